Context: an optimization exercise on an open-source flow, tuned for small area. The choices shown serve that exercise and are no tape-out recipe.
Where RTL was checked, it was by simulation tests only, not by an equivalence proof against the original.
Order is by start time. A run may have started before the one above it ended, and the first run may already hold edits.
Not every run is shown, and edits may drop behaviour that the tests do not exercise.
For runs 8 to 10, only the layout was checked, not whether the RTL still works.
Power and IR drop assume default switching activity.

===== flow/constraint.sdc =====
create_clock -name core_clock -period 10.0 [get_ports {clk_i}]
set_input_delay 2.0000 -clock core_clock [delete_from_list [all_inputs] [get_ports {clk_i}]]
set_output_delay 2.0000 -clock core_clock [all_outputs]
set_load 0.01 [all_outputs]

===== flow/run.sh =====
#!/bin/bash
# synth_recipe.tcl (not shown) runs the flow's synth.tcl, then flattens the netlist and writes it again
# the make line also repeats each setting of config.mk as NAME=value (left out here)
make -C /OpenROAD-flow-scripts/flow DESIGN_CONFIG=/design/flow/config.mk WORK_HOME=/design/flow/orfs CLKGATE_MAP_FILE= SYNTH_SCRIPT=/design/flow/synth_recipe.tcl finish

===== flow/config.mk =====
export PLATFORM = sky130hd
export DESIGN_NAME = uart
export DESIGN_NICKNAME = uart
export VERILOG_FILES = /design/flow/design.v
export SDC_FILE = /design/flow/constraint.sdc
export NUM_CORES = 4
export LEC_CHECK = 0
export CAP_MARGIN = 20
export CORE_MARGIN = 2
export CORE_UTILIZATION = 40
export PLACE_DENSITY = 0.6
export SLEW_MARGIN = 20

===== flow/design.v =====
module count_fifo #(   
    parameter DATA_WIDTH = 8,
    parameter FIFO_DEPTH = 4
) (
    input logic clk,
    input logic rst,
    input logic wr_en,
    input logic rd_en,
    input logic [DATA_WIDTH-1:0] wdata,
    output logic [DATA_WIDTH-1:0] rdata,
    output logic full,
    output logic empty
);
  localparam ADDR_WIDTH = $clog2(FIFO_DEPTH);
  logic [DATA_WIDTH-1:0] fifo_mem[FIFO_DEPTH];
  logic [ADDR_WIDTH-1:0] write_ptr, read_ptr;
  logic [ADDR_WIDTH:0] fifo_count;
  always_ff @(posedge clk) begin
    if (rst) begin
      write_ptr  <= 0;
      read_ptr   <= 0;
      fifo_count <= 0;
    end else begin
      case ({
        wr_en, rd_en
      })
        2'b10:   fifo_count <= fifo_count + 1;
        2'b01:   fifo_count <= fifo_count - 1;
        default: fifo_count <= fifo_count;
      endcase
      if (wr_en && !full) begin
        fifo_mem[write_ptr] <= wdata;
        write_ptr <= write_ptr + 1;
      end
      if (rd_en && !empty) begin
        rdata <= fifo_mem[read_ptr];
        read_ptr <= read_ptr + 1;
      end
    end
  end
  assign full  = (fifo_count == FIFO_DEPTH);
  assign empty = (fifo_count == 0);
endmodule
module le_fifo #(
    parameter DATA_WIDTH = 8,
    parameter FIFO_DEPTH = 4
) (
    input logic clk,
    input logic rst,
    input logic wr_en,
    input logic rd_en,
    input logic [DATA_WIDTH-1:0] wdata,
    output logic [DATA_WIDTH-1:0] rdata,
    output logic full,
    output logic empty
);
  localparam ADDR_WIDTH = $clog2(FIFO_DEPTH);
  logic [DATA_WIDTH-1:0] fifo_mem[FIFO_DEPTH];
  logic [ADDR_WIDTH-1:0] write_ptr, read_ptr;
  always_ff @(posedge clk) begin
    if (rst) begin
      write_ptr <= 0;
      read_ptr  <= 0;
    end else begin
      if (wr_en && !full) begin
        fifo_mem[write_ptr] <= wdata;
        write_ptr <= write_ptr + 1;
      end
      if (rd_en && !empty) begin
        rdata <= fifo_mem[read_ptr];
        read_ptr <= read_ptr + 1;
      end
    end
  end
  assign full  = ((write_ptr + 1'b1) == read_ptr);
  assign empty = (write_ptr == read_ptr);
endmodule
module wbit_fifo #(
    parameter DATA_WIDTH = 8,
    parameter FIFO_DEPTH = 4
) (
    input logic clk,
    input logic rst,
    input logic wr_en,
    input logic rd_en,
    input logic [DATA_WIDTH-1:0] wdata,
    output logic [DATA_WIDTH-1:0] rdata,
    output logic full,
    output logic empty
);
  localparam ADDR_WIDTH = $clog2(FIFO_DEPTH);
  logic [DATA_WIDTH-1:0] fifo_mem[FIFO_DEPTH];
  logic [ADDR_WIDTH:0] write_ptr, read_ptr;
  logic wrap_around;
  always_ff @(posedge clk) begin
    if (rst) begin
      write_ptr <= 0;
      read_ptr  <= 0;
    end else begin
      if (wr_en && !full) begin
        fifo_mem[write_ptr[ADDR_WIDTH-1:0]] <= wdata;
        write_ptr <= write_ptr + 1;
      end
      if (rd_en && !empty) begin
        rdata <= fifo_mem[read_ptr[ADDR_WIDTH-1:0]];
        read_ptr <= read_ptr + 1;
      end
    end
  end
  assign wrap_around = (write_ptr[ADDR_WIDTH] ^ read_ptr[ADDR_WIDTH]);
  assign full = wrap_around & (write_ptr[ADDR_WIDTH-1:0] == read_ptr[ADDR_WIDTH-1:0]);
  assign empty = (write_ptr == read_ptr);
endmodule
module uart_tx #(
    parameter DATA_WIDTH = 8,
    parameter FIFO_DEPTH = 16
) (
    input logic clk_i,
    input logic rst_ni,
    input logic [15:0] baud_div_i,
    input logic tx_we_i,      
    input logic tx_en_i,      
    input logic [DATA_WIDTH-1:0] din_i,  
    output logic empty_o,   
    output logic full_o,    
    output logic tx_bit_o   
);
  localparam COUNTER_WIDTH = $clog2(DATA_WIDTH);
  logic                     rd_en;   
  logic [   DATA_WIDTH-1:0] data;   
  logic [   DATA_WIDTH-1:0] data_q;   
  logic [COUNTER_WIDTH-1:0] bit_counter;   
  logic [             15:0] baud_counter;   
  typedef enum logic [1:0] {
    IDLE,            
    SENDING_START,   
    SENDING_DATA,    
    SENDING_STOP     
  } state_t;
  state_t state, next_state;
  wbit_fifo #(
      .DATA_WIDTH(DATA_WIDTH),
      .FIFO_DEPTH(FIFO_DEPTH)
  ) tx_buffer (
      .clk  (clk_i),
      .rst  (!rst_ni),
      .wr_en(tx_we_i),
      .rd_en(rd_en),
      .wdata(din_i),
      .rdata(data),
      .full (full_o),
      .empty(empty_o)
  );
  always_comb begin
    next_state = state;
    rd_en = 1'b0;   
    unique case (state)
      IDLE: begin
        if (tx_en_i && !empty_o) begin
          rd_en = 1'b1;
          next_state = SENDING_START;
        end
      end
      SENDING_START: begin
        if (baud_counter == baud_div_i - 1) begin
          next_state = SENDING_DATA;
        end
      end
      SENDING_DATA: begin
        if (baud_counter == baud_div_i - 1 && bit_counter == DATA_WIDTH - 1) begin
          next_state = SENDING_STOP;
        end
      end
      SENDING_STOP: begin
        if (baud_counter == baud_div_i - 1) begin
          if (tx_en_i && !empty_o) begin
            rd_en = 1'b1;
            next_state = SENDING_START;
          end else begin
            next_state = IDLE;
          end
        end
      end
    endcase
    case (state)
      IDLE:          tx_bit_o = 1'b1;
      SENDING_START: tx_bit_o = 1'b0;
      SENDING_DATA:  tx_bit_o = data_q[bit_counter];
      SENDING_STOP:  tx_bit_o = 1'b1;
      default:       tx_bit_o = 1'b1;
    endcase
  end
  always_ff @(posedge clk_i or negedge rst_ni) begin
    if (!rst_ni) begin
      state <= IDLE;
      baud_counter <= 0;
      bit_counter <= 0;
      data_q <= '1;
    end else begin
      state <= next_state;
      if (state == IDLE) begin
        baud_counter <= 0;
      end else if (baud_counter == baud_div_i - 1) begin
        baud_counter <= 0;
      end else begin
        baud_counter <= baud_counter + 1;
      end
      if (baud_counter == baud_div_i - 1) begin
        case (state)
          IDLE: begin
            bit_counter <= 0;
          end
          SENDING_START: begin
            bit_counter <= 0;
            data_q <= data;
          end
          SENDING_DATA: begin
            if (bit_counter < DATA_WIDTH - 1) begin
              bit_counter <= bit_counter + 1;
            end
          end
          SENDING_STOP: begin
            bit_counter <= 0;
          end
          default: ;
        endcase
      end
    end
  end
endmodule
module uart_rx #(
    parameter DATA_WIDTH = 8,
    parameter FIFO_DEPTH = 16
) (
    input logic        clk_i,        
    input logic        rst_ni,       
    input logic [15:0] baud_div_i,   
    input logic        rx_re_i,      
    input logic        rx_en_i,      
    input logic        rx_bit_i,     
    output logic [DATA_WIDTH-1:0] dout_o,   
    output logic                  full_o,   
    output logic                  empty_o   
);
  localparam COUNTER_WIDTH = $clog2(DATA_WIDTH + 1);
  logic [   DATA_WIDTH-1:0] rx_data_reg;   
  logic [COUNTER_WIDTH-1:0] bit_counter;   
  logic [             15:0] baud_counter;   
  typedef enum logic [1:0] {
    IDLE,   
    START_BIT,   
    DATA_BITS,   
    STOP_BIT   
  } state_t;
  state_t state, next_state;
  logic mid_tick;
  logic end_tick;
  logic rx_we;
  assign mid_tick = (baud_counter == (baud_div_i >> 1));
  assign end_tick = (baud_counter == baud_div_i);
  wbit_fifo #(
      .DATA_WIDTH(DATA_WIDTH),
      .FIFO_DEPTH(FIFO_DEPTH)
  ) rx_buffer (
      .clk  (clk_i),
      .rst  (!rst_ni),
      .wr_en(rx_we),
      .rd_en(rx_re_i),
      .wdata(rx_data_reg),
      .rdata(dout_o),
      .full (full_o),
      .empty(empty_o)
  );
  assign rx_we = (state == STOP_BIT) && end_tick;
  always_comb begin
    next_state = state;
    unique case (state)
      IDLE: begin
        if (rx_en_i && !rx_bit_i && !full_o) begin
          next_state = START_BIT;
        end
      end
      START_BIT: begin
        if (mid_tick) begin
          if (!rx_bit_i) begin
            next_state = DATA_BITS;
          end else begin
            next_state = IDLE;
          end
        end
      end
      DATA_BITS: begin
        if (mid_tick && bit_counter == DATA_WIDTH - 1) begin
          next_state = STOP_BIT;
        end
      end
      STOP_BIT: begin
        if (mid_tick) begin
          if (rx_bit_i == 1'b1) begin
            next_state = IDLE;
          end
        end
      end
    endcase
  end
  always_ff @(posedge clk_i or negedge rst_ni) begin
    if (!rst_ni) begin
      state    <= IDLE;
      baud_counter <= '0;
      bit_counter <= '0;
      rx_data_reg <= '0;
    end else begin
      state <= next_state;
      if (state == IDLE || end_tick) begin
        baud_counter <= '0;
      end else begin
        baud_counter <= baud_counter + 1'b1;
      end
      if (mid_tick) begin
        if (state == DATA_BITS) begin
          rx_data_reg[bit_counter] <= rx_bit_i;
          if (bit_counter < DATA_WIDTH - 1) begin
            bit_counter <= bit_counter + 1'b1;
          end
        end else if (state == START_BIT) begin
          bit_counter <= '0;
        end
      end
    end
  end
endmodule
module uart #(
    parameter DATA_WIDTH = 8,
    parameter FIFO_DEPTH = 16
) (
    input  logic        clk_i,        
    input  logic        rst_ni,       
    input  logic        stb_i,        
    input  logic [ 1:0] adr_i,        
    input  logic [ 3:0] byte_sel_i,   
    input  logic        we_i,         
    input  logic [31:0] dat_i,        
    output logic [31:0] dat_o,        
    input  logic        uart_rx_i,    
    output logic        uart_tx_o     
);
  logic                                                                                                               [          15:0] baud_div_reg;   
  logic                                                                                                                                tx_en_reg;   
  logic                                                                                                                                rx_en_reg;   
  logic                                                                                                                                tx_full_o;   
  logic                                                                                                                                tx_empty_o;   
  logic                                                                                                                                rx_full_o;   
  logic                                                                                                                                rx_empty_o;   
  logic                                                                                                                                rx_frame_error;   
  logic                                                                                                                                tx_we_o;   
  logic                                                                                                                                rx_re_o;   
  logic                                                                                                               [DATA_WIDTH-1:0] dout_o;   
  logic                                                                                                               [          31:0] rdata;
  logic                                                                                                                                rd_state;
  assign rx_frame_error = 1'b0;
  enum logic [1:0] {UART_BAUD_ADDR = 2'b00, UART_CTRL_ADDR = 2'b01, UART_STATUS_ADDR = 2'b10, UART_DATA_ADDR = 2'b11}                  uart_reg_e;
  uart_tx #(
      .DATA_WIDTH(DATA_WIDTH),
      .FIFO_DEPTH(FIFO_DEPTH)
  ) uart_tx_inst (
      .clk_i     (clk_i),
      .rst_ni    (rst_ni),
      .baud_div_i(baud_div_reg),
      .tx_we_i   (tx_we_o),
      .tx_en_i   (tx_en_reg),
      .din_i     (dat_i[DATA_WIDTH-1:0]),
      .full_o    (tx_full_o),
      .empty_o   (tx_empty_o),
      .tx_bit_o  (uart_tx_o)
  );
  uart_rx #(
      .DATA_WIDTH(DATA_WIDTH),
      .FIFO_DEPTH(FIFO_DEPTH)
  ) uart_rx_inst (
      .clk_i     (clk_i),
      .rst_ni    (rst_ni),
      .baud_div_i(baud_div_reg),
      .rx_re_i   (rx_re_o),
      .rx_en_i   (rx_en_reg),
      .dout_o    (dout_o),
      .full_o    (rx_full_o),
      .empty_o   (rx_empty_o),
      .rx_bit_i  (uart_rx_i)
  );
  always_ff @(posedge clk_i) begin
    if (!rst_ni) begin
      baud_div_reg <= 16'd0;
      tx_en_reg    <= 1'b0;
      rx_en_reg    <= 1'b0;
    end else if (stb_i && we_i) begin
      unique case (adr_i)
        UART_BAUD_ADDR: begin
          if (byte_sel_i[0] || byte_sel_i[1]) baud_div_reg <= dat_i[15:0];
        end
        UART_CTRL_ADDR: begin
          if (byte_sel_i[0]) begin
            tx_en_reg <= dat_i[0];
            rx_en_reg <= dat_i[1];
          end
        end
        default: ;   
      endcase
    end
  end
  always_comb begin
    tx_we_o = 1'b0;
    rx_re_o = 1'b0;
    if (stb_i) begin
      unique case (adr_i)
        UART_DATA_ADDR: begin
          if (we_i) begin
            tx_we_o = ~tx_full_o;
          end else begin
            rx_re_o = ~rx_empty_o;
          end
        end
        default: ;
      endcase
    end
  end
  always_ff @(posedge clk_i) begin
    if (!rst_ni) begin
      rdata <= '0;
      rd_state <= '0;
    end else begin
      rdata <= rdata;
      rd_state <= stb_i && adr_i == UART_DATA_ADDR && !we_i && !rx_empty_o;
      if (stb_i) begin
        unique case (adr_i)
          UART_BAUD_ADDR:   rdata <= {16'b0, baud_div_reg};
          UART_CTRL_ADDR:   rdata <= {29'b0, rx_en_reg, tx_en_reg};
          UART_STATUS_ADDR: rdata <= {27'b0, rx_frame_error, rx_empty_o, rx_full_o, tx_empty_o, tx_full_o};
          default:          rdata <= '0;
        endcase
      end
    end
  end
  assign dat_o = rd_state ? {{(32 - DATA_WIDTH) {1'b0}}, dout_o} : rdata;
endmodule

==> results of run 1 <==
## area by class of cell
cell class	instances	area [µm²]
Inverter	30	113
Clock buffer	62	1270
Clock inverter	13	181
Sequential cell	386	10800
Timing Repair Buffer	51	483
Fill cell	3622	22800
Multi-Input combinational cell	694	5750
Tap cell	539	674
## Yosys cell counts (3+ instances only)
master / instances
nor2_1: 110
mux2i_1: 9
dfxtp_1: 55
buf_1: 6
mux4_2: 82
nand3b_1: 4
o31ai_1: 5
o22ai_1: 3
o211ai_1: 4
buf_2: 4
nor2b_1: 22
nand4_1: 18
o21ai_0: 36
xor2_1: 43
nand2_1: 69
a21o_1: 3
buf_6: 4
and3_1: 9
nor3b_1: 4
a21oi_1: 46
buf_4: 18
nor4_1: 12
nor3_1: 7
mux2_1: 8
or4_1: 5
xnor2_1: 53
dfstp_2: 8
clkbuf_1: 44
nand3_1: 28
ha_1: 26
mux2_2: 11
or3_1: 14
edfxtp_1: 272
clkbuf_8: 6
dfrtp_1: 51
inv_1: 29
nand2b_1: 3
## through the flow
stage,utilization (%),setup slack (ns),hold slack [ns],total power [µW]
after floorplan,-,5.89,0.434,2150
after global placement,42.3,4.73,0.440,2250
after detailed placement,42.3,4.70,0.449,2260
after CTS,45.7,5.28,0.465,3880
after global routing,45.7,5.02,0.482,4000
final,45.7,5.30,0.461,3840
## worst reg2reg max path: cells and delay by family (launching register included)
family | cells | cell delay (ns)
buffers and inverters | 1 | 0.56
flip-flops | 1 | 0.31
XOR/XNOR | 1 | 0.18
AND/OR/NAND/NOR | 5 | 2.15
## layer usage
layer | wire length, µm | up-vias
met3 | 1540 | 46
met1 | 15800 | 4732
met5 | 0 | -
met2 | 17300 | 176
li1 | - | 4400
met4 | 607 | 0
## power by group through the flow
stage / clock, µW / combinational [µW] / sequential (µW)
after detailed placement: 0 / 289 / 1980
after CTS: 1640 / 291 / 1940
after floorplan: 0 / 227 / 1920
final: 1610 / 289 / 1940
after global routing: 1700 / 331 / 1960
after global placement: 0 / 283 / 1970
## final timing paths
check	start	slack, ns	to
setup / recovery	adr_i[1]	5.30	uart_tx_inst.tx_buffer.fifo_mem[12][4]$_DFFE_PP_
hold / removal	uart_tx_inst.tx_buffer.rdata[7]$_DFFE_PP_	0.46	uart_tx_inst.data_q[7]$_DFFE_PN1P_
setup reg to reg	uart_tx_inst.tx_buffer.read_ptr[0]$_SDFFE_PN0P_	6.43	uart_tx_inst.tx_buffer.fifo_mem[12][4]$_DFFE_PP_
hold reg to reg	uart_tx_inst.tx_buffer.rdata[7]$_DFFE_PP_	0.46	uart_tx_inst.data_q[7]$_DFFE_PN1P_
max in group asynchronous	rst_ni	7.79	uart_tx_inst.baud_counter[4]$_DFF_PN0_
min in group asynchronous	rst_ni	1.58	uart_tx_inst.bit_counter[0]$_DFFE_PN0P_
## cells by family after synthesis
kind of cell | synth area share, %
compound gates | 4.41
buf+inv | 3.51
other cells | 0.0220
xor+xnor | 4.93
mux | 12.6
simple gates | 9.49
fa+ha+maj | 1.91
flops | 63.1
==> flow_metrics.env, run 1 <==
export IMPL_gp_congestion=0.777
export IMPL_cap_violations=0
export IMPL_holdBufCountCts=0
export IMPL_required_ns=10.18
export IMPL_rows=75
export IMPL_ff2ff_path_depth=7
export IMPL_dp_final_hpwl_mm=23.0
export IMPL_crit_family="simple AND/OR/NAND/NOR gates"
export IMPL_dp_cells=1700
export IMPL_initial_core_util_pct=40.5
export IMPL_grtUsageMet2_pct=26.9
export IMPL_grt_use_met3_pct=3.19
export IMPL_cpMostUsedCell="nand3_1"
export IMPL_cts_resized=0
export IMPL_cts_setup_buffers=0
export IMPL_grt_pass1_vias=9486
export IMPL_pin_count=76
export IMPL_synth_edf_count=272
export IMPL_die_y_um=210
export IMPL_port_buffers=41
export IMPL_setup_violations=0
export IMPL_drv_slew=0
export IMPL_skew_ns=0.0274
export IMPL_power_share_switching_pct=24.4
export IMPL_grt_max_degree=71
export IMPL_fin_nets=1273
export IMPL_p_seq_share_pct=50.6
export IMPL_crit_type="input pin to register"
export IMPL_grt_pass1_wl_mm=55.3
export IMPL_min_period_ns=4.70
export IMPL_dieArea_um2=44300
export IMPL_rsz0062_at_grt="false"
export IMPL_synth_flop_cell="edfxtp_1"
export IMPL_async_flop_share_pct=15.3
export IMPL_finalCritPeriodShare_pct=47.0
export IMPL_grt_overflow=0
export IMPL_ant_nets=0
export IMPL_setup_tns_ns=0
export IMPL_area_delta_synth_final_pct=12.8
export IMPL_clockBufferDepth=3
export IMPL_top_regs="uart_rx_inst.rx_buffer.fifo_mem: 128 flops, uart_tx_inst.tx_buffer.fifo_mem: 128 flops"
export IMPL_antenna_diode_count=0
export IMPL_max_freq_mhz=213
export IMPL_clkPwrFrac_pct=41.9
export IMPL_slew_headroom_pct=30.8
export IMPL_yosys_warnings=4
export IMPL_drc=0
export IMPL_holdPathStages=1
export IMPL_startpoint_type="input pin"
export IMPL_ys_ff_latch=386
export IMPL_netlist_top_cells_area="edfxtp_1 (48%), mux4_2 (11%), dfrtp_1 (7.5%)"
export IMPL_routedWlPerCell_um=19.9
export IMPL_synth_cells=1178
export IMPL_drive_gt1_share_pct=16.1
export IMPL_clk_latency_ns=0.58
export IMPL_critPathBufInv=1
export IMPL_first_pass_iters=5
export IMPL_cpMaxStageDelayCell="nor3b_1"
export IMPL_busiest_layer="met2"
export IMPL_grt_use_met1_pct=22.3
export IMPL_cts_sinks=386
export IMPL_status="no timing/DRC/antenna violations"
export IMPL_hold_viol_final=0
export IMPL_critPathMaxFanout=11
export IMPL_antenna_found_initial=0
export IMPL_ir_drop_v=0.000114
export IMPL_cts_tree="done"
export IMPL_post_synth_cell_area_avg_um2=14.5
export IMPL_p_per_area_nw_per_um2=200
export IMPL_layout_commonest_cell="edfxtp_1"
export IMPL_power_internal_uw=2900
export IMPL_p_leak_uw=0.00653
export IMPL_max_stage_delay_ns=0.88
export IMPL_routed_wl_mm=35.3
export IMPL_avgViaCountPerCell=5.27
export IMPL_path_clk_slew_ns=0.06
export IMPL_finalNonFillerCells=1775
export IMPL_syn_area_um2=17000
export IMPL_p_sw_uw=935
export IMPL_endpoint_kind="register"
export IMPL_holdCritPathClass="register to register"
export IMPL_grt_usage_pct=16.3
export IMPL_die_w_um=210
export IMPL_drtIter0Drc=641
export IMPL_cts_buffers_inserted=41
export IMPL_yosysTopAreaCell="edfxtp_1"
export IMPL_core_area_um2=42000
export IMPL_power_frac_comb_pct=7.5
export IMPL_vias=9354
export IMPL_worst_path_stages=5
export IMPL_root_buffer="clkbuf_16"
export IMPL_fin_area_um2=19200
export IMPL_path_cells="clkdlybuf4s50_1, nand3_1, nor3b_1, nand3_1, nor2_1"
export IMPL_h_tree_depth=2
export IMPL_synth_cell_types=75
export IMPL_ys_seq_area_share_pct=63.1
export IMPL_synth_top_area_share_pct=47.9
export IMPL_crit_arrival_ns=4.88
export IMPL_layout_common_cells="edfxtp_1 (272), nor2_1 (110), mux4_2 (82)"
export IMPL_dpl_instance_area_um2=17800
export IMPL_worst_pin_slew_ns=1.04
==> run 2, diff against run 1 <==
==> flow/design.v (replaced) <==
module shift_fifo #(
    parameter DEPTH = 16,
    parameter EXTRA = 1
) (
    input  logic                        clk,
    input  logic                        rst,
    input  logic                        wr_en,   
    input  logic                        rd_en,   
    input  logic [7:0]                  wdata,
    output logic [8*(DEPTH+EXTRA)-1:0]  mem,
    output logic [$clog2(DEPTH+1)-1:0]  count
);
  always_ff @(posedge clk) begin
    if (wr_en) mem <= {mem[8*(DEPTH+EXTRA)-9:0], wdata};
  end
  always_ff @(posedge clk) begin
    if (rst) count <= '0;
    else if (wr_en && !rd_en) count <= count + 1'b1;
    else if (!wr_en && rd_en) count <= count - 1'b1;
  end
endmodule
module uart_tx (
    input  logic        clk_i,
    input  logic        rst_ni,
    input  logic [15:0] baud_div_i,
    input  logic        tx_we_i,    
    input  logic        tx_en_i,
    input  logic [ 7:0] din_i,
    output logic        empty_o,
    output logic        full_o,
    output logic        tx_bit_o
);
  function automatic logic [7:0] mux16(input logic [127:0] m, input logic [3:0] s);
    logic [63:0] l1;
    logic [31:0] l2;
    logic [15:0] l3;
    for (int i = 0; i < 8; i++) l1[8*i+:8] = s[0] ? m[16*i+8+:8] : m[16*i+:8];
    for (int i = 0; i < 4; i++) l2[8*i+:8] = s[1] ? l1[16*i+8+:8] : l1[16*i+:8];
    for (int i = 0; i < 2; i++) l3[8*i+:8] = s[2] ? l2[16*i+8+:8] : l2[16*i+:8];
    mux16 = s[3] ? l3[15:8] : l3[7:0];
  endfunction
  localparam logic [3:0] P_STOP = 4'b0000, P_IDLE = 4'b0001, P_START = 4'b0111;
  logic [  3:0] phase;
  logic [ 15:0] baud_counter;
  logic [135:0] mem;
  logic [  4:0] count;
  logic         tick, go, pop, push;
  logic [ 16:0] bc_inc;
  logic [  7:0] cur;
  assign empty_o = (count == 5'd0);
  assign full_o  = count[4];
  assign bc_inc = {1'b0, baud_counter} + 17'd1;
  assign tick   = (bc_inc == {1'b0, baud_div_i});
  assign go     = tx_en_i && !empty_o;
  assign pop    = go && (phase == P_IDLE || (phase == P_STOP && tick));
  assign push   = tx_we_i && !full_o;
  shift_fifo #(
      .DEPTH(16),
      .EXTRA(1)
  ) tx_buffer (
      .clk  (clk_i),
      .rst  (!rst_ni),
      .wr_en(push),
      .rd_en(pop),
      .wdata(din_i),
      .mem  (mem),
      .count(count)
  );
  assign cur = count[4] ? mem[135:128] : mux16(mem[127:0], count[3:0]);
  always_comb begin
    if (phase[3]) tx_bit_o = cur[phase[2:0]];
    else tx_bit_o = (phase != P_START);
  end
  always_ff @(posedge clk_i or negedge rst_ni) begin
    if (!rst_ni) begin
      phase <= P_IDLE;
    end else begin
      if (phase == P_IDLE) begin
        if (go) phase <= P_START;
      end else if (tick) begin
        if (phase == P_STOP) phase <= go ? P_START : P_IDLE;
        else phase <= phase + 4'd1;
      end
    end
  end
  always_ff @(posedge clk_i) begin
    if (phase == P_IDLE || tick) baud_counter <= '0;
    else baud_counter <= bc_inc[15:0];
  end
endmodule
module uart_rx (
    input  logic        clk_i,
    input  logic        rst_ni,
    input  logic [15:0] baud_div_i,
    input  logic        rx_re_i,    
    input  logic        rx_en_i,
    input  logic        rx_bit_i,
    output logic [ 7:0] dout_o,     
    output logic        full_o,
    output logic        empty_o
);
  function automatic logic [7:0] mux16(input logic [127:0] m, input logic [3:0] s);
    logic [63:0] l1;
    logic [31:0] l2;
    logic [15:0] l3;
    for (int i = 0; i < 8; i++) l1[8*i+:8] = s[0] ? m[16*i+8+:8] : m[16*i+:8];
    for (int i = 0; i < 4; i++) l2[8*i+:8] = s[1] ? l1[16*i+8+:8] : l1[16*i+:8];
    for (int i = 0; i < 2; i++) l3[8*i+:8] = s[2] ? l2[16*i+8+:8] : l2[16*i+:8];
    mux16 = s[3] ? l3[15:8] : l3[7:0];
  endfunction
  localparam logic [3:0] P_STOP = 4'b0000, P_IDLE = 4'b0001, P_START = 4'b0111;
  logic [  3:0] phase;
  logic [ 15:0] baud_counter;
  logic [  7:0] shift;
  logic [127:0] mem;
  logic [  4:0] count;
  logic         mid_tick, end_tick, rx_we;
  assign mid_tick = (baud_counter == {1'b0, baud_div_i[15:1]});
  assign end_tick = (baud_counter == baud_div_i);
  assign empty_o = (count == 5'd0);
  assign full_o  = count[4];
  assign rx_we   = (phase == P_STOP) && end_tick && !full_o;
  shift_fifo #(
      .DEPTH(16),
      .EXTRA(0)
  ) rx_buffer (
      .clk  (clk_i),
      .rst  (!rst_ni),
      .wr_en(rx_we),
      .rd_en(rx_re_i),
      .wdata(shift),
      .mem  (mem),
      .count(count)
  );
  assign dout_o = mux16(mem, count[3:0]);
  always_ff @(posedge clk_i or negedge rst_ni) begin
    if (!rst_ni) begin
      phase <= P_IDLE;
    end else begin
      if (phase == P_IDLE) begin
        if (rx_en_i && !rx_bit_i && !full_o) phase <= P_START;
      end else if (mid_tick) begin
        if (phase == P_START) phase <= rx_bit_i ? P_IDLE : 4'b1000;
        else if (phase == P_STOP) begin
          if (rx_bit_i) phase <= P_IDLE;
        end else phase <= phase + 4'd1;
      end
    end
  end
  always_ff @(posedge clk_i) begin
    if (phase == P_IDLE || end_tick) baud_counter <= '0;
    else baud_counter <= baud_counter + 16'd1;
  end
  always_ff @(posedge clk_i) begin
    if (phase[3] && mid_tick) shift <= {rx_bit_i, shift[7:1]};
  end
endmodule
module uart #(
    parameter DATA_WIDTH = 8,
    parameter FIFO_DEPTH = 16
) (
    input  logic        clk_i,
    input  logic        rst_ni,
    input  logic        stb_i,
    input  logic [ 1:0] adr_i,
    input  logic [ 3:0] byte_sel_i,
    input  logic        we_i,
    input  logic [31:0] dat_i,
    output logic [31:0] dat_o,
    input  logic        uart_rx_i,
    output logic        uart_tx_o
);
  logic [15:0] baud_div_reg;
  logic        tx_en_reg, rx_en_reg;
  logic        tx_full, tx_empty, rx_full, rx_empty;
  logic [ 7:0] rx_byte;
  logic [ 1:0] rd_adr;   
  logic [ 3:0] status_q;   
  uart_tx uart_tx_inst (
      .clk_i     (clk_i),
      .rst_ni    (rst_ni),
      .baud_div_i(baud_div_reg),
      .tx_we_i   (stb_i && we_i && adr_i == 2'd3),
      .tx_en_i   (tx_en_reg),
      .din_i     (dat_i[7:0]),
      .empty_o   (tx_empty),
      .full_o    (tx_full),
      .tx_bit_o  (uart_tx_o)
  );
  uart_rx uart_rx_inst (
      .clk_i     (clk_i),
      .rst_ni    (rst_ni),
      .baud_div_i(baud_div_reg),
      .rx_re_i   (stb_i && !we_i && adr_i == 2'd3 && !rx_empty),
      .rx_en_i   (rx_en_reg),
      .rx_bit_i  (uart_rx_i),
      .dout_o    (rx_byte),
      .full_o    (rx_full),
      .empty_o   (rx_empty)
  );
  always_ff @(posedge clk_i) begin
    if (!rst_ni) begin
      baud_div_reg <= 16'd0;
      tx_en_reg    <= 1'b0;
      rx_en_reg    <= 1'b0;
    end else if (stb_i && we_i) begin
      if (adr_i == 2'd0 && (byte_sel_i[0] || byte_sel_i[1])) baud_div_reg <= dat_i[15:0];
      if (adr_i == 2'd1 && byte_sel_i[0]) begin
        tx_en_reg <= dat_i[0];
        rx_en_reg <= dat_i[1];
      end
    end
  end
  always_ff @(posedge clk_i) begin
    rd_adr   <= adr_i;
    status_q <= {rx_empty, rx_full, tx_empty, tx_full};
  end
  always_comb begin
    dat_o = '0;
    unique case (rd_adr)
      2'd0: dat_o[15:0] = baud_div_reg;
      2'd1: dat_o[1:0] = {rx_en_reg, tx_en_reg};
      2'd2: dat_o[3:0] = status_q;
      2'd3: if (!status_q[3]) dat_o[7:0] = rx_byte;
    endcase
  end
endmodule
==> flow_metrics.env, run 2 <==
export IMPL_power_share_switching_pct=25.3
export IMPL_die_y_um=197
export IMPL_cts_resized=0
export IMPL_slew_headroom_pct=29.4
export IMPL_finalCritPeriodShare_pct=55.6
export IMPL_crit_type="register to primary output"
export IMPL_top_register="uart_tx_inst.tx_buffer.mem"
export IMPL_ys_seq_area_share_pct=64.7
export IMPL_dieArea_um2=39000
export IMPL_p_per_area_nw_per_um2=207
export IMPL_required_ns=8.00
export IMPL_clk_latency_ns=0.53
export IMPL_core_area_um2=36700
export IMPL_layout_commonest_cell="edfxtp_1"
export IMPL_h_tree_depth=2
export IMPL_area_delta_synth_final_pct=13.4
export IMPL_path_clk_slew_ns=0.06
export IMPL_critPathMaxFanout=29
export IMPL_endpoint_kind="primary output"
export IMPL_antenna_found_initial=0
export IMPL_fin_ws_ns=4.44
export IMPL_async_flop_share_pct=2.31
export IMPL_grt_pass1_vias=8249
export IMPL_rsz0062_at_grt="false"
export IMPL_die_w_um=197
export IMPL_n_fill_cell=3144
export IMPL_power_uw=3510
export IMPL_r2r_end="uart_tx_inst.tx_buffer.count[4]$_SDFFE_PN0P_"
export IMPL_ys_ff_latch=346
export IMPL_min_period_ns=5.56
export IMPL_ir_drop_v=0.000156
export IMPL_rrSetupSlack_ns=5.57
export IMPL_skew_ns=0.0134
export IMPL_clkPwrFrac_pct=38.8
export IMPL_holdPathStages=0
export IMPL_post_synth_cell_area_avg_um2=15.2
export IMPL_worst_pin_slew_ns=1.06
export IMPL_yosysTopAreaCell="edfxtp_1"
export IMPL_grt_usage_pct=15.1
export IMPL_routedWlPerCell_um=19.0
export IMPL_dp_slack_ns=4.79
export IMPL_initial_core_util_pct=40.8
export IMPL_dp_cells=1443
export IMPL_grt_overflow=0
export IMPL_vias=8108
export IMPL_max_freq_mhz=180
export IMPL_grt_max_degree=92
export IMPL_cap_violations=0
export IMPL_pin_count=76
export IMPL_yosys_warnings=5
export IMPL_grt_pass1_wl_mm=46.4
export IMPL_syn_area_um2=15000
export IMPL_cts_sinks=346
export IMPL_holdBufCountCts=0
export IMPL_avgViaCountPerCell=5.36
export IMPL_p_leak_uw=0.00564
export IMPL_finalNonFillerCells=1513
export IMPL_synth_common_cells="edfxtp_1 (272), mux4_2 (71), dfxtp_1 (66)"
export IMPL_ff2ff_path_depth=15
export IMPL_gp_congestion=0.847
export IMPL_cts_setup_buffers=0
export IMPL_power_internal_uw=2620
export IMPL_netlist_top_cells_area="edfxtp_1 (55%), mux4_2 (11%), dfxtp_1 (8.8%)"
export IMPL_drv_slew=0
export IMPL_cts_buffers_inserted=38
export IMPL_rr_startpoint="uart_tx_inst.baud_counter[4]$_SDFF_PP0_"
export IMPL_dp_final_hpwl_mm=18.0
export IMPL_startpoint_type="register"
export IMPL_clockBufferDepth=3
export IMPL_first_pass_iters=5
export IMPL_largest_reg_flops=136
export IMPL_synth_top_area_share_pct=54.5
export IMPL_ant_nets=0
export IMPL_routed_wl_mm=28.8
export IMPL_top_regs="uart_tx_inst.tx_buffer.mem: 136 flops, uart_rx_inst.rx_buffer.mem: 128 flops"
export IMPL_drc=0
export IMPL_fin_nets=1076
export IMPL_cp_startpoint="uart_tx_inst.tx_buffer.count[1]$_SDFFE_PN0P_"
export IMPL_rows=70
export IMPL_crit_arrival_ns=3.56
export IMPL_setup_tns_ns=0
export IMPL_p_seq_share_pct=49.0
export IMPL_synth_cell_types=67
export IMPL_hold_viol_final=0
export IMPL_holdCritPathClass="register to register"
export IMPL_antenna_diode_count=0
export IMPL_port_buffers=41
export IMPL_layout_common_cells="edfxtp_1 (272), mux4_2 (71), nor2_1 (63), dfxtp_1 (63)"
export IMPL_drive_gt1_share_pct=15.2
export IMPL_power_frac_comb_pct=12.3
export IMPL_status="no timing/DRC/antenna violations"
export IMPL_synth_edf_count=272
export IMPL_synth_flop_cell="edfxtp_1"
export IMPL_worstSetupEndpoint="uart_tx_o"
export IMPL_synth_most_common_cell="edfxtp_1"
export IMPL_setup_violations=0
export IMPL_cts_tree="done"
export IMPL_p_sw_uw=887
export IMPL_synth_cells=983
export IMPL_root_buffer="clkbuf_16"
export IMPL_drtIter0Drc=530
-- run 2: changes by cell type after synthesis, sizes merged, moves of 12 or more --
cell    delta
nor2      -46
nand2     -36
o21ai     -13
a21oi     -23
mux2i     +18
dfrtp     -45
clkbuf    -14
xnor2     -12
and2      +15
mux2      -16
-- run 2: worst min path at each step --
stage	start	to	slack, ns
floorplan	uart_rx_inst.rx_buffer.count[4]$_SDFFE_PN0P_	status_q[2]$_DFF_P_	0.39
global placement	uart_rx_inst.shift[0]$_DFFE_PP_	uart_rx_inst.rx_buffer.mem[0]$_DFFE_PP_	0.42
detailed placement	uart_rx_inst.shift[0]$_DFFE_PP_	uart_rx_inst.rx_buffer.mem[0]$_DFFE_PP_	0.42
CTS	uart_rx_inst.shift[0]$_DFFE_PP_	uart_rx_inst.rx_buffer.mem[0]$_DFFE_PP_	0.43
global route	uart_rx_inst.rx_buffer.mem[65]$_DFFE_PP_	uart_rx_inst.rx_buffer.mem[73]$_DFFE_PP_	0.45
finish	uart_rx_inst.shift[0]$_DFFE_PP_	uart_rx_inst.rx_buffer.mem[0]$_DFFE_PP_	0.43
-- run 2: kinds of logic after synthesis --
kind of cell / after synthesis / synth area share [%]
other cells: 1 / 0.0250
xor+xnor: 80 / 4.73
simple gates: 232 / 8.26
compound gates: 106 / 4.75
fa+ha+maj: 18 / 1.60
flops: 346 / 64.7
mux: 101 / 12.7
buf+inv: 99 / 3.20
-- run 2: power groups by stage --
stage	Combinational, µW	Sequential [µW]	Clock (µW)
global route	491	1730	1450
CTS	436	1720	1400
global placement	430	1740	0
finish	431	1720	1360
floorplan	361	1700	0
detailed placement	433	1750	0
-- run 2: stage by stage --
step           utilization, %  area (µm²)  hold slack [ns]
3_5_place_dp             42.9       15700            0.416
2_1_floorplan               -       15000            0.391
5_1_grt                  46.3       17000            0.447
4_1_cts                  46.2       17000            0.426
3_3_place_gp             42.9       15700            0.416
6_report                 46.3       17000            0.432
-- run 2: worst max-delay path: stages, from the launching register on --
cell and delay [ns]:
dfxtp_2 0.43, buf_4 0.45, mux4_2 0.58, mux2i_1 0.14, nor2_1 0.06, a211oi_1 0.34
a31oi_1 0.13, a32oi_1 0.19, o21ai_0 0.16, clkdlybuf4s50_1 0.52
-- run 2: cell type report --
type / count / area (µm²) / area share (%)
clock inverter: 21 / 169 / 0.995
sequential: 346 / 9700 / 57.1
tap: 468 / 586 / 3.45
clock buffer: 49 / 1050 / 6.21
timing repair buffer: 50 / 482 / 2.84
multi-input combinational: 553 / 4890 / 28.8
inverter: 26 / 97.6 / 0.575
-- run 2: layer usage --
layer  GRT usage [%]  vias up  share of wire [%]
met5               0        -                  0
met3            2.75       46                4.2
met1            22.3     4115                 48
li1                -     3789                  -
met2            22.4      158                 45
met4            5.24        0                2.7
==> run 3, diff against run 2 <==
--- a/flow/config.mk
+++ b/flow/config.mk
@@ -8,5 +8,6 @@
 export CAP_MARGIN = 20
 export CORE_MARGIN = 2
 export CORE_UTILIZATION = 40
+export CTS_BUF_LIST = sky130_fd_sc_hd__clkbuf_4
 export PLACE_DENSITY = 0.6
 export SLEW_MARGIN = 20
==> flow_metrics.env, run 3 <==
export IMPL_synth_edf_count=272
export IMPL_holdCritPathClass="register to register"
export IMPL_pin_count=76
export IMPL_ir_drop_v=0.000123
export IMPL_synth_most_common_cell="edfxtp_1"
export IMPL_holdBufCountCts=0
export IMPL_cts_sinks=346
export IMPL_slew_headroom_pct=28.6
export IMPL_largest_reg_flops=136
export IMPL_startpoint_type="register"
export IMPL_layout_common_cells="edfxtp_1 (272), clkbuf_4 (133), mux4_2 (71)"
export IMPL_yosysTopAreaCell="edfxtp_1"
export IMPL_synthMuxAreaShare_pct=12.7
export IMPL_required_ns=8.00
export IMPL_fin_nets=1131
export IMPL_cts_tree="done"
export IMPL_ff2ff_path_depth=15
export IMPL_path_clk_slew_ns=0.07
export IMPL_h_tree_depth=3
export IMPL_synthAdderAreaFrac_pct=1.60
export IMPL_setup_tns_ns=0
export IMPL_synth_compound_area_share_pct=4.75
export IMPL_hold_path_end="uart_rx_inst.rx_buffer.mem[0]$_DFFE_PP_"
export IMPL_async_flop_share_pct=2.31
export IMPL_status="no timing/DRC/antenna violations"
export IMPL_ys_seq_area_share_pct=64.7
export IMPL_ant_nets=0
export IMPL_routedWlPerCell_um=18.4
export IMPL_holdPathStages=0
export IMPL_path_cells="buf_4, mux4_2, mux2i_1, nor2_1, a211oi_1, a31oi_1, a32oi_1, o21ai_0, clkdlybuf4s50_1"
export IMPL_top_register="uart_tx_inst.tx_buffer.mem"
export IMPL_power_internal_uw=2480
export IMPL_skew_ns=0.0372
export IMPL_max_freq_mhz=172
export IMPL_synthSimpleGateAreaFrac_pct=8.26
export IMPL_avgViaCountPerCell=5.27
export IMPL_synth_top_family_by_area="multiplexers"
export IMPL_fin_ws_ns=4.20
export IMPL_synth_cells=983
export IMPL_antenna_found_initial=1
export IMPL_gp_congestion=0.847
export IMPL_syn_area_um2=15000
export IMPL_drc=0
export IMPL_critPathMaxFanout=29
export IMPL_power_frac_comb_pct=12.7
export IMPL_p_per_area_nw_per_um2=201
export IMPL_setup_violations=0
export IMPL_grt_usage_pct=15.8
export IMPL_initial_core_util_pct=40.8
export IMPL_r2r_end="uart_tx_inst.tx_buffer.count[4]$_SDFFE_PN0P_"
export IMPL_dieArea_um2=39000
export IMPL_drtIter0Drc=554
export IMPL_synth_top_area_share_pct=54.5
export IMPL_drv_slew=0
export IMPL_hold_viol_final=0
export IMPL_top_regs="uart_tx_inst.tx_buffer.mem: 136 flops, uart_rx_inst.rx_buffer.mem: 128 flops"
export IMPL_first_pass_iters=4
export IMPL_p_leak_uw=0.00573
export IMPL_root_buffer="clkbuf_4"
export IMPL_rows=70
export IMPL_cts_buffers_inserted=93
export IMPL_crit_type="register to primary output"
export IMPL_grt_max_degree=92
export IMPL_rr_startpoint="uart_tx_inst.baud_counter[4]$_SDFF_PP0_"
export IMPL_cts_resized=0
export IMPL_synthXorXnorAreaFrac_pct=4.73
export IMPL_rrSetupSlack_ns=5.57
export IMPL_synth_cell_types=67
export IMPL_grt_pass1_vias=8765
export IMPL_die_y_um=197
export IMPL_layout_commonest_cell="edfxtp_1"
export IMPL_clkPwrFrac_pct=36.8
export IMPL_p_sw_uw=913
export IMPL_cpMaxStageDelayCell="mux4_2"
export IMPL_dp_slack_ns=4.79
export IMPL_worst_pin_slew_ns=1.07
export IMPL_grt_pass1_wl_mm=47.9
export IMPL_p_seq_share_pct=50.6
export IMPL_critPathBufInv=2
export IMPL_ys_ff_latch=346
export IMPL_crit_arrival_ns=3.80
export IMPL_min_period_ns=5.80
export IMPL_clk_latency_ns=0.74
export IMPL_core_area_um2=36700
export IMPL_yosys_warnings=5
export IMPL_utilization_pct=46.1
export IMPL_power_uw=3400
export IMPL_die_w_um=197
export IMPL_clockBufferDepth=3
export IMPL_area_delta_synth_final_pct=13.1
export IMPL_dp_final_hpwl_mm=18.0
export IMPL_cap_violations=0
export IMPL_synth_flop_cell="edfxtp_1"
export IMPL_worstHoldStart="uart_rx_inst.shift[0]$_DFFE_PP_"
export IMPL_port_buffers=41
export IMPL_crit_family="buffers and inverters"
export IMPL_power_share_switching_pct=26.9
export IMPL_grt_overflow=0
export IMPL_endpoint_kind="primary output"
export IMPL_rsz0062_at_grt="false"
export IMPL_post_synth_cell_area_avg_um2=15.2
export IMPL_drive_gt1_share_pct=21.5
export IMPL_netlist_top_cells_area="edfxtp_1 (55%), mux4_2 (11%), dfxtp_1 (8.8%)"
export IMPL_finalCritPeriodShare_pct=58.0
export IMPL_vias=8476
export IMPL_synth_common_cells="edfxtp_1 (272), mux4_2 (71), dfxtp_1 (66)"
export IMPL_cts_setup_buffers=0
export IMPL_routed_wl_mm=29.6
export IMPL_max_stage_delay_ns=0.57
[run 3: power groups by stage]
stage | logic [µW] | registers [µW] | clock network, µW
after CTS | 437 | 1720 | 1300
after floorplan | 361 | 1700 | 0
final | 431 | 1720 | 1250
after global routing | 492 | 1730 | 1370
after detailed placement | 433 | 1750 | 0
after global placement | 430 | 1740 | 0
[run 3: kinds of logic (layout without fill, tap and decap cells)]
group | count (synthesis) | count (layout)
AO/OA/AOI/OAI | 106 | 106
XOR/XNOR | 80 | 80
adder cells (fa/ha/maj) | 18 | 18
buffers and inverters | 99 | 239
flip-flops | 346 | 346
multiplexers | 101 | 101
other | 1 | 17
AND/OR/NAND/NOR | 232 | 232
[run 3: worst max path at each step]
stage	startpoint	to	slack [ns]	depth (start not counted)
after floorplan	stb_i	uart_tx_inst.tx_buffer.count[4]$_SDFFE_PN0P_	0.50	10
after global placement	uart_tx_inst.tx_buffer.count[0]$_SDFFE_PN0P_	uart_tx_o	4.81	7
after detailed placement	uart_tx_inst.tx_buffer.count[0]$_SDFFE_PN0P_	uart_tx_o	4.79	8
after CTS	uart_tx_inst.tx_buffer.count[0]$_SDFFE_PN0P_	uart_tx_o	3.97	8
after global routing	uart_tx_inst.tx_buffer.count[1]$_SDFFE_PN0P_	uart_tx_o	3.93	9
final	uart_tx_inst.tx_buffer.count[1]$_SDFFE_PN0P_	uart_tx_o	4.20	9
[run 3: layer usage]
layer	global-route usage [%]	share of wire, %
met5	0	0
met2	22.8	45
met1	22.6	47
met3	3.98	5.6
met4	6.93	2.4
[run 3: area by class of cell]
type	instances	area, µm²
fillers	3200	19800
flip-flops and latches	346	9700
multi-input cells	553	4890
clock buffers	133	998
well taps	468	586
repair buffers	50	482
clock inverters	30	180
inverters	26	97.6
diodes	1	2.50
[run 3: stage by stage]
step / instance area, µm² / instances / hold slack, ns
2_1_floorplan: 15000 / 998 / 0.391
3_3_place_gp: 15700 / 1443 / 0.416
3_5_place_dp: 15700 / 1443 / 0.416
4_1_cts: 16900 / 1606 / 0.404
5_1_grt: 16900 / 1607 / 0.424
6_report: 16900 / 1607 / 0.410
==> run 4, diff against run 3 <==
--- a/flow/config.mk
+++ b/flow/config.mk
@@ -8,6 +8,8 @@
 export CAP_MARGIN = 20
 export CORE_MARGIN = 2
 export CORE_UTILIZATION = 40
-export CTS_BUF_LIST = sky130_fd_sc_hd__clkbuf_4
+export CTS_BUF_LIST = sky130_fd_sc_hd__clkbuf_16
+export CTS_CLUSTER_DIAMETER = 60
+export CTS_CLUSTER_SIZE = 30
 export PLACE_DENSITY = 0.6
 export SLEW_MARGIN = 20
==> flow_metrics.env, run 4 <==
export IMPL_die_y_um=197
export IMPL_routed_wl_mm=28.5
export IMPL_first_pass_iters=5
export IMPL_skew_ns=0.0388
export IMPL_required_ns=8.00
export IMPL_dp_slack_ns=4.79
export IMPL_gp_congestion=0.847
export IMPL_port_buffers=41
export IMPL_min_period_ns=5.62
export IMPL_initial_core_util_pct=40.8
export IMPL_rows=70
export IMPL_finalCritPeriodShare_pct=56.2
export IMPL_synth_cells=983
export IMPL_area_delta_synth_final_pct=12.9
export IMPL_top_register="uart_tx_inst.tx_buffer.mem"
export IMPL_drive_gt1_share_pct=15.0
export IMPL_path_clk_slew_ns=0.09
export IMPL_cap_violations=0
export IMPL_utilization_pct=46.1
export IMPL_synth_flop_cell="edfxtp_1"
export IMPL_avgViaCountPerCell=5.41
export IMPL_path_cells="buf_4, mux4_2, mux2i_1, nor2_1, a211oi_1, a31oi_1, a32oi_1, o21ai_0, clkdlybuf4s50_1"
export IMPL_p_leak_uw=0.00559
export IMPL_max_freq_mhz=178
export IMPL_routedWlPerCell_um=19.0
export IMPL_hold_viol_final=0
export IMPL_p_per_area_nw_per_um2=204
export IMPL_critPathBufInv=2
export IMPL_drc=0
export IMPL_core_area_um2=36700
export IMPL_status="no timing/DRC/antenna violations"
export IMPL_rsz0062_at_grt="false"
export IMPL_holdCritPathClass="register to register"
export IMPL_dieArea_um2=39000
export IMPL_synth_top_area_share_pct=54.5
export IMPL_post_synth_cell_area_avg_um2=15.2
export IMPL_cts_buffers_inserted=31
export IMPL_slew_headroom_pct=28.5
export IMPL_layout_common_cells="edfxtp_1 (272), mux4_2 (71), nor2_1 (63), dfxtp_1 (63)"
export IMPL_h_tree_depth=1
export IMPL_die_w_um=197
export IMPL_fin_ws_ns=4.38
export IMPL_seq_area_um2=9700
export IMPL_synth_edf_count=272
export IMPL_crit_family="buffers and inverters"
export IMPL_setup_tns_ns=0
export IMPL_grt_pass1_vias=8123
export IMPL_ys_ff_latch=346
export IMPL_cts_setup_buffers=0
export IMPL_setup_violations=0
export IMPL_cpMaxStageDelayCell="mux4_2"
export IMPL_antenna_diode_count=0
export IMPL_crit_arrival_ns=3.62
export IMPL_async_flop_share_pct=2.31
export IMPL_endpoint_kind="primary output"
export IMPL_ant_nets=0
export IMPL_antenna_found_initial=0
export IMPL_cts_tree="done"
export IMPL_max_stage_delay_ns=0.58
export IMPL_ys_seq_area_share_pct=64.7
export IMPL_grt_overflow=0
export IMPL_yosys_warnings=5
export IMPL_cts_sinks=346
export IMPL_critPathMaxFanout=29
export IMPL_grt_max_degree=92
export IMPL_drtIter0Drc=569
export IMPL_grt_usage_pct=14.9
export IMPL_rrSetupSlack_ns=5.56
export IMPL_root_buffer="clkbuf_16"
export IMPL_layout_commonest_cell="edfxtp_1"
export IMPL_yosysTopAreaCell="edfxtp_1"
export IMPL_largest_reg_flops=136
export IMPL_vias=8110
export IMPL_top_regs="uart_tx_inst.tx_buffer.mem: 136 flops, uart_rx_inst.rx_buffer.mem: 128 flops"
export IMPL_syn_area_um2=15000
export IMPL_clockBufferDepth=3
export IMPL_crit_type="register to primary output"
export IMPL_synth_common_cells="edfxtp_1 (272), mux4_2 (71), dfxtp_1 (66)"
export IMPL_ir_drop_v=0.000178
export IMPL_holdBufCountCts=0
export IMPL_worst_pin_slew_ns=1.07
export IMPL_netlist_top_cells_area="edfxtp_1 (55%), mux4_2 (11%), dfxtp_1 (8.8%)"
export IMPL_dp_final_hpwl_mm=18.0
export IMPL_grt_pass1_wl_mm=46.1
export IMPL_startpoint_type="register"
export IMPL_synth_cell_types=67
export IMPL_synth_most_common_cell="edfxtp_1"
export IMPL_clk_latency_ns=0.58
export IMPL_multi_input_area_um2=4890
export IMPL_fin_nets=1069
export IMPL_n_fill_cell=3144
export IMPL_pin_count=76
export IMPL_drv_slew=0
export IMPL_cts_resized=0
-- run 4: changes by cell type in the layout (fill, tap and decap cells not counted), moves of 2 or more --
cell and delta:
clkinv_8 +3, clkbuf_4 -133, inv_2 -2, clkinv_2 -2, clkinv_16 +2, clkinv_1 -17
inv_12 +6, inv_16 +4, clkbuf_16 +31
-- run 4: cells by family (layout without fill, tap and decap cells) --
kind of cell / Yosys count / count (layout) / synth area share [%]
compound gates: 106 / 106 / 4.75
xor+xnor: 80 / 80 / 4.73
fa+ha+maj: 18 / 18 / 1.60
buf+inv: 99 / 133 / 3.20
flops: 346 / 346 / 64.7
mux: 101 / 101 / 12.7
other cells: 1 / 16 / 0.0250
simple gates: 232 / 232 / 8.26
-- run 4: power breakdown --
| group | total [µW] | internal [µW] | switching, µW |
|---|---|---|---|
| combinational | 431 | 191 | 240 |
| clock | 1300 | 657 | 640 |
| sequential | 1720 | 1630 | 87.6 |
-- run 4: path summary, 6_finish.rpt --
path                                                         startpoint                                           end  cells after the start
max                        uart_tx_inst.tx_buffer.count[1]$_SDFFE_PN0P_                                     uart_tx_o                      9
min reg2reg                    uart_rx_inst.rx_buffer.mem[82]$_DFFE_PP_      uart_rx_inst.rx_buffer.mem[90]$_DFFE_PP_                      0
min in group asynchronous                                        rst_ni             uart_rx_inst.phase[1]$_DFFE_PN0P_                      2
max in group asynchronous                                        rst_ni             uart_tx_inst.phase[0]$_DFFE_PN1P_                      2
max reg2reg                     uart_tx_inst.baud_counter[4]$_SDFF_PP0_  uart_tx_inst.tx_buffer.count[4]$_SDFFE_PN0P_                     15
min                            uart_rx_inst.rx_buffer.mem[82]$_DFFE_PP_      uart_rx_inst.rx_buffer.mem[90]$_DFFE_PP_                      0
-- run 4: layout make-up --
cell class	instances	area share (%)
clock buffers	31	4.59
clock inverters	26	2.24
inverters	26	0.577
multi-input cells	553	28.9
flip-flops and latches	346	57.4
well taps	468	3.46
repair buffers	50	2.85
-- run 4: metrics by stage --
stage / area (µm²) / instances / total power [µW] / hold slack, ns
global route: 16900 / 1500 / 3610 / 0.437
floorplan: 15000 / 998 / 2060 / 0.391
global placement: 15700 / 1443 / 2170 / 0.416
detailed placement: 15700 / 1443 / 2180 / 0.416
finish: 16900 / 1500 / 3440 / 0.434
CTS: 16900 / 1500 / 3490 / 0.421
-- run 4: per-layer routing --
metal / track usage (%) / routed length (µm) / vias to the layer above
met1: 22.6 / 13900 / 4148
met2: 22.2 / 12800 / 138
li1: - / - / 3779
met4: 3.90 / 638 / 0
met3: 2.46 / 1200 / 45
met5: 0 / 0 / -
==> run 5, diff against run 4 <==
--- a/flow/config.mk
+++ b/flow/config.mk
@@ -8,8 +8,8 @@
 export CAP_MARGIN = 20
 export CORE_MARGIN = 2
 export CORE_UTILIZATION = 40
-export CTS_BUF_LIST = sky130_fd_sc_hd__clkbuf_16
-export CTS_CLUSTER_DIAMETER = 60
-export CTS_CLUSTER_SIZE = 30
+export CTS_BUF_LIST = sky130_fd_sc_hd__clkbuf_8
+export CTS_CLUSTER_DIAMETER = 40
+export CTS_CLUSTER_SIZE = 20
 export PLACE_DENSITY = 0.6
 export SLEW_MARGIN = 20
==> flow_metrics.env, run 5 <==
export IMPL_ir_drop_v=0.000181
export IMPL_pin_count=76
export IMPL_layout_common_cells="edfxtp_1 (272), mux4_2 (71), nor2_1 (63), dfxtp_1 (63), clkbuf_8 (49)"
export IMPL_ys_seq_area_share_pct=64.7
export IMPL_critPathMaxFanout=29
export IMPL_grt_overflow=0
export IMPL_port_buffers=41
export IMPL_p_leak_uw=0.00559
export IMPL_die_y_um=197
export IMPL_synth_cells=983
export IMPL_seq_area_um2=9700
export IMPL_drv_slew=0
export IMPL_rows=70
export IMPL_ant_nets=0
export IMPL_async_flop_share_pct=2.31
export IMPL_max_freq_mhz=178
export IMPL_drtIter0Drc=613
export IMPL_top_regs="uart_tx_inst.tx_buffer.mem: 136 flops, uart_rx_inst.rx_buffer.mem: 128 flops"
export IMPL_root_buffer="clkbuf_8"
export IMPL_routed_wl_mm=29.0
export IMPL_antenna_found_initial=0
export IMPL_multi_input_area_um2=4890
export IMPL_slew_headroom_pct=29.1
export IMPL_startpoint_type="register"
export IMPL_dp_cells=1443
export IMPL_yosys_warnings=5
export IMPL_layout_commonest_cell="edfxtp_1"
export IMPL_skew_ns=0.0283
export IMPL_p_seq_share_pct=50.9
export IMPL_avgViaCountPerCell=5.33
export IMPL_worst_pin_slew_ns=1.06
export IMPL_synth_most_common_cell="edfxtp_1"
export IMPL_synth_common_cells="edfxtp_1 (272), mux4_2 (71), dfxtp_1 (66)"
export IMPL_endpoint_kind="primary output"
export IMPL_worstSetupEndpoint="uart_tx_o"
export IMPL_power_frac_comb_pct=12.8
export IMPL_power_internal_uw=2440
export IMPL_grt_max_degree=92
export IMPL_synth_flop_cell="edfxtp_1"
export IMPL_dpl_instance_area_um2=15700
export IMPL_cts_buffers_inserted=49
export IMPL_status="no timing/DRC/antenna violations"
export IMPL_rsz0062_at_grt="false"
export IMPL_worstHoldStart="uart_rx_inst.shift[0]$_DFFE_PP_"
export IMPL_holdCritPathClass="register to register"
export IMPL_rr_startpoint="uart_tx_inst.baud_counter[4]$_SDFF_PP0_"
export IMPL_synth_edf_count=272
export IMPL_min_period_ns=5.62
export IMPL_clkPwrFrac_pct=36.4
export IMPL_rrSetupSlack_ns=5.55
export IMPL_grt_pass1_wl_mm=46.8
export IMPL_core_area_um2=36700
export IMPL_grt_pass1_vias=8293
export IMPL_setup_violations=0
export IMPL_setup_tns_ns=0
export IMPL_grt_usage_pct=15.4
export IMPL_gp_congestion=0.847
export IMPL_clk_latency_ns=0.62
export IMPL_hold_viol_final=0
export IMPL_synth_top_area_share_pct=54.5
export IMPL_syn_area_um2=15000
export IMPL_ys_ff_latch=346
export IMPL_power_share_switching_pct=27.6
export IMPL_first_pass_iters=4
export IMPL_drive_gt1_share_pct=17.3
export IMPL_die_w_um=197
export IMPL_top_register="uart_tx_inst.tx_buffer.mem"
export IMPL_cts_resized=0
export IMPL_n_fill_cell=3181
export IMPL_h_tree_depth=2
export IMPL_p_sw_uw=931
export IMPL_fin_nets=1087
export IMPL_finalCritPeriodShare_pct=56.2
export IMPL_netlist_top_cells_area="edfxtp_1 (55%), mux4_2 (11%), dfxtp_1 (8.8%)"
export IMPL_largest_reg_flops=136
export IMPL_cp_startpoint="uart_tx_inst.tx_buffer.count[1]$_SDFFE_PN0P_"
export IMPL_ff2ff_path_depth=15
export IMPL_holdBufCountCts=0
export IMPL_p_per_area_nw_per_um2=200
export IMPL_clockBufferDepth=3
export IMPL_path_clk_slew_ns=0.08
export IMPL_cts_sinks=346
export IMPL_area_delta_synth_final_pct=12.5
export IMPL_vias=8184
export IMPL_synth_cell_types=67
export IMPL_yosysTopAreaCell="edfxtp_1"
export IMPL_initial_core_util_pct=40.8
export IMPL_crit_type="register to primary output"
export IMPL_finalNonFillerCells=1535
export IMPL_cts_setup_buffers=0
export IMPL_required_ns=8.00
export IMPL_dieArea_um2=39000
export IMPL_dp_final_hpwl_mm=18.0
export IMPL_drc=0
export IMPL_post_synth_cell_area_avg_um2=15.2
export IMPL_r2r_end="uart_tx_inst.tx_buffer.count[4]$_SDFFE_PN0P_"
export IMPL_routedWlPerCell_um=18.9
export IMPL_antenna_diode_count=0
export IMPL_fin_area_um2=16800
export IMPL_crit_arrival_ns=3.62
export IMPL_cap_violations=0
export IMPL_cts_tree="done"
## run 5: changes by cell type in the layout (fill, tap and decap cells not counted), sizes merged
cell      previous run  this run
bufinv               1         5
clkbuf              31        49
clkinv              11        15
clkinvlp             1         7
inv                 39        42
## run 5: area by class of cell
cell class,count,share of cell area [%]
flip-flops and latches,346,57.6
multi-input cells,553,29.0
inverters,26,0.579
repair buffers,50,2.86
clock inverters,43,2.50
clock buffers,49,4.00
well taps,468,3.48
## run 5: routing by layer
metal	part of all wire, %	global-route usage, %	vias to the layer above
met1	48	22.4	4132
met4	2.4	5.99	0
met2	45	22.7	177
met3	4.8	3.19	48
met5	0	0	-
li1	-	-	3827
## run 5: worst max-delay path: stages, from the launching register on
cell and delay [ns]:
dfxtp_2 0.44, buf_4 0.46, mux4_2 0.58, mux2i_1 0.14
nor2_1 0.06, a211oi_1 0.32, a31oi_1 0.13, a32oi_1 0.19
o21ai_0 0.15, clkdlybuf4s50_1 0.52
## run 5: cells by family (layout without fill, tap and decap cells)
family                   Yosys count  count (layout)  share of synthesized area [%]
AO/OA/AOI/OAI                    106             106                           4.75
XOR/XNOR                          80              80                           4.73
adder cells (fa/ha/maj)           18              18                           1.60
buffers and inverters             99             168                           3.20
flip-flops                       346             346                           64.7
multiplexers                     101             101                           12.7
other                              1              16                         0.0250
AND/OR/NAND/NOR                  232             232                           8.26
## run 5: worst min path at each step
stage,depth (start not counted),endpoint,slack (ns)
final,0,uart_rx_inst.rx_buffer.mem[0]$_DFFE_PP_,0.43
after global routing,0,uart_rx_inst.rx_buffer.mem[44]$_DFFE_PP_,0.44
after CTS,0,uart_rx_inst.rx_buffer.mem[72]$_DFFE_PP_,0.44
after detailed placement,0,uart_rx_inst.rx_buffer.mem[0]$_DFFE_PP_,0.42
after global placement,0,uart_rx_inst.rx_buffer.mem[0]$_DFFE_PP_,0.42
after floorplan,0,status_q[2]$_DFF_P_,0.39
## run 5: power groups by stage
stage | registers [µW] | clock network (µW) | logic [µW]
6_report | 1720 | 1230 | 430
4_1_cts | 1720 | 1270 | 436
5_1_grt | 1730 | 1330 | 491
3_5_place_dp | 1750 | 0 | 433
3_3_place_gp | 1740 | 0 | 430
2_1_floorplan | 1700 | 0 | 361
## run 5: per-stage QoR
stage          worst slack [ns]  hold WS (ns)  util, %  power [µW]
2_1_floorplan             0.501         0.391        -        2060
3_3_place_gp               4.81         0.416     42.9        2170
3_5_place_dp               4.79         0.416     42.9        2180
4_1_cts                    4.11         0.437     45.9        3430
5_1_grt                    4.07         0.440     45.9        3550
6_report                   4.38         0.433     45.9        3370
==> run 6, diff against run 5 <==
==> flow/flow/run.sh (new file) <==
#!/bin/bash
# Standard layout with two changes: clock tree without dummy loads, and
# port buffers of the smallest buffer cell.
set -euo pipefail
export CTS_ARGS="-sink_clustering_enable -repair_clock_nets -dont_use_dummy_load"
export BUFFER_PORTS_ARGS="-buffer_cell sky130_fd_sc_hd__buf_1"
bash standard.sh > standard.log 2>&1
==> flow/standard.sh (new file) <==
#!/bin/bash
# synth_recipe.tcl (not shown) runs the flow's synth.tcl, then flattens the netlist and writes it again
# the make line also repeats each setting of config.mk as NAME=value (left out here)
make -C /OpenROAD-flow-scripts/flow DESIGN_CONFIG=/design/flow/config.mk WORK_HOME=/design/flow/orfs CLKGATE_MAP_FILE= SYNTH_SCRIPT=/design/flow/synth_recipe.tcl "${@:-finish}"
--- a/flow/config.mk
+++ b/flow/config.mk
@@ -8,8 +8,5 @@
 export CAP_MARGIN = 20
 export CORE_MARGIN = 2
 export CORE_UTILIZATION = 40
-export CTS_BUF_LIST = sky130_fd_sc_hd__clkbuf_8
-export CTS_CLUSTER_DIAMETER = 40
-export CTS_CLUSTER_SIZE = 20
 export PLACE_DENSITY = 0.6
 export SLEW_MARGIN = 20
removed: flow/run.sh
==> flow_metrics.env, run 6 <==
export IMPL_status="no timing/DRC/antenna violations"
export IMPL_worst_pin_slew_ns=0.971
export IMPL_largest_reg_flops=136
export IMPL_clockBufferDepth=3
export IMPL_root_buffer="clkbuf_16"
export IMPL_post_synth_cell_area_avg_um2=15.2
export IMPL_drv_slew=0
export IMPL_max_freq_mhz=190
export IMPL_grt_pass1_wl_mm=45.1
export IMPL_drive_gt1_share_pct=13.8
export IMPL_synth_most_common_cell="edfxtp_1"
export IMPL_dpl_instance_area_um2=15500
export IMPL_initial_core_util_pct=40.8
export IMPL_grt_max_degree=94
export IMPL_cap_violations=0
export IMPL_crit_type="register to primary output"
export IMPL_max_stage_delay_ns=0.60
export IMPL_crit_arrival_ns=3.27
export IMPL_grt_overflow=0
export IMPL_holdCritPathClass="register to register"
export IMPL_synth_top_area_share_pct=54.5
export IMPL_setup_tns_ns=0
export IMPL_synth_flop_cell="edfxtp_1"
export IMPL_die_w_um=197
export IMPL_ys_seq_area_share_pct=64.7
export IMPL_top_register="uart_tx_inst.tx_buffer.mem"
export IMPL_p_per_area_nw_per_um2=200
export IMPL_routedWlPerCell_um=19.0
export IMPL_cts_buffers_inserted=38
export IMPL_h_tree_depth=2
export IMPL_antenna_found_initial=0
export IMPL_min_period_ns=5.27
export IMPL_synth_cell_types=67
export IMPL_finalCritPeriodShare_pct=52.7
export IMPL_drtIter0Drc=730
export IMPL_yosys_warnings=5
export IMPL_dp_final_hpwl_mm=18.0
export IMPL_required_ns=8.00
export IMPL_first_pass_iters=5
export IMPL_slew_headroom_pct=35.2
export IMPL_pin_count=76
export IMPL_avgViaCountPerCell=5.44
export IMPL_cts_resized=0
export IMPL_critPathMaxFanout=20
export IMPL_clk_latency_ns=0.52
export IMPL_cts_tree="done"
export IMPL_cts_sinks=346
export IMPL_startpoint_type="register"
export IMPL_vias=8064
export IMPL_routed_wl_mm=28.2
export IMPL_layout_commonest_cell="edfxtp_1"
export IMPL_fin_ws_ns=4.73
export IMPL_rows=70
export IMPL_skew_ns=0.0606
export IMPL_grt_usage_pct=14.7
export IMPL_fin_nets=1077
export IMPL_port_buffers=41
export IMPL_synth_edf_count=272
export IMPL_dieArea_um2=39000
export IMPL_setup_violations=0
export IMPL_power_uw=3300
export IMPL_path_clk_slew_ns=0.06
export IMPL_synth_cells=983
export IMPL_area_delta_synth_final_pct=9.86
export IMPL_ir_drop_v=0.000140
export IMPL_gp_congestion=0.843
export IMPL_fin_area_um2=16500
export IMPL_netlist_top_cells_area="edfxtp_1 (55%), mux4_2 (11%), dfxtp_1 (8.8%)"
export IMPL_layout_common_cells="edfxtp_1 (272), mux4_2 (71), nor2_1 (63), dfxtp_1 (63)"
export IMPL_holdBufCountCts=0
export IMPL_top_regs="uart_tx_inst.tx_buffer.mem: 136 flops, uart_rx_inst.rx_buffer.mem: 128 flops"
export IMPL_yosysTopAreaCell="edfxtp_1"
export IMPL_async_flop_share_pct=2.31
export IMPL_ys_ff_latch=346
export IMPL_drc=0
export IMPL_die_y_um=197
export IMPL_syn_area_um2=15000
export IMPL_grt_pass1_vias=7958
export IMPL_ant_nets=0
export IMPL_hold_viol_final=0
export IMPL_p_leak_uw=0.00540
export IMPL_antenna_diode_count=0
export IMPL_endpoint_kind="primary output"
export IMPL_path_cells="buf_4, mux4_2, a22oi_1, a31oi_1, a211o_1, a32oi_1, o21ai_0, buf_1"
export IMPL_cts_setup_buffers=0
export IMPL_synth_common_cells="edfxtp_1 (272), mux4_2 (71), dfxtp_1 (66)"
export IMPL_rsz0062_at_grt="false"
export IMPL_cpMaxStageDelayCell="dfxtp_2"
export IMPL_core_area_um2=36700
export IMPL_dp_slack_ns=4.94
==> run 6: layout make-up <==
cell class	count	area, µm²
tap	468	586
multi-input combinational	553	4890
inverter	26	97.6
clock buffer	38	951
fill	3190	20200
timing repair buffer	51	233
sequential	346	9700
==> run 6: kinds of logic (layout without fill, tap and decap cells) <==
group,after synthesis,after routing,share of synthesized area [%]
DFF,346,346,64.7
and+or+nand+nor,232,232,8.26
AOI/OAI and AO/OA,106,106,4.75
muxes,101,101,12.7
buffers and inverters,99,115,3.20
xor gates and xnor gates,80,80,4.73
adders and majority gates,18,18,1.60
other,1,16,0.0250
==> run 6: through the flow <==
stage	instances	hold slack, ns	utilization, %
floorplan	998	0.391	-
global placement	1444	0.413	42.2
detailed placement	1444	0.413	42.2
CTS	1482	0.401	44.8
global route	1482	0.412	44.8
finish	1482	0.420	44.8
==> run 6: routing by layer <==
layer | global-route usage [%] | share of wire [%] | up-vias
li1 | - | - | 3763
met1 | 22.2 | 47 | 4056
met2 | 21.7 | 45 | 196
met3 | 2.61 | 5.2 | 49
met4 | 4.40 | 2.2 | 0
met5 | 0 | 0 | -
==> run 6: path summary, 6_finish.rpt <==
kind / startpoint / endpoint / slack [ns] / depth (start not counted)
max: uart_tx_inst.tx_buffer.count[0]$_SDFFE_PN0P_ / uart_tx_o / 4.73 / 8
min: uart_rx_inst.rx_buffer.mem[63]$_DFFE_PP_ / uart_rx_inst.rx_buffer.mem[71]$_DFFE_PP_ / 0.42 / 0
max reg2reg: uart_tx_inst.baud_counter[4]$_SDFF_PP0_ / uart_tx_inst.tx_buffer.count[4]$_SDFFE_PN0P_ / 5.55 / 15
min reg2reg: uart_rx_inst.rx_buffer.mem[63]$_DFFE_PP_ / uart_rx_inst.rx_buffer.mem[71]$_DFFE_PP_ / 0.42 / 0
max in group asynchronous: rst_ni / uart_rx_inst.phase[0]$_DFFE_PN1P_ / 8.15 / 2
min in group asynchronous: rst_ni / uart_tx_inst.phase[1]$_DFFE_PN0P_ / 1.50 / 2
==> run 6: report_power, final <==
group          switching [µW]  total, µW  leakage (µW)  internal, µW
clock                     496       1160      0.000468           665
combinational             242        420       0.00184           179
sequential               84.2       1720       0.00309          1630
total                     822       3300       0.00540          2480
==> run 6: critical path: cells and delay by family (launching register included) <==
kind / cells / cell delay (ns)
buf+inv: 2 / 0.60
mux: 1 / 0.55
flops: 1 / 0.60
compound gates: 5 / 1.00
==> run 7, diff against run 6 <==
==> flow/flow/run.sh (replaced) <==
#!/bin/bash
# Standard layout with two changes: clock tree without dummy loads, and
# port buffers of the smallest buffer cell.
set -euo pipefail
export CTS_ARGS="-sink_clustering_enable -repair_clock_nets -dont_use_dummy_load -buf_list sky130_fd_sc_hd__clkbuf_8 -sink_clustering_size 20 -sink_clustering_max_diameter 40"
export BUFFER_PORTS_ARGS="-buffer_cell sky130_fd_sc_hd__buf_1"
bash standard.sh > standard.log 2>&1
==> flow_metrics.env, run 7 <==
export IMPL_status="no timing/DRC/antenna violations"
export IMPL_synth_flop_cell="edfxtp_1"
export IMPL_max_stage_delay_ns=0.61
export IMPL_avgViaCountPerCell=5.40
export IMPL_area_delta_synth_final_pct=7.92
export IMPL_drtIter0Drc=517
export IMPL_async_flop_share_pct=2.31
export IMPL_clockBufferDepth=3
export IMPL_clk_latency_ns=0.59
export IMPL_hold_viol_final=0
export IMPL_p_per_area_nw_per_um2=187
export IMPL_layout_commonest_cell="edfxtp_1"
export IMPL_drive_gt1_share_pct=14.6
export IMPL_slew_headroom_pct=34.0
export IMPL_h_tree_depth=2
export IMPL_top_register="uart_tx_inst.tx_buffer.mem"
export IMPL_busiest_layer="met2"
export IMPL_synthXorXnorAreaFrac_pct=4.73
export IMPL_synthAdderAreaFrac_pct=1.60
export IMPL_top_regs="uart_tx_inst.tx_buffer.mem: 136 flops, uart_rx_inst.rx_buffer.mem: 128 flops"
export IMPL_required_ns=8.00
export IMPL_largest_reg_flops=136
export IMPL_initial_core_util_pct=40.8
export IMPL_multi_input_area_um2=4890
export IMPL_ys_seq_area_share_pct=64.7
export IMPL_holdCritPathClass="register to register"
export IMPL_rsz0062_at_grt="false"
export IMPL_die_y_um=197
export IMPL_synth_compound_area_share_pct=4.75
export IMPL_synth_most_common_cell="edfxtp_1"
export IMPL_drv_slew=0
export IMPL_dieArea_um2=39000
export IMPL_grt_usage_pct=14.9
export IMPL_yosysTopAreaCell="edfxtp_1"
export IMPL_skew_ns=0.0553
export IMPL_grtUsageMet2_pct=21.9
export IMPL_setup_violations=0
export IMPL_cts_sinks=346
export IMPL_cpMaxStageDelayCell="dfxtp_2"
export IMPL_rows=70
export IMPL_first_pass_iters=5
export IMPL_core_area_um2=36700
export IMPL_path_clk_slew_ns=0.07
export IMPL_grt_overflow=0
export IMPL_yosys_warnings=5
export IMPL_finalCritPeriodShare_pct=53.5
export IMPL_synth_top_family_by_area="multiplexers"
export IMPL_min_period_ns=5.35
export IMPL_setup_tns_ns=0
export IMPL_ant_nets=0
export IMPL_grt_use_met1_pct=21.8
export IMPL_p_leak_uw=0.00528
export IMPL_seq_area_um2=9700
export IMPL_vias=8060
export IMPL_pin_count=76
export IMPL_cts_setup_buffers=0
export IMPL_antenna_diode_count=0
export IMPL_synth_cells=983
export IMPL_grt_max_degree=94
export IMPL_cap_violations=0
export IMPL_n_fill_cell=3228
export IMPL_crit_type="register to primary output"
export IMPL_antenna_found_initial=0
export IMPL_synthMuxAreaShare_pct=12.7
export IMPL_die_w_um=197
export IMPL_path_cells="buf_4, mux4_2, a22oi_1, a31oi_1, a211o_1, a32oi_1, o21ai_0, buf_1"
export IMPL_max_freq_mhz=187
export IMPL_routedWlPerCell_um=19.0
export IMPL_grt_use_met3_pct=3.30
export IMPL_synth_edf_count=272
export IMPL_ir_drop_v=0.000122
export IMPL_netlist_top_cells_area="edfxtp_1 (55%), mux4_2 (11%), dfxtp_1 (8.8%)"
export IMPL_synthSimpleGateAreaFrac_pct=8.26
export IMPL_endpoint_kind="primary output"
export IMPL_post_synth_cell_area_avg_um2=15.2
export IMPL_critPathMaxFanout=20
export IMPL_drc=0
export IMPL_root_buffer="clkbuf_8"
export IMPL_synth_cell_types=67
export IMPL_ys_ff_latch=346
export IMPL_fin_area_um2=16200
export IMPL_layout_common_cells="edfxtp_1 (272), mux4_2 (71), nor2_1 (63), dfxtp_1 (63), clkbuf_8 (48)"
export IMPL_grt_pass1_vias=8078
export IMPL_fin_nets=1087
export IMPL_worst_pin_slew_ns=0.989
export IMPL_synth_top_area_share_pct=54.5
export IMPL_holdBufCountCts=0
export IMPL_crit_arrival_ns=3.35
export IMPL_synth_common_cells="edfxtp_1 (272), mux4_2 (71), dfxtp_1 (66)"
export IMPL_gp_congestion=0.843
export IMPL_routed_wl_mm=28.3
export IMPL_port_buffers=41
export IMPL_syn_area_um2=15000
export IMPL_cts_resized=0
export IMPL_grt_pass1_wl_mm=45.2
export IMPL_startpoint_type="register"
export IMPL_cts_tree="done"
export IMPL_dpl_instance_area_um2=15500
export IMPL_dp_final_hpwl_mm=18.0
export IMPL_cts_buffers_inserted=48
[run 7: cell counts after synthesis]
No cell type changed its count.
[run 7: where the power goes]
part	internal [µW]	switching, µW	total, µW	leakage [µW]
combinational	179	241	420	0.00184
clock	423	472	894	0.000345
sequential	1630	83.5	1710	0.00309
[run 7: cells by family (layout without fill, tap and decap cells)]
| kind of cell | Yosys count | in the layout |
|---|---|---|
| multiplexers | 101 | 101 |
| buffers and inverters | 99 | 125 |
| AO/OA/AOI/OAI | 106 | 106 |
| other | 1 | 16 |
| adder cells (fa/ha/maj) | 18 | 18 |
| AND/OR/NAND/NOR | 232 | 232 |
| XOR/XNOR | 80 | 80 |
| flip-flops | 346 | 346 |
[run 7: worst max-delay path, delay by kind of cell (launching register included)]
| kind | cells | cell delay [ns] |
|---|---|---|
| AO/OA/AOI/OAI | 5 | 1.02 |
| flip-flops | 1 | 0.61 |
| buffers and inverters | 2 | 0.60 |
| multiplexers | 1 | 0.56 |
[run 7: final timing paths]
kind	end	cells past startpoint	from	slack, ns
setup / recovery	uart_tx_o	8	uart_tx_inst.tx_buffer.count[0]$_SDFFE_PN0P_	4.65
hold / removal	uart_tx_inst.tx_buffer.mem[115]$_DFFE_PP_	0	uart_tx_inst.tx_buffer.mem[107]$_DFFE_PP_	0.42
setup reg to reg	uart_tx_inst.tx_buffer.count[4]$_SDFFE_PN0P_	15	uart_tx_inst.baud_counter[4]$_SDFF_PP0_	5.57
hold reg to reg	uart_tx_inst.tx_buffer.mem[115]$_DFFE_PP_	0	uart_tx_inst.tx_buffer.mem[107]$_DFFE_PP_	0.42
max in group asynchronous	uart_tx_inst.phase[0]$_DFFE_PN1P_	2	rst_ni	8.24
min in group asynchronous	uart_rx_inst.phase[1]$_DFFE_PN0P_	2	rst_ni	1.43
[run 7: per-layer routing]
metal,wire (µm),part of all wire [%]
met1,13300,47
met2,12800,45
met3,1570,5.5
met4,618,2.2
met5,0,0
[run 7: through the flow]
stage / instances / utilization [%] / worst slack (ns) / hold WS, ns / total power (µW)
floorplan: 998 / - / 0.501 / 0.391 / 2060
global placement: 1444 / 42.2 / 5.04 / 0.413 / 2160
detailed placement: 1444 / 42.2 / 4.94 / 0.413 / 2170
CTS: 1492 / 44.0 / 4.53 / 0.429 / 3070
global route: 1492 / 44.0 / 4.41 / 0.435 / 3190
finish: 1492 / 44.0 / 4.65 / 0.423 / 3030
[run 7: area by class of cell]
type / instances / area share (%)
multi-input cells: 553 / 30.3
flip-flops and latches: 346 / 60.0
repair buffers: 51 / 1.44
clock buffers: 48 / 4.09
well taps: 468 / 3.62
inverters: 26 / 0.604
==> run 8, diff against run 7 <==
--- a/flow/design.v
+++ b/flow/design.v
@@ -49,7 +49,15 @@
   logic [  7:0] cur;
   assign empty_o = (count == 5'd0);
   assign full_o  = count[4];
-  assign bc_inc = {1'b0, baud_counter} + 17'd1;
+  logic [16:0] carry;
+  always_comb begin
+    carry[0] = 1'b1;
+    for (int i = 0; i < 16; i++) begin
+      bc_inc[i]  = baud_counter[i] ^ carry[i];
+      carry[i+1] = baud_counter[i] & carry[i];
+    end
+    bc_inc[16] = carry[16];
+  end
   assign tick   = (bc_inc == {1'b0, baud_div_i});
   assign go     = tx_en_i && !empty_o;
   assign pop    = go && (phase == P_IDLE || (phase == P_STOP && tick));
@@ -115,6 +123,15 @@
   logic [127:0] mem;
   logic [  4:0] count;
   logic         mid_tick, end_tick, rx_we;
+  logic [15:0] bc_inc;
+  logic [16:0] carry;
+  always_comb begin
+    carry[0] = 1'b1;
+    for (int i = 0; i < 16; i++) begin
+      bc_inc[i]  = baud_counter[i] ^ carry[i];
+      carry[i+1] = baud_counter[i] & carry[i];
+    end
+  end
   assign mid_tick = (baud_counter == {1'b0, baud_div_i[15:1]});
   assign end_tick = (baud_counter == baud_div_i);
   assign empty_o = (count == 5'd0);
@@ -149,7 +166,7 @@
   end
   always_ff @(posedge clk_i) begin
     if (phase == P_IDLE || end_tick) baud_counter <= '0;
-    else baud_counter <= baud_counter + 16'd1;
+    else baud_counter <= bc_inc;
   end
   always_ff @(posedge clk_i) begin
     if (phase[3] && mid_tick) shift <= {rx_bit_i, shift[7:1]};
==> flow/flow/run.sh (replaced) <==
#!/bin/bash
# Standard layout with two changes: clock tree without dummy loads, and
# port buffers of the smallest buffer cell.
set -euo pipefail
export CTS_ARGS="-sink_clustering_enable -repair_clock_nets -dont_use_dummy_load -buf_list sky130_fd_sc_hd__clkbuf_16 -sink_clustering_size 30 -sink_clustering_max_diameter 50"
export BUFFER_PORTS_ARGS="-buffer_cell sky130_fd_sc_hd__buf_1"
bash standard.sh > standard.log 2>&1
==> flow_metrics.env, run 8 <==
export IMPL_ys_ff_latch=346
export IMPL_dp_final_hpwl_mm=17.4
export IMPL_yosys_warnings=5
export IMPL_synth_top_area_share_pct=56.2
export IMPL_largest_reg_flops=136
export IMPL_critPathBufInv=1
export IMPL_cap_violations=0
export IMPL_cpMaxStageDelayCell="fa_1"
export IMPL_area_delta_synth_final_pct=10.7
export IMPL_grt_pass1_wl_mm=43.1
export IMPL_clk_latency_ns=0.54
export IMPL_post_synth_cell_area_avg_um2=16.3
export IMPL_grt_pass1_vias=7571
export IMPL_grt_max_degree=77
export IMPL_synthMuxAreaShare_pct=12.9
export IMPL_dp_cells=1362
export IMPL_pin_count=76
export IMPL_initial_core_util_pct=40.8
export IMPL_synth_edf_count=272
export IMPL_synth_common_cells="edfxtp_1 (272), dfxtp_1 (66), mux4_2 (56)"
export IMPL_cts_buffers_inserted=37
export IMPL_cts_resized=0
export IMPL_holdCritPathClass="register to register"
export IMPL_hold_viol_final=0
export IMPL_p_leak_uw=0.00557
export IMPL_cts_tree="done"
export IMPL_ant_nets=0
export IMPL_synth_cells=890
export IMPL_setup_violations=0
export IMPL_power_uw=3400
export IMPL_fin_ws_ns=4.18
export IMPL_startpoint_type="register"
export IMPL_max_stage_delay_ns=0.42
export IMPL_required_ns=10.42
export IMPL_antenna_found_initial=1
export IMPL_min_period_ns=5.82
export IMPL_path_clk_slew_ns=0.08
export IMPL_netlist_top_cells_area="edfxtp_1 (56%), dfxtp_1 (9.1%), mux4_2 (8.7%)"
export IMPL_drtIter0Drc=684
export IMPL_rows=69
export IMPL_finalNonFillerCells=1399
export IMPL_p_seq_share_pct=51.7
export IMPL_fin_nets=1028
export IMPL_synthXorXnorAreaFrac_pct=3.43
export IMPL_top_register="uart_tx_inst.tx_buffer.mem"
export IMPL_vias=7438
export IMPL_dieArea_um2=37900
export IMPL_core_area_um2=35700
export IMPL_root_buffer="clkbuf_16"
export IMPL_utilization_pct=45.2
export IMPL_drv_slew=0
export IMPL_antenna_diode_count=0
export IMPL_synth_flop_cell="edfxtp_1"
export IMPL_slew_headroom_pct=37.3
export IMPL_p_per_area_nw_per_um2=211
export IMPL_cpMostUsedCell="ha_1"
export IMPL_top_regs="uart_tx_inst.tx_buffer.mem: 136 flops, uart_rx_inst.rx_buffer.mem: 128 flops"
export IMPL_synthAdderAreaFrac_pct=3.98
export IMPL_layout_commonest_cell="edfxtp_1"
export IMPL_synth_compound_area_share_pct=4.03
export IMPL_drive_gt1_share_pct=13.6
export IMPL_synth_cell_types=64
export IMPL_routed_wl_mm=27.1
export IMPL_drc=0
export IMPL_crit_arrival_ns=6.24
export IMPL_status="no timing/DRC/antenna violations"
export IMPL_routedWlPerCell_um=19.4
export IMPL_avgViaCountPerCell=5.32
export IMPL_rsz0062_at_grt="false"
export IMPL_crit_type="register to register"
export IMPL_syn_area_um2=14500
export IMPL_grt_usage_pct=14.5
export IMPL_finalCritPeriodShare_pct=58.2
export IMPL_die_w_um=195
export IMPL_worst_pin_slew_ns=0.941
export IMPL_skew_ns=0.0748
export IMPL_critPathMaxFanout=4
export IMPL_gp_congestion=0.790
export IMPL_power_share_switching_pct=25.0
export IMPL_port_buffers=41
export IMPL_cts_setup_buffers=0
export IMPL_ir_drop_v=0.000121
export IMPL_async_flop_share_pct=2.31
export IMPL_synthSimpleGateAreaFrac_pct=6.52
export IMPL_synth_top_family_by_area="multiplexers"
export IMPL_ys_seq_area_share_pct=66.7
export IMPL_power_internal_uw=2550
export IMPL_cts_sinks=346
export IMPL_crit_family="adder cells"
export IMPL_clockBufferDepth=3
export IMPL_layout_common_cells="edfxtp_1 (272), dfxtp_1 (64), mux4_2 (56)"
export IMPL_power_frac_comb_pct=14.9
export IMPL_holdBufCountCts=0
export IMPL_first_pass_iters=5
export IMPL_endpoint_kind="register"
export IMPL_dp_slack_ns=4.19
export IMPL_h_tree_depth=2
export IMPL_grt_overflow=0
export IMPL_clkPwrFrac_pct=33.4
export IMPL_setup_tns_ns=0
export IMPL_max_freq_mhz=172
export IMPL_yosysTopAreaCell="edfxtp_1"
export IMPL_die_y_um=195
export IMPL_p_sw_uw=850
export IMPL_synth_most_common_cell="edfxtp_1"
## run 8: per-stage QoR
stage               hold WS, ns  cell area [µm²]
floorplan                 0.384            14600
global placement          0.406            15200
detailed placement        0.414            15200
CTS                       0.408            16100
global route              0.411            16100
finish                    0.405            16100
## run 8: per-layer routing
| metal | vias to the layer above | GRT usage [%] | wire length, µm |
|---|---|---|---|
| li1 | 3475 | - | - |
| met1 | 3751 | 21.6 | 13300 |
| met2 | 165 | 21.6 | 11900 |
| met3 | 45 | 2.79 | 1270 |
| met4 | 2 | 4.10 | 574 |
| met5 | - | 0 | 13 |
## run 8: path summary, 6_finish.rpt
check | cells past startpoint | slack [ns] | endpoint | from
setup / recovery | 28 | 4.18 | uart_tx_inst.tx_buffer.count[4]$_SDFFE_PN0P_ | uart_tx_inst.baud_counter[0]$_SDFF_PP0_
hold / removal | 0 | 0.41 | uart_tx_inst.tx_buffer.mem[112]$_DFFE_PP_ | uart_tx_inst.tx_buffer.mem[104]$_DFFE_PP_
setup reg to reg | 28 | 4.18 | uart_tx_inst.tx_buffer.count[4]$_SDFFE_PN0P_ | uart_tx_inst.baud_counter[0]$_SDFF_PP0_
hold reg to reg | 0 | 0.41 | uart_tx_inst.tx_buffer.mem[112]$_DFFE_PP_ | uart_tx_inst.tx_buffer.mem[104]$_DFFE_PP_
max in group asynchronous | 2 | 8.18 | uart_rx_inst.phase[0]$_DFFE_PN1P_ | rst_ni
min in group asynchronous | 2 | 1.49 | uart_rx_inst.phase[3]$_DFFE_PN0P_ | rst_ni
## run 8: cells by family (layout without fill, tap and decap cells)
group / Yosys count / after routing
AND/OR/NAND/NOR: 161 / 161
XOR/XNOR: 57 / 57
flip-flops: 346 / 346
buffers and inverters: 75 / 108
other: 1 / 16
AO/OA/AOI/OAI: 89 / 89
multiplexers: 116 / 116
adder cells (fa/ha/maj): 45 / 45
## run 8: power groups by stage
stage / sequential, µW / clock, µW / combinational [µW]
final: 1760 / 1140 / 505
after global routing: 1770 / 1220 / 568
after CTS: 1760 / 1180 / 511
after detailed placement: 1790 / 0 / 508
after global placement: 1780 / 0 / 504
after floorplan: 1750 / 0 / 416
## run 8: layout make-up
class                      count  area [µm²]
timing repair buffer          53         244
fill                        3116       19600
inverter                      18        67.6
clock buffer                  37         926
sequential                   346        9690
multi-input combinational    484        4590
tap                          461         577
==> run 9, diff against run 8 <==
==> flow/flow/run.sh (replaced) <==
#!/bin/bash
# Standard layout with two changes: clock tree without dummy loads, and
# port buffers of the smallest buffer cell.
set -euo pipefail
export CTS_ARGS="-sink_clustering_enable -repair_clock_nets -dont_use_dummy_load -buf_list sky130_fd_sc_hd__clkbuf_8 -sink_clustering_size 20 -sink_clustering_max_diameter 40"
export BUFFER_PORTS_ARGS="-buffer_cell sky130_fd_sc_hd__buf_1"
bash standard.sh > standard.log 2>&1
==> flow_metrics.env, run 9 <==
export IMPL_status="no timing/DRC/antenna violations"
export IMPL_cpMaxStageDelayCell="fa_1"
export IMPL_synth_cell_types=64
export IMPL_p_per_area_nw_per_um2=198
export IMPL_synth_flop_cell="edfxtp_1"
export IMPL_layout_commonest_cell="edfxtp_1"
export IMPL_cp_startpoint="uart_tx_inst.baud_counter[0]$_SDFF_PP0_"
export IMPL_setup_tns_ns=0
export IMPL_holdWs_ns=0.384
export IMPL_rsz0062_at_grt="false"
export IMPL_clockBufferDepth=3
export IMPL_cts_sinks=346
export IMPL_top_register="uart_tx_inst.tx_buffer.mem"
export IMPL_core_area_um2=35700
export IMPL_initial_core_util_pct=40.8
export IMPL_grt_max_degree=77
export IMPL_grt_usage_pct=14.7
export IMPL_clk_latency_ns=0.60
export IMPL_port_buffers=41
export IMPL_p_seq_share_pct=56.1
export IMPL_rrSetupSlack_ns=4.17
export IMPL_startpoint_type="register"
export IMPL_max_freq_mhz=172
export IMPL_crit_family="adder cells"
export IMPL_critPathMaxFanout=4
export IMPL_holdCritPathClass="register to register"
export IMPL_cts_resized=0
export IMPL_n_fill_cell=3141
export IMPL_power_share_switching_pct=26.4
export IMPL_layout_common_cells="edfxtp_1 (272), dfxtp_1 (64), mux4_2 (56)"
export IMPL_grt_pass1_wl_mm=43.4
export IMPL_p_sw_uw=828
export IMPL_cts_tree="done"
export IMPL_rows=69
export IMPL_r2r_end="uart_tx_inst.tx_buffer.count[4]$_SDFFE_PN0P_"
export IMPL_syn_area_um2=14500
export IMPL_clkPwrFrac_pct=27.8
export IMPL_critPathBufInv=1
export IMPL_grt_pass1_vias=7622
export IMPL_hold_viol_final=0
export IMPL_async_flop_share_pct=2.31
export IMPL_worstSetupEndpoint="uart_tx_inst.tx_buffer.count[4]$_SDFFE_PN0P_"
export IMPL_yosys_warnings=5
export IMPL_antenna_found_initial=1
export IMPL_vias=7440
export IMPL_synth_top_area_share_pct=56.2
export IMPL_root_buffer="clkbuf_8"
export IMPL_ir_drop_v=0.000143
export IMPL_path_clk_slew_ns=0.09
export IMPL_max_stage_delay_ns=0.41
export IMPL_rr_startpoint="uart_tx_inst.baud_counter[0]$_SDFF_PP0_"
export IMPL_p_leak_uw=0.00544
export IMPL_h_tree_depth=2
export IMPL_cap_violations=0
export IMPL_skew_ns=0.0950
export IMPL_routedWlPerCell_um=19.4
export IMPL_yosysTopAreaCell="edfxtp_1"
export IMPL_drv_slew=0
export IMPL_fin_nets=1037
export IMPL_post_synth_cell_area_avg_um2=16.3
export IMPL_dieArea_um2=37900
export IMPL_min_period_ns=5.83
export IMPL_ys_ff_latch=346
export IMPL_drc=0
export IMPL_gp_congestion=0.790
export IMPL_power_frac_comb_pct=16.1
export IMPL_crit_type="register to register"
export IMPL_cts_buffers_inserted=46
export IMPL_grt_overflow=0
export IMPL_die_w_um=195
export IMPL_holdBufCountCts=0
export IMPL_area_delta_synth_final_pct=8.71
export IMPL_synth_cells=890
export IMPL_largest_reg_flops=136
export IMPL_avgViaCountPerCell=5.28
export IMPL_dp_cells=1362
export IMPL_slew_headroom_pct=36.5
export IMPL_cts_setup_buffers=0
export IMPL_ys_seq_area_share_pct=66.7
export IMPL_synth_most_common_cell="edfxtp_1"
export IMPL_netlist_top_cells_area="edfxtp_1 (56%), dfxtp_1 (9.1%), mux4_2 (8.7%)"
export IMPL_finalCritPeriodShare_pct=58.3
export IMPL_routed_wl_mm=27.3
export IMPL_pin_count=76
export IMPL_utilization_pct=44.3
export IMPL_drtIter0Drc=637
export IMPL_worstHoldStart="uart_tx_inst.tx_buffer.mem[104]$_DFFE_PP_"
export IMPL_top_regs="uart_tx_inst.tx_buffer.mem: 136 flops, uart_rx_inst.rx_buffer.mem: 128 flops"
export IMPL_ant_nets=0
export IMPL_synth_edf_count=272
export IMPL_power_internal_uw=2310
export IMPL_setup_violations=0
export IMPL_endpoint_kind="register"
export IMPL_drive_gt1_share_pct=14.5
export IMPL_worst_pin_slew_ns=0.953
export IMPL_holdPathStages=0
export IMPL_dp_final_hpwl_mm=17.4
export IMPL_required_ns=10.48
export IMPL_ff2ff_path_depth=28
export IMPL_die_y_um=195
export IMPL_synth_common_cells="edfxtp_1 (272), dfxtp_1 (66), mux4_2 (56)"
export IMPL_worst_path_stages=28
export IMPL_power_uw=3130
export IMPL_antenna_diode_count=0
export IMPL_finalNonFillerCells=1408
export IMPL_crit_arrival_ns=6.31
export IMPL_first_pass_iters=4
export IMPL_cpMostUsedCell="ha_1"
==> run 9: cell counts after synthesis <==
Identical to the previous run, type by type.
==> run 9: worst min-delay path by stage <==
stage / endpoint / slack, ns
detailed placement: uart_rx_inst.rx_buffer.mem[0]$_DFFE_PP_ / 0.41
global placement: uart_rx_inst.rx_buffer.mem[0]$_DFFE_PP_ / 0.41
CTS: uart_tx_inst.tx_buffer.mem[112]$_DFFE_PP_ / 0.39
floorplan: status_q[0]$_DFF_P_ / 0.38
global route: uart_tx_inst.tx_buffer.mem[112]$_DFFE_PP_ / 0.38
finish: uart_tx_inst.tx_buffer.mem[112]$_DFFE_PP_ / 0.38
==> run 9: through the flow <==
step	instance area, µm²	setup WS [ns]
CTS	15800	4.13
global route	15800	3.79
detailed placement	15200	4.19
global placement	15200	4.22
floorplan	14600	0.422
finish	15800	4.17
==> run 9: logic make-up after synthesis <==
family                     after synthesis  share of synthesized area (%)
AOI/OAI and AO/OA                       89                           4.03
xor gates and xnor gates                57                           3.43
adders and majority gates               45                           3.98
buffers and inverters                   75                           2.47
DFF                                    346                           66.7
muxes                                  116                           12.9
other                                    1                         0.0258
and+or+nand+nor                        161                           6.52
==> run 9: final cells by class <==
type | count | area (µm²) | area share, %
clock buffers | 46 | 633 | 4.01
flip-flops and latches | 346 | 9690 | 61.3
repair buffers | 53 | 244 | 1.54
inverters | 18 | 67.6 | 0.427
well taps | 461 | 577 | 3.65
multi-input cells | 484 | 4590 | 29.0
==> run 9: layer usage <==
layer	global-route usage [%]	vias to the layer above	part of all wire, %	wire [µm]
li1	-	3487	-	-
met1	21.6	3754	49	13400
met3	3.51	44	5.1	1390
met4	4.39	2	1.9	509
met5	0	-	0.048	13
met2	21.6	153	44	12000
==> run 9: worst reg2reg max path: cells and delay by family (launching register included) <==
kind	cells	cell delay, ns
buffers and inverters	1	0.11
and+or+nand+nor	4	0.86
adders and majority gates	17	3.49
DFF	1	0.34
AOI/OAI and AO/OA	4	0.71
xor gates and xnor gates	2	0.23
==> run 9: power by group through the flow <==
stage	Sequential [µW]	Clock (µW)	Combinational (µW)
6_report	1760	871	505
5_1_grt	1770	966	566
4_1_cts	1760	917	510
3_5_place_dp	1790	0	508
3_3_place_gp	1780	0	504
2_1_floorplan	1750	0	416
==> run 10, diff against run 9 <==
--- a/flow/design.v
+++ b/flow/design.v
@@ -13,10 +13,22 @@
   always_ff @(posedge clk) begin
     if (wr_en) mem <= {mem[8*(DEPTH+EXTRA)-9:0], wdata};
   end
+  localparam CW = $clog2(DEPTH + 1);
+  logic up, dn;
+  logic [CW-1:0] all1, all0;
+  assign up = wr_en && !rd_en;
+  assign dn = rd_en && !wr_en;
+  always_comb begin
+    all1[0] = 1'b1;
+    all0[0] = 1'b1;
+    for (int i = 1; i < CW; i++) begin
+      all1[i] = all1[i-1] & count[i-1];
+      all0[i] = all0[i-1] & !count[i-1];
+    end
+  end
   always_ff @(posedge clk) begin
     if (rst) count <= '0;
-    else if (wr_en && !rd_en) count <= count + 1'b1;
-    else if (!wr_en && rd_en) count <= count - 1'b1;
+    else count <= count ^ ((all1 & {CW{up}}) | (all0 & {CW{dn}}));
   end
 endmodule
 module uart_tx (
@@ -87,7 +99,7 @@
         if (go) phase <= P_START;
       end else if (tick) begin
         if (phase == P_STOP) phase <= go ? P_START : P_IDLE;
-        else phase <= phase + 4'd1;
+        else phase <= phase ^ {&phase[2:0], &phase[1:0], phase[0], 1'b1};
       end
     end
   end
@@ -160,7 +172,7 @@
         if (phase == P_START) phase <= rx_bit_i ? P_IDLE : 4'b1000;
         else if (phase == P_STOP) begin
           if (rx_bit_i) phase <= P_IDLE;
-        end else phase <= phase + 4'd1;
+        end else phase <= phase ^ {&phase[2:0], &phase[1:0], phase[0], 1'b1};
       end
     end
   end
==> flow_metrics.env, run 10 <==
export IMPL_status="no timing/DRC/antenna violations"
export IMPL_cts_tree="done"
export IMPL_hold_path_end="status_q[2]$_DFF_P_"
export IMPL_drive_gt1_share_pct=14.6
export IMPL_synthSimpleGateAreaFrac_pct=6.51
export IMPL_routed_wl_mm=25.8
export IMPL_power_uw=2980
export IMPL_yosys_warnings=5
export IMPL_drtIter0Drc=479
export IMPL_cap_violations=0
export IMPL_startpoint_type="register"
export IMPL_pin_count=76
export IMPL_r2r_end="uart_tx_inst.tx_buffer.count[3]$_SDFF_PN0_"
export IMPL_rr_startpoint="uart_tx_inst.baud_counter[0]$_SDFF_PP0_"
export IMPL_rows=69
export IMPL_cts_buffers_inserted=40
export IMPL_cts_sinks=346
export IMPL_critPathMaxFanout=3
export IMPL_ys_seq_area_share_pct=67.5
export IMPL_holdPathStages=0
export IMPL_grt_max_degree=70
export IMPL_p_per_area_nw_per_um2=192
export IMPL_cts_resized=0
export IMPL_grt_usage_pct=13.9
export IMPL_vias=7146
export IMPL_setup_violations=0
export IMPL_ys_ff_latch=346
export IMPL_die_y_um=193
export IMPL_largest_reg_flops=136
export IMPL_top_regs="uart_tx_inst.tx_buffer.mem: 136 flops, uart_rx_inst.rx_buffer.mem: 128 flops"
export IMPL_port_buffers=41
export IMPL_dp_final_hpwl_mm=16.4
export IMPL_synth_top_area_share_pct=56.9
export IMPL_netlist_top_cells_area="edfxtp_1 (57%), mux4_2 (11%), dfxtp_1 (9.2%)"
export IMPL_crit_family="adder cells"
export IMPL_rsz0062_at_grt="false"
export IMPL_async_flop_share_pct=2.31
export IMPL_antenna_found_initial=1
export IMPL_synth_top_family_by_area="multiplexers"
export IMPL_h_tree_depth=2
export IMPL_clk_latency_ns=0.58
export IMPL_hold_viol_final=0
export IMPL_crit_type="register to register"
export IMPL_cpMostUsedCell="ha_1"
export IMPL_clockBufferDepth=3
export IMPL_first_pass_iters=4
export IMPL_ff2ff_path_depth=26
export IMPL_core_area_um2=35500
export IMPL_synth_compound_area_share_pct=2.70
export IMPL_slew_headroom_pct=37.9
export IMPL_ant_nets=0
export IMPL_synth_most_common_cell="edfxtp_1"
export IMPL_synth_common_cells="edfxtp_1 (272), mux4_2 (70), dfxtp_1 (66)"
export IMPL_syn_area_um2=14400
export IMPL_ir_drop_v=0.000130
export IMPL_dieArea_um2=37400
export IMPL_synthMuxAreaShare_pct=14.0
export IMPL_synth_edf_count=272
export IMPL_root_buffer="clkbuf_8"
export IMPL_max_stage_delay_ns=0.40
export IMPL_cts_setup_buffers=0
export IMPL_worstHoldStart="uart_rx_inst.rx_buffer.count[4]$_SDFF_PN0_"
export IMPL_crit_arrival_ns=5.95
export IMPL_avgViaCountPerCell=5.25
export IMPL_synth_cell_types=49
export IMPL_top_register="uart_tx_inst.tx_buffer.mem"
export IMPL_synth_flop_cell="edfxtp_1"
export IMPL_p_leak_uw=0.00510
export IMPL_synth_cells=851
export IMPL_dp_slack_ns=4.41
export IMPL_fin_nets=986
export IMPL_holdBufCountCts=0
export IMPL_required_ns=10.43
export IMPL_skew_ns=0.0594
export IMPL_setup_tns_ns=0
export IMPL_grt_pass1_vias=7331
export IMPL_grt_overflow=0
export IMPL_antenna_diode_count=0
export IMPL_grt_pass1_wl_mm=41.5
export IMPL_initial_core_util_pct=40.5
export IMPL_rrSetupSlack_ns=4.49
export IMPL_synthAdderAreaFrac_pct=3.57
export IMPL_min_period_ns=5.51
export IMPL_gp_congestion=0.773
export IMPL_cpMaxStageDelayCell="nor3_1"
export IMPL_max_freq_mhz=181
export IMPL_layout_commonest_cell="edfxtp_1"
export IMPL_yosysTopAreaCell="edfxtp_1"
export IMPL_endpoint_kind="register"
export IMPL_routedWlPerCell_um=19.0
export IMPL_drv_slew=0
export IMPL_path_clk_slew_ns=0.07
export IMPL_fin_ws_ns=4.49
export IMPL_die_w_um=193
export IMPL_holdCritPathClass="register to register"
export IMPL_finalCritPeriodShare_pct=55.1
export IMPL_area_delta_synth_final_pct=7.90
export IMPL_critPathBufInv=0
export IMPL_drc=0
export IMPL_post_synth_cell_area_avg_um2=16.9
export IMPL_worst_pin_slew_ns=0.931
export IMPL_layout_common_cells="edfxtp_1 (272), mux4_2 (70), dfxtp_1 (64)"
export IMPL_synthXorXnorAreaFrac_pct=3.41
## run 10: worst reg2reg max path, stage by stage, from the launching register on
cell and delay, ns:
dfxtp_1 0.35, ha_1 0.21, ha_1 0.18, ha_1 0.18, ha_1 0.18, ha_1 0.18
ha_1 0.19, ha_1 0.19, ha_1 0.18, ha_1 0.18, ha_1 0.18, ha_1 0.18
ha_1 0.19, ha_1 0.18, ha_1 0.18, ha_1 0.29, xor2_1 0.15, nor4_1 0.32
nand2_1 0.13, nor3_1 0.40, nand3_1 0.16, a21o_1 0.20, ha_1 0.20, and3_1 0.17
o2bb2ai_1 0.13, xor2_1 0.17, and2_1 0.18
## run 10: final cells by class
| class | count | area (µm²) |
|---|---|---|
| Timing Repair Buffer | 50 | 221 |
| Multi-Input combinational cell | 452 | 4400 |
| Clock buffer | 40 | 551 |
| Fill cell | 3107 | 20000 |
| Tap cell | 461 | 577 |
| Sequential cell | 346 | 9690 |
| Inverter | 12 | 50.0 |
## run 10: logic make-up after synthesis
logic type,Yosys count
AO/OA/AOI/OAI,61
buffers and inverters,68
AND/OR/NAND/NOR,165
multiplexers,113
other,1
XOR/XNOR,56
adder cells (fa/ha/maj),41
flip-flops,346
## run 10: power breakdown
part | leakage, µW | internal, µW | switching (µW)
Clock | 0.000288 | 356 | 447
Combinational | 0.00172 | 182 | 241
Sequential | 0.00309 | 1680 | 76.0
Total | 0.00510 | 2220 | 764
## run 10: metal layers
layer	GRT usage, %	up-vias	wire, µm
li1	-	3315	-
met2	21.9	135	12100
met1	19.7	3645	12000
met5	0	-	13
met3	2.75	49	1130
met4	3.96	2	537
## run 10: worst max path at each step
stage                                             from                                          to  slack, ns  depth (start not counted)
2_1_floorplan                                 adr_i[1]  uart_tx_inst.tx_buffer.count[4]$_SDFF_PN0_       3.75                          8
4_1_cts        uart_tx_inst.baud_counter[0]$_SDFF_PP0_  uart_tx_inst.tx_buffer.count[3]$_SDFF_PN0_       4.39                         26
3_5_place_dp   uart_tx_inst.baud_counter[0]$_SDFF_PP0_  uart_tx_inst.tx_buffer.count[3]$_SDFF_PN0_       4.41                         26
6_report       uart_tx_inst.baud_counter[0]$_SDFF_PP0_  uart_tx_inst.tx_buffer.count[3]$_SDFF_PN0_       4.49                         26
5_1_grt        uart_tx_inst.baud_counter[0]$_SDFF_PP0_  uart_tx_inst.tx_buffer.count[4]$_SDFF_PN0_       3.95                         27
3_3_place_gp   uart_tx_inst.baud_counter[0]$_SDFF_PP0_  uart_tx_inst.tx_buffer.count[3]$_SDFF_PN0_       4.41                         26
## run 10: metrics by stage
stage	hold WS (ns)	instance area (µm²)	util, %	std cells
global route	0.418	15500	43.7	1361
global placement	0.396	14900	42.1	1321
finish	0.403	15500	43.7	1361
detailed placement	0.398	14900	42.1	1321
floorplan	0.329	14400	-	866
CTS	0.404	15500	43.7	1361
==> run 11, diff against run 10 <==
--- a/flow/design.v
+++ b/flow/design.v
@@ -1,3 +1,29 @@
+module updown_count #(
+    parameter W = 5
+) (
+    input  logic         clk,
+    input  logic         rst,
+    input  logic         inc,
+    input  logic         dec,
+    output logic [W-1:0] count
+);
+  logic up, dn;
+  logic [W-1:0] all1, all0;
+  assign up = inc && !dec;
+  assign dn = dec && !inc;
+  always_comb begin
+    all1[0] = 1'b1;
+    all0[0] = 1'b1;
+    for (int i = 1; i < W; i++) begin
+      all1[i] = all1[i-1] & count[i-1];
+      all0[i] = all0[i-1] & !count[i-1];
+    end
+  end
+  always_ff @(posedge clk) begin
+    if (rst) count <= '0;
+    else count <= count ^ ((all1 & {W{up}}) | (all0 & {W{dn}}));
+  end
+endmodule
 module shift_fifo #(
     parameter DEPTH = 16,
     parameter EXTRA = 1
@@ -13,23 +39,15 @@
   always_ff @(posedge clk) begin
     if (wr_en) mem <= {mem[8*(DEPTH+EXTRA)-9:0], wdata};
   end
-  localparam CW = $clog2(DEPTH + 1);
-  logic up, dn;
-  logic [CW-1:0] all1, all0;
-  assign up = wr_en && !rd_en;
-  assign dn = rd_en && !wr_en;
-  always_comb begin
-    all1[0] = 1'b1;
-    all0[0] = 1'b1;
-    for (int i = 1; i < CW; i++) begin
-      all1[i] = all1[i-1] & count[i-1];
-      all0[i] = all0[i-1] & !count[i-1];
-    end
-  end
-  always_ff @(posedge clk) begin
-    if (rst) count <= '0;
-    else count <= count ^ ((all1 & {CW{up}}) | (all0 & {CW{dn}}));
-  end
+  updown_count #(
+      .W($clog2(DEPTH + 1))
+  ) counter (
+      .clk  (clk),
+      .rst  (rst),
+      .inc  (wr_en),
+      .dec  (rd_en),
+      .count(count)
+  );
 endmodule
 module uart_tx (
     input  logic        clk_i,
@@ -54,11 +72,12 @@
   localparam logic [3:0] P_STOP = 4'b0000, P_IDLE = 4'b0001, P_START = 4'b0111;
   logic [  3:0] phase;
   logic [ 15:0] baud_counter;
-  logic [135:0] mem;
+  logic [127:0] mem;
+  logic [  7:0] tx_shift;
   logic [  4:0] count;
   logic         tick, go, pop, push;
   logic [ 16:0] bc_inc;
-  logic [  7:0] cur;
+  logic [  7:0] head;
   assign empty_o = (count == 5'd0);
   assign full_o  = count[4];
   logic [16:0] carry;
@@ -76,7 +95,7 @@
   assign push   = tx_we_i && !full_o;
   shift_fifo #(
       .DEPTH(16),
-      .EXTRA(1)
+      .EXTRA(0)
   ) tx_buffer (
       .clk  (clk_i),
       .rst  (!rst_ni),
@@ -86,9 +105,13 @@
       .mem  (mem),
       .count(count)
   );
-  assign cur = count[4] ? mem[135:128] : mux16(mem[127:0], count[3:0]);
-  always_comb begin
-    if (phase[3]) tx_bit_o = cur[phase[2:0]];
+  assign head = mux16({mem[119:0], mem[127:120]}, count[3:0]);
+  always_ff @(posedge clk_i) begin
+    if (pop) tx_shift <= head;
+    else if (phase[3] && tick) tx_shift <= {1'b0, tx_shift[7:1]};
+  end
+  always_comb begin
+    if (phase[3]) tx_bit_o = tx_shift[0];
     else tx_bit_o = (phase != P_START);
   end
   always_ff @(posedge clk_i or negedge rst_ni) begin
@@ -131,10 +154,7 @@
   localparam logic [3:0] P_STOP = 4'b0000, P_IDLE = 4'b0001, P_START = 4'b0111;
   logic [  3:0] phase;
   logic [ 15:0] baud_counter;
-  logic [  7:0] shift;
-  logic [127:0] mem;
-  logic [  4:0] count;
-  logic         mid_tick, end_tick, rx_we;
+  logic         mid_tick, end_tick, start, wr, shift_en;
   logic [15:0] bc_inc;
   logic [16:0] carry;
   always_comb begin
@@ -146,28 +166,41 @@
   end
   assign mid_tick = (baud_counter == {1'b0, baud_div_i[15:1]});
   assign end_tick = (baud_counter == baud_div_i);
-  assign empty_o = (count == 5'd0);
-  assign full_o  = count[4];
-  assign rx_we   = (phase == P_STOP) && end_tick && !full_o;
-  shift_fifo #(
-      .DEPTH(16),
-      .EXTRA(0)
-  ) rx_buffer (
+  logic [127:0] mem;
+  logic [  4:0] q;
+  logic         free0;
+  assign full_o  = q[4] && !free0;
+  assign empty_o = (q == {4'b0, free0});
+  assign start   = (phase == P_IDLE) && rx_en_i && !rx_bit_i && !full_o;
+  assign wr      = (phase == P_STOP) && end_tick && !full_o;
+  assign shift_en = (start && !free0) || (wr && !free0);
+  always_ff @(posedge clk_i) begin
+    if (phase[3] && mid_tick) mem[7:0] <= {rx_bit_i, mem[7:1]};
+  end
+  always_ff @(posedge clk_i) begin
+    if (shift_en) mem[127:8] <= mem[119:0];
+  end
+  always_ff @(posedge clk_i) begin
+    if (!rst_ni) free0 <= 1'b0;
+    else if (start) free0 <= 1'b1;
+    else if (wr) free0 <= 1'b0;
+  end
+  updown_count #(
+      .W(5)
+  ) counter (
       .clk  (clk_i),
       .rst  (!rst_ni),
-      .wr_en(rx_we),
-      .rd_en(rx_re_i),
-      .wdata(shift),
-      .mem  (mem),
-      .count(count)
-  );
-  assign dout_o = mux16(mem, count[3:0]);
+      .inc  (shift_en),
+      .dec  (rx_re_i),
+      .count(q)
+  );
+  assign dout_o = mux16(mem, q[3:0]);
   always_ff @(posedge clk_i or negedge rst_ni) begin
     if (!rst_ni) begin
       phase <= P_IDLE;
     end else begin
       if (phase == P_IDLE) begin
-        if (rx_en_i && !rx_bit_i && !full_o) phase <= P_START;
+        if (start) phase <= P_START;
       end else if (mid_tick) begin
         if (phase == P_START) phase <= rx_bit_i ? P_IDLE : 4'b1000;
         else if (phase == P_STOP) begin
@@ -179,9 +212,6 @@
   always_ff @(posedge clk_i) begin
     if (phase == P_IDLE || end_tick) baud_counter <= '0;
     else baud_counter <= bc_inc;
-  end
-  always_ff @(posedge clk_i) begin
-    if (phase[3] && mid_tick) shift <= {rx_bit_i, shift[7:1]};
   end
 endmodule
 module uart #(
==> flow/flow/run.sh (replaced) <==
#!/bin/bash
# Standard layout with two changes: clock tree without dummy loads, and
# port buffers of the smallest buffer cell.
set -euo pipefail
export CTS_ARGS="-sink_clustering_enable -repair_clock_nets -dont_use_dummy_load -buf_list sky130_fd_sc_hd__clkbuf_4 sky130_fd_sc_hd__clkbuf_8 -sink_clustering_size 16 -sink_clustering_max_diameter 30"
export BUFFER_PORTS_ARGS="-buffer_cell sky130_fd_sc_hd__buf_1"
bash standard.sh > standard.log 2>&1
--- a/flow/config.mk
+++ b/flow/config.mk
@@ -7,6 +7,6 @@
 export LEC_CHECK = 0
 export CAP_MARGIN = 20
 export CORE_MARGIN = 2
-export CORE_UTILIZATION = 40
-export PLACE_DENSITY = 0.6
+export CORE_UTILIZATION = 65
+export PLACE_DENSITY = 0.8
 export SLEW_MARGIN = 20
==> flow_metrics.env, run 11 <==
export IMPL_port_buffers=41
export IMPL_synth_edf_count=264
export IMPL_gp_congestion=0.893
export IMPL_synth_cell_types=56
export IMPL_initial_core_util_pct=66.7
export IMPL_synth_most_common_cell="edfxtp_1"
export IMPL_pin_count=76
export IMPL_async_flop_share_pct=2.36
export IMPL_syn_area_um2=14100
export IMPL_synth_top_area_share_pct=56.0
export IMPL_synth_flop_cell="edfxtp_1"
export IMPL_rows=53
export IMPL_synth_cells=853
export IMPL_error="[ERROR STA-0564] clock_tree_synthesis positional arguments not supported."
export IMPL_netlist_top_cells_area="edfxtp_1 (56%), mux4_2 (10%), dfxtp_1 (9.5%)"
export IMPL_yosys_warnings=5
export IMPL_stop_stage="clock tree synthesis"
export IMPL_ys_seq_area_share_pct=66.9
export IMPL_post_synth_cell_area_avg_um2=16.6
export IMPL_yosysTopAreaCell="edfxtp_1"
export IMPL_die_w_um=152
export IMPL_dp_final_hpwl_mm=16.8
export IMPL_die_y_um=152
export IMPL_ys_ff_latch=339
export IMPL_dp_slack_ns=4.15
export IMPL_status="aborted with a tool error"
export IMPL_synth_common_cells="edfxtp_1 (264), dfxtp_1 (67), mux4_2 (65)"
run 11: through the flow:
step / area [µm²] / hold WS (ns) / power [µW] / std cells / utilization, %
floorplan: 14200 / 0.367 / 2280 / 868 / -
global placement: 14500 / 0.399 / 2350 / 1136 / 68.3
detailed placement: 14500 / 0.411 / 2410 / 1136 / 68.3
run 11: worst min path at each step:
stage / to / cells past startpoint
2_1_floorplan: status_q[0]$_DFF_P_ / 0
3_3_place_gp: status_q[0]$_DFF_P_ / 0
3_5_place_dp: status_q[0]$_DFF_P_ / 0
run 11: cells by family after synthesis:
family          Yosys count  synth area share [%]
compound gates           72                  3.70
xor+xnor                 56                  3.52
fa+ha+maj                41                  3.63
buf+inv                  76                  2.56
flops                   339                  66.9
mux                      98                  12.8
other cells               1                0.0265
simple gates            170                  6.86
run 11: power groups by stage:
stage | registers (µW) | clock network (µW) | logic, µW
floorplan | 1840 | 0 | 437
global placement | 1850 | 0 | 503
detailed placement | 1870 | 0 | 536
==> run 12, diff against run 11 <==
==> flow/flow/run.sh (replaced) <==
#!/bin/bash
# Standard layout with two changes: clock tree without dummy loads, and
# port buffers of the smallest buffer cell.
set -euo pipefail
export CTS_ARGS="-sink_clustering_enable -repair_clock_nets -dont_use_dummy_load -buf_list {sky130_fd_sc_hd__clkbuf_4 sky130_fd_sc_hd__clkbuf_8} -sink_clustering_size 16 -sink_clustering_max_diameter 30"
export BUFFER_PORTS_ARGS="-buffer_cell sky130_fd_sc_hd__buf_1"
bash standard.sh > standard.log 2>&1
==> flow_metrics.env, run 12 <==
export IMPL_max_stage_delay_ns=0.76
export IMPL_required_ns=8.00
export IMPL_post_synth_cell_area_avg_um2=16.6
export IMPL_slew_headroom_pct=40.2
export IMPL_critPathMaxFanout=22
export IMPL_crit_arrival_ns=3.54
export IMPL_pin_count=76
export IMPL_grt_usage_pct=23.9
export IMPL_p_leak_uw=0.00530
export IMPL_cts_tree="done"
export IMPL_ant_nets=0
export IMPL_dp_cells=1136
export IMPL_yosys_warnings=5
export IMPL_synth_flop_cell="edfxtp_1"
export IMPL_rows=53
export IMPL_min_period_ns=5.54
export IMPL_holdCritPathClass="register to register"
export IMPL_status="no timing/DRC/antenna violations"
export IMPL_setup_violations=0
export IMPL_drtIter0Drc=758
export IMPL_finalNonFillerCells=1190
export IMPL_worst_pin_slew_ns=0.895
export IMPL_grt_max_degree=97
export IMPL_yosysTopAreaCell="edfxtp_1"
export IMPL_clockBufferDepth=3
export IMPL_clk_latency_ns=0.58
export IMPL_dieArea_um2=23000
export IMPL_antenna_found_initial=0
export IMPL_syn_area_um2=14100
export IMPL_grt_pass1_vias=7843
export IMPL_holdBufCountCts=0
export IMPL_async_flop_share_pct=2.36
export IMPL_gp_congestion=0.893
export IMPL_root_buffer="clkbuf_8"
export IMPL_rsz0062_at_grt="false"
export IMPL_worst_path_stages=6
export IMPL_grt_overflow=0
export IMPL_startpoint_type="register"
export IMPL_vias=7505
export IMPL_first_pass_iters=5
export IMPL_drive_gt1_share_pct=17.4
export IMPL_hold_viol_final=0
export IMPL_synth_common_cells="edfxtp_1 (264), dfxtp_1 (67), mux4_2 (65)"
export IMPL_fin_nets=1001
export IMPL_layout_commonest_cell="edfxtp_1"
export IMPL_crit_type="register to primary output"
export IMPL_dpl_instance_area_um2=14500
export IMPL_synth_edf_count=264
export IMPL_netlist_top_cells_area="edfxtp_1 (56%), mux4_2 (10%), dfxtp_1 (9.5%)"
export IMPL_p_per_area_nw_per_um2=217
export IMPL_fin_ws_ns=4.46
export IMPL_cpMaxStageDelayCell="dfxtp_2"
export IMPL_die_w_um=152
export IMPL_ir_drop_v=0.000159
export IMPL_routed_wl_mm=26.3
export IMPL_cts_sinks=339
export IMPL_utilization_pct=71.9
export IMPL_port_buffers=41
export IMPL_layout_common_cells="edfxtp_1 (264), mux4_2 (65), dfxtp_1 (65)"
export IMPL_skew_ns=0.0725
export IMPL_synth_cells=853
export IMPL_drc=0
export IMPL_avgViaCountPerCell=6.31
export IMPL_top_regs="uart_rx_inst.mem: 128 flops, uart_tx_inst.tx_buffer.mem: 128 flops"
export IMPL_drv_slew=0
export IMPL_holdPathStages=0
export IMPL_cts_buffers_inserted=54
export IMPL_h_tree_depth=2
export IMPL_dp_slack_ns=4.15
export IMPL_routedWlPerCell_um=22.1
export IMPL_endpoint_kind="primary output"
export IMPL_fin_area_um2=15200
export IMPL_ys_ff_latch=339
export IMPL_synth_top_area_share_pct=56.0
export IMPL_finalCritPeriodShare_pct=55.4
export IMPL_cap_violations=0
export IMPL_area_delta_synth_final_pct=7.79
export IMPL_setup_tns_ns=0
export IMPL_critPathBufInv=2
export IMPL_n_fill_cell=1304
export IMPL_die_y_um=152
export IMPL_crit_family="compound AO/OA/AOI/OAI gates"
export IMPL_path_clk_slew_ns=0.06
export IMPL_cts_resized=0
export IMPL_grt_pass1_wl_mm=41.9
export IMPL_path_cells="buf_4, mux4_2, a22o_1, a221oi_1, o22ai_1, buf_1"
export IMPL_synth_cell_types=56
export IMPL_initial_core_util_pct=66.7
export IMPL_ff2ff_path_depth=25
export IMPL_core_area_um2=21200
export IMPL_antenna_diode_count=0
export IMPL_max_freq_mhz=181
export IMPL_dp_final_hpwl_mm=16.8
export IMPL_cts_setup_buffers=0
export IMPL_synth_most_common_cell="edfxtp_1"
export IMPL_ys_seq_area_share_pct=66.9
-- run 12: cell counts after synthesis --
Identical to the previous run, type by type.
-- run 12: per-stage QoR --
step           hold slack [ns]  total power [µW]
2_1_floorplan            0.367              2280
3_3_place_gp             0.399              2350
3_5_place_dp             0.411              2410
4_1_cts                  0.371              3340
5_1_grt                  0.393              3470
6_report                 0.377              3320
-- run 12: worst paths after layout --
| path | start | to | slack (ns) |
|---|---|---|---|
| max | uart_rx_inst.counter.count[0]$_SDFF_PN0_ | dat_o[2] | 4.46 |
| min | uart_tx_inst.tx_buffer.mem[98]$_DFFE_PP_ | uart_tx_inst.tx_buffer.mem[106]$_DFFE_PP_ | 0.38 |
| max reg2reg | uart_tx_inst.baud_counter[0]$_SDFF_PP0_ | uart_tx_inst.tx_buffer.counter.count[3]$_SDFF_PN0_ | 4.48 |
| min reg2reg | uart_tx_inst.tx_buffer.mem[98]$_DFFE_PP_ | uart_tx_inst.tx_buffer.mem[106]$_DFFE_PP_ | 0.38 |
| max in group asynchronous | rst_ni | uart_tx_inst.phase[0]$_DFFE_PN1P_ | 8.20 |
| min in group asynchronous | rst_ni | uart_tx_inst.phase[3]$_DFFE_PN0P_ | 1.43 |
-- run 12: kinds of logic (layout without fill, tap and decap cells) --
| group | after synthesis | after routing | share of synthesized area (%) |
|---|---|---|---|
| flip-flops | 339 | 339 | 66.9 |
| AND/OR/NAND/NOR | 170 | 170 | 6.86 |
| multiplexers | 98 | 98 | 12.8 |
| buffers and inverters | 76 | 123 | 2.56 |
| AO/OA/AOI/OAI | 72 | 72 | 3.70 |
| XOR/XNOR | 56 | 56 | 3.52 |
| adder cells (fa/ha/maj) | 41 | 41 | 3.63 |
| other | 1 | 16 | 0.0265 |
-- run 12: area by class of cell --
| type | instances | area, µm² | share of cell area, % |
|---|---|---|---|
| Sequential cell | 339 | 9470 | 62.1 |
| Multi-Input combinational cell | 453 | 4390 | 28.8 |
| Clock buffer | 54 | 743 | 4.87 |
| Tap cell | 275 | 344 | 2.26 |
| Timing Repair Buffer | 50 | 225 | 1.48 |
| Inverter | 19 | 73.8 | 0.484 |
-- run 12: power breakdown --
| group | internal [µW] | leakage, µW | switching (µW) |
|---|---|---|---|
| combinational | 229 | 0.00186 | 305 |
| sequential | 1740 | 0.00305 | 108 |
| clock | 473 | 0.000388 | 465 |
| total | 2440 | 0.00530 | 878 |
-- run 12: layer usage --
layer | track usage, % | routed length, µm
met1 | 34.5 | 11300
met2 | 37.4 | 12700
met3 | 5.24 | 1940
met4 | 6.85 | 376
met5 | 0 | 0
==> run 13, diff against run 12 <==
==> flow/flow/run.sh (replaced) <==
#!/bin/bash
# Standard layout with two changes: clock tree without dummy loads, and
# port buffers of the smallest buffer cell.
set -euo pipefail
export CTS_ARGS="-sink_clustering_enable -repair_clock_nets -dont_use_dummy_load -buf_list sky130_fd_sc_hd__clkbuf_8 -sink_clustering_size 20 -sink_clustering_max_diameter 40"
export BUFFER_PORTS_ARGS="-buffer_cell sky130_fd_sc_hd__buf_1"
bash standard.sh > standard.log 2>&1
==> flow_metrics.env, run 13 <==
export IMPL_status="no timing/DRC/antenna violations"
export IMPL_utilization_pct=71.0
export IMPL_h_tree_depth=2
export IMPL_holdCritPathClass="register to register"
export IMPL_ys_ff_latch=339
export IMPL_cpMostUsedCell="ha_1"
export IMPL_antenna_diode_count=0
export IMPL_vias=7475
export IMPL_worst_pin_slew_ns=0.898
export IMPL_max_freq_mhz=179
export IMPL_ir_drop_v=0.000175
export IMPL_cts_tree="done"
export IMPL_initial_core_util_pct=66.7
export IMPL_drtIter0Drc=719
export IMPL_synth_flop_cell="edfxtp_1"
export IMPL_die_y_um=152
export IMPL_area_delta_synth_final_pct=6.43
export IMPL_grt_pass1_vias=7744
export IMPL_path_clk_slew_ns=0.09
export IMPL_netlist_top_cells_area="edfxtp_1 (56%), mux4_2 (10%), dfxtp_1 (9.5%)"
export IMPL_drc=0
export IMPL_yosysTopAreaCell="edfxtp_1"
export IMPL_synth_most_common_cell="edfxtp_1"
export IMPL_antenna_found_initial=0
export IMPL_dieArea_um2=23000
export IMPL_first_pass_iters=4
export IMPL_post_synth_cell_area_avg_um2=16.6
export IMPL_rsz0062_at_grt="false"
export IMPL_setup_tns_ns=0
export IMPL_drv_slew=0
export IMPL_critPathMaxFanout=11
export IMPL_synth_cell_types=56
export IMPL_routed_wl_mm=26.4
export IMPL_p_per_area_nw_per_um2=210
export IMPL_ff2ff_path_depth=27
export IMPL_port_buffers=41
export IMPL_synth_common_cells="edfxtp_1 (264), dfxtp_1 (67), mux4_2 (65)"
export IMPL_ant_nets=0
export IMPL_die_w_um=152
export IMPL_dp_final_hpwl_mm=16.8
export IMPL_required_ns=10.43
export IMPL_drive_gt1_share_pct=16.1
export IMPL_cap_violations=0
export IMPL_holdPathStages=0
export IMPL_grt_pass1_wl_mm=41.6
export IMPL_cts_sinks=339
export IMPL_max_stage_delay_ns=0.43
export IMPL_holdBufCountCts=0
export IMPL_syn_area_um2=14100
export IMPL_top_regs="uart_rx_inst.mem: 128 flops, uart_tx_inst.tx_buffer.mem: 128 flops"
export IMPL_routedWlPerCell_um=22.4
export IMPL_n_fill_cell=1323
export IMPL_rrSetupSlack_ns=4.43
export IMPL_cts_buffers_inserted=40
export IMPL_crit_arrival_ns=6.01
export IMPL_synth_cells=853
export IMPL_ys_seq_area_share_pct=66.9
export IMPL_hold_viol_final=0
export IMPL_root_buffer="clkbuf_8"
export IMPL_setup_violations=0
export IMPL_synth_top_area_share_pct=56.0
export IMPL_fin_nets=987
export IMPL_grt_overflow=0
export IMPL_min_period_ns=5.57
export IMPL_synth_edf_count=264
export IMPL_clk_latency_ns=0.55
export IMPL_async_flop_share_pct=2.36
export IMPL_slew_headroom_pct=40.0
export IMPL_startpoint_type="register"
export IMPL_pin_count=76
export IMPL_p_leak_uw=0.00520
export IMPL_rows=53
export IMPL_cts_resized=0
export IMPL_layout_common_cells="edfxtp_1 (264), mux4_2 (65), dfxtp_1 (65)"
export IMPL_layout_commonest_cell="edfxtp_1"
export IMPL_gp_congestion=0.893
export IMPL_skew_ns=0.0577
export IMPL_grt_max_degree=97
export IMPL_avgViaCountPerCell=6.36
export IMPL_yosys_warnings=5
export IMPL_endpoint_kind="register"
export IMPL_clockBufferDepth=3
export IMPL_crit_type="register to register"
export IMPL_core_area_um2=21200
export IMPL_grt_usage_pct=23.8
export IMPL_finalCritPeriodShare_pct=55.7
export IMPL_cts_setup_buffers=0
export IMPL_cpMaxStageDelayCell="nor4_1"
run 13: cell counts after synthesis:
No cell type changed its count.
run 13: kinds of logic (layout without fill, tap and decap cells):
logic type               Yosys count  after routing  share of synthesized area (%)
flip-flops                       339            339                           66.9
AND/OR/NAND/NOR                  170            170                           6.86
multiplexers                      98             98                           12.8
buffers and inverters             76            109                           2.56
AO/OA/AOI/OAI                     72             72                           3.70
XOR/XNOR                          56             56                           3.52
adder cells (fa/ha/maj)           41             41                           3.63
other                              1             16                         0.0265
run 13: stage by stage:
step / setup slack (ns) / cells / area [µm²] / hold WS, ns / total power [µW]
after global routing: 4.08 / 1176 / 15100 / 0.420 / 3310
after floorplan: 0.316 / 868 / 14200 / 0.367 / 2280
after global placement: 4.25 / 1136 / 14500 / 0.399 / 2350
after detailed placement: 4.15 / 1136 / 14500 / 0.411 / 2410
final: 4.43 / 1176 / 15100 / 0.406 / 3160
after CTS: 4.03 / 1176 / 15000 / 0.408 / 3190
run 13: worst paths after layout:
path                                                    startpoint                                                 end
min in group asynchronous                                   rst_ni                   uart_tx_inst.phase[3]$_DFFE_PN0P_
setup / recovery           uart_tx_inst.baud_counter[0]$_SDFF_PP0_  uart_tx_inst.tx_buffer.counter.count[4]$_SDFF_PN0_
hold / removal                      uart_rx_inst.mem[39]$_DFFE_PN_                      uart_rx_inst.mem[47]$_DFFE_PN_
setup reg to reg           uart_tx_inst.baud_counter[0]$_SDFF_PP0_  uart_tx_inst.tx_buffer.counter.count[4]$_SDFF_PN0_
hold reg to reg                     uart_rx_inst.mem[39]$_DFFE_PN_                      uart_rx_inst.mem[47]$_DFFE_PN_
max in group asynchronous                                   rst_ni                   uart_rx_inst.phase[0]$_DFFE_PN1P_
run 13: where the power goes:
| group | switching, µW | internal [µW] | leakage, µW |
|---|---|---|---|
| Combinational | 306 | 229 | 0.00186 |
| Clock | 434 | 355 | 0.000288 |
| Sequential | 108 | 1730 | 0.00305 |
| Total | 847 | 2320 | 0.00520 |
run 13: routing by layer:
layer  share of wire, %  GRT usage [%]
met1                 42           34.4
met2                 48           37.0
met3                7.6           5.33
met4                1.9           7.08
met5                  0              0
run 13: cell type report:
class / instances / area [µm²] / area share, %
clock buffer: 40 / 551 / 3.66
timing repair buffer: 50 / 225 / 1.50
inverter: 19 / 73.8 / 0.490
tap: 275 / 344 / 2.29
multi-input combinational: 453 / 4390 / 29.2
sequential: 339 / 9470 / 62.9
run 13: worst max-delay path: cells and delay by family (launching register included):
kind,cells,cell delay (ns)
buffers and inverters,1,0.12
xor gates and xnor gates,2,0.27
AOI/OAI and AO/OA,1,0.30
DFF,1,0.33
and+or+nand+nor,7,1.42
adders and majority gates,16,3.04
==> run 14, diff against run 13 <==
==> flow/flow/run.sh (replaced) <==
#!/bin/bash
# Standard layout with two changes: clock tree without dummy loads, and
# port buffers of the smallest buffer cell.
set -euo pipefail
export CTS_ARGS="-sink_clustering_enable -repair_clock_nets -dont_use_dummy_load -buf_list sky130_fd_sc_hd__clkbuf_8 -sink_clustering_size 20 -sink_clustering_max_diameter 60"
export SKIP_REPAIR_TIE_FANOUT=1
export BUFFER_PORTS_ARGS="-buffer_cell sky130_fd_sc_hd__buf_1"
bash standard.sh > standard.log 2>&1
==> flow_metrics.env, run 14 <==
export IMPL_startpoint_type="register"
export IMPL_cts_buffers_inserted=24
export IMPL_power_share_switching_pct=27.2
export IMPL_rows=53
export IMPL_synth_most_common_cell="edfxtp_1"
export IMPL_die_y_um=152
export IMPL_p_sw_uw=814
export IMPL_cts_setup_buffers=0
export IMPL_slew_headroom_pct=44.6
export IMPL_finalCritPeriodShare_pct=55.7
export IMPL_crit_family="adder cells"
export IMPL_rrSetupSlack_ns=4.43
export IMPL_initial_core_util_pct=66.7
export IMPL_wl_met1_mm=11.0
export IMPL_p_per_area_nw_per_um2=202
export IMPL_cpMostUsedCell="ha_1"
export IMPL_grt_usage_pct=23.6
export IMPL_area_delta_synth_final_pct=4.51
export IMPL_max_freq_mhz=180
export IMPL_synth_edf_count=264
export IMPL_crit_arrival_ns=5.76
export IMPL_skew_ns=0.0880
export IMPL_crit_type="register to register"
export IMPL_die_w_um=152
export IMPL_layout_common_cells="edfxtp_1 (264), mux4_2 (65), dfxtp_1 (65)"
export IMPL_grt_max_degree=97
export IMPL_drv_slew=0
export IMPL_power_internal_uw=2180
export IMPL_setup_violations=0
export IMPL_routedWlPerCell_um=22.7
export IMPL_clkPwrFrac_pct=20.4
export IMPL_hold_viol_final=0
export IMPL_power_frac_comb_pct=18.6
export IMPL_grt_pass1_wl_mm=41.4
export IMPL_utilization_pct=69.7
export IMPL_synth_top_area_share_pct=56.0
export IMPL_ant_nets=0
export IMPL_core_area_um2=21200
export IMPL_async_flop_share_pct=2.36
export IMPL_dieArea_um2=23000
export IMPL_critPathBufInv=0
export IMPL_avgViaCountPerCell=6.42
export IMPL_yosysTopAreaCell="edfxtp_1"
export IMPL_holdBufCountCts=0
export IMPL_wl_met2_mm=13.0
export IMPL_clk_latency_ns=0.59
export IMPL_drive_gt1_share_pct=14.8
export IMPL_root_buffer="clkbuf_8"
export IMPL_path_cells="ha_1, ha_1, ha_1, ha_1, ha_1, ha_1, ha_1, ha_1, ha_1, ha_1, ha_1, ha_1, ha_1, ha_1, ha_1, xnor2_1, nand4_1, or3_1, or4_2, o21ai_1"
export IMPL_synth_flop_cell="edfxtp_1"
export IMPL_cts_sinks=339
export IMPL_dp_final_hpwl_mm=17.1
export IMPL_max_stage_delay_ns=0.72
export IMPL_topRoutingLayerUsed="met4"
export IMPL_layout_commonest_cell="edfxtp_1"
export IMPL_required_ns=10.19
export IMPL_synth_cell_types=56
export IMPL_fin_nets=956
export IMPL_netlist_top_cells_area="edfxtp_1 (56%), mux4_2 (10%), dfxtp_1 (9.5%)"
export IMPL_critPathMaxFanout=8
export IMPL_clockBufferDepth=3
export IMPL_ir_drop_v=0.000165
export IMPL_gp_congestion=0.965
export IMPL_cap_violations=0
export IMPL_grt_overflow=0
export IMPL_path_clk_slew_ns=0.11
export IMPL_synth_cells=853
export IMPL_cts_tree="done"
export IMPL_yosys_warnings=5
export IMPL_synth_common_cells="edfxtp_1 (264), dfxtp_1 (67), mux4_2 (65)"
export IMPL_vias=7367
export IMPL_h_tree_depth=1
export IMPL_drtIter0Drc=671
export IMPL_first_pass_iters=5
export IMPL_port_buffers=41
export IMPL_holdCritPathClass="register to register"
export IMPL_ys_seq_area_share_pct=66.9
export IMPL_ys_ff_latch=339
export IMPL_setup_tns_ns=0
export IMPL_p_seq_share_pct=61.0
export IMPL_drc=0
export IMPL_min_period_ns=5.57
export IMPL_top_regs="uart_rx_inst.mem: 128 flops, uart_tx_inst.tx_buffer.mem: 128 flops"
export IMPL_routed_wl_mm=26.1
export IMPL_grt_pass1_vias=7555
export IMPL_post_synth_cell_area_avg_um2=16.6
export IMPL_syn_area_um2=14100
export IMPL_status="no timing/DRC/antenna violations"
export IMPL_antenna_found_initial=2
export IMPL_worst_pin_slew_ns=0.829
export IMPL_cpMaxStageDelayCell="or4_2"
export IMPL_endpoint_kind="register"
export IMPL_cts_resized=0
export IMPL_rsz0062_at_grt="false"
export IMPL_dr_wl_met3_mm=1.35
export IMPL_pin_count=76
export IMPL_p_leak_uw=0.00503
==> run 14: worst paths after layout <==
path                                                     startpoint                                  endpoint  depth (start not counted)
min                        uart_tx_inst.tx_buffer.mem[47]$_DFFE_PP_  uart_tx_inst.tx_buffer.mem[55]$_DFFE_PP_                          0
max reg2reg                 uart_tx_inst.baud_counter[0]$_SDFF_PP0_        uart_tx_inst.tx_shift[6]$_DFFE_PP_                         20
min reg2reg                uart_tx_inst.tx_buffer.mem[47]$_DFFE_PP_  uart_tx_inst.tx_buffer.mem[55]$_DFFE_PP_                          0
max                         uart_tx_inst.baud_counter[0]$_SDFF_PP0_        uart_tx_inst.tx_shift[6]$_DFFE_PP_                         20
min in group asynchronous                                    rst_ni         uart_rx_inst.phase[3]$_DFFE_PN0P_                          2
max in group asynchronous                                    rst_ni         uart_rx_inst.phase[0]$_DFFE_PN1P_                          2
==> run 14: routing by layer <==
| metal | vias to the layer above | GRT usage, % |
|---|---|---|
| met2 | 237 | 38.8 |
| li1 | 3299 | - |
| met5 | - | 0 |
| met3 | 47 | 3.74 |
| met1 | 3784 | 33.4 |
| met4 | 0 | 7.08 |
==> run 14: through the flow <==
stage | area (µm²) | worst slack [ns] | hold WS (ns) | power, µW | std cells
2_1_floorplan | 14100 | 0.316 | 0.367 | 2280 | 853
3_3_place_gp | 14400 | 4.28 | 0.387 | 2350 | 1121
3_5_place_dp | 14400 | 4.16 | 0.386 | 2410 | 1121
4_1_cts | 14800 | 4.11 | 0.408 | 3010 | 1145
5_1_grt | 14800 | 4.09 | 0.415 | 3130 | 1146
6_report | 14800 | 4.43 | 0.395 | 2990 | 1147
==> run 14: cells by family after synthesis <==
family | after synthesis | share of synthesized area [%]
AO/OA/AOI/OAI | 72 | 3.70
XOR/XNOR | 56 | 3.52
adder cells (fa/ha/maj) | 41 | 3.63
buffers and inverters | 76 | 2.56
flip-flops | 339 | 66.9
multiplexers | 98 | 12.8
other | 1 | 0.0265
AND/OR/NAND/NOR | 170 | 6.86
==> run 14: power by group through the flow <==
stage | Combinational, µW | Clock (µW) | Sequential [µW]
after floorplan | 437 | 0 | 1840
after global placement | 518 | 0 | 1830
after detailed placement | 555 | 0 | 1850
after CTS | 557 | 632 | 1820
after global routing | 613 | 677 | 1840
final | 555 | 611 | 1820
==> run 14: worst register-to-register path, delay by kind of cell (launching register included) <==
family          cells  cell delay (ns)
compound gates      1             0.62
simple gates        3             1.16
flops               1             0.36
fa+ha+maj          15             2.89
xor+xnor            1             0.14
==> run 14: final cells by class <==
type | count | area (µm²)
timing repair buffer | 50 | 225
antenna | 2 | 5.00
fill | 1389 | 6430
tap | 275 | 344
clock buffer | 24 | 330
multi-input combinational | 438 | 4330
inverter | 19 | 73.8
sequential | 339 | 9470
==> run 15, diff against run 14 <==
==> flow/flow/run.sh (replaced) <==
#!/bin/bash
# Standard layout with two changes: clock tree without dummy loads, and
# port buffers of the smallest buffer cell.
set -euo pipefail
export CTS_ARGS="-sink_clustering_enable -repair_clock_nets -dont_use_dummy_load -buf_list sky130_fd_sc_hd__clkbuf_16 -sink_clustering_size 30 -sink_clustering_max_diameter 60"
export SKIP_REPAIR_TIE_FANOUT=1
export BUFFER_PORTS_ARGS="-buffer_cell sky130_fd_sc_hd__buf_1"
bash standard.sh > standard.log 2>&1
==> flow_metrics.env, run 15 <==
export IMPL_path_clk_slew_ns=0.08
export IMPL_seq_area_um2=9470
export IMPL_crit_arrival_ns=6.04
export IMPL_status="no timing/DRC/antenna violations"
export IMPL_max_freq_mhz=178
export IMPL_layout_commonest_cell="edfxtp_1"
export IMPL_synth_compound_area_share_pct=3.70
export IMPL_routedWlPerCell_um=23.1
export IMPL_setup_violations=0
export IMPL_area_delta_synth_final_pct=6.40
export IMPL_ant_nets=0
export IMPL_synth_edf_count=264
export IMPL_fin_nets=956
export IMPL_rr_startpoint="uart_tx_inst.baud_counter[0]$_SDFF_PP0_"
export IMPL_cts_setup_buffers=0
export IMPL_p_seq_share_pct=56.5
export IMPL_cts_sinks=339
export IMPL_yosys_warnings=5
export IMPL_top_regs="uart_rx_inst.mem: 128 flops, uart_tx_inst.tx_buffer.mem: 128 flops"
export IMPL_port_buffers=41
export IMPL_hold_viol_final=0
export IMPL_core_area_um2=21200
export IMPL_drv_slew=0
export IMPL_rows=53
export IMPL_multi_input_area_um2=4330
export IMPL_drive_gt1_share_pct=14.8
export IMPL_async_flop_share_pct=2.36
export IMPL_first_pass_iters=5
export IMPL_fin_ws_ns=4.38
export IMPL_startpoint_type="register"
export IMPL_cts_buffers_inserted=24
export IMPL_post_synth_cell_area_avg_um2=16.6
export IMPL_antenna_found_initial=1
export IMPL_initial_core_util_pct=66.7
export IMPL_power_frac_comb_pct=17.2
export IMPL_drc=0
export IMPL_n_fill_cell=1357
export IMPL_hold_path_end="status_q[0]$_DFF_P_"
export IMPL_synth_flop_cell="edfxtp_1"
export IMPL_avgViaCountPerCell=6.50
export IMPL_slew_headroom_pct=45.3
export IMPL_critPathMaxFanout=11
export IMPL_finalCritPeriodShare_pct=56.2
export IMPL_syn_area_um2=14100
export IMPL_synthSimpleGateAreaFrac_pct=6.86
export IMPL_cts_tree="done"
export IMPL_min_period_ns=5.62
export IMPL_rsz0062_at_grt="false"
export IMPL_synthMuxAreaShare_pct=12.8
export IMPL_power_share_switching_pct=26.2
export IMPL_synthXorXnorAreaFrac_pct=3.52
export IMPL_ys_ff_latch=339
export IMPL_h_tree_depth=1
export IMPL_synth_common_cells="edfxtp_1 (264), dfxtp_1 (67), mux4_2 (65)"
export IMPL_layout_common_cells="edfxtp_1 (264), mux4_2 (65), dfxtp_1 (65)"
export IMPL_crit_type="register to register"
export IMPL_dp_final_hpwl_mm=17.1
export IMPL_synth_cell_types=56
export IMPL_root_buffer="clkbuf_16"
export IMPL_setup_tns_ns=0
export IMPL_pin_count=76
export IMPL_r2r_end="uart_tx_inst.tx_buffer.counter.count[4]$_SDFF_PN0_"
export IMPL_rrSetupSlack_ns=4.38
export IMPL_grt_pass1_vias=7617
export IMPL_required_ns=10.42
export IMPL_gp_congestion=0.965
export IMPL_worstHoldStart="uart_tx_inst.tx_buffer.counter.count[4]$_SDFF_PN0_"
export IMPL_cts_resized=0
export IMPL_p_per_area_nw_per_um2=215
export IMPL_grt_overflow=0
export IMPL_die_y_um=152
export IMPL_dieArea_um2=23000
export IMPL_die_w_um=152
export IMPL_drtIter0Drc=646
export IMPL_holdCritPathClass="register to register"
export IMPL_clkPwrFrac_pct=26.2
export IMPL_ys_seq_area_share_pct=66.9
export IMPL_vias=7447
export IMPL_dp_slack_ns=4.16
export IMPL_synth_top_area_share_pct=56.0
export IMPL_power_internal_uw=2390
export IMPL_cap_violations=0
export IMPL_routed_wl_mm=26.4
export IMPL_p_leak_uw=0.00516
export IMPL_endpoint_kind="register"
export IMPL_ir_drop_v=0.000174
export IMPL_netlist_top_cells_area="edfxtp_1 (56%), mux4_2 (10%), dfxtp_1 (9.5%)"
export IMPL_clockBufferDepth=3
export IMPL_synth_top_family_by_area="multiplexers"
export IMPL_yosysTopAreaCell="edfxtp_1"
export IMPL_clk_latency_ns=0.53
export IMPL_grt_max_degree=97
export IMPL_skew_ns=0.0579
export IMPL_p_sw_uw=845
export IMPL_grt_usage_pct=24.0
export IMPL_ff2ff_path_depth=27
export IMPL_holdPathStages=0
export IMPL_synth_cells=853
export IMPL_grt_pass1_wl_mm=42.1
export IMPL_synthAdderAreaFrac_pct=3.63
export IMPL_synth_most_common_cell="edfxtp_1"
export IMPL_holdBufCountCts=0
export IMPL_worst_pin_slew_ns=0.821
-- run 15: area by class of cell --
class | instances | share of cell area [%]
inverters | 19 | 0.490
diodes | 1 | 0.0166
flip-flops and latches | 339 | 62.9
clock buffers | 24 | 3.99
repair buffers | 50 | 1.50
well taps | 275 | 2.29
multi-input cells | 438 | 28.8
-- run 15: per-stage QoR --
stage / area [µm²] / hold WS, ns / power [µW] / instances / util, %
after floorplan: 14100 / 0.367 / 2280 / 853 / -
after global placement: 14400 / 0.387 / 2350 / 1121 / 68.1
after detailed placement: 14400 / 0.386 / 2410 / 1121 / 68.1
after CTS: 15000 / 0.408 / 3250 / 1145 / 70.9
after global routing: 15100 / 0.410 / 3370 / 1146 / 70.9
final: 15100 / 0.406 / 3230 / 1146 / 70.9
-- run 15: power groups by stage --
stage               sequential (µW)  clock, µW  combinational (µW)
finish                         1830        848                 557
global route                   1840        914                 616
CTS                            1820        869                 558
detailed placement             1850          0                 555
global placement               1830          0                 518
floorplan                      1840          0                 437
-- run 15: how the worst max path moves through the flow --
stage	from	end	slack, ns
5_1_grt	uart_tx_inst.baud_counter[0]$_SDFF_PP0_	uart_tx_inst.tx_buffer.counter.count[4]$_SDFF_PN0_	4.00
3_3_place_gp	uart_tx_inst.baud_counter[0]$_SDFF_PP0_	uart_tx_inst.tx_shift[2]$_DFFE_PP_	4.28
3_5_place_dp	uart_tx_inst.baud_counter[0]$_SDFF_PP0_	uart_tx_inst.tx_shift[3]$_DFFE_PP_	4.16
4_1_cts	uart_tx_inst.baud_counter[0]$_SDFF_PP0_	uart_tx_inst.tx_shift[3]$_DFFE_PP_	4.10
2_1_floorplan	uart_rx_i	uart_rx_inst.counter.count[4]$_SDFF_PN0_	0.32
6_report	uart_tx_inst.baud_counter[0]$_SDFF_PP0_	uart_tx_inst.tx_buffer.counter.count[4]$_SDFF_PN0_	4.38
-- run 15: worst max-delay path, cell delays in order, from the launching register on --
cell     delay, ns
dfxtp_1       0.34
ha_1          0.20
ha_1          0.18
ha_1          0.19
ha_1          0.18
ha_1          0.17
ha_1          0.18
ha_1          0.19
ha_1          0.18
ha_1          0.18
ha_1          0.19
ha_1          0.18
ha_1          0.18
ha_1          0.18
ha_1          0.18
ha_1          0.31
xnor2_1       0.14
nand4_1       0.09
or3_1         0.35
nor4_1        0.50
a21oi_2       0.31
inv_1         0.11
ha_1          0.16
nand2_1       0.10
nor3_1        0.15
nor2_1        0.09
xnor2_1       0.12
and2_1        0.15
-- run 15: layer usage --
metal,vias to the layer above,track usage [%],wire [µm]
li1,3294,-,-
met1,3819,33.4,10900
met5,-,0,0
met4,0,7.18,810
met3,59,3.74,1420
met2,275,39.9,13300
-- run 15: cells by family (layout without fill, tap and decap cells) --
logic type,Yosys count,in the layout
AOI/OAI and AO/OA,72,72
and+or+nand+nor,170,170
buffers and inverters,76,93
adders and majority gates,41,41
other,1,2
DFF,339,339
muxes,98,98
xor gates and xnor gates,56,56
==> run 16, diff against run 15 <==
==> flow/flow/run.sh (replaced) <==
#!/bin/bash
# Standard layout with two changes: clock tree without dummy loads, and
# port buffers of the smallest buffer cell.
set -euo pipefail
export CTS_ARGS="-sink_clustering_enable -repair_clock_nets -dont_use_dummy_load -buf_list {sky130_fd_sc_hd__clkbuf_8 sky130_fd_sc_hd__clkbuf_16} -sink_clustering_size 20 -sink_clustering_max_diameter 60"
export SKIP_REPAIR_TIE_FANOUT=1
export BUFFER_PORTS_ARGS="-buffer_cell sky130_fd_sc_hd__buf_1"
bash standard.sh > standard.log 2>&1
==> flow_metrics.env, run 16 <==
export IMPL_clk_latency_ns=0.54
export IMPL_rr_startpoint="uart_tx_inst.baud_counter[0]$_SDFF_PP0_"
export IMPL_cts_tree="done"
export IMPL_routed_wl_mm=26.4
export IMPL_slew_headroom_pct=42.9
export IMPL_top_regs="uart_rx_inst.mem: 128 flops, uart_tx_inst.tx_buffer.mem: 128 flops"
export IMPL_vias=7406
export IMPL_ys_ff_latch=339
export IMPL_cts_resized=0
export IMPL_netlist_top_cells_area="edfxtp_1 (56%), mux4_2 (10%), dfxtp_1 (9.5%)"
export IMPL_synth_top_area_share_pct=56.0
export IMPL_first_pass_iters=5
export IMPL_grt_overflow=0
export IMPL_critPathBufInv=1
export IMPL_ir_drop_v=0.000223
export IMPL_cts_buffers_inserted=24
export IMPL_cts_sinks=339
export IMPL_port_buffers=41
export IMPL_holdBufCountCts=0
export IMPL_worst_pin_slew_ns=0.855
export IMPL_finalCritPeriodShare_pct=56.2
export IMPL_crit_family="adder cells"
export IMPL_layout_common_cells="edfxtp_1 (264), mux4_2 (65), dfxtp_1 (65)"
export IMPL_synth_cell_types=56
export IMPL_synth_flop_cell="edfxtp_1"
export IMPL_initial_core_util_pct=66.7
export IMPL_rsz0062_at_grt="false"
export IMPL_avgViaCountPerCell=6.46
export IMPL_antenna_found_initial=2
export IMPL_required_ns=10.42
export IMPL_drc=0
export IMPL_p_leak_uw=0.00516
export IMPL_synth_edf_count=264
export IMPL_yosysTopAreaCell="edfxtp_1"
export IMPL_area_delta_synth_final_pct=6.42
export IMPL_ant_nets=0
export IMPL_root_buffer="clkbuf_16"
export IMPL_routedWlPerCell_um=23.0
export IMPL_drive_gt1_share_pct=14.8
export IMPL_cts_setup_buffers=0
export IMPL_crit_type="register to register"
export IMPL_clockBufferDepth=3
export IMPL_core_area_um2=21200
export IMPL_pin_count=76
export IMPL_hold_viol_final=0
export IMPL_yosys_warnings=5
export IMPL_endpoint_kind="register"
export IMPL_startpoint_type="register"
export IMPL_die_w_um=152
export IMPL_worstSetupEndpoint="uart_tx_inst.tx_buffer.counter.count[4]$_SDFF_PN0_"
export IMPL_cp_startpoint="uart_tx_inst.baud_counter[0]$_SDFF_PP0_"
export IMPL_grt_pass1_wl_mm=42.0
export IMPL_setup_tns_ns=0
export IMPL_n_fill_cell=1355
export IMPL_ff2ff_path_depth=27
export IMPL_status="no timing/DRC/antenna violations"
export IMPL_max_freq_mhz=178
export IMPL_r2r_end="uart_tx_inst.tx_buffer.counter.count[4]$_SDFF_PN0_"
export IMPL_synth_most_common_cell="edfxtp_1"
export IMPL_setup_violations=0
export IMPL_dp_final_hpwl_mm=17.1
export IMPL_grt_pass1_vias=7577
export IMPL_fin_nets=956
export IMPL_cpMostUsedCell="ha_1"
export IMPL_post_synth_cell_area_avg_um2=16.6
export IMPL_max_stage_delay_ns=0.49
export IMPL_syn_area_um2=14100
export IMPL_h_tree_depth=1
export IMPL_ys_seq_area_share_pct=66.9
export IMPL_path_clk_slew_ns=0.07
export IMPL_synth_cells=853
export IMPL_utilization_pct=70.9
export IMPL_cap_violations=0
export IMPL_layout_commonest_cell="edfxtp_1"
export IMPL_async_flop_share_pct=2.36
export IMPL_crit_arrival_ns=6.05
export IMPL_synth_common_cells="edfxtp_1 (264), dfxtp_1 (67), mux4_2 (65)"
export IMPL_drtIter0Drc=664
export IMPL_gp_congestion=0.965
export IMPL_grt_max_degree=97
export IMPL_holdCritPathClass="register to register"
export IMPL_skew_ns=0.0604
export IMPL_rows=53
export IMPL_die_y_um=152
export IMPL_cpMaxStageDelayCell="nor4_1"
export IMPL_critPathMaxFanout=11
export IMPL_worst_path_stages=27
export IMPL_grt_usage_pct=23.8
export IMPL_dieArea_um2=23000
export IMPL_drv_slew=0
export IMPL_p_per_area_nw_per_um2=215
export IMPL_rrSetupSlack_ns=4.38
export IMPL_min_period_ns=5.62
==> run 16: per-layer routing <==
| metal | GRT usage [%] | share of wire [%] |
|---|---|---|
| met3 | 3.98 | 5.2 |
| met5 | 0 | 0 |
| met2 | 39.3 | 50 |
| met1 | 33.7 | 42 |
| met4 | 6.30 | 2.6 |
==> run 16: power by group <==
part           internal (µW)  switching [µW]  leakage, µW  total (µW)
Clock                    423             424     0.000296         848
Sequential              1730            94.1      0.00305        1830
Combinational            229             327      0.00181         556
Total                   2390             845      0.00516        3230
==> run 16: final cells by class <==
class                   instances  area (µm²)  share of cell area (%)
well taps                     275         344                    2.29
multi-input cells             438        4330                    28.8
diodes                          2        5.00                  0.0332
clock buffers                  24         601                    3.99
flip-flops and latches        339        9470                    62.9
inverters                      19        73.8                   0.490
repair buffers                 50         225                    1.50
==> run 16: cells by family (layout without fill, tap and decap cells) <==
logic type      count (synthesis)  in the layout  synth area share [%]
fa+ha+maj                      41             41                  3.63
buf+inv                        76             93                  2.56
mux                            98             98                  12.8
flops                         339            339                  66.9
xor+xnor                       56             56                  3.52
compound gates                 72             72                  3.70
simple gates                  170            170                  6.86
other cells                     1              3                0.0265
==> run 16: how the worst min path moves through the flow <==
| stage | startpoint | to | slack, ns | cells after the start |
|---|---|---|---|---|
| finish | uart_tx_inst.tx_buffer.mem[47]$_DFFE_PP_ | uart_tx_inst.tx_buffer.mem[55]$_DFFE_PP_ | 0.41 | 0 |
| global route | uart_tx_inst.tx_buffer.mem[30]$_DFFE_PP_ | uart_tx_inst.tx_buffer.mem[38]$_DFFE_PP_ | 0.42 | 0 |
| CTS | uart_tx_inst.tx_buffer.counter.count[4]$_SDFF_PN0_ | status_q[0]$_DFF_P_ | 0.42 | 0 |
| detailed placement | uart_tx_inst.tx_buffer.counter.count[4]$_SDFF_PN0_ | status_q[0]$_DFF_P_ | 0.39 | 0 |
| global placement | uart_tx_inst.tx_buffer.counter.count[4]$_SDFF_PN0_ | status_q[0]$_DFF_P_ | 0.39 | 0 |
| floorplan | uart_tx_inst.tx_buffer.counter.count[4]$_SDFF_PN0_ | status_q[0]$_DFF_P_ | 0.37 | 0 |
==> run 16: through the flow <==
step	total power, µW	hold WS, ns	setup WS [ns]	area [µm²]	std cells
floorplan	2280	0.367	0.316	14100	853
CTS	3250	0.416	4.09	15000	1145
detailed placement	2410	0.386	4.16	14400	1121
global placement	2350	0.387	4.28	14400	1121
finish	3230	0.412	4.38	15100	1147
global route	3370	0.424	3.97	15100	1146
==> run 17, diff against run 16 <==
==> flow/flow/run.sh (replaced) <==
#!/bin/bash
# Standard layout with two changes: clock tree without dummy loads, and
# port buffers of the smallest buffer cell.
set -euo pipefail
export CTS_ARGS="-sink_clustering_enable -repair_clock_nets -dont_use_dummy_load -buf_list sky130_fd_sc_hd__clkbuf_8 -sink_clustering_size 18 -sink_clustering_max_diameter 60"
export SKIP_REPAIR_TIE_FANOUT=1
export BUFFER_PORTS_ARGS="-buffer_cell sky130_fd_sc_hd__buf_1"
bash standard.sh > standard.log 2>&1
--- a/flow/config.mk
+++ b/flow/config.mk
@@ -7,6 +7,6 @@
 export LEC_CHECK = 0
 export CAP_MARGIN = 20
 export CORE_MARGIN = 2
-export CORE_UTILIZATION = 65
-export PLACE_DENSITY = 0.8
+export CORE_UTILIZATION = 75
+export PLACE_DENSITY = 0.85
 export SLEW_MARGIN = 20
==> flow_metrics.env, run 17 <==
export IMPL_rows=50
export IMPL_rr_startpoint="uart_tx_inst.baud_counter[0]$_SDFF_PP0_"
export IMPL_layout_commonest_cell="edfxtp_1"
export IMPL_first_pass_iters=5
export IMPL_cpMostUsedCell="ha_1"
export IMPL_grt_pass1_wl_mm=41.6
export IMPL_skew_ns=0.0642
export IMPL_synth_edf_count=264
export IMPL_fin_ws_ns=4.30
export IMPL_status="no timing/DRC/antenna violations"
export IMPL_crit_family="adder cells"
export IMPL_ir_drop_v=0.000244
export IMPL_syn_area_um2=14100
export IMPL_routedWlPerCell_um=24.3
export IMPL_die_y_um=141
export IMPL_h_tree_depth=1
export IMPL_ys_seq_area_share_pct=66.9
export IMPL_avgViaCountPerCell=6.69
export IMPL_max_freq_mhz=176
export IMPL_holdBufCountCts=0
export IMPL_cts_resized=0
export IMPL_clockBufferDepth=3
export IMPL_antenna_diode_count=0
export IMPL_initial_core_util_pct=76.1
export IMPL_layout_common_cells="edfxtp_1 (264), mux4_2 (65), dfxtp_1 (65)"
export IMPL_crit_arrival_ns=5.90
export IMPL_hold_path_end="uart_tx_inst.tx_buffer.mem[104]$_DFFE_PP_"
export IMPL_post_synth_cell_area_avg_um2=16.6
export IMPL_synth_cell_types=56
export IMPL_drc=0
export IMPL_required_ns=10.20
export IMPL_fin_nets=955
export IMPL_worstHoldStart="uart_tx_inst.tx_buffer.mem[96]$_DFFE_PP_"
export IMPL_hold_viol_final=0
export IMPL_holdCritPathClass="register to register"
export IMPL_rrSetupSlack_ns=4.30
export IMPL_max_stage_delay_ns=0.81
export IMPL_port_buffers=41
export IMPL_endpoint_kind="register"
export IMPL_synth_most_common_cell="edfxtp_1"
export IMPL_grt_overflow=0
export IMPL_drv_slew=0
export IMPL_setup_tns_ns=0
export IMPL_area_delta_synth_final_pct=4.06
export IMPL_antenna_found_initial=0
export IMPL_dieArea_um2=20000
export IMPL_top_regs="uart_rx_inst.mem: 128 flops, uart_tx_inst.tx_buffer.mem: 128 flops"
export IMPL_cp_startpoint="uart_tx_inst.baud_counter[0]$_SDFF_PP0_"
export IMPL_core_area_um2=18600
export IMPL_grt_usage_pct=27.4
export IMPL_n_fill_cell=987
export IMPL_cpMaxStageDelayCell="o21ai_0"
export IMPL_cap_violations=0
export IMPL_grt_pass1_vias=7534
export IMPL_netlist_top_cells_area="edfxtp_1 (56%), mux4_2 (10%), dfxtp_1 (9.5%)"
export IMPL_rsz0062_at_grt="false"
export IMPL_root_buffer="clkbuf_8"
export IMPL_cts_tree="done"
export IMPL_cts_sinks=339
export IMPL_pin_count=76
export IMPL_gp_congestion=0.904
export IMPL_r2r_end="uart_tx_inst.tx_shift[6]$_DFFE_PP_"
export IMPL_p_per_area_nw_per_um2=203
export IMPL_worst_pin_slew_ns=0.992
export IMPL_min_period_ns=5.70
export IMPL_synth_common_cells="edfxtp_1 (264), dfxtp_1 (67), mux4_2 (65)"
export IMPL_yosys_warnings=5
export IMPL_slew_headroom_pct=33.2
export IMPL_critPathBufInv=0
export IMPL_dp_final_hpwl_mm=17.9
export IMPL_clk_latency_ns=0.58
export IMPL_p_leak_uw=0.00503
export IMPL_ff2ff_path_depth=20
export IMPL_drive_gt1_share_pct=14.7
export IMPL_startpoint_type="register"
export IMPL_yosysTopAreaCell="edfxtp_1"
export IMPL_ys_ff_latch=339
export IMPL_synth_cells=853
export IMPL_async_flop_share_pct=2.36
export IMPL_ant_nets=0
export IMPL_setup_violations=0
export IMPL_holdPathStages=0
export IMPL_die_w_um=141
export IMPL_grt_max_degree=106
export IMPL_dp_slack_ns=4.25
export IMPL_path_clk_slew_ns=0.09
export IMPL_vias=7374
export IMPL_cts_buffers_inserted=24
export IMPL_drtIter0Drc=681
export IMPL_cts_setup_buffers=0
export IMPL_finalCritPeriodShare_pct=57.0
export IMPL_synth_flop_cell="edfxtp_1"
export IMPL_path_cells="ha_1, ha_1, ha_1, ha_1, ha_1, ha_1, ha_1, ha_1, ha_1, ha_1, ha_1, ha_1, ha_1, ha_1, ha_1, xnor2_1, nand4_1, or3_1, or4_2, o21ai_0"
export IMPL_routed_wl_mm=26.8
export IMPL_synth_top_area_share_pct=56.0
export IMPL_critPathMaxFanout=8
export IMPL_crit_type="register to register"
[run 17: cell counts after synthesis]
Identical to the previous run, type by type.
[run 17: area by class of cell]
class | instances | area, µm² | area share, %
flip-flops and latches | 339 | 9470 | 64.4
multi-input cells | 438 | 4330 | 29.4
clock buffers | 24 | 330 | 2.24
well taps | 234 | 293 | 1.99
repair buffers | 49 | 218 | 1.48
inverters | 19 | 73.8 | 0.501
[run 17: worst max path at each step]
| stage | end | slack, ns | cells after the start |
|---|---|---|---|
| floorplan | uart_rx_inst.counter.count[4]$_SDFF_PN0_ | 0.32 | 8 |
| global placement | uart_tx_inst.tx_shift[5]$_DFFE_PP_ | 4.38 | 20 |
| detailed placement | uart_tx_inst.tx_shift[6]$_DFFE_PP_ | 4.25 | 20 |
| CTS | uart_tx_inst.tx_shift[6]$_DFFE_PP_ | 4.26 | 20 |
| global route | uart_tx_inst.tx_shift[6]$_DFFE_PP_ | 3.97 | 20 |
| finish | uart_tx_inst.tx_shift[6]$_DFFE_PP_ | 4.30 | 20 |
[run 17: worst reg2reg max path, stage by stage, from the launching register on]
cell and delay (ns):
dfxtp_1 0.34, ha_1 0.21, ha_1 0.18, ha_1 0.18, ha_1 0.18, ha_1 0.18
ha_1 0.18, ha_1 0.18, ha_1 0.18, ha_1 0.18, ha_1 0.20, ha_1 0.19
ha_1 0.18, ha_1 0.18, ha_1 0.19, ha_1 0.31, xnor2_1 0.14, nand4_1 0.08
or3_1 0.35, or4_2 0.73, o21ai_0 0.81
[run 17: power breakdown]
part | switching [µW] | internal, µW
logic | 325 | 228
clock network | 393 | 216
registers | 96.3 | 1730
[run 17: logic make-up after synthesis]
| family | Yosys count | share of synthesized area, % |
|---|---|---|
| other | 1 | 0.0265 |
| flip-flops | 339 | 66.9 |
| multiplexers | 98 | 12.8 |
| AND/OR/NAND/NOR | 170 | 6.86 |
| adder cells (fa/ha/maj) | 41 | 3.63 |
| XOR/XNOR | 56 | 3.52 |
| buffers and inverters | 76 | 2.56 |
| AO/OA/AOI/OAI | 72 | 3.70 |
[run 17: routing by layer]
metal	global-route usage [%]	share of wire (%)
met5	0	0
met4	9.47	3.2
met3	3.71	5.2
met2	46.4	51
met1	37.6	40
[run 17: per-stage QoR]
| stage | power (µW) | std cells | util (%) | hold slack, ns | cell area, µm² |
|---|---|---|---|---|---|
| floorplan | 2280 | 853 | - | 0.367 | 14100 |
| global placement | 2350 | 1079 | 77.4 | 0.387 | 14400 |
| detailed placement | 2410 | 1079 | 77.4 | 0.407 | 14400 |
| CTS | 3000 | 1103 | 79.2 | 0.425 | 14700 |
| global route | 3110 | 1103 | 79.2 | 0.440 | 14700 |
| finish | 2990 | 1103 | 79.2 | 0.420 | 14700 |
==> run 18, diff against run 17 <==
==> flow/flow/run.sh (replaced) <==
#!/bin/bash
# Standard layout with two changes: clock tree without dummy loads, and
# port buffers of the smallest buffer cell.
set -euo pipefail
export CTS_ARGS="-sink_clustering_enable -repair_clock_nets -dont_use_dummy_load -buf_list sky130_fd_sc_hd__clkbuf_4 -sink_clustering_size 10 -sink_clustering_max_diameter 40"
export SKIP_REPAIR_TIE_FANOUT=1
export BUFFER_PORTS_ARGS="-buffer_cell sky130_fd_sc_hd__buf_1"
bash standard.sh > standard.log 2>&1
==> flow_metrics.env, run 18 <==
export IMPL_holdCritPathClass="register to register"
export IMPL_critPathBufInv=0
export IMPL_rows=50
export IMPL_synth_most_common_cell="edfxtp_1"
export IMPL_min_period_ns=5.71
export IMPL_cap_violations=0
export IMPL_die_y_um=141
export IMPL_routedWlPerCell_um=23.8
export IMPL_yosysTopAreaCell="edfxtp_1"
export IMPL_worst_pin_slew_ns=0.993
export IMPL_holdBufCountCts=0
export IMPL_cts_resized=0
export IMPL_cts_setup_buffers=0
export IMPL_grt_usage_pct=27.2
export IMPL_layout_common_cells="edfxtp_1 (264), mux4_2 (65), dfxtp_1 (65)"
export IMPL_setup_tns_ns=0
export IMPL_die_w_um=141
export IMPL_power_internal_uw=2160
export IMPL_crit_type="register to register"
export IMPL_max_freq_mhz=175
export IMPL_crit_arrival_ns=5.99
export IMPL_endpoint_kind="register"
export IMPL_drc=0
export IMPL_synth_cells=853
export IMPL_slew_headroom_pct=33.1
export IMPL_cpMostUsedCell="ha_1"
export IMPL_syn_area_um2=14100
export IMPL_dpl_instance_area_um2=14400
export IMPL_max_stage_delay_ns=0.81
export IMPL_p_per_area_nw_per_um2=203
export IMPL_critPathMaxFanout=8
export IMPL_dieArea_um2=20000
export IMPL_ys_seq_area_share_pct=66.9
export IMPL_drive_gt1_share_pct=16.6
export IMPL_clk_latency_ns=0.68
export IMPL_initial_core_util_pct=76.1
export IMPL_netlist_top_cells_area="edfxtp_1 (56%), mux4_2 (10%), dfxtp_1 (9.5%)"
export IMPL_drtIter0Drc=653
export IMPL_root_buffer="clkbuf_4"
export IMPL_p_leak_uw=0.00505
export IMPL_cts_tree="done"
export IMPL_synth_top_area_share_pct=56.0
export IMPL_required_ns=10.28
export IMPL_vias=7526
export IMPL_dp_final_hpwl_mm=17.9
export IMPL_routed_wl_mm=26.7
export IMPL_cts_sinks=339
export IMPL_hold_viol_final=0
export IMPL_cpMaxStageDelayCell="o21ai_0"
export IMPL_setup_violations=0
export IMPL_grt_pass1_vias=7662
export IMPL_pin_count=76
export IMPL_ir_drop_v=0.000250
export IMPL_path_clk_slew_ns=0.10
export IMPL_synth_flop_cell="edfxtp_1"
export IMPL_grt_max_degree=106
export IMPL_startpoint_type="register"
export IMPL_p_sw_uw=826
export IMPL_first_pass_iters=5
export IMPL_ant_nets=0
export IMPL_clockBufferDepth=3
export IMPL_post_synth_cell_area_avg_um2=16.6
export IMPL_antenna_found_initial=1
export IMPL_core_area_um2=18600
export IMPL_crit_family="adder cells"
export IMPL_grt_pass1_wl_mm=41.4
export IMPL_grt_overflow=0
export IMPL_drv_slew=0
export IMPL_gp_congestion=0.904
export IMPL_skew_ns=0.0906
export IMPL_async_flop_share_pct=2.36
export IMPL_synth_cell_types=56
export IMPL_status="no timing/DRC/antenna violations"
export IMPL_cts_buffers_inserted=43
export IMPL_path_cells="ha_1, ha_1, ha_1, ha_1, ha_1, ha_1, ha_1, ha_1, ha_1, ha_1, ha_1, ha_1, ha_1, ha_1, ha_1, xnor2_1, nand4_1, or3_1, or4_2, o21ai_0"
export IMPL_synth_edf_count=264
export IMPL_fin_area_um2=14700
export IMPL_yosys_warnings=5
export IMPL_area_delta_synth_final_pct=4.02
export IMPL_avgViaCountPerCell=6.70
export IMPL_n_fill_cell=982
export IMPL_clkPwrFrac_pct=20.3
export IMPL_p_seq_share_pct=61.3
export IMPL_top_regs="uart_rx_inst.mem: 128 flops, uart_tx_inst.tx_buffer.mem: 128 flops"
export IMPL_fin_nets=974
export IMPL_layout_commonest_cell="edfxtp_1"
export IMPL_seq_area_um2=9470
export IMPL_finalCritPeriodShare_pct=57.1
export IMPL_power_frac_comb_pct=18.5
export IMPL_multi_input_area_um2=4330
export IMPL_power_share_switching_pct=27.7
export IMPL_ys_ff_latch=339
export IMPL_h_tree_depth=2
export IMPL_synth_common_cells="edfxtp_1 (264), dfxtp_1 (67), mux4_2 (65)"
export IMPL_rsz0062_at_grt="false"
export IMPL_port_buffers=41
## run 18: cell counts after synthesis
No cell type changed its count.
## run 18: per-stage QoR
step	setup WS (ns)	cells	hold slack (ns)	utilization (%)	power (µW)
after floorplan	0.316	853	0.367	-	2280
after global placement	4.38	1079	0.387	77.4	2350
after detailed placement	4.25	1079	0.407	77.4	2410
after CTS	4.26	1122	0.431	79.2	3000
after global routing	3.98	1123	0.444	79.2	3120
final	4.29	1123	0.428	79.2	2990
## run 18: cell type report
cell class / instances / share of cell area (%)
Antenna cell: 1 / 0.0170
Multi-Input combinational cell: 438 / 29.4
Timing Repair Buffer: 49 / 1.48
Sequential cell: 339 / 64.4
Inverter: 19 / 0.502
Tap cell: 234 / 1.99
Clock buffer: 43 / 2.19
## run 18: worst paths after layout
check / startpoint / endpoint / slack, ns / cells after the start
setup / recovery: uart_tx_inst.baud_counter[0]$_SDFF_PP0_ / uart_tx_inst.tx_shift[6]$_DFFE_PP_ / 4.29 / 20
hold / removal: uart_tx_inst.tx_buffer.mem[96]$_DFFE_PP_ / uart_tx_inst.tx_buffer.mem[104]$_DFFE_PP_ / 0.43 / 0
setup reg to reg: uart_tx_inst.baud_counter[0]$_SDFF_PP0_ / uart_tx_inst.tx_shift[6]$_DFFE_PP_ / 4.29 / 20
hold reg to reg: uart_tx_inst.tx_buffer.mem[96]$_DFFE_PP_ / uart_tx_inst.tx_buffer.mem[104]$_DFFE_PP_ / 0.43 / 0
max in group asynchronous: rst_ni / uart_rx_inst.phase[0]$_DFFE_PN1P_ / 8.29 / 2
min in group asynchronous: rst_ni / uart_tx_inst.phase[3]$_DFFE_PN0P_ / 1.33 / 2
## run 18: layer usage
layer,track usage (%),wire length [µm]
met1,37.4,10800
met2,45.1,13600
met3,4.79,1550
met4,9.42,741
met5,0,0
## run 18: logic make-up after synthesis
group,Yosys count,synth area share (%)
flops,339,66.9
simple gates,170,6.86
mux,98,12.8
buf+inv,76,2.56
compound gates,72,3.70
xor+xnor,56,3.52
fa+ha+maj,41,3.63
other cells,1,0.0265
## run 18: power groups by stage
stage               clock [µW]  sequential, µW  combinational [µW]
floorplan                    0            1840                 437
global placement             0            1830                 515
detailed placement           0            1860                 552
CTS                        621            1830                 552
global route               670            1840                 605
finish                     605            1830                 551
==> run 19, diff against run 18 <==
==> flow/flow/run.sh (replaced) <==
#!/bin/bash
# Standard layout with two changes: clock tree without dummy loads, and
# port buffers of the smallest buffer cell.
set -euo pipefail
export CTS_ARGS="-sink_clustering_enable -repair_clock_nets -dont_use_dummy_load -buf_list sky130_fd_sc_hd__clkbuf_8 -sink_clustering_size 18 -sink_clustering_max_diameter 60"
export SKIP_REPAIR_TIE_FANOUT=1
export BUFFER_PORTS_ARGS="-buffer_cell sky130_fd_sc_hd__buf_1"
bash standard.sh > standard.log 2>&1
--- a/flow/config.mk
+++ b/flow/config.mk
@@ -7,6 +7,6 @@
 export LEC_CHECK = 0
 export CAP_MARGIN = 20
 export CORE_MARGIN = 2
-export CORE_UTILIZATION = 75
-export PLACE_DENSITY = 0.85
+export CORE_UTILIZATION = 85
+export PLACE_DENSITY = 0.92
 export SLEW_MARGIN = 20
==> flow_metrics.env, run 19 <==
export IMPL_status="aborted with a tool error"
export IMPL_stop_stage="detailed placement"
export IMPL_error="[ERROR DPL-0033] detailed placement checks failed during check placement."
export IMPL_async_flop_share_pct=2.36
export IMPL_yosysTopAreaCell="edfxtp_1"
export IMPL_yosys_warnings=5
export IMPL_rows=47
export IMPL_pin_count=76
export IMPL_syn_area_um2=14100
export IMPL_ys_ff_latch=339
export IMPL_synth_flop_cell="edfxtp_1"
export IMPL_synth_most_common_cell="edfxtp_1"
export IMPL_gp_congestion=0.887
export IMPL_synth_cell_types=56
export IMPL_port_buffers=41
export IMPL_post_synth_cell_area_avg_um2=16.6
export IMPL_netlist_top_cells_area="edfxtp_1 (56%), mux4_2 (10%), dfxtp_1 (9.5%)"
export IMPL_synth_top_area_share_pct=56.0
export IMPL_synth_cells=853
export IMPL_ys_seq_area_share_pct=66.9
export IMPL_dp_final_hpwl_mm=23.9
export IMPL_initial_core_util_pct=86.2
export IMPL_synth_common_cells="edfxtp_1 (264), dfxtp_1 (67), mux4_2 (65)"
export IMPL_die_y_um=133
export IMPL_die_w_um=133
export IMPL_synth_edf_count=264
[run 19: cell counts after synthesis]
Identical to the previous run, type by type.
[run 19: cell families after synthesis]
kind of cell	after synthesis	synth area share, %
other	1	0.0265
multiplexers	98	12.8
XOR/XNOR	56	3.52
flip-flops	339	66.9
buffers and inverters	76	2.56
adder cells (fa/ha/maj)	41	3.63
AO/OA/AOI/OAI	72	3.70
AND/OR/NAND/NOR	170	6.86
[run 19: worst max path at each step]
stage,startpoint,end,slack [ns],cells after the start
2_1_floorplan,uart_rx_i,uart_rx_inst.counter.count[4]$_SDFF_PN0_,0.32,8
3_3_place_gp,uart_tx_inst.baud_counter[0]$_SDFF_PP0_,uart_tx_inst.tx_shift[7]$_SDFFCE_PP0P_,4.30,20
[run 19: power groups by stage]
stage          clock (µW)  sequential (µW)  combinational, µW
2_1_floorplan           0             1840                437
3_3_place_gp            0             1840                517
[run 19: metrics by stage]
step              setup slack, ns  hold slack, ns
floorplan                   0.316           0.367
global placement             4.30           0.387
==> run 20, diff against run 19 <==
--- a/flow/config.mk
+++ b/flow/config.mk
@@ -7,6 +7,6 @@
 export LEC_CHECK = 0
 export CAP_MARGIN = 20
 export CORE_MARGIN = 2
-export CORE_UTILIZATION = 85
-export PLACE_DENSITY = 0.92
+export CORE_UTILIZATION = 80
+export PLACE_DENSITY = 0.88
 export SLEW_MARGIN = 20
==> flow_metrics.env, run 20 <==
export IMPL_max_freq_mhz=174
export IMPL_status="no timing/DRC/antenna violations"
export IMPL_async_flop_share_pct=2.36
export IMPL_cpMostUsedCell="ha_1"
export IMPL_h_tree_depth=1
export IMPL_grt_overflow=0
export IMPL_path_cells="ha_1, ha_1, ha_1, ha_1, ha_1, ha_1, ha_1, ha_1, ha_1, ha_1, ha_1, ha_1, ha_1, ha_1, ha_1, xnor2_1, nand4_1, or3_1, or4_2, o21ai_1"
export IMPL_setup_tns_ns=0
export IMPL_netlist_top_cells_area="edfxtp_1 (56%), mux4_2 (10%), dfxtp_1 (9.5%)"
export IMPL_area_delta_synth_final_pct=3.91
export IMPL_min_period_ns=5.75
export IMPL_holdCritPathClass="register to register"
export IMPL_finalNonFillerCells=1094
export IMPL_skew_ns=0.0756
export IMPL_holdBufCountCts=0
export IMPL_drtIter0Drc=1107
export IMPL_path_clk_slew_ns=0.12
export IMPL_dp_cells=1071
export IMPL_synth_edf_count=264
export IMPL_rsz0062_at_grt="false"
export IMPL_drv_slew=0
export IMPL_dp_final_hpwl_mm=20.8
export IMPL_drive_gt1_share_pct=14.7
export IMPL_grt_max_degree=67
export IMPL_synth_cells=853
export IMPL_rr_startpoint="uart_tx_inst.baud_counter[0]$_SDFF_PP0_"
export IMPL_crit_type="register to register"
export IMPL_post_synth_cell_area_avg_um2=16.6
export IMPL_ys_ff_latch=339
export IMPL_p_leak_uw=0.00502
export IMPL_grt_pass1_wl_mm=46.3
export IMPL_synth_common_cells="edfxtp_1 (264), dfxtp_1 (67), mux4_2 (65)"
export IMPL_root_buffer="clkbuf_8"
export IMPL_layout_commonest_cell="edfxtp_1"
export IMPL_n_fill_cell=730
export IMPL_cts_buffers_inserted=23
export IMPL_cts_setup_buffers=0
export IMPL_gp_congestion=0.957
export IMPL_worst_pin_slew_ns=0.820
export IMPL_initial_core_util_pct=81.8
export IMPL_holdWs_ns=0.405
export IMPL_drc=0
export IMPL_layout_common_cells="edfxtp_1 (264), mux4_2 (65), dfxtp_1 (65)"
export IMPL_startpoint_type="register"
export IMPL_die_y_um=137
export IMPL_cpMaxStageDelayCell="or4_2"
export IMPL_max_stage_delay_ns=0.73
export IMPL_port_buffers=41
export IMPL_p_per_area_nw_per_um2=206
export IMPL_setup_violations=0
export IMPL_clk_latency_ns=0.57
export IMPL_synth_top_area_share_pct=56.0
export IMPL_first_pass_iters=6
export IMPL_hold_path_end="uart_rx_inst.mem[101]$_DFFE_PN_"
export IMPL_rows=48
export IMPL_antenna_diode_count=0
export IMPL_avgViaCountPerCell=7.25
export IMPL_utilization_pct=85.0
export IMPL_ff2ff_path_depth=20
export IMPL_cts_resized=0
export IMPL_rrSetupSlack_ns=4.25
export IMPL_grt_pass1_vias=7987
export IMPL_dieArea_um2=18800
export IMPL_cts_tree="done"
export IMPL_die_w_um=137
export IMPL_finalCritPeriodShare_pct=57.5
export IMPL_power_uw=3020
export IMPL_hold_viol_final=0
export IMPL_required_ns=10.21
export IMPL_critPathMaxFanout=8
export IMPL_worstHoldStart="uart_rx_inst.mem[93]$_DFFE_PN_"
export IMPL_cap_violations=0
export IMPL_antenna_found_initial=0
export IMPL_clockBufferDepth=3
export IMPL_slew_headroom_pct=45.3
export IMPL_synth_cell_types=56
export IMPL_routed_wl_mm=30.1
export IMPL_ys_seq_area_share_pct=66.9
export IMPL_vias=7927
export IMPL_r2r_end="uart_tx_inst.tx_shift[5]$_DFFE_PP_"
export IMPL_fin_nets=955
export IMPL_crit_arrival_ns=5.96
export IMPL_pin_count=76
export IMPL_grt_usage_pct=33.6
export IMPL_yosys_warnings=5
export IMPL_syn_area_um2=14100
export IMPL_synth_flop_cell="edfxtp_1"
export IMPL_yosysTopAreaCell="edfxtp_1"
export IMPL_ir_drop_v=0.000199
export IMPL_synth_most_common_cell="edfxtp_1"
export IMPL_ant_nets=0
export IMPL_routedWlPerCell_um=27.5
export IMPL_top_regs="uart_rx_inst.mem: 128 flops, uart_tx_inst.tx_buffer.mem: 128 flops"
export IMPL_cts_sinks=339
export IMPL_holdPathStages=0
export IMPL_core_area_um2=17300
export IMPL_endpoint_kind="register"
run 20: cell counts after synthesis:
No cell type changed its count.
run 20: final cells by class:
cell class                      count  area, µm²  share of cell area, %
Tap cell                          225        282                   1.92
Multi-Input combinational cell    438       4330                   29.5
Clock buffer                       23        317                   2.15
Timing Repair Buffer               50        221                   1.51
Inverter                           19       73.8                  0.502
Sequential cell                   339       9470                   64.4
run 20: cell families (layout without fill, tap and decap cells):
kind of cell | Yosys count | after routing | synth area share, %
multiplexers | 98 | 98 | 12.8
AND/OR/NAND/NOR | 170 | 170 | 6.86
buffers and inverters | 76 | 92 | 2.56
other | 1 | 1 | 0.0265
flip-flops | 339 | 339 | 66.9
adder cells (fa/ha/maj) | 41 | 41 | 3.63
AO/OA/AOI/OAI | 72 | 72 | 3.70
XOR/XNOR | 56 | 56 | 3.52
run 20: through the flow:
stage | cell area, µm² | setup slack, ns
finish | 14700 | 4.25
global route | 14700 | 3.93
CTS | 14700 | 3.93
detailed placement | 14400 | 3.96
global placement | 14400 | 4.34
floorplan | 14100 | 0.316
run 20: power by group:
group | switching [µW] | internal, µW
Combinational | 348 | 231
Clock | 397 | 207
Sequential | 109 | 1730
run 20: critical path: cells and delay by family (launching register included):
family | cells | cell delay [ns]
AND/OR/NAND/NOR | 3 | 1.19
AO/OA/AOI/OAI | 1 | 0.65
flip-flops | 1 | 0.37
XOR/XNOR | 1 | 0.17
adder cells (fa/ha/maj) | 15 | 3.01
run 20: per-layer routing:
metal | global-route usage (%) | vias to the layer above | part of all wire, %
li1 | - | 3282 | -
met2 | 54.2 | 564 | 49
met4 | 16.1 | 0 | 6.6
met3 | 5.89 | 157 | 8.7
met5 | 0 | - | 0
met1 | 45.5 | 3924 | 36
run 20: how the worst max path moves through the flow:
stage / startpoint / depth (start not counted) / endpoint
after floorplan: uart_rx_i / 8 / uart_rx_inst.counter.count[4]$_SDFF_PN0_
after global routing: uart_tx_inst.baud_counter[0]$_SDFF_PP0_ / 27 / uart_tx_inst.tx_buffer.counter.count[4]$_SDFF_PN0_
after global placement: uart_tx_inst.baud_counter[0]$_SDFF_PP0_ / 20 / uart_tx_inst.tx_shift[3]$_DFFE_PP_
final: uart_tx_inst.baud_counter[0]$_SDFF_PP0_ / 20 / uart_tx_inst.tx_shift[5]$_DFFE_PP_
after CTS: uart_tx_inst.baud_counter[0]$_SDFF_PP0_ / 21 / uart_tx_inst.tx_shift[2]$_DFFE_PP_
after detailed placement: uart_tx_inst.baud_counter[0]$_SDFF_PP0_ / 20 / uart_tx_inst.tx_shift[5]$_DFFE_PP_
==> run 21, diff against run 20 <==
==> flow/flow/run.sh (replaced) <==
#!/bin/bash
# The standard layout (standard.sh) with these changes:
# - synthesis: the standard synthesis script, except that ABC maps the logic
#   with an area-oriented script (flow/abc_area.script). Flip-flop mapping and
#   register names are those of the standard synthesis.
# - clock tree: no dummy loads; clkbuf_8 buffers; sink clusters of up to 18
#   flip-flops within 60 um.
# - port buffers: buf_1.
# - one tie cell drives all constant outputs.
# Each tool's output goes to the ORFS logs under orfs/logs; make's output to
# standard.log.
set -euo pipefail
W=$PWD
sed "s#^source \$::env(SCRIPTS_DIR)/synth_preamble.tcl#&\nset abc_args [lreplace \$abc_args 1 1 $W/flow/abc_area.script]#" \
  "$FLOW_HOME/scripts/synth.tcl" > synth_area.tcl
sed "s#source \$::env(SCRIPTS_DIR)/synth.tcl#source $W/synth_area.tcl#" synth_recipe.tcl > synth_recipe_area.tcl
sed "s#SYNTH_SCRIPT=[^ ]*#SYNTH_SCRIPT=$W/synth_recipe_area.tcl#" standard.sh > standard_area.sh
grep -q "abc_area.script" synth_area.tcl
grep -q "synth_area.tcl" synth_recipe_area.tcl
grep -q "synth_recipe_area.tcl" standard_area.sh
export CTS_ARGS="-sink_clustering_enable -repair_clock_nets -dont_use_dummy_load -buf_list sky130_fd_sc_hd__clkbuf_8 -sink_clustering_size 18 -sink_clustering_max_diameter 60"
export SKIP_REPAIR_TIE_FANOUT=1
export BUFFER_PORTS_ARGS="-buffer_cell sky130_fd_sc_hd__buf_1"
bash standard_area.sh > standard.log 2>&1
==> flow/flow/abc_area.script (new file) <==
&get -n
&st
&dc2
&dch -f
&nf -p -R 1000 -C 32 -F 8 -A 4
&put
--- a/flow/config.mk
+++ b/flow/config.mk
@@ -7,6 +7,6 @@
 export LEC_CHECK = 0
 export CAP_MARGIN = 20
 export CORE_MARGIN = 2
-export CORE_UTILIZATION = 80
-export PLACE_DENSITY = 0.88
+export CORE_UTILIZATION = 75
+export PLACE_DENSITY = 0.85
 export SLEW_MARGIN = 20
==> flow_metrics.env, run 21 <==
export IMPL_root_buffer="clkbuf_8"
export IMPL_wl_met2_mm=13.8
export IMPL_grt_pass1_vias=7980
export IMPL_ys_seq_area_share_pct=69.2
export IMPL_power_internal_uw=1850
export IMPL_cts_resized=0
export IMPL_dr_wl_met3_mm=1.92
export IMPL_ant_nets=0
export IMPL_synth_flop_cell="edfxtp_1"
export IMPL_status="no timing/DRC/antenna violations"
export IMPL_worst_path_stages=8
export IMPL_dp_cells=1201
export IMPL_ys_ff_latch=339
export IMPL_async_flop_share_pct=2.36
export IMPL_p_sw_uw=548
export IMPL_cap_violations=0
export IMPL_first_pass_iters=5
export IMPL_die_y_um=139
export IMPL_fin_ws_ns=4.30
export IMPL_setup_tns_ns=0
export IMPL_dp_final_hpwl_mm=17.6
export IMPL_holdWs_ns=0.403
export IMPL_dieArea_um2=19300
export IMPL_grt_overflow=0
export IMPL_antenna_found_initial=0
export IMPL_netlist_top_cells_area="edfxtp_1 (58%), dfxtp_1 (9.8%), mux4_2 (5.3%)"
export IMPL_finalNonFillerCells=1224
export IMPL_path_clk_slew_ns=0.10
export IMPL_grt_pass1_wl_mm=43.0
export IMPL_critPathMaxFanout=38
export IMPL_core_area_um2=18000
export IMPL_clockBufferDepth=3
export IMPL_routedWlPerCell_um=22.7
export IMPL_cts_tree="done"
export IMPL_min_period_ns=5.70
export IMPL_top_regs="uart_rx_inst.mem: 128 flops, uart_tx_inst.tx_buffer.mem: 128 flops"
export IMPL_avgViaCountPerCell=6.73
export IMPL_required_ns=8.00
export IMPL_crit_family="compound AO/OA/AOI/OAI gates"
export IMPL_yosys_warnings=5
export IMPL_gp_congestion=0.896
export IMPL_grt_max_degree=71
export IMPL_drive_gt1_share_pct=7.54
export IMPL_initial_core_util_pct=76.2
export IMPL_slew_headroom_pct=29.5
export IMPL_crit_arrival_ns=3.70
export IMPL_wl_met1_mm=11.2
export IMPL_p_leak_uw=0.00477
export IMPL_holdPathStages=0
export IMPL_ff2ff_path_depth=29
export IMPL_crit_type="register to primary output"
export IMPL_rows=49
export IMPL_cts_sinks=339
export IMPL_clkPwrFrac_pct=24.8
export IMPL_die_w_um=139
export IMPL_antenna_diode_count=0
export IMPL_drv_slew=0
export IMPL_power_share_switching_pct=22.9
export IMPL_finalCritPeriodShare_pct=57.0
export IMPL_cpMaxStageDelayCell="mux4_2"
export IMPL_post_synth_cell_area_avg_um2=14.7
export IMPL_worst_pin_slew_ns=1.05
export IMPL_area_delta_synth_final_pct=5.58
export IMPL_power_frac_comb_pct=8.3
export IMPL_startpoint_type="register"
export IMPL_max_freq_mhz=176
export IMPL_holdBufCountCts=0
export IMPL_p_per_area_nw_per_um2=166
export IMPL_clk_latency_ns=0.55
export IMPL_rsz0062_at_grt="false"
export IMPL_dp_slack_ns=4.48
export IMPL_cts_buffers_inserted=23
export IMPL_pin_count=76
export IMPL_synth_most_common_cell="edfxtp_1"
export IMPL_path_cells="buf_4, mux4_2, mux2_1, a222oi_1, nor2_1, a2111oi_0, a21oi_1, buf_1"
export IMPL_layout_commonest_cell="edfxtp_1"
export IMPL_topRoutingLayerUsed="met4"
export IMPL_endpoint_kind="primary output"
export IMPL_utilization_pct=80.5
export IMPL_synth_common_cells="edfxtp_1 (264), nand2_1 (71), dfxtp_1 (67), nor2_1 (67), a21oi_1 (61)"
export IMPL_drc=0
export IMPL_p_seq_share_pct=66.9
export IMPL_synth_cells=932
export IMPL_setup_violations=0
export IMPL_fin_nets=1081
export IMPL_ir_drop_v=0.000168
export IMPL_syn_area_um2=13700
export IMPL_layout_common_cells="edfxtp_1 (264), nand2_1 (71), nor2_1 (67)"
export IMPL_synth_top_area_share_pct=57.9
export IMPL_port_buffers=41
export IMPL_h_tree_depth=1
export IMPL_yosysTopAreaCell="edfxtp_1"
export IMPL_max_stage_delay_ns=0.60
export IMPL_vias=8239
export IMPL_cts_setup_buffers=0
export IMPL_grt_usage_pct=28.4
export IMPL_routed_wl_mm=27.7
export IMPL_synth_cell_types=46
export IMPL_synth_edf_count=264
export IMPL_holdCritPathClass="register to register"
export IMPL_critPathBufInv=2
export IMPL_hold_viol_final=0
export IMPL_drtIter0Drc=912
export IMPL_skew_ns=0.0465
[run 21: cell families (layout without fill, tap and decap cells)]
kind of cell | count (synthesis) | count (layout) | synth area share, %
compound gates | 187 | 187 | 8.59
xor+xnor | 32 | 32 | 2.05
fa+ha+maj | 41 | 41 | 3.75
buf+inv | 52 | 115 | 1.86
flops | 339 | 339 | 69.2
mux | 51 | 51 | 6.73
other cells | 1 | 1 | 0.0274
simple gates | 229 | 229 | 7.81
[run 21: worst paths after layout]
check                                                                     end                                      from  slack, ns
max in group asynchronous                   uart_rx_inst.phase[0]$_DFFE_PN1P_                                    rst_ni       8.28
min                                           uart_rx_inst.mem[109]$_DFFE_PN_           uart_rx_inst.mem[101]$_DFFE_PN_       0.40
min reg2reg                                   uart_rx_inst.mem[109]$_DFFE_PN_           uart_rx_inst.mem[101]$_DFFE_PN_       0.40
max                                                                  dat_o[1]  uart_rx_inst.counter.count[0]$_SDFF_PN0_       4.30
max reg2reg                uart_tx_inst.tx_buffer.counter.count[4]$_SDFF_PN0_   uart_tx_inst.baud_counter[0]$_SDFF_PP0_       4.41
min in group asynchronous                   uart_tx_inst.phase[1]$_DFFE_PN0P_                                    rst_ni       1.42
[run 21: per-stage QoR]
stage | instance area, µm² | power (µW)
after detailed placement | 14100 | 1830
after floorplan | 13700 | 1770
after global routing | 14500 | 2480
final | 14500 | 2400
after CTS | 14500 | 2410
after global placement | 14100 | 1820
[run 21: worst register-to-register path, delay by kind of cell, from the launching register on]
family	cells	cell delay [ns]
AO/OA/AOI/OAI	5	0.77
adder cells (fa/ha/maj)	16	3.06
buffers and inverters	2	0.19
flip-flops	1	0.36
AND/OR/NAND/NOR	6	1.17
[run 21: power groups by stage]
| stage | logic [µW] | registers [µW] | clock network, µW |
|---|---|---|---|
| 2_1_floorplan | 142 | 1630 | 0 |
| 6_report | 199 | 1600 | 594 |
| 5_1_grt | 221 | 1610 | 651 |
| 3_3_place_gp | 187 | 1630 | 0 |
| 3_5_place_dp | 197 | 1630 | 0 |
| 4_1_cts | 198 | 1600 | 609 |
[run 21: routing by layer]
layer | up-vias | track usage [%]
met5 | - | 0
met4 | 0 | 9.57
met3 | 70 | 3.87
met2 | 413 | 47.1
met1 | 4046 | 39.9
li1 | 3710 | -
[run 21: area by class of cell]
cell class	instances	area, µm²
Clock buffer	23	317
Multi-Input combinational cell	541	3970
Fill cell	936	3510
Timing Repair Buffer	56	267
Tap cell	229	287
Inverter	36	138
Sequential cell	339	9470
==> run 22, diff against run 21 <==
==> flow/flow/abc_area.script (replaced) <==
strash
ifraig
dc2
dch -f
amap -m -F 4 -A 8
==> flow_metrics.env, run 22 <==
export IMPL_ir_drop_v=0.000169
export IMPL_skew_ns=0.0511
export IMPL_ys_ff_latch=339
export IMPL_cpMostUsedCell="ha_1"
export IMPL_layout_common_cells="edfxtp_1 (264), o22ai_1 (114), clkinv_1 (83)"
export IMPL_p_per_area_nw_per_um2=176
export IMPL_slew_headroom_pct=25.2
export IMPL_cap_violations=0
export IMPL_top_regs="uart_rx_inst.mem: 128 flops, uart_tx_inst.tx_buffer.mem: 128 flops"
export IMPL_port_buffers=41
export IMPL_synth_common_cells="edfxtp_1 (264), o22ai_1 (114), clkinv_1 (84)"
export IMPL_p_sw_uw=623
export IMPL_area_delta_synth_final_pct=5.78
export IMPL_status="no timing/DRC/antenna violations"
export IMPL_rr_startpoint="uart_tx_inst.baud_counter[0]$_SDFF_PP0_"
export IMPL_holdBufCountCts=0
export IMPL_drv_slew=0
export IMPL_hold_path_end="uart_tx_inst.tx_buffer.mem[86]$_DFFE_PP_"
export IMPL_power_frac_comb_pct=12.3
export IMPL_r2r_end="uart_tx_inst.tx_buffer.counter.count[4]$_SDFF_PN0_"
export IMPL_rrSetupSlack_ns=3.68
export IMPL_holdCritPathClass="register to register"
export IMPL_dp_cells=1249
export IMPL_vias=8884
export IMPL_core_area_um2=17800
export IMPL_synth_edf_count=264
export IMPL_drive_gt1_share_pct=4.21
export IMPL_drtIter0Drc=1153
export IMPL_max_freq_mhz=158
export IMPL_setup_tns_ns=0
export IMPL_root_buffer="clkbuf_8"
export IMPL_n_fill_cell=984
export IMPL_setup_violations=0
export IMPL_antenna_diode_count=0
export IMPL_min_period_ns=6.32
export IMPL_worst_pin_slew_ns=1.12
export IMPL_finalCritPeriodShare_pct=63.2
export IMPL_critPathMaxFanout=18
export IMPL_dp_final_hpwl_mm=17.7
export IMPL_grt_pass1_wl_mm=44.4
export IMPL_rows=49
export IMPL_clk_latency_ns=0.57
export IMPL_ff2ff_path_depth=27
export IMPL_routedWlPerCell_um=21.7
export IMPL_cts_setup_buffers=0
export IMPL_rsz0062_at_grt="false"
export IMPL_grt_usage_pct=28.6
export IMPL_p_leak_uw=0.00474
export IMPL_cts_resized=0
export IMPL_required_ns=10.46
export IMPL_dieArea_um2=19100
export IMPL_pin_count=76
export IMPL_netlist_top_cells_area="edfxtp_1 (59%), dfxtp_1 (9.9%), o22ai_1 (5.3%)"
export IMPL_holdWs_ns=0.435
export IMPL_power_internal_uw=1900
export IMPL_layout_commonest_cell="edfxtp_1"
export IMPL_yosysTopAreaCell="edfxtp_1"
export IMPL_cpMaxStageDelayCell="nand3_1"
export IMPL_hold_viol_final=0
export IMPL_die_w_um=138
export IMPL_seq_area_um2=9470
export IMPL_initial_core_util_pct=75.9
export IMPL_synth_top_area_share_pct=58.6
export IMPL_avgViaCountPerCell=6.98
export IMPL_synth_cell_types=43
export IMPL_power_share_switching_pct=24.7
export IMPL_routed_wl_mm=27.6
export IMPL_power_uw=2530
export IMPL_antenna_found_initial=0
export IMPL_ys_seq_area_share_pct=70.0
export IMPL_syn_area_um2=13500
export IMPL_synth_most_common_cell="edfxtp_1"
export IMPL_crit_arrival_ns=6.78
export IMPL_h_tree_depth=1
export IMPL_endpoint_kind="register"
export IMPL_cts_sinks=339
export IMPL_crit_type="register to register"
export IMPL_grt_overflow=0
export IMPL_gp_congestion=0.942
export IMPL_path_clk_slew_ns=0.11
export IMPL_first_pass_iters=7
export IMPL_yosys_warnings=5
export IMPL_p_seq_share_pct=63.7
export IMPL_cts_buffers_inserted=24
export IMPL_synth_flop_cell="edfxtp_1"
export IMPL_max_stage_delay_ns=0.56
export IMPL_synth_cells=980
export IMPL_fin_nets=1130
export IMPL_ant_nets=0
export IMPL_post_synth_cell_area_avg_um2=13.8
export IMPL_clockBufferDepth=3
export IMPL_clkPwrFrac_pct=24.0
export IMPL_multi_input_area_um2=3650
export IMPL_holdPathStages=0
export IMPL_grt_pass1_vias=8464
export IMPL_cts_tree="done"
export IMPL_async_flop_share_pct=2.36
export IMPL_drc=0
export IMPL_die_y_um=138
export IMPL_startpoint_type="register"
export IMPL_finalNonFillerCells=1273
export IMPL_worstHoldStart="uart_tx_inst.tx_buffer.mem[78]$_DFFE_PP_"
export IMPL_grt_max_degree=85
-- run 22: cell count changes in the layout (fill, tap and decap cells not counted), moves of 20 or more --
cell,before,now
a21oi_1,60,28
a22oi_1,1,26
and2_0,20,0
clkinv_1,35,83
mux4_2,32,0
nand2_1,71,17
o21ai_0,46,70
o22a_1,0,22
o22ai_1,21,114
xnor2_1,22,0
-- run 22: worst max-delay path by stage --
stage | startpoint | endpoint | slack (ns) | cells after the start
after floorplan | stb_i | uart_tx_inst.tx_buffer.counter.count[4]$_SDFF_PN0_ | 2.29 | 9
after global placement | uart_tx_inst.baud_counter[0]$_SDFF_PP0_ | uart_tx_inst.tx_buffer.counter.count[4]$_SDFF_PN0_ | 3.91 | 27
after detailed placement | uart_tx_inst.baud_counter[0]$_SDFF_PP0_ | uart_tx_inst.tx_buffer.counter.count[4]$_SDFF_PN0_ | 3.72 | 27
after CTS | uart_tx_inst.baud_counter[0]$_SDFF_PP0_ | uart_tx_inst.tx_buffer.counter.count[4]$_SDFF_PN0_ | 3.67 | 27
after global routing | uart_tx_inst.baud_counter[0]$_SDFF_PP0_ | uart_tx_inst.tx_buffer.counter.count[4]$_SDFF_PN0_ | 3.21 | 27
final | uart_tx_inst.baud_counter[0]$_SDFF_PP0_ | uart_tx_inst.tx_buffer.counter.count[4]$_SDFF_PN0_ | 3.68 | 27
-- run 22: through the flow --
stage	utilization, %	instance area [µm²]	setup WS [ns]
CTS	80.3	14300	3.67
finish	80.3	14300	3.68
floorplan	-	13600	2.29
global placement	78.4	14000	3.91
global route	80.3	14300	3.21
detailed placement	78.4	14000	3.72
-- run 22: logic make-up (layout without fill, tap and decap cells) --
logic type / count (synthesis) / count (layout) / synth area share, %
compound gates: 354 / 354 / 18.0
flops: 339 / 339 / 70.0
simple gates: 145 / 145 / 4.96
buf+inv: 100 / 164 / 3.22
fa+ha+maj: 41 / 41 / 3.79
other cells: 1 / 1 / 0.0277
-- run 22: metal layers --
metal,part of all wire [%],vias up,track usage [%]
met5,0,-,0
met4,2.8,0,7.30
met3,8.6,64,3.64
li1,-,4047,-
met1,42,4317,44.7
met2,46,456,44.0
-- run 22: power groups by stage --
stage | registers (µW) | logic (µW) | clock network [µW]
2_1_floorplan | 1630 | 236 | 0
3_3_place_gp | 1640 | 290 | 0
3_5_place_dp | 1640 | 303 | 0
4_1_cts | 1610 | 307 | 614
5_1_grt | 1620 | 353 | 660
6_report | 1610 | 310 | 607
-- run 22: area by class of cell --
type                            count  area share [%]
Sequential cell                   339            66.2
Clock buffer                       24            2.31
Inverter                           84            2.22
Timing Repair Buffer               56            1.86
Tap cell                          229            2.00
Multi-Input combinational cell    541            25.5
-- run 22: worst max-delay path, delay by kind of cell (launching register included) --
family,cells,cell delay [ns]
compound gates,4,0.73
fa+ha+maj,16,3.11
buf+inv,3,0.41
flops,1,0.36
simple gates,4,1.62
==> run 23, diff against run 22 <==
--- a/flow/config.mk
+++ b/flow/config.mk
@@ -5,8 +5,8 @@
 export SDC_FILE = /design/flow/constraint.sdc
 export NUM_CORES = 4
 export LEC_CHECK = 0
-export CAP_MARGIN = 20
+export CAP_MARGIN = 0
 export CORE_MARGIN = 2
 export CORE_UTILIZATION = 75
 export PLACE_DENSITY = 0.85
-export SLEW_MARGIN = 20
+export SLEW_MARGIN = 0
==> flow_metrics.env, run 23 <==
export IMPL_syn_area_um2=13500
export IMPL_power_uw=2530
export IMPL_dpl_instance_area_um2=14000
export IMPL_grt_pass1_wl_mm=44.4
export IMPL_synth_top_area_share_pct=58.6
export IMPL_antenna_diode_count=0
export IMPL_max_freq_mhz=158
export IMPL_startpoint_type="register"
export IMPL_routedWlPerCell_um=21.7
export IMPL_yosysTopAreaCell="edfxtp_1"
export IMPL_seq_area_um2=9470
export IMPL_first_pass_iters=7
export IMPL_core_area_um2=17800
export IMPL_holdBufCountCts=0
export IMPL_slew_headroom_pct=25.2
export IMPL_min_period_ns=6.32
export IMPL_synth_top_family_by_area="compound AO/OA/AOI/OAI gates"
export IMPL_post_synth_cell_area_avg_um2=13.8
export IMPL_routed_wl_mm=27.6
export IMPL_cts_setup_buffers=0
export IMPL_ir_drop_v=0.000169
export IMPL_die_w_um=138
export IMPL_hold_viol_final=0
export IMPL_avgViaCountPerCell=6.98
export IMPL_synth_edf_count=264
export IMPL_drtIter0Drc=1153
export IMPL_cpMostUsedCell="ha_1"
export IMPL_grt_pass1_vias=8464
export IMPL_layout_commonest_cell="edfxtp_1"
export IMPL_dp_cells=1249
export IMPL_ys_seq_area_share_pct=70.0
export IMPL_gp_congestion=0.942
export IMPL_grt_max_degree=85
export IMPL_drc=0
export IMPL_dieArea_um2=19100
export IMPL_holdWs_ns=0.435
export IMPL_rsz0062_at_grt="false"
export IMPL_synth_common_cells="edfxtp_1 (264), o22ai_1 (114), clkinv_1 (84)"
export IMPL_grt_usage_pct=28.6
export IMPL_fin_nets=1130
export IMPL_clk_latency_ns=0.57
export IMPL_max_stage_delay_ns=0.56
export IMPL_dp_final_hpwl_mm=17.7
export IMPL_skew_ns=0.0511
export IMPL_setup_tns_ns=0
export IMPL_synthAdderAreaFrac_pct=3.79
export IMPL_netlist_top_cells_area="edfxtp_1 (59%), dfxtp_1 (9.9%), o22ai_1 (5.3%)"
export IMPL_p_leak_uw=0.00474
export IMPL_h_tree_depth=1
export IMPL_n_fill_cell=984
export IMPL_yosys_warnings=5
export IMPL_synth_flop_cell="edfxtp_1"
export IMPL_critPathBufInv=3
export IMPL_grt_overflow=0
export IMPL_initial_core_util_pct=75.9
export IMPL_clockBufferDepth=3
export IMPL_synthXorXnorAreaFrac_pct=0
export IMPL_synthMuxAreaShare_pct=0
export IMPL_worst_pin_slew_ns=1.12
export IMPL_synth_most_common_cell="edfxtp_1"
export IMPL_crit_arrival_ns=6.78
export IMPL_synthSimpleGateAreaFrac_pct=4.96
export IMPL_pin_count=76
export IMPL_layout_common_cells="edfxtp_1 (264), o22ai_1 (114), clkinv_1 (83)"
export IMPL_die_y_um=138
export IMPL_cts_buffers_inserted=24
export IMPL_holdCritPathClass="register to register"
export IMPL_setup_violations=0
export IMPL_ys_ff_latch=339
export IMPL_cts_resized=0
export IMPL_endpoint_kind="register"
export IMPL_critPathMaxFanout=18
export IMPL_cts_sinks=339
export IMPL_cap_violations=0
export IMPL_path_clk_slew_ns=0.11
export IMPL_port_buffers=41
export IMPL_status="no timing/DRC/antenna violations"
export IMPL_fin_area_um2=14300
export IMPL_cts_tree="done"
export IMPL_root_buffer="clkbuf_8"
export IMPL_multi_input_area_um2=3650
export IMPL_synth_cell_types=43
export IMPL_drive_gt1_share_pct=4.21
export IMPL_finalCritPeriodShare_pct=63.2
export IMPL_synth_compound_area_share_pct=18.0
export IMPL_vias=8884
export IMPL_async_flop_share_pct=2.36
export IMPL_crit_type="register to register"
export IMPL_finalNonFillerCells=1273
export IMPL_top_regs="uart_rx_inst.mem: 128 flops, uart_tx_inst.tx_buffer.mem: 128 flops"
export IMPL_ant_nets=0
export IMPL_p_per_area_nw_per_um2=176
export IMPL_required_ns=10.46
export IMPL_rows=49
export IMPL_drv_slew=0
export IMPL_crit_family="adder cells"
export IMPL_synth_cells=980
export IMPL_area_delta_synth_final_pct=5.78
export IMPL_antenna_found_initial=0
export IMPL_cpMaxStageDelayCell="nand3_1"
run 23: metal layers:
| layer | vias to the layer above | part of all wire [%] | GRT usage (%) |
|---|---|---|---|
| li1 | 4047 | - | - |
| met4 | 0 | 2.8 | 7.30 |
| met1 | 4317 | 42 | 44.7 |
| met2 | 456 | 46 | 44.0 |
| met5 | - | 0 | 0 |
| met3 | 64 | 8.6 | 3.64 |
run 23: worst register-to-register path, delay by kind of cell (launching register included):
| kind | cells | cell delay [ns] |
|---|---|---|
| AO/OA/AOI/OAI | 4 | 0.73 |
| adder cells (fa/ha/maj) | 16 | 3.11 |
| buffers and inverters | 3 | 0.42 |
| flip-flops | 1 | 0.36 |
| AND/OR/NAND/NOR | 4 | 1.62 |
run 23: final cells by class:
type                       count  area share (%)
clock buffer                  24            2.31
inverter                      84            2.22
multi-input combinational    541            25.5
sequential                   339            66.2
tap                          229            2.00
timing repair buffer          56            1.86
run 23: kinds of logic after synthesis:
kind of cell / count (synthesis)
buffers and inverters: 100
DFF: 339
and+or+nand+nor: 145
AOI/OAI and AO/OA: 354
other: 1
adders and majority gates: 41
run 23: where the power goes:
group          switching, µW  internal [µW]  leakage, µW
sequential              46.5           1560      0.00303
clock                    391            216     0.000173
combinational            186            124      0.00154
run 23: path summary, 6_finish.rpt:
| check | startpoint | end | slack [ns] | cells after the start |
|---|---|---|---|---|
| max | uart_tx_inst.baud_counter[0]$_SDFF_PP0_ | uart_tx_inst.tx_buffer.counter.count[4]$_SDFF_PN0_ | 3.68 | 27 |
| min | uart_tx_inst.tx_buffer.mem[78]$_DFFE_PP_ | uart_tx_inst.tx_buffer.mem[86]$_DFFE_PP_ | 0.43 | 0 |
| max reg2reg | uart_tx_inst.baud_counter[0]$_SDFF_PP0_ | uart_tx_inst.tx_buffer.counter.count[4]$_SDFF_PN0_ | 3.68 | 27 |
| min reg2reg | uart_tx_inst.tx_buffer.mem[78]$_DFFE_PP_ | uart_tx_inst.tx_buffer.mem[86]$_DFFE_PP_ | 0.43 | 0 |
| max in group asynchronous | rst_ni | uart_rx_inst.phase[0]$_DFFE_PN1P_ | 8.28 | 2 |
| min in group asynchronous | rst_ni | uart_tx_inst.phase[1]$_DFFE_PN0P_ | 1.42 | 2 |
run 23: metrics by stage:
stage / worst slack [ns] / utilization [%]
2_1_floorplan: 2.29 / -
3_3_place_gp: 3.91 / 78.4
3_5_place_dp: 3.72 / 78.4
4_1_cts: 3.67 / 80.3
5_1_grt: 3.21 / 80.3
6_report: 3.68 / 80.3
==> run 24, diff against run 23 <==
--- a/flow/flow/run.sh
+++ b/flow/flow/run.sh
@@ -18,7 +18,7 @@
 grep -q "abc_area.script" synth_area.tcl
 grep -q "synth_area.tcl" synth_recipe_area.tcl
 grep -q "synth_recipe_area.tcl" standard_area.sh
-export CTS_ARGS="-sink_clustering_enable -repair_clock_nets -dont_use_dummy_load -buf_list sky130_fd_sc_hd__clkbuf_8 -sink_clustering_size 18 -sink_clustering_max_diameter 60"
+export CTS_ARGS="-sink_clustering_enable -repair_clock_nets -dont_use_dummy_load -buf_list sky130_fd_sc_hd__clkbuf_8 -sink_clustering_size 20 -sink_clustering_max_diameter 60"
 export SKIP_REPAIR_TIE_FANOUT=1
 export BUFFER_PORTS_ARGS="-buffer_cell sky130_fd_sc_hd__buf_1"
 bash standard_area.sh > standard.log 2>&1
--- a/flow/config.mk
+++ b/flow/config.mk
@@ -5,8 +5,8 @@
 export SDC_FILE = /design/flow/constraint.sdc
 export NUM_CORES = 4
 export LEC_CHECK = 0
-export CAP_MARGIN = 0
+export CAP_MARGIN = 20
 export CORE_MARGIN = 2
 export CORE_UTILIZATION = 75
 export PLACE_DENSITY = 0.85
-export SLEW_MARGIN = 0
+export SLEW_MARGIN = 20
==> flow_metrics.env, run 24 <==
export IMPL_status="no timing/DRC/antenna violations"
export IMPL_clkPwrFrac_pct=23.5
export IMPL_grt_pass1_wl_mm=44.2
export IMPL_layout_common_cells="edfxtp_1 (264), o22ai_1 (114), clkinv_1 (83)"
export IMPL_drv_slew=0
export IMPL_setup_tns_ns=0
export IMPL_routedWlPerCell_um=21.6
export IMPL_fin_nets=1128
export IMPL_synthAdderAreaFrac_pct=3.79
export IMPL_rrSetupSlack_ns=3.68
export IMPL_gp_congestion=0.942
export IMPL_syn_area_um2=13500
export IMPL_finalCritPeriodShare_pct=63.2
export IMPL_hold_viol_final=0
export IMPL_rows=49
export IMPL_drive_gt1_share_pct=4.03
export IMPL_seq_area_um2=9470
export IMPL_ir_drop_v=0.000153
export IMPL_grt_usage_pct=28.5
export IMPL_p_seq_share_pct=64.2
export IMPL_critPathMaxFanout=18
export IMPL_vias=8842
export IMPL_synth_cell_types=43
export IMPL_worst_pin_slew_ns=1.08
export IMPL_p_sw_uw=620
export IMPL_max_freq_mhz=158
export IMPL_power_frac_comb_pct=12.3
export IMPL_required_ns=10.46
export IMPL_cts_sinks=339
export IMPL_drtIter0Drc=1273
export IMPL_crit_family="adder cells"
export IMPL_finalNonFillerCells=1271
export IMPL_grt_overflow=0
export IMPL_synth_common_cells="edfxtp_1 (264), o22ai_1 (114), clkinv_1 (84)"
export IMPL_holdBufCountCts=0
export IMPL_p_leak_uw=0.00473
export IMPL_pin_count=76
export IMPL_root_buffer="clkbuf_8"
export IMPL_synth_top_area_share_pct=58.6
export IMPL_async_flop_share_pct=2.36
export IMPL_routed_wl_mm=27.5
export IMPL_ant_nets=0
export IMPL_startpoint_type="register"
export IMPL_synth_flop_cell="edfxtp_1"
export IMPL_cts_tree="done"
export IMPL_p_per_area_nw_per_um2=175
export IMPL_ff2ff_path_depth=27
export IMPL_dp_cells=1249
export IMPL_cpMostUsedCell="ha_1"
export IMPL_cts_buffers_inserted=22
export IMPL_crit_type="register to register"
export IMPL_grt_max_degree=85
export IMPL_critPathBufInv=3
export IMPL_clk_latency_ns=0.56
export IMPL_slew_headroom_pct=27.7
export IMPL_synth_compound_area_share_pct=18.0
export IMPL_synth_cells=980
export IMPL_setup_violations=0
export IMPL_core_area_um2=17800
export IMPL_synthMuxAreaShare_pct=0
export IMPL_clockBufferDepth=3
export IMPL_min_period_ns=6.32
export IMPL_endpoint_kind="register"
export IMPL_cpMaxStageDelayCell="nand3_1"
export IMPL_yosysTopAreaCell="edfxtp_1"
export IMPL_multi_input_area_um2=3650
export IMPL_first_pass_iters=7
export IMPL_r2r_end="uart_tx_inst.tx_buffer.counter.count[4]$_SDFF_PN0_"
export IMPL_grt_pass1_vias=8413
export IMPL_dp_final_hpwl_mm=17.7
export IMPL_avgViaCountPerCell=6.96
export IMPL_yosys_warnings=5
export IMPL_dp_slack_ns=3.72
export IMPL_cap_violations=0
export IMPL_n_fill_cell=963
export IMPL_rr_startpoint="uart_tx_inst.baud_counter[0]$_SDFF_PP0_"
export IMPL_top_regs="uart_rx_inst.mem: 128 flops, uart_tx_inst.tx_buffer.mem: 128 flops"
export IMPL_area_delta_synth_final_pct=5.57
export IMPL_antenna_diode_count=0
export IMPL_path_clk_slew_ns=0.12
export IMPL_power_internal_uw=1890
export IMPL_crit_arrival_ns=6.78
export IMPL_antenna_found_initial=0
export IMPL_synthSimpleGateAreaFrac_pct=4.96
export IMPL_initial_core_util_pct=75.9
export IMPL_h_tree_depth=1
export IMPL_holdCritPathClass="register to register"
export IMPL_fin_ws_ns=3.68
export IMPL_cp_startpoint="uart_tx_inst.baud_counter[0]$_SDFF_PP0_"
export IMPL_port_buffers=41
export IMPL_post_synth_cell_area_avg_um2=13.8
export IMPL_rsz0062_at_grt="false"
export IMPL_holdWs_ns=0.444
export IMPL_power_share_switching_pct=24.7
export IMPL_synthXorXnorAreaFrac_pct=0
export IMPL_utilization_pct=80.1
export IMPL_cts_setup_buffers=0
export IMPL_worstSetupEndpoint="uart_tx_inst.tx_buffer.counter.count[4]$_SDFF_PN0_"
export IMPL_netlist_top_cells_area="edfxtp_1 (59%), dfxtp_1 (9.9%), o22ai_1 (5.3%)"
export IMPL_ys_ff_latch=339
export IMPL_die_y_um=138
export IMPL_layout_commonest_cell="edfxtp_1"
export IMPL_dieArea_um2=19100
export IMPL_synth_top_family_by_area="compound AO/OA/AOI/OAI gates"
export IMPL_max_stage_delay_ns=0.57
export IMPL_skew_ns=0.0397
export IMPL_synth_edf_count=264
export IMPL_die_w_um=138
export IMPL_ys_seq_area_share_pct=70.0
export IMPL_synth_most_common_cell="edfxtp_1"
export IMPL_cts_resized=0
export IMPL_worst_path_stages=27
export IMPL_drc=0
==> run 24: cell counts after synthesis <==
Identical to the previous run, type by type.
==> run 24: cell type report <==
class                      count  area share, %
sequential                   339           66.3
multi-input combinational    541           25.5
clock buffer                  22           2.12
inverter                      84           2.22
tap                          229           2.00
timing repair buffer          56           1.86
==> run 24: routing by layer <==
layer | vias to the layer above | track usage [%] | share of wire (%)
li1 | 4045 | - | -
met1 | 4291 | 44.9 | 43
met2 | 451 | 43.6 | 46
met4 | 0 | 6.34 | 2.1
met5 | - | 0 | 0
met3 | 55 | 3.81 | 8.4
==> run 24: worst reg2reg max path, cell delays in order, from the launching register on <==
cell and delay, ns:
dfxtp_1 0.36, ha_1 0.21, ha_1 0.18, ha_1 0.18, ha_1 0.18, ha_1 0.19
ha_1 0.18, ha_1 0.19, ha_1 0.19, ha_1 0.19, ha_1 0.18, ha_1 0.19
ha_1 0.18, ha_1 0.18, ha_1 0.18, ha_1 0.30, clkinv_1 0.08, a222oi_1 0.33
nand4b_1 0.24, nand2_1 0.53, nand3_1 0.57, clkinv_1 0.26, ha_1 0.21, clkinv_1 0.08
nor3_1 0.27, o22ai_1 0.14, o21ai_0 0.19, a21oi_1 0.06
==> run 24: logic make-up after synthesis <==
family | Yosys count
flip-flops | 339
other | 1
adder cells (fa/ha/maj) | 41
AND/OR/NAND/NOR | 145
AO/OA/AOI/OAI | 354
buffers and inverters | 100
==> run 24: power groups by stage <==
stage               clock network [µW]  logic, µW  registers (µW)
floorplan                            0        236            1630
global placement                     0        290            1640
detailed placement                   0        303            1640
CTS                                596        306            1610
global route                       643        351            1620
finish                             590        309            1610
==> run 24: worst min-delay path by stage <==
stage	slack, ns	depth (start not counted)	endpoint	from
2_1_floorplan	0.40	0	status_q[0]$_DFF_P_	uart_tx_inst.tx_buffer.counter.count[4]$_SDFF_PN0_
3_3_place_gp	0.43	0	uart_rx_inst.mem[35]$_DFFE_PN_	uart_rx_inst.mem[27]$_DFFE_PN_
3_5_place_dp	0.43	0	uart_rx_inst.mem[35]$_DFFE_PN_	uart_rx_inst.mem[27]$_DFFE_PN_
4_1_cts	0.44	0	uart_rx_inst.mem[60]$_DFFE_PN_	uart_rx_inst.mem[52]$_DFFE_PN_
5_1_grt	0.44	0	uart_rx_inst.mem[118]$_DFFE_PN_	uart_rx_inst.mem[110]$_DFFE_PN_
6_report	0.44	0	uart_tx_inst.tx_buffer.mem[34]$_DFFE_PP_	uart_tx_inst.tx_buffer.mem[26]$_DFFE_PP_
==> run 24: metrics by stage <==
stage                     total power [µW]  cell area (µm²)
after detailed placement              1940            14000
after global routing                  2610            14300
after CTS                             2510            14300
after global placement                1930            14000
final                                 2510            14300
after floorplan                       1860            13600
==> run 25, diff against run 24 <==
--- a/flow/flow/run.sh
+++ b/flow/flow/run.sh
@@ -18,7 +18,7 @@
 grep -q "abc_area.script" synth_area.tcl
 grep -q "synth_area.tcl" synth_recipe_area.tcl
 grep -q "synth_recipe_area.tcl" standard_area.sh
-export CTS_ARGS="-sink_clustering_enable -repair_clock_nets -dont_use_dummy_load -buf_list sky130_fd_sc_hd__clkbuf_8 -sink_clustering_size 20 -sink_clustering_max_diameter 60"
+export CTS_ARGS="-sink_clustering_enable -repair_clock_nets -dont_use_dummy_load -buf_list sky130_fd_sc_hd__clkbuf_8 -sink_clustering_size 18 -sink_clustering_max_diameter 60"
 export SKIP_REPAIR_TIE_FANOUT=1
 export BUFFER_PORTS_ARGS="-buffer_cell sky130_fd_sc_hd__buf_1"
 bash standard_area.sh > standard.log 2>&1
--- a/flow/config.mk
+++ b/flow/config.mk
@@ -8,5 +8,6 @@
 export CAP_MARGIN = 20
 export CORE_MARGIN = 2
 export CORE_UTILIZATION = 75
+export GPL_TIMING_DRIVEN = 0
 export PLACE_DENSITY = 0.85
 export SLEW_MARGIN = 20
==> flow_metrics.env, run 25 <==
export IMPL_drtIter0Drc=1244
export IMPL_ff2ff_path_depth=27
export IMPL_max_stage_delay_ns=0.58
export IMPL_rows=49
export IMPL_dr_wl_met3_mm=2.60
export IMPL_topRoutingLayerUsed="met4"
export IMPL_routed_wl_mm=28.4
export IMPL_critPathBufInv=3
export IMPL_endpoint_kind="register"
export IMPL_power_share_switching_pct=24.8
export IMPL_p_sw_uw=624
export IMPL_first_pass_iters=8
export IMPL_synth_most_common_cell="edfxtp_1"
export IMPL_setup_tns_ns=0
export IMPL_p_per_area_nw_per_um2=173
export IMPL_synth_cell_types=43
export IMPL_crit_arrival_ns=6.91
export IMPL_gp_congestion=0.899
export IMPL_finalCritPeriodShare_pct=64.5
export IMPL_power_internal_uw=1890
export IMPL_clk_latency_ns=0.56
export IMPL_holdCritPathClass="register to register"
export IMPL_path_clk_slew_ns=0.11
export IMPL_crit_family="adder cells"
export IMPL_drive_gt1_share_pct=6.42
export IMPL_wl_met1_mm=11.8
export IMPL_clockBufferDepth=3
export IMPL_ys_seq_area_share_pct=70.0
export IMPL_holdWs_ns=0.453
export IMPL_top_regs="uart_rx_inst.mem: 128 flops, uart_tx_inst.tx_buffer.mem: 128 flops"
export IMPL_min_period_ns=6.45
export IMPL_clkPwrFrac_pct=23.4
export IMPL_pin_count=76
export IMPL_area_delta_synth_final_pct=7.37
export IMPL_root_buffer="clkbuf_8"
export IMPL_antenna_found_initial=0
export IMPL_vias=9092
export IMPL_fin_nets=1145
export IMPL_dieArea_um2=19100
export IMPL_wl_met2_mm=13.2
export IMPL_holdBufCountCts=0
export IMPL_cts_sinks=339
export IMPL_p_leak_uw=0.00486
export IMPL_dp_final_hpwl_mm=18.5
export IMPL_layout_common_cells="edfxtp_1 (264), o22ai_1 (114), clkinv_1 (82)"
export IMPL_hold_viol_final=0
export IMPL_max_freq_mhz=155
export IMPL_yosysTopAreaCell="edfxtp_1"
export IMPL_initial_core_util_pct=75.9
export IMPL_cts_resized=0
export IMPL_port_buffers=41
export IMPL_cts_buffers_inserted=22
export IMPL_antenna_diode_count=0
export IMPL_ys_ff_latch=339
export IMPL_cap_violations=0
export IMPL_startpoint_type="register"
export IMPL_h_tree_depth=1
export IMPL_cp_startpoint="uart_tx_inst.baud_counter[0]$_SDFF_PP0_"
export IMPL_yosys_warnings=5
export IMPL_worst_path_stages=27
export IMPL_skew_ns=0.0340
export IMPL_cts_setup_buffers=0
export IMPL_setup_violations=0
export IMPL_rsz0062_at_grt="false"
export IMPL_cts_tree="done"
export IMPL_die_w_um=138
export IMPL_grt_usage_pct=28.6
export IMPL_worstHoldStart="uart_rx_inst.mem[30]$_DFFE_PN_"
export IMPL_async_flop_share_pct=2.36
export IMPL_status="no timing/DRC/antenna violations"
export IMPL_layout_commonest_cell="edfxtp_1"
export IMPL_avgViaCountPerCell=7.06
export IMPL_synth_cells=980
export IMPL_grt_pass1_wl_mm=44.1
export IMPL_synth_flop_cell="edfxtp_1"
export IMPL_slew_headroom_pct=28.4
export IMPL_ir_drop_v=0.000164
export IMPL_drc=0
export IMPL_cpMaxStageDelayCell="nand3_1"
export IMPL_required_ns=10.45
export IMPL_p_seq_share_pct=64.1
export IMPL_die_y_um=138
export IMPL_rr_startpoint="uart_tx_inst.baud_counter[0]$_SDFF_PP0_"
export IMPL_grt_pass1_vias=8543
export IMPL_netlist_top_cells_area="edfxtp_1 (59%), dfxtp_1 (9.9%), o22ai_1 (5.3%)"
export IMPL_syn_area_um2=13500
export IMPL_core_area_um2=17800
export IMPL_grt_overflow=0
export IMPL_cpMostUsedCell="ha_1"
export IMPL_crit_type="register to register"
export IMPL_synth_common_cells="edfxtp_1 (264), o22ai_1 (114), clkinv_1 (84)"
export IMPL_post_synth_cell_area_avg_um2=13.8
export IMPL_routedWlPerCell_um=22.0
export IMPL_worst_pin_slew_ns=1.07
export IMPL_grt_max_degree=92
export IMPL_synth_edf_count=264
export IMPL_power_frac_comb_pct=12.5
export IMPL_critPathMaxFanout=18
export IMPL_holdPathStages=0
export IMPL_ant_nets=0
export IMPL_drv_slew=0
export IMPL_synth_top_area_share_pct=58.6
run 25: worst paths after layout:
| kind | endpoint | slack, ns |
|---|---|---|
| worst max-delay path | uart_tx_inst.tx_buffer.counter.count[4]$_SDFF_PN0_ | 3.55 |
| worst min-delay path | uart_rx_inst.mem[38]$_DFFE_PN_ | 0.45 |
| worst max register to register | uart_tx_inst.tx_buffer.counter.count[4]$_SDFF_PN0_ | 3.55 |
| worst min register to register | uart_rx_inst.mem[38]$_DFFE_PN_ | 0.45 |
| max in group asynchronous | uart_tx_inst.phase[1]$_DFFE_PN0P_ | 8.15 |
| min in group asynchronous | uart_rx_inst.phase[3]$_DFFE_PN0P_ | 1.44 |
run 25: cell families after synthesis:
family                     after synthesis  synth area share (%)
buffers and inverters                  100                  3.22
AOI/OAI and AO/OA                      354                  18.0
DFF                                    339                  70.0
and+or+nand+nor                        145                  4.96
adders and majority gates               41                  3.79
other                                    1                0.0277
run 25: layout make-up:
class / instances / area [µm²]
plain buffers: 16 / 120
clock buffers: 22 / 303
fillers: 920 / 3300
inverters: 84 / 322
multi-input cells: 541 / 3660
flip-flops and latches: 339 / 9480
well taps: 229 / 287
repair buffers: 57 / 373
run 25: through the flow:
step	area (µm²)	total power, µW	setup slack [ns]	util, %	cells
after floorplan	13600	1860	2.29	-	980
after global placement	14000	1930	0.588	78.4	1250
after detailed placement	14200	1950	3.67	79.8	1266
after CTS	14500	2520	3.62	81.5	1288
after global routing	14500	2600	3.20	81.5	1288
final	14500	2520	3.55	81.5	1288
run 25: metal layers:
layer | up-vias | track usage [%]
li1 | 4091 | -
met2 | 498 | 44.6
met3 | 66 | 4.16
met1 | 4437 | 42.6
met5 | - | 0
met4 | 0 | 9.83
run 25: power groups by stage:
| stage | Combinational [µW] | Sequential, µW | Clock, µW |
|---|---|---|---|
| after floorplan | 236 | 1630 | 0 |
| after global placement | 292 | 1640 | 0 |
| after detailed placement | 308 | 1640 | 0 |
| after CTS | 312 | 1610 | 594 |
| after global routing | 350 | 1620 | 634 |
| final | 314 | 1610 | 589 |
==> run 26, diff against run 25 <==
==> flow/run.sh (new file) <==
#!/bin/bash
# synth_recipe.tcl (not shown) runs the flow's synth.tcl, then flattens the netlist and writes it again
# the make line also repeats each setting of config.mk as NAME=value (left out here)
make -C /OpenROAD-flow-scripts/flow DESIGN_CONFIG=/design/flow/config.mk WORK_HOME=/design/flow/orfs CLKGATE_MAP_FILE= SYNTH_SCRIPT=/design/flow/synth_recipe.tcl finish
--- a/flow/config.mk
+++ b/flow/config.mk
@@ -8,6 +8,8 @@
 export CAP_MARGIN = 20
 export CORE_MARGIN = 2
 export CORE_UTILIZATION = 75
-export GPL_TIMING_DRIVEN = 0
+export CTS_BUF_LIST = sky130_fd_sc_hd__clkbuf_8
+export CTS_CLUSTER_DIAMETER = 60
+export CTS_CLUSTER_SIZE = 18
 export PLACE_DENSITY = 0.85
 export SLEW_MARGIN = 20
removed: flow/flow/run.sh
removed: flow/flow/abc_area.script
removed: flow/standard.sh
==> flow_metrics.env, run 26 <==
export IMPL_p_per_area_nw_per_um2=203
export IMPL_cts_setup_buffers=0
export IMPL_drive_gt1_share_pct=14.6
export IMPL_ys_seq_area_share_pct=66.9
export IMPL_layout_commonest_cell="edfxtp_1"
export IMPL_synth_edf_count=264
export IMPL_yosys_warnings=5
export IMPL_area_delta_synth_final_pct=7.10
export IMPL_critPathMaxFanout=11
export IMPL_initial_core_util_pct=76.1
export IMPL_setup_violations=0
export IMPL_layout_common_cells="edfxtp_1 (264), mux4_2 (65), dfxtp_1 (65)"
export IMPL_ir_drop_v=0.000169
export IMPL_async_flop_share_pct=2.36
export IMPL_cap_violations=0
export IMPL_first_pass_iters=5
export IMPL_finalCritPeriodShare_pct=60.6
export IMPL_slew_headroom_pct=26.8
export IMPL_die_y_um=141
export IMPL_holdCritPathClass="register to register"
export IMPL_gp_congestion=0.908
export IMPL_multi_input_area_um2=4390
export IMPL_grt_pass1_wl_mm=40.7
export IMPL_endpoint_kind="register"
export IMPL_pin_count=76
export IMPL_grt_overflow=0
export IMPL_drv_slew=0
export IMPL_routed_wl_mm=25.9
export IMPL_drc=0
export IMPL_vias=7419
export IMPL_synth_cells=853
export IMPL_crit_arrival_ns=6.54
export IMPL_holdBufCountCts=0
export IMPL_avgViaCountPerCell=6.53
export IMPL_ant_nets=0
export IMPL_routedWlPerCell_um=22.8
export IMPL_worst_pin_slew_ns=1.10
export IMPL_synth_common_cells="edfxtp_1 (264), dfxtp_1 (67), mux4_2 (65)"
export IMPL_port_buffers=41
export IMPL_synth_flop_cell="edfxtp_1"
export IMPL_drtIter0Drc=707
export IMPL_cts_tree="done"
export IMPL_die_w_um=141
export IMPL_fin_nets=969
export IMPL_grt_pass1_vias=7559
export IMPL_path_clk_slew_ns=0.12
export IMPL_setup_tns_ns=0
export IMPL_status="no timing/DRC/antenna violations"
export IMPL_required_ns=10.47
export IMPL_rsz0062_at_grt="false"
export IMPL_antenna_diode_count=0
export IMPL_grt_max_degree=106
export IMPL_root_buffer="clkbuf_8"
export IMPL_startpoint_type="register"
export IMPL_dieArea_um2=20000
export IMPL_clk_latency_ns=0.57
export IMPL_cts_resized=0
export IMPL_syn_area_um2=14100
export IMPL_top_regs="uart_rx_inst.mem: 128 flops, uart_tx_inst.tx_buffer.mem: 128 flops"
export IMPL_hold_viol_final=0
export IMPL_p_leak_uw=0.00528
export IMPL_n_fill_cell=954
export IMPL_ys_ff_latch=339
export IMPL_core_area_um2=18600
export IMPL_yosysTopAreaCell="edfxtp_1"
export IMPL_cts_sinks=339
export IMPL_post_synth_cell_area_avg_um2=16.6
export IMPL_antenna_found_initial=0
export IMPL_dp_final_hpwl_mm=17.3
export IMPL_rows=50
export IMPL_synth_most_common_cell="edfxtp_1"
export IMPL_seq_area_um2=9470
export IMPL_skew_ns=0.0187
export IMPL_min_period_ns=6.06
export IMPL_cts_buffers_inserted=23
export IMPL_power_uw=3080
export IMPL_h_tree_depth=1
export IMPL_grt_usage_pct=26.4
export IMPL_netlist_top_cells_area="edfxtp_1 (56%), mux4_2 (10%), dfxtp_1 (9.5%)"
export IMPL_synth_cell_types=56
export IMPL_max_freq_mhz=165
export IMPL_clockBufferDepth=3
export IMPL_crit_type="register to register"
export IMPL_synth_top_area_share_pct=56.0
run 26: cell count changes in the layout (fill, tap and decap cells not counted), sizes merged, moves of 41 or more:
| cell | delta |
|---|---|
| o22ai | -109 |
| nor2 | -49 |
| mux4 | +65 |
| clkinv | -83 |
| buf | -65 |
| o21ai | -56 |
| clkdlybuf4s50 | +41 |
run 26: area by class of cell:
cell class              count  share of cell area, %
clock inverters            19                  0.892
repair buffers             49                   3.13
flip-flops and latches    339                   62.5
multi-input cells         453                   28.9
clock buffers              23                   2.09
well taps                 234                   1.93
inverters                  19                  0.487
run 26: worst max-delay path, cell delays in order (launching register included):
cell and delay [ns]:
dfxtp_1 0.35, ha_1 0.20, ha_1 0.18, ha_1 0.18
ha_1 0.20, ha_1 0.20, ha_1 0.19, ha_1 0.18
ha_1 0.18, ha_1 0.19, ha_1 0.19, ha_1 0.19
ha_1 0.19, ha_1 0.19, ha_1 0.18, ha_1 0.30
xnor2_1 0.14, nand4_1 0.09, or3_1 0.35, nor4_1 0.50
a21oi_1 0.45, inv_1 0.15, ha_1 0.21, nand2_1 0.13
o21ai_0 0.35, xnor2_1 0.14, and2_1 0.17
run 26: logic make-up (layout without fill, tap and decap cells):
group / Yosys count / count (layout) / share of synthesized area (%)
multiplexers: 98 / 98 / 12.8
AND/OR/NAND/NOR: 170 / 170 / 6.86
buffers and inverters: 76 / 110 / 2.56
XOR/XNOR: 56 / 56 / 3.52
adder cells (fa/ha/maj): 41 / 41 / 3.63
AO/OA/AOI/OAI: 72 / 72 / 3.70
other: 1 / 16 / 0.0265
flip-flops: 339 / 339 / 66.9
run 26: metal layers:
metal  part of all wire [%]  track usage (%)  up-vias
met5                      0                0        -
met4                    3.4             8.53        0
met3                    5.3             3.24       62
met2                     50             43.5      276
met1                     42             37.9     3767
li1                       -                -     3314
run 26: metrics by stage:
| step | instances | cell area [µm²] | setup slack (ns) | utilization (%) | hold slack (ns) |
|---|---|---|---|---|---|
| final | 1136 | 15200 | 3.94 | 81.5 | 0.417 |
| after global routing | 1136 | 15200 | 3.67 | 81.5 | 0.421 |
| after CTS | 1136 | 15100 | 3.98 | 81.5 | 0.410 |
| after detailed placement | 1094 | 14700 | 4.03 | 79.1 | 0.395 |
| after global placement | 1094 | 14700 | 4.31 | 79.1 | 0.390 |
| after floorplan | 868 | 14200 | 0.316 | - | 0.367 |
run 26: final timing paths:
check / cells after the start / slack, ns / startpoint / endpoint
max: 26 / 3.94 / uart_tx_inst.baud_counter[0]$_SDFF_PP0_ / uart_tx_inst.tx_buffer.counter.count[3]$_SDFF_PN0_
min: 0 / 0.42 / uart_tx_inst.tx_buffer.counter.count[4]$_SDFF_PN0_ / status_q[0]$_DFF_P_
max reg2reg: 26 / 3.94 / uart_tx_inst.baud_counter[0]$_SDFF_PP0_ / uart_tx_inst.tx_buffer.counter.count[3]$_SDFF_PN0_
min reg2reg: 0 / 0.42 / uart_tx_inst.tx_buffer.counter.count[4]$_SDFF_PN0_ / status_q[0]$_DFF_P_
max in group asynchronous: 2 / 7.87 / rst_ni / uart_tx_inst.phase[0]$_DFFE_PN1P_
min in group asynchronous: 2 / 1.81 / rst_ni / uart_rx_inst.phase[1]$_DFFE_PN0P_
run 26: power by group:
group,internal (µW),switching [µW]
Combinational,239,324
Clock,272,417
Sequential,1730,94.4
Total,2240,835
==> run 27, diff against run 26 <==
==> flow/flow/run.sh (new file) <==
#!/bin/bash
# The standard layout (standard.sh) with these changes:
# - synthesis: the standard synthesis script, except that ABC maps the logic
#   with an area-oriented script (flow/abc_area.script). Flip-flop mapping and
#   register names are those of the standard synthesis.
# - clock tree: no dummy loads; clkbuf_8 buffers; sink clusters of up to 18
#   flip-flops within 60 um.
# - port buffers: buf_1.
# - one tie cell drives all constant outputs.
# Each tool's output goes to the ORFS logs under orfs/logs; make's output to
# standard.log.
set -euo pipefail
W=$PWD
sed "s#^source \$::env(SCRIPTS_DIR)/synth_preamble.tcl#&\nset abc_args [lreplace \$abc_args 1 1 $W/flow/abc_area.script]#" \
  "$FLOW_HOME/scripts/synth.tcl" > synth_area.tcl
sed "s#source \$::env(SCRIPTS_DIR)/synth.tcl#source $W/synth_area.tcl#" synth_recipe.tcl > synth_recipe_area.tcl
sed "s#SYNTH_SCRIPT=[^ ]*#SYNTH_SCRIPT=$W/synth_recipe_area.tcl#" standard.sh > standard_area.sh
grep -q "abc_area.script" synth_area.tcl
grep -q "synth_area.tcl" synth_recipe_area.tcl
grep -q "synth_recipe_area.tcl" standard_area.sh
export CTS_ARGS="-sink_clustering_enable -repair_clock_nets -dont_use_dummy_load -buf_list sky130_fd_sc_hd__clkbuf_8 -sink_clustering_size 18 -sink_clustering_max_diameter 80"
export SKIP_REPAIR_TIE_FANOUT=1
export BUFFER_PORTS_ARGS="-buffer_cell sky130_fd_sc_hd__buf_1"
bash standard_area.sh > standard.log 2>&1
==> flow/flow/abc_area.script (new file) <==
strash
ifraig
dc2
dch -f
amap -m -F 4 -A 8
==> flow/standard.sh (new file) <==
#!/bin/bash
# synth_recipe.tcl (not shown) runs the flow's synth.tcl, then flattens the netlist and writes it again
# the make line also repeats each setting of config.mk as NAME=value (left out here)
make -C /OpenROAD-flow-scripts/flow DESIGN_CONFIG=/design/flow/config.mk WORK_HOME=/design/flow/orfs CLKGATE_MAP_FILE= SYNTH_SCRIPT=/design/flow/synth_recipe.tcl "${@:-finish}"
--- a/flow/config.mk
+++ b/flow/config.mk
@@ -8,8 +8,5 @@
 export CAP_MARGIN = 20
 export CORE_MARGIN = 2
 export CORE_UTILIZATION = 75
-export CTS_BUF_LIST = sky130_fd_sc_hd__clkbuf_8
-export CTS_CLUSTER_DIAMETER = 60
-export CTS_CLUSTER_SIZE = 18
 export PLACE_DENSITY = 0.85
 export SLEW_MARGIN = 20
removed: flow/run.sh
==> flow_metrics.env, run 27 <==
export IMPL_drive_gt1_share_pct=4.03
export IMPL_endpoint_kind="register"
export IMPL_critPathMaxFanout=18
export IMPL_synth_cells=980
export IMPL_rsz0062_at_grt="false"
export IMPL_crit_arrival_ns=6.78
export IMPL_utilization_pct=80.1
export IMPL_cts_buffers_inserted=22
export IMPL_dp_final_hpwl_mm=17.7
export IMPL_synth_cell_types=43
export IMPL_crit_type="register to register"
export IMPL_holdBufCountCts=0
export IMPL_finalCritPeriodShare_pct=63.2
export IMPL_async_flop_share_pct=2.36
export IMPL_hold_viol_final=0
export IMPL_drc=0
export IMPL_die_y_um=138
export IMPL_ir_drop_v=0.000188
export IMPL_p_leak_uw=0.00473
export IMPL_cts_sinks=339
export IMPL_root_buffer="clkbuf_8"
export IMPL_initial_core_util_pct=75.9
export IMPL_routedWlPerCell_um=21.8
export IMPL_area_delta_synth_final_pct=5.57
export IMPL_routed_wl_mm=27.7
export IMPL_yosys_warnings=5
export IMPL_post_synth_cell_area_avg_um2=13.8
export IMPL_ys_seq_area_share_pct=70.0
export IMPL_cts_resized=0
export IMPL_min_period_ns=6.32
export IMPL_top_regs="uart_rx_inst.mem: 128 flops, uart_tx_inst.tx_buffer.mem: 128 flops"
export IMPL_fin_ws_ns=3.68
export IMPL_netlist_top_cells_area="edfxtp_1 (59%), dfxtp_1 (9.9%), o22ai_1 (5.3%)"
export IMPL_cts_tree="done"
export IMPL_setup_violations=0
export IMPL_holdWs_ns=0.444
export IMPL_skew_ns=0.0239
export IMPL_rows=49
export IMPL_status="no timing/DRC/antenna violations"
export IMPL_power_uw=2510
export IMPL_vias=8891
export IMPL_holdCritPathClass="register to register"
export IMPL_grt_pass1_vias=8417
export IMPL_core_area_um2=17800
export IMPL_rrSetupSlack_ns=3.68
export IMPL_grt_pass1_wl_mm=44.4
export IMPL_ys_ff_latch=339
export IMPL_synth_top_area_share_pct=58.6
export IMPL_dieArea_um2=19100
export IMPL_startpoint_type="register"
export IMPL_layout_commonest_cell="edfxtp_1"
export IMPL_die_w_um=138
export IMPL_grt_usage_pct=28.7
export IMPL_dp_slack_ns=3.72
export IMPL_setup_tns_ns=0
export IMPL_drtIter0Drc=1210
export IMPL_p_per_area_nw_per_um2=176
export IMPL_grt_max_degree=85
export IMPL_worst_pin_slew_ns=1.06
export IMPL_antenna_diode_count=0
export IMPL_synth_edf_count=264
export IMPL_port_buffers=41
export IMPL_cap_violations=0
export IMPL_pin_count=76
export IMPL_antenna_found_initial=0
export IMPL_max_freq_mhz=158
export IMPL_first_pass_iters=5
export IMPL_required_ns=10.46
export IMPL_gp_congestion=0.942
export IMPL_yosysTopAreaCell="edfxtp_1"
export IMPL_path_clk_slew_ns=0.11
export IMPL_ant_nets=0
export IMPL_synth_flop_cell="edfxtp_1"
export IMPL_syn_area_um2=13500
export IMPL_clockBufferDepth=3
export IMPL_cts_setup_buffers=0
export IMPL_fin_nets=1128
export IMPL_synth_most_common_cell="edfxtp_1"
export IMPL_layout_common_cells="edfxtp_1 (264), o22ai_1 (114), clkinv_1 (83)"
export IMPL_clk_latency_ns=0.57
export IMPL_drv_slew=0
export IMPL_synth_common_cells="edfxtp_1 (264), o22ai_1 (114), clkinv_1 (84)"
export IMPL_avgViaCountPerCell=7.00
export IMPL_grt_overflow=0
export IMPL_slew_headroom_pct=28.9
export IMPL_h_tree_depth=1
-- run 27: changes by cell type after synthesis, moves of 24 or more --
cell      change
nor2_1       +49
clkbuf_1     -29
a22oi_1      +24
xnor2_1      -38
clkinv_1     +84
mux2i_1      -25
and2_1       -33
o22ai_1     +110
mux4_2       -65
o21ai_0      +57
-- run 27: worst max-delay path, stage by stage, from the launching register on --
cell and delay [ns]:
dfxtp_1 0.36, ha_1 0.21, ha_1 0.18, ha_1 0.18
ha_1 0.19, ha_1 0.19, ha_1 0.18, ha_1 0.19
ha_1 0.19, ha_1 0.19, ha_1 0.18, ha_1 0.18
ha_1 0.18, ha_1 0.18, ha_1 0.18, ha_1 0.30
clkinv_1 0.08, a222oi_1 0.33, nand4b_1 0.24, nand2_1 0.51
nand3_1 0.58, clkinv_1 0.26, ha_1 0.21, clkinv_1 0.08
nor3_1 0.26, o22ai_1 0.14, o21ai_0 0.20, a21oi_1 0.06
-- run 27: through the flow --
stage,std cells,area (µm²)
after floorplan,980,13600
after global placement,1249,14000
after detailed placement,1249,14000
after CTS,1271,14300
after global routing,1271,14300
final,1271,14300
-- run 27: kinds of logic after synthesis --
group,count (synthesis),synth area share [%]
and+or+nand+nor,145,4.96
adders and majority gates,41,3.79
AOI/OAI and AO/OA,354,18.0
buffers and inverters,100,3.22
DFF,339,70.0
other,1,0.0277
-- run 27: where the power goes --
| part | switching [µW] | internal, µW |
|---|---|---|
| combinational | 184 | 125 |
| clock | 392 | 199 |
| sequential | 46.6 | 1560 |
| total | 623 | 1890 |
-- run 27: per-layer routing --
layer | track usage [%] | wire (µm) | vias to the layer above | part of all wire [%]
met1 | 44.7 | 11800 | 4330 | 42
met5 | 0 | 0 | - | 0
li1 | - | - | 4049 | -
met3 | 4.47 | 2670 | 58 | 9.6
met2 | 43.6 | 12600 | 454 | 45
met4 | 7.41 | 675 | 0 | 2.4
-- run 27: final timing paths --
check | start | to | cells past startpoint
max | uart_tx_inst.baud_counter[0]$_SDFF_PP0_ | uart_tx_inst.tx_buffer.counter.count[4]$_SDFF_PN0_ | 27
min | uart_rx_inst.mem[31]$_DFFE_PN_ | uart_rx_inst.mem[39]$_DFFE_PN_ | 0
max reg2reg | uart_tx_inst.baud_counter[0]$_SDFF_PP0_ | uart_tx_inst.tx_buffer.counter.count[4]$_SDFF_PN0_ | 27
min reg2reg | uart_rx_inst.mem[31]$_DFFE_PN_ | uart_rx_inst.mem[39]$_DFFE_PN_ | 0
max in group asynchronous | rst_ni | uart_tx_inst.phase[0]$_DFFE_PN1P_ | 2
min in group asynchronous | rst_ni | uart_rx_inst.phase[1]$_DFFE_PN0P_ | 2
-- run 27: layout make-up --
cell class                      count  area [µm²]
Fill cell                         980        3550
Sequential cell                   339        9470
Timing Repair Buffer               56         267
Tap cell                          229         287
Multi-Input combinational cell    541        3650
Inverter                           84         318
Clock buffer                       22         303

[re-timing with driven ports]
Ports are ideal in the flow. The routed layouts listed here were re-timed in OpenROAD. Step 1 sets driving cells, clkbuf_16 on the clock port and buf_2 on the other inputs (assumed; they add their load-dependent delay and slew). Step 2 times the ports against the registers' clock, not the clock port: input delays grow and output delays shrink by t, the midpoint of the rising clock arrivals with the driver on. Slacks: ideal ports / drivers / drivers and shift; pairs: ideal ports / drivers.
run	t, ns	setup WS [ns]	hold WS [ns]
run 1	0.627	5.301 / 5.292 / 4.665	0.461 / 0.461 / 0.461
run 2	0.571	4.440 / 4.389 / 4.791	0.432 / 0.432 / 0.432
run 3	0.774	4.203 / 4.156 / 4.812	0.410 / 0.410 / 0.410
run 4	0.615	4.383 / 4.332 / 4.787	0.434 / 0.434 / 0.434
run 5	0.656	4.381 / 4.333 / 4.794	0.433 / 0.433 / 0.433
run 6	0.546	4.727 / 4.675 / 5.026	0.420 / 0.420 / 0.420
run 7	0.611	4.646 / 4.598 / 4.991	0.423 / 0.423 / 0.423
run 8	0.552	4.180 / 4.180 / 4.180	0.405 / 0.405 / 0.405
run 9	0.598	4.174 / 4.174 / 4.174	0.384 / 0.384 / 0.384
run 10	0.594	4.487 / 4.487 / 4.487	0.403 / 0.403 / 0.403
run 12	0.593	4.460 / 4.414 / 4.483	0.377 / 0.377 / 0.377
run 13	0.575	4.426 / 4.382 / 4.426	0.406 / 0.406 / 0.406
run 14	0.598	4.430 / 4.430 / 4.430	0.395 / 0.395 / 0.395
run 15	0.554	4.382 / 4.382 / 4.382	0.406 / 0.406 / 0.406
run 16	0.555	4.376 / 4.376 / 4.376	0.412 / 0.412 / 0.412
run 17	0.598	4.304 / 4.304 / 4.304	0.420 / 0.420 / 0.420
run 18	0.676	4.289 / 4.289 / 4.289	0.428 / 0.428 / 0.428
run 20	0.576	4.249 / 4.249 / 4.249	0.405 / 0.405 / 0.405
run 21	0.573	4.304 / 4.260 / 4.408	0.403 / 0.403 / 0.403
run 22	0.583	3.677 / 3.677 / 3.677	0.435 / 0.435 / 0.435
run 23	0.583	3.677 / 3.677 / 3.677	0.435 / 0.435 / 0.435
run 24	0.581	3.681 / 3.681 / 3.681	0.444 / 0.444 / 0.444
run 25	0.587	3.545 / 3.523 / 3.545	0.453 / 0.453 / 0.453
run 26	0.603	3.936 / 3.936 / 3.936	0.417 / 0.417 / 0.417
run 27	0.597	3.681 / 3.681 / 3.681	0.444 / 0.444 / 0.444
After both steps every run listed still meets setup and hold. For run 1, which loses most, drivers alone change the setup slack by -0.009 ns; drivers and shift together by -0.636 ns.
